This design comes from an exercise in tuning for small area on the open sky130 flow, not from production work.
Where RTL was checked, it was by simulation tests only, not by an equivalence proof against the original.
The runs stand in the order in which they began. Some may have run side by side, so a run need not build on the results above it, and the first need not be the original design.
Not every run is shown, and edits may drop behaviour that the tests do not exercise.
The RTL of runs 6, 8, 10 and 16 was laid out without a check of its function.
The clock cells of runs 15 to 23 come from the design's own scripts or RTL, not from TritonCTS.
The clock input has no modelled driver; a real chip could not lean on it and would need a root buffer or a full tree.

==> flow/design.v <==
module ultrasonic_sensor(
    input clk,
    input reset,
    input echo,
    output reg trig,
    output reg [7:0] distance_cm,
    output reg transmit_ready
);
    reg [19:0] counter;
    reg [21:0] echo_counter;  
    reg [3:0] state;
    localparam IDLE      = 0;
    localparam TRIG_HIGH = 1;
    localparam WAIT_ECHO = 2;
    localparam COUNT_ECHO = 3;
    localparam DONE      = 4;
    always @(posedge clk or posedge reset) begin
        if (reset) begin
            counter <= 0;
            echo_counter <= 0;
            trig <= 0;
            distance_cm <= 0;
            state <= IDLE;
            transmit_ready <= 0;
        end else begin
            case (state)
                IDLE: begin
                    trig <= 0;
                    transmit_ready <= 0;
                    counter <= counter + 1;
                    if (counter == 20'd500000) begin   
                        counter <= 0;
                        state <= TRIG_HIGH;
                    end
                end
                TRIG_HIGH: begin
                    trig <= 1;
                    counter <= counter + 1;
                    if (counter == 20'd500) begin     
                        trig <= 0;
                        counter <= 0;
                        state <= WAIT_ECHO;
                    end
                end
                WAIT_ECHO: begin
                    if (echo == 1) begin
                        echo_counter <= 0;
                        state <= COUNT_ECHO;
                    end
                end
                COUNT_ECHO: begin
                    if (echo == 1) begin
                        echo_counter <= echo_counter + 1;
                    end else begin
                        state <= DONE;
                    end
                end
					DONE: begin
						 distance_cm <= (echo_counter * 37'd22000) >> 26;
						 transmit_ready <= 1;
						 state <= IDLE;
					end
                default: state <= IDLE;
            endcase
        end
    end
endmodule
module uart_rx #(
    parameter CLK_FREQ = 50000000,
    parameter BAUD_RATE = 9600
)(
    input clk,
    input reset,
    input rx_in,
    output reg [7:0] data_out,
    output reg data_ready
);
    localparam integer BAUD_TICK_COUNT = CLK_FREQ / BAUD_RATE;
    localparam integer HALF_BAUD_TICK = BAUD_TICK_COUNT / 2;
    reg [15:0] baud_counter;
    reg [3:0] bit_index;
    reg rx_sync_0, rx_sync_1;
    reg rx_sampled;
    reg receiving;
    reg [7:0] data_buffer;
    always @(posedge clk or posedge reset) begin
        if (reset) begin
            rx_sync_0 <= 1;
            rx_sync_1 <= 1;
        end else begin
            rx_sync_0 <= rx_in;
            rx_sync_1 <= rx_sync_0;
        end
    end
    always @(posedge clk or posedge reset) begin
        if (reset) begin
            baud_counter <= 0;
            bit_index <= 0;
            receiving <= 0;
            data_ready <= 0;
            data_out <= 0;
        end else begin
            data_ready <= 0;   
            if (!receiving) begin
                if (rx_sync_1 == 0) begin
                    receiving <= 1;
                    baud_counter <= HALF_BAUD_TICK;   
                    bit_index <= 0;
                end
            end else begin
                if (baud_counter == BAUD_TICK_COUNT - 1) begin
                    baud_counter <= 0;
                    if (bit_index == 0) begin
                        if (rx_sync_1 == 0) begin
                            bit_index <= bit_index + 1;
                        end else begin
                            receiving <= 0;
                        end
                    end else if (bit_index >= 1 && bit_index <= 8) begin
                        data_buffer[bit_index - 1] <= rx_sync_1;
                        bit_index <= bit_index + 1;
                    end else if (bit_index == 9) begin
                        if (rx_sync_1 == 1) begin
                            data_out <= data_buffer;
                            data_ready <= 1;
                        end
                        receiving <= 0;
                    end
                end else begin
                    baud_counter <= baud_counter + 1;
                end
            end
        end
    end
endmodule
module uart_tx #(
    parameter CLK_FREQ = 50000000,  
    parameter BAUD_RATE = 9600
)(
    input clk,
    input reset,
    input [7:0] data_in,
    input data_valid,
    output reg tx_out,
    output reg tx_done
);
    localparam integer BAUD_TICK_COUNT = CLK_FREQ / BAUD_RATE;
    reg [15:0] baud_rate_counter;
    reg [3:0] state;
    reg [7:0] data_buffer;
    reg [2:0] bit_index;
    localparam IDLE = 0;
    localparam START_BIT = 1;
    localparam DATA_BITS = 2;
    localparam STOP_BIT = 3;
    always @(posedge clk or posedge reset) begin
        if (reset) begin
            baud_rate_counter <= 0;
            state <= IDLE;
            tx_out <= 1;  
            tx_done <= 0;
            data_buffer <= 0;
            bit_index <= 0;
        end else begin
            case (state)
                IDLE: begin
                    tx_done <= 0;
                    baud_rate_counter <= 0;
                    if (data_valid) begin
                        data_buffer <= data_in;
                        state <= START_BIT;
                    end
                end
                START_BIT: begin
                    if (baud_rate_counter == BAUD_TICK_COUNT - 1) begin
                        baud_rate_counter <= 0;
                        tx_out <= 0;  
                        state <= DATA_BITS;
                        bit_index <= 0;
                    end else begin
                        baud_rate_counter <= baud_rate_counter + 1;
                    end
                end
                DATA_BITS: begin
                    if (baud_rate_counter == BAUD_TICK_COUNT - 1) begin
                        baud_rate_counter <= 0;
                        tx_out <= data_buffer[bit_index];
                        if (bit_index == 7) begin
                            state <= STOP_BIT;
                        end else begin
                            bit_index <= bit_index + 1;
                        end
                    end else begin
                        baud_rate_counter <= baud_rate_counter + 1;
                    end
                end
                STOP_BIT: begin
                    if (baud_rate_counter == BAUD_TICK_COUNT - 1) begin
                        baud_rate_counter <= 0;
                        tx_out <= 1;  
                        state <= IDLE;
                        tx_done <= 1;
                    end else begin
                        baud_rate_counter <= baud_rate_counter + 1;
                    end
                end
            endcase
        end
    end
endmodule
  module top_module(
    input clk,
    input reset,
    input echo,
    input RS232_DTE_RXD,   
    output trig,
    output RS232_DTE_TXD,
    output [7:0] led
);
    wire [7:0] raw_distance;
	 reg [7:0] filtered_distance;
    wire transmit_ready;
    wire [7:0] rx_data;
    wire rx_data_ready;
    reg measure_enable;   
    uart_rx #(
        .CLK_FREQ(50000000),
        .BAUD_RATE(9600)
    ) uart_rx_inst (
        .clk(clk),
        .reset(reset),
        .rx_in(RS232_DTE_RXD),
        .data_out(rx_data),
        .data_ready(rx_data_ready)
    );
    reg usensor_reset;
    always @(posedge clk or posedge reset) begin
        if (reset) 
            usensor_reset <= 1;
        else
            usensor_reset <= ~measure_enable;
    end
    ultrasonic_sensor usensor(
        .clk(clk),
        .reset(usensor_reset),
        .echo(echo),
        .trig(trig),
        .distance_cm(raw_distance),
        .transmit_ready(transmit_ready)
    );
    uart_tx #(
        .CLK_FREQ(50000000),
        .BAUD_RATE(9600)
    ) uart_tx_inst (
        .clk(clk),
        .reset(reset),
        .data_in(filtered_distance),  
        .data_valid(transmit_ready),
        .tx_out(RS232_DTE_TXD),
        .tx_done()
    );
 always @(posedge clk or posedge reset) begin
    if (reset) begin
        measure_enable <= 1;
    end else if (rx_data_ready) begin
        if (rx_data == 8'h44)  
            measure_enable <= 0;
        else if (rx_data == 8'h45)  
            measure_enable <= 1;
    end
end
    reg [1:0] dist_index;
    reg [7:0] dist_buffer [0:3];
    reg [9:0] avg_distance;  
    always @(posedge clk or posedge reset) begin
        if (reset) begin
            dist_index <= 0;
            dist_buffer[0] <= 0;
            dist_buffer[1] <= 0;
            dist_buffer[2] <= 0;
            dist_buffer[3] <= 0;
            avg_distance <= 0;
            filtered_distance <= 0;
        end else if (transmit_ready) begin
            dist_buffer[dist_index] <= raw_distance;
            dist_index <= dist_index + 1;
            if (dist_index == 2'd3) begin
                avg_distance <= (dist_buffer[0] + dist_buffer[1] + dist_buffer[2] + dist_buffer[3]) >> 2;
                filtered_distance <= avg_distance[7:0];
            end
        end
    end
assign led = filtered_distance;
endmodule
==> flow/run.sh <==
#!/bin/bash
# synth_recipe.tcl (not shown) runs the flow's synth.tcl, then flattens the netlist and writes it again
# the make line also repeats each setting of config.mk as NAME=value (left out here)
make -C /OpenROAD-flow-scripts/flow DESIGN_CONFIG=/design/flow/config.mk WORK_HOME=/design/flow/orfs CLKGATE_MAP_FILE= SYNTH_SCRIPT=/design/flow/synth_recipe.tcl finish
==> flow/config.mk <==
export PLATFORM = sky130hd
export DESIGN_NAME = top_module
export DESIGN_NICKNAME = top_module
export VERILOG_FILES = /design/flow/design.v
export SDC_FILE = /design/flow/constraint.sdc
export NUM_CORES = 4
export LEC_CHECK = 0
export CAP_MARGIN = 20
export CORE_MARGIN = 2
export CORE_UTILIZATION = 40
export SLEW_MARGIN = 20
==> flow/constraint.sdc <==
create_clock -name core_clock -period 20.0 [get_ports {clk}]
set_input_delay 4.0000 -clock core_clock [delete_from_list [all_inputs] [get_ports {clk}]]
set_output_delay 4.0000 -clock core_clock [all_outputs]
set_load 0.01 [all_outputs]
==> impl_metrics.toml, run 1 <==
[worst_setup_path]
required_ns = 20.36
timing.rr.end = "usensor.distance_cm[4]"
cp.buffers_inverters = 2
worstPathCellList = "clkdlybuf4s50_1 -> nand3b_1 -> inv_1 -> nand2_1 -> or3_1 -> o21ai_0"
critPathLaunch = "echo"
crit_family = "simple AND/OR/NAND/NOR gates"
path_max_fanout = 22
cp_slowest_stage_delay_ns = 0.67
cp_num_cells = 6
startpoint_type = "primary input"
timing.rr.start = "usensor.echo_counter[14]"
rrSetupSlack_ns = 14.79
crit_type = "in -> reg"
endpoint = "usensor.echo_counter[21]"
worst_path_max_delay_cell = "nand3b_1"
cp.arrival_ns = 6.64
worstSetupEndpointType = "flip-flop"
ff2ff_path_depth = 15

[global_route]
grt_overflow_total = 0
grt_pass1_wl_um = 48400
grt_max_degree = 64
grt_pass1_vias = 9763
antenna_found_initial = 0
grt_util_all_layers = 0.165

[drt]
dr.pass1.iters = 5
wl_um = 27700
dr_wl_met3_um = 672
drtAntennaViolNets = 0
vias = 9420
vias_per_cell = 5.23
met2_length_um = 13300
routedWlPerCell_um = 15.4
m1WireLength_um = 13400
highest_layer = "met4"
drcViolationCount = 0
drt_iter0_markers = 489

[cells_and_area]
syn_to_final_growth_pct = 8.74
layout-drive-gt1-share = 0.0914
diodes = 0
num-nets-final = 1607

[placement]
dp_hpwl_um = 20900
port_buffers = 13
dp_slack_ns = 13.24
gp_congestion = 0.810

[clock_network]
cts_resized = 0
numCtsBuffers = 17
ctsHoldBuffers = 0
clockBufferDepth = 2
post-cts-setup-buffer-count = 0
cts.reportedPaths.clkPinSlew_ns = 0.07
cts.sinks = 177
cts_tree = "built"
clk_latency_ns = 0.44
root_buffer = "clkbuf_16"
cts_max_level = 4

[outcome]
outcome = "complete, no violations"

[yosys]
ys_seq_area_frac = 0.323
synth_ff_type = "dfrtp_1"
syn_nets = 1599
postSynth.asyncResetShare = 0.955
synth.avg_cell_area_sq_um = 10.5
synth_common_cells = "164 x dfrtp_1, 152 x inv_1, 141 x ha_1, 129 x fa_1, 127 x nand2_1"
synth.area.top_cells = "dfrtp_1 30%, fa_1 19%, ha_1 13%"
syn_area_sq_um = 13900
yosysTopAreaCellShare = 0.296
synth_edf_count = 8
yosysWarningCount = 5
yosysUniqueCellTypes = 81
ys_ff_latch = 177
synth_cells = 1325
synth.most_common_cell = "dfrtp_1"
yosysTopAreaCell = "dfrtp_1"

[floorplanning]
ios = 14
fp.dieH_um = 190
start_util = 0.404
die_x_um = 190
dieArea_sq_um = 36100
coreArea_sq_um = 34300
row_count = 68

[timing]
fin_crit_sh = 0.314
finalMaxSlewViolations = 0
rsz0062_at_grt = "false"
tns_ns = 0
whs_ns = 0.361
max_freq_mhz = 159
fin_skew_ns = 0.0124
hold_violations = 0
period_minus_slack_ns = 6.28
worst_slew_pin_slew_ns = 0.974
setup_ws_ns = 13.72
max-slew-margin-rel = 0.349
setup_viol = 0

[job]
max-cap-violations = 0

[worst_hold_path]
hold_path.class = "reg -> reg"
[placed cells by master (no fill, tap or decap), drive strengths merged, types with 6 or more instances in the layout]
cell | synthesis | layout
a21o | 7 | 7
a21oi | 51 | 51
a22o | 8 | 8
and3 | 12 | 12
clkbuf | 21 | 19
clkdlybuf4s50 | 0 | 13
dfrtp | 164 | 164
edfxtp | 8 | 8
fa | 129 | 129
ha | 141 | 141
inv | 152 | 156
mux2 | 59 | 59
nand2 | 127 | 127
nand2b | 12 | 12
nand3 | 36 | 36
nand3b | 6 | 6
nand4 | 25 | 25
nor2 | 61 | 61
nor2b | 9 | 9
nor3 | 20 | 20
nor4 | 6 | 6
nor4b | 7 | 7
o21ai | 105 | 105
o31ai | 11 | 11
or3 | 20 | 20
xnor2 | 18 | 18
xor2 | 23 | 23
[worst reg2reg max path, delay by kind of cell, from the launching register on]
kind	cells	cell delay [ns]
simple gates	5	1.02
compound gates	2	0.47
buf+inv	2	0.11
flops	1	0.63
fa+ha+maj	6	2.88
[worst min path at each step]
stage	start	end	slack, ns	depth (start not counted)
2_1_floorplan	uart_rx_inst.rx_sync_0	uart_rx_inst.rx_sync_1	0.35	0
3_3_place_gp	uart_rx_inst.rx_sync_0	uart_rx_inst.rx_sync_1	0.35	0
3_5_place_dp	uart_rx_inst.rx_sync_0	uart_rx_inst.rx_sync_1	0.35	0
4_1_cts	uart_rx_inst.rx_sync_0	uart_rx_inst.rx_sync_1	0.36	0
5_1_grt	uart_rx_inst.rx_sync_0	uart_rx_inst.rx_sync_1	0.37	0
6_report	uart_rx_inst.rx_sync_0	uart_rx_inst.rx_sync_1	0.36	0
[cell families (layout without fill, tap and decap cells)]
family          Yosys count  count (layout)  share of synthesized area
simple gates            368             368                      0.136
fa+ha+maj               270             270                      0.314
compound gates          225             225                     0.0976
buf+inv                 179             199                     0.0490
flops                   177             177                      0.323
mux                      65              65                     0.0541
xor+xnor                 41              41                     0.0265
[layout make-up]
type                       instances  area (sq um)
clock buffer                      19           443
clock inverter                    12           150
fill                            3263         19200
inverter                         152           573
multi-input combinational        969          8700
sequential                       177          4480
tap                              455           569
timing repair buffer              16           153
[flip-flops by register name (all words and copies together) (netlist names), 4 cells and up]
name / cells
usensor.counter: 20
uart_rx_inst.data_out: 8
avg_distance: 8
uart_rx_inst.baud_counter: 16
usensor.echo_counter: 22
uart_rx_inst.bit_index: 4
uart_rx_inst.data_buffer: 8
uart_tx_inst.data_buffer: 8
usensor.distance_cm: 8
dist_buffer: 32
filtered_distance: 8
uart_tx_inst.baud_rate_counter: 16
[per-layer routing]
layer  GRT usage  up-vias
li1            -     4559
met4      0.0408        0
met5           0        -
met3      0.0291       23
met2       0.276       95
met1       0.224     4743
[per-stage QoR]
stage                     std cells   util  cell area, sq um
after CTS                      1800  0.439             15100
after floorplan                1325      -             13900
after global routing           1800  0.439             15100
final                          1800  0.439             15100
after global placement         1769  0.422             14500
after detailed placement       1769  0.422             14500
Power of run 1 is not shown: the default activity estimate is doubtful for this run.
==> run 2, diff against run 1 <==
==> flow/design.v (replaced) <==
module top_module(
    input clk,
    input reset,
    input echo,
    input RS232_DTE_RXD,
    output trig,
    output RS232_DTE_TXD,
    output [7:0] led
);
    localparam [12:0] LZ = 13'd1;
    localparam [12:0] LH = 13'd306;
    localparam [12:0] LT = 13'd4822;
    function [12:0] lstep(input [12:0] s);
        lstep = {s[11:0], s[12] ^ s[2]};
    endfunction
    reg rx_s0, rx_s1;
    always @(posedge clk or posedge reset)
        if (reset) begin
            rx_s0 <= 1'b1;
            rx_s1 <= 1'b1;
        end else begin
            rx_s0 <= RS232_DTE_RXD;
            rx_s1 <= rx_s0;
        end
    reg [3:0]  ri;
    reg [12:0] rc;
    reg        rx_m;    
    reg        rx_b0;   
    reg        me_e;    
    reg        me;
    reg        usr;     
    wire rx_idle = (ri == 4'd0);
    wire rx_tick = (rc == LT);
    always @(posedge clk) begin
        if (rx_idle)
            rc <= LH;
        else if (rx_tick)
            rc <= LZ;
        else
            rc <= lstep(rc);
    end
    always @(posedge clk) begin
        if (rx_idle)
            rx_m <= 1'b1;
        else if (rx_tick && ri >= 4'd3 && ri <= 4'd9 &&
                 (rx_s1 != (ri == 4'd4 || ri == 4'd8)))
            rx_m <= 1'b0;
        if (rx_tick && ri == 4'd2)
            rx_b0 <= rx_s1;
    end
    always @(posedge clk or posedge reset)
        if (reset) begin
            ri <= 4'd0;
            me_e <= 1'b1;
        end else begin
            if (rx_idle) begin
                if (!rx_s1) ri <= 4'd1;
            end else if (rx_tick) begin
                if (ri == 4'd10 || (ri == 4'd1 && rx_s1))
                    ri <= 4'd0;
                else
                    ri <= ri + 4'd1;
                if (ri == 4'd10 && rx_s1 && rx_m)
                    me_e <= rx_b0;
            end
        end
    always @(posedge clk or posedge reset)
        if (reset) begin
            me <= 1'b1;
            usr <= 1'b1;
        end else begin
            me <= me_e;
            usr <= ~me;
        end
    localparam [29:0] K     = 30'd1375;
    localparam [29:0] SS    = 30'd386241428;   
    localparam [29:0] XEND  = 30'd687104;      
    localparam [21:0] WRAPV = 22'd4192929;     
    localparam [2:0] S_FR = 3'b000;   
    localparam [2:0] S_FT = 3'b010;   
    localparam [2:0] S_CN = 3'b001;   
    localparam [2:0] S_W  = 3'b100;   
    localparam [2:0] S_C  = 3'b101;   
    localparam [2:0] S_D  = 3'b110;   
    reg [2:0]  st;
    reg [29:0] sr;
    wire st_f  = (st == S_FR) || (st == S_FT);
    wire st_cn = (st == S_CN);
    wire st_w  = (st == S_W);
    wire st_c  = (st == S_C);
    wire transmit_ready = (st == S_FT);
    wire trig_win = (sr[29:28] == 2'b00);
    wire cn_end = trig_win && ((sr & XEND) == XEND);
    wire wrap = (sr[21:0] == WRAPV);
    wire inc = st_cn || (st_c && echo);
    wire [7:0] raw_distance = sr[29:22];
    assign trig = st_cn && trig_win;
    always @(posedge clk) begin
        if (st_f)
            sr <= SS;
        else if (st_w || (st_c && echo && wrap))
            sr <= 30'd0;
        else
            sr <= sr + (inc ? K : 30'd0);
    end
    always @(posedge clk or posedge usr)
        if (usr)
            st <= S_FR;
        else case (st)
            S_FR, S_FT: st <= S_CN;
            S_CN: if (cn_end) st <= S_W;
            S_W:  if (echo) st <= S_C;
            S_C:  if (!echo) st <= S_D;
            S_D:  st <= S_FT;
            default: st <= S_FR;
        endcase
    reg [1:0] fi;
    reg [9:0] acc;
    reg [7:0] avg;
    reg [7:0] filt;
    always @(posedge clk or posedge reset)
        if (reset) begin
            fi <= 2'd0;
            acc <= 10'd0;
            avg <= 8'd0;
            filt <= 8'd0;
        end else if (transmit_ready) begin
            fi <= fi + 2'd1;
            if (fi == 2'd3) begin
                avg <= acc[9:2];
                filt <= avg;
                acc <= {2'b00, raw_distance};
            end else
                acc <= acc + {2'b00, raw_distance};
        end
    assign led = filt;
    reg [12:0] tc;
    reg [9:0]  ts;
    wire tx_tick = (tc == LT);
    always @(posedge clk)
        if (transmit_ready || tx_tick)
            tc <= LZ;
        else
            tc <= lstep(tc);
    always @(posedge clk or posedge reset)
        if (reset)
            ts <= 10'h3ff;
        else begin
            if (tx_tick)
                ts[0] <= ts[1];
            if (transmit_ready)
                ts[9:1] <= {filt, 1'b0};
            else if (tx_tick)
                ts[9:1] <= {1'b1, ts[9:2]};
        end
    assign RS232_DTE_TXD = ts[0];
endmodule
==> impl_metrics.toml, run 2 <==
[cells_and_area]
syn_to_final_growth_pct = 10.7
diodes = 0
layout_common_cells = "57 x dfxtp_1, 40 x o21ai_0, 37 x nor2_1"
largestRegisters = "sr (30), rc (13), tc (13)"
final_common_cell = "dfxtp_1"
largest_register_ffs = 30
top_register = "sr"
finalInstanceArea_sq_um = 5580
layout-drive-gt1-share = 0.123
num-nets-final = 529

[timing]
finalMaxSlewViolations = 0
max-slew-margin-rel = 0.398
worst_slew_pin_slew_ns = 0.901
rsz0062_at_grt = "false"
hold_violations = 0
period_minus_slack_ns = 6.61
max_freq_mhz = 151
fin_crit_sh = 0.330
tns_ns = 0
fin_skew_ns = 0.0115
setup_viol = 0

[global_route]
grt_max_degree = 48
grt_util_all_layers = 0.144
grt_overflow_total = 0
antenna_found_initial = 0
grt_pass1_wl_um = 15500
grt_pass1_vias = 3397

[drt]
vias = 3486
dr.pass1.iters = 5
vias_per_cell = 5.17
drcViolationCount = 0
drtAntennaViolNets = 0
drt_iter0_markers = 170
wl_um = 8940
routedWlPerCell_um = 13.3

[yosys]
yosysTopAreaCellShare = 0.227
ys_ff_latch = 108
synth.most_common_cell = "dfxtp_1"
synth.area.top_cells = "dfxtp_1 23%, dfrtp_1 17%, dfstp_2 7.8%"
synth.avg_cell_area_sq_um = 10.1
yosysWarningCount = 1
ys_seq_area_frac = 0.485
synth_cells = 500
synth_common_cells = "57 x dfxtp_1, 41 x o21ai_0, 37 x nor2_1, 36 x nand2_1, 35 x dfrtp_1"
yosysTopAreaCell = "dfxtp_1"
synth_edf_count = 1
syn_area_sq_um = 5040
syn_nets = 528
synth_ff_type = "dfxtp_1"
yosysUniqueCellTypes = 58
postSynth.asyncResetShare = 0.463

[floorplanning]
start_util = 0.414
fp.dieH_um = 116
row_count = 40
dieArea_sq_um = 13500
ios = 14
coreArea_sq_um = 12200
die_x_um = 116

[worst_setup_path]
path_max_fanout = 10
ff2ff_path_depth = 10
crit_family = "simple AND/OR/NAND/NOR gates"
cp.arrival_ns = 6.82
worstPathCellList = "clkdlybuf4s50_1 -> nor2_1 -> nor2_1 -> ha_1 -> fa_1 -> a21oi_1 -> o211ai_1 -> o21ba_2 -> nand4_1 -> xor2_1 -> o21ai_0"
cp.buffers_inverters = 1
worst_path_max_delay_cell = "nor2_1"
worstSetupEndpointType = "flip-flop"
crit_type = "in -> reg"
cp_common_cell = "nor2_1"
startpoint_type = "primary input"
required_ns = 20.21
cp_num_cells = 11
cp_slowest_stage_delay_ns = 0.59

[clock_network]
cts.reportedPaths.clkPinSlew_ns = 0.07
cts_max_level = 3
post-cts-setup-buffer-count = 0
cts_tree = "built"
cts_resized = 0
root_buffer = "clkbuf_16"
numCtsBuffers = 9
clockBufferDepth = 2
ctsHoldBuffers = 0
clk_latency_ns = 0.35
cts.sinks = 108

[job]
max-cap-violations = 0

[placement]
place_area_sq_um = 5280
dp_hpwl_um = 6170
port_buffers = 13
gp_congestion = 0.865

[outcome]
outcome = "complete, no violations"

[worst_hold_path]
hold_path.class = "reg -> async"
==> run 2: cell count changes after synthesis, sizes merged, moves of 41 or more <==
cell | previous run | this run
fa | 129 | 2
dfxtp | 0 | 57
dfrtp | 164 | 35
o21ai | 105 | 42
mux2 | 59 | 18
nand2 | 127 | 36
ha | 141 | 22
inv | 152 | 13
==> run 2: layout make-up <==
class,instances,area (sq um)
sequential,108,2440
timing repair buffer,15,145
inverter,13,50.0
tap,168,210
fill,1137,6580
clock buffer,10,239
multi-input combinational,354,2440
clock inverter,6,53.8
==> run 2: logic make-up after synthesis <==
| kind of cell | Yosys count | synth area share |
|---|---|---|
| compound gates | 102 | 0.127 |
| xor+xnor | 33 | 0.0574 |
| fa+ha+maj | 24 | 0.0626 |
| buf+inv | 38 | 0.0313 |
| flops | 108 | 0.485 |
| mux | 29 | 0.0621 |
| simple gates | 166 | 0.175 |
==> run 2: final timing paths <==
path | end | start | slack [ns]
max | sr[18] | echo | 13.39
min | st[0] | usr | 0.12
max reg2reg | sr[18] | st[1] | 16.95
min reg2reg | st[0] | usr | 0.12
max in group asynchronous | filt[3] | reset | 15.42
min in group core_clock | rx_s1 | rx_s0 | 0.36
==> run 2: per-layer routing <==
layer  vias up  GRT usage  share of wire
li1       1776          -              -
met1      1652      0.176           0.48
met5         -          0              0
met2        48      0.240           0.48
met4         0     0.0484          0.012
met3        10     0.0498          0.030
==> run 2: through the flow <==
| stage | hold slack, ns | cells | util | setup slack (ns) |
|---|---|---|---|---|
| 2_1_floorplan | 0.0966 | 500 | - | 13.93 |
| 3_3_place_gp | 0.107 | 658 | 0.434 | 13.14 |
| 3_5_place_dp | 0.121 | 658 | 0.434 | 13.03 |
| 4_1_cts | 0.128 | 674 | 0.459 | 13.40 |
| 5_1_grt | 0.147 | 674 | 0.459 | 13.11 |
| 6_report | 0.120 | 674 | 0.459 | 13.39 |
Power of run 2 is not shown: the default activity estimate is doubtful for this run.
==> run 3, diff against run 2 <==
--- a/flow/config.mk
+++ b/flow/config.mk
@@ -5,6 +5,7 @@
 export SDC_FILE = /design/flow/constraint.sdc
 export NUM_CORES = 4
 export LEC_CHECK = 0
+export ABC_AREA = 1
 export CAP_MARGIN = 20
 export CORE_MARGIN = 2
 export CORE_UTILIZATION = 40
==> impl_metrics.toml, run 3 <==
[drt]
drcViolationCount = 0
vias_per_cell = 4.89
dr.pass1.iters = 5
routedWlPerCell_um = 12.4
vias = 4809
wl_um = 12200
drt_iter0_markers = 318
drtAntennaViolNets = 0

[timing]
fin_skew_ns = 0.0136
max-slew-margin-rel = 0.439
max_freq_mhz = 155
worst_slew_pin_slew_ns = 0.840
fin_crit_sh = 0.323
tns_ns = 0
rsz0062_at_grt = "false"
setup_viol = 0
finalMaxSlewViolations = 0
period_minus_slack_ns = 6.46
hold_violations = 0

[yosys]
synth.area.top_cells = "dfxtp_1 20%, dfrtp_1 15%, nand2_1 15%"
postSynth.asyncResetShare = 0.463
yosysWarningCount = 1
syn_nets = 816
yosysTopAreaCell = "dfxtp_1"
ys_ff_latch = 108
synth.most_common_cell = "nand2_1"
syn_area_sq_um = 5660
ys_seq_area_frac = 0.431
yosysUniqueCellTypes = 41
synth_edf_count = 1
synth.avg_cell_area_sq_um = 7.18
synth_ff_type = "dfxtp_1"
synth_cells = 788
yosysTopAreaCellShare = 0.202
synth_common_cells = "231 x nand2_1, 114 x inv_1, 106 x nor2_1, 58 x nand3_1, 57 x dfxtp_1"

[worst_setup_path]
required_ns = 20.23
timing.rr.start = "st[1]"
ff2ff_path_depth = 14
startpoint_type = "primary input"
cp.arrival_ns = 6.69
timing.rr.end = "sr[28]"
path_max_fanout = 10
rrSetupSlack_ns = 17.03
crit_type = "in -> reg"
worstSetupEndpointType = "flip-flop"

[cells_and_area]
layout-drive-gt1-share = 0.0609
syn_to_final_growth_pct = 11.2
diodes = 0
layout_common_cells = "231 x nand2_1, 113 x inv_1, 106 x nor2_1"
largest_register_ffs = 30
num-nets-final = 827
final_common_cell = "nand2_1"
largestRegisters = "sr (30), rc (13), tc (13)"
top_register = "sr"
n_fill_cell = 1450

[job]
max-cap-violations = 0

[clock_network]
numCtsBuffers = 9
root_buffer = "clkbuf_16"
clk_latency_ns = 0.36
cts_max_level = 3
cts_resized = 0
post-cts-setup-buffer-count = 0
cts.reportedPaths.clkPinSlew_ns = 0.07
clockBufferDepth = 2
cts.sinks = 108
ctsHoldBuffers = 0
cts_tree = "built"

[placement]
dp_hpwl_um = 8920
gp_congestion = 0.906
port_buffers = 13

[floorplanning]
dieArea_sq_um = 15100
coreArea_sq_um = 13800
start_util = 0.409
ios = 14
fp.dieH_um = 123
row_count = 43
die_x_um = 123

[global_route]
antenna_found_initial = 0
grt_pass1_wl_um = 20500
grt_pass1_vias = 4334
grt_util_all_layers = 0.172
grt_overflow_total = 0
grt_max_degree = 48

[worst_hold_path]
hold_path.class = "reg -> async"

[outcome]
outcome = "complete, no violations"
## run 3: cell count changes in the layout (fill, tap and decap cells not counted), sizes merged, moves of 11 or more
cell   delta
and3     -14
inv     +103
mux2     -18
mux2i    -11
nand2   +198
nand3    +48
nor2     +75
o21ai    -17
xor2     -13
## run 3: worst max-delay path by stage
stage               slack (ns)      to  from  cells after the start
finish                   13.54  sr[28]  echo                     14
global route             13.27  sr[12]  echo                     14
CTS                      13.57  sr[28]  echo                     14
detailed placement       13.20  sr[28]  echo                     14
global placement         13.26  sr[28]  echo                     14
floorplan                14.11  sr[28]  echo                     13
## run 3: per-layer routing
layer  up-vias  global-route usage  routed length, um
met5         -                   0                  0
met4         0              0.0618                203
met3        12              0.0318                461
met2        74               0.261               5320
met1      2197               0.244               6210
li1       2526                   -                  -
## run 3: area by class of cell
cell class	instances	area [sq um]	area share
clock buffers	11	275	0.0438
clock inverters	5	68.8	0.0109
well taps	180	225	0.0358
flip-flops and latches	108	2440	0.388
multi-input cells	549	2700	0.430
inverters	117	440	0.0700
repair buffers	14	138	0.0219
## run 3: kinds of logic (layout without fill, tap and decap cells)
group | after synthesis | after routing | synth area share
XOR/XNOR | 14 | 14 | 0.0217
AND/OR/NAND/NOR | 442 | 442 | 0.330
AO/OA/AOI/OAI | 69 | 69 | 0.0701
adder cells (fa/ha/maj) | 24 | 24 | 0.0557
buffers and inverters | 131 | 147 | 0.0909
flip-flops | 108 | 108 | 0.431
## run 3: per-stage QoR
| step | instances | instance area, sq um | utilization | hold slack [ns] | setup slack, ns |
|---|---|---|---|---|---|
| after CTS | 984 | 6290 | 0.455 | 0.118 | 13.57 |
| after global placement | 968 | 5950 | 0.430 | 0.112 | 13.26 |
| after floorplan | 788 | 5660 | - | 0.0966 | 14.11 |
| final | 984 | 6290 | 0.455 | 0.114 | 13.54 |
| after global routing | 984 | 6290 | 0.455 | 0.133 | 13.27 |
| after detailed placement | 968 | 5950 | 0.430 | 0.111 | 13.20 |
## run 3: worst max-delay path, cell delays in order
cell and delay (ns):
clkdlybuf4s50_1 0.48, nor2_1 0.06, nor2_1 0.62, ha_1 0.36
fa_1 0.27, nand3_1 0.09, nand3_1 0.13, nand2_1 0.07
nand2_1 0.15, nand2_1 0.07, nand2_1 0.16, nand3_1 0.09
nand3_1 0.09, nand2_1 0.05
Power of run 3 is not shown: the default activity estimate is doubtful for this run.
==> run 4, diff against run 3 <==
--- a/flow/config.mk
+++ b/flow/config.mk
@@ -5,8 +5,8 @@
 export SDC_FILE = /design/flow/constraint.sdc
 export NUM_CORES = 4
 export LEC_CHECK = 0
-export ABC_AREA = 1
 export CAP_MARGIN = 20
 export CORE_MARGIN = 2
-export CORE_UTILIZATION = 40
+export CORE_UTILIZATION = 70
+export CTS_BUF_LIST = sky130_fd_sc_hd__clkbuf_8
 export SLEW_MARGIN = 20
==> impl_metrics.toml, run 4 <==
[floorplanning]
start_util = 0.733
row_count = 30
dieArea_sq_um = 7890
ios = 14
die_x_um = 88.8
fp.dieH_um = 88.8
coreArea_sq_um = 6870

[yosys]
syn_area_sq_um = 5040
yosysTopAreaCellShare = 0.227
synth_edf_count = 1
ys_seq_area_frac = 0.485
synth_common_cells = "57 x dfxtp_1, 41 x o21ai_0, 37 x nor2_1, 36 x nand2_1, 35 x dfrtp_1"
yosysUniqueCellTypes = 58
synth.most_common_cell = "dfxtp_1"
synth_ff_type = "dfxtp_1"
synth.area.top_cells = "dfxtp_1 23%, dfrtp_1 17%, dfstp_2 7.8%"
synth_cells = 500
postSynth.asyncResetShare = 0.463
yosysWarningCount = 1
syn_nets = 528
ys_ff_latch = 108
synth.avg_cell_area_sq_um = 10.1
yosysTopAreaCell = "dfxtp_1"

[clock_network]
cts_tree = "built"
post-cts-setup-buffer-count = 0
cts.sinks = 108
cts_max_level = 3
cts_resized = 0
root_buffer = "clkbuf_8"
clockBufferDepth = 2
numCtsBuffers = 9
clk_latency_ns = 0.38
cts.reportedPaths.clkPinSlew_ns = 0.10
ctsHoldBuffers = 0

[cells_and_area]
layout-drive-gt1-share = 0.123
top_register = "sr"
n_fill_cell = 472
diodes = 0
final_common_cell = "dfxtp_1"
fin_cells = 602
finalInstanceArea_sq_um = 5390
largest_register_ffs = 30
syn_to_final_growth_pct = 6.93
num-nets-final = 529
layout_common_cells = "57 x dfxtp_1, 40 x o21ai_0, 37 x nor2_1"
final_util = 0.784
largestRegisters = "sr (30), rc (13), tc (13)"

[placement]
port_buffers = 13
place_area_sq_um = 5190
gp_congestion = 0.892
place_inst = 586
dp_hpwl_um = 5970

[drt]
highest_layer = "met4"
vias = 3527
drtAntennaViolNets = 0
dr.pass1.iters = 4
m1WireLength_um = 4100
vias_per_cell = 5.86
dr_wl_met3_um = 244
drt_iter0_markers = 106
wl_um = 8560
drcViolationCount = 0
met2_length_um = 4080
routedWlPerCell_um = 14.2

[worst_setup_path]
timing.rr.start = "st[1]"
critPathLaunch = "echo"
cp.arrival_ns = 6.86
worstSetupEndpointType = "flip-flop"
required_ns = 20.24
startpoint_type = "primary input"
crit_type = "in -> reg"
rrSetupSlack_ns = 16.90
path_max_fanout = 10
ff2ff_path_depth = 9

[outcome]
outcome = "complete, no violations"

[timing]
max-slew-margin-rel = 0.389
finalMaxSlewViolations = 0
tns_ns = 0
fin_skew_ns = 0.0163
max_freq_mhz = 151
rsz0062_at_grt = "false"
setup_viol = 0
hold_violations = 0
worst_slew_pin_slew_ns = 0.916
period_minus_slack_ns = 6.62
fin_crit_sh = 0.331

[global_route]
antenna_found_initial = 0
grt_overflow_total = 0
grt_max_degree = 48
grt_pass1_vias = 3337
grt_pass1_wl_um = 15000
grt_util_all_layers = 0.241

[worst_hold_path]
hold_path.class = "reg -> async"

[job]
max-cap-violations = 0
run 4: cells by family after synthesis:
kind of cell / count (synthesis) / synth area share
AND/OR/NAND/NOR: 166 / 0.175
flip-flops: 108 / 0.485
AO/OA/AOI/OAI: 102 / 0.127
buffers and inverters: 38 / 0.0313
XOR/XNOR: 33 / 0.0574
multiplexers: 29 / 0.0621
adder cells (fa/ha/maj): 24 / 0.0626
run 4: metrics by stage:
| stage | setup slack (ns) | hold slack, ns |
|---|---|---|
| after floorplan | 13.93 | 0.0966 |
| after global placement | 13.15 | 0.110 |
| after detailed placement | 13.00 | 0.115 |
| after CTS | 13.40 | 0.126 |
| after global routing | 13.24 | 0.143 |
| final | 13.38 | 0.119 |
run 4: path summary, 6_finish.rpt:
kind / endpoint
worst max-delay path: sr[25]
worst min-delay path: st[0]
worst max register to register: sr[25]
worst min register to register: st[0]
max in group asynchronous: acc[6]
min in group core_clock: rx_s1
run 4: final cells by class:
cell class                      instances  area, sq um  share of cell area
Multi-Input combinational cell        354         2440               0.453
Sequential cell                       108         2440               0.453
Inverter                               13         48.8             0.00906
Clock buffer                           10          138              0.0256
Clock inverter                          6         55.1              0.0102
Timing Repair Buffer                   15          145              0.0269
Tap cell                               96          120              0.0223
run 4: routing by layer:
| metal | GRT usage | vias to the layer above |
|---|---|---|
| li1 | - | 1769 |
| met1 | 0.320 | 1696 |
| met5 | 0 | - |
| met3 | 0.0513 | 12 |
| met4 | 0.0813 | 0 |
| met2 | 0.395 | 50 |
run 4: critical path: stages:
cell and delay, ns:
clkdlybuf4s50_1 0.50, nor2_1 0.07, nor2_1 0.59, ha_1 0.37
o211ai_1 0.13, o211ai_1 0.32, a41oi_2 0.28, nor4b_2 0.36
xnor2_1 0.16, o21ai_1 0.08
Power of run 4 is not shown: the default activity estimate is doubtful for this run.
==> run 5, diff against run 4 <==
--- a/flow/design.v
+++ b/flow/design.v
@@ -26,10 +26,8 @@
     reg [12:0] rc;
     reg        rx_m;    
     reg        rx_b0;   
-    reg        me_e;    
-    reg        me;
     reg        usr;     
-    wire rx_idle = (ri == 4'd0);
+    wire rx_idle = (ri == 4'd0) || (ri == 4'd11) || (ri == 4'd12) || (ri == 4'd14);
     wire rx_tick = (rc == LT);
     always @(posedge clk) begin
         if (rx_idle)
@@ -50,32 +48,33 @@
     end
     always @(posedge clk or posedge reset)
         if (reset) begin
-            ri <= 4'd0;
-            me_e <= 1'b1;
+            ri <= 4'd14;
+            usr <= 1'b1;
         end else begin
-            if (rx_idle) begin
-                if (!rx_s1) ri <= 4'd1;
+            if (ri == 4'd12 || ri == 4'd13)
+                usr <= ~rx_b0;
+            else if (ri == 4'd14)
+                usr <= 1'b0;
+            if (ri == 4'd11) begin
+                ri <= rx_s1 ? 4'd12 : 4'd13;
+            end else if (ri == 4'd13) begin
+                ri <= 4'd1;
+            end else if (rx_idle) begin
+                ri <= rx_s1 ? 4'd0 : 4'd1;
             end else if (rx_tick) begin
-                if (ri == 4'd10 || (ri == 4'd1 && rx_s1))
+                if (ri == 4'd10)
+                    ri <= (rx_s1 && rx_m) ? 4'd11 : 4'd0;
+                else if (ri == 4'd1 && rx_s1)
                     ri <= 4'd0;
                 else
                     ri <= ri + 4'd1;
-                if (ri == 4'd10 && rx_s1 && rx_m)
-                    me_e <= rx_b0;
             end
-        end
-    always @(posedge clk or posedge reset)
-        if (reset) begin
-            me <= 1'b1;
-            usr <= 1'b1;
-        end else begin
-            me <= me_e;
-            usr <= ~me;
         end
     localparam [29:0] K     = 30'd1375;
     localparam [29:0] SS    = 30'd386241428;   
     localparam [29:0] XEND  = 30'd687104;      
-    localparam [21:0] WRAPV = 22'd4192929;     
+    localparam [29:0] NB    = 30'd1073739074;  
+    localparam [21:0] WRAPV = 22'd4190179;     
     localparam [2:0] S_FR = 3'b000;   
     localparam [2:0] S_FT = 3'b010;   
     localparam [2:0] S_CN = 3'b001;   
@@ -92,16 +91,15 @@
     wire trig_win = (sr[29:28] == 2'b00);
     wire cn_end = trig_win && ((sr & XEND) == XEND);
     wire wrap = (sr[21:0] == WRAPV);
-    wire inc = st_cn || (st_c && echo);
     wire [7:0] raw_distance = sr[29:22];
     assign trig = st_cn && trig_win;
     always @(posedge clk) begin
         if (st_f)
             sr <= SS;
         else if (st_w || (st_c && echo && wrap))
-            sr <= 30'd0;
+            sr <= NB;
         else
-            sr <= sr + (inc ? K : 30'd0);
+            sr <= sr + K;
     end
     always @(posedge clk or posedge usr)
         if (usr)
==> impl_metrics.toml, run 5 <==
[clock_network]
cts_tree = "built"
root_buffer = "clkbuf_8"
cts_max_level = 3
numCtsBuffers = 9
cts_resized = 0
cts.sinks = 106
clk_latency_ns = 0.37
ctsHoldBuffers = 0
cts.reportedPaths.clkPinSlew_ns = 0.10
clockBufferDepth = 2
post-cts-setup-buffer-count = 0

[global_route]
grt_overflow_total = 0
gr-usage-met2 = 0.423
grt_util_met1 = 0.343
met3_usage = 0.0499
grt.busiest_layer = "met2"
antenna_found_initial = 0
grt_pass1_vias = 3526
grt_util_all_layers = 0.260
grt_pass1_wl_um = 16000
grt_max_degree = 46

[worst_setup_path]
cp_slowest_stage_delay_ns = 0.61
timing.rr.start = "st[2]"
rrSetupSlack_ns = 16.93
path_max_fanout = 8
required_ns = 16.00
cp.buffers_inverters = 1
worstPathCellList = "nand2b_1 -> nor4_1 -> clkdlybuf4s50_1"
ff2ff_path_depth = 4
worst_path_max_delay_cell = "clkdlybuf4s50_1"
worstSetupEndpointType = "output port"
crit_type = "reg -> out"
timing.rr.end = "filt[4]"
cp.arrival_ns = 1.94
crit_family = "buffers and inverters"
startpoint_type = "flip-flop"

[cells_and_area]
fin_cells = 603
top_register = "sr"
num-nets-final = 523
layout-drive-gt1-share = 0.124
final_common_cell = "dfxtp_1"
largestRegisters = "sr (30), rc (13), tc (13)"
diodes = 0
largest_register_ffs = 30
layout_common_cells = "57 x dfxtp_1, 39 x nand2_1, 32 x dfrtp_1"
syn_to_final_growth_pct = 6.61

[timing]
hold_violations = 0
rsz0062_at_grt = "false"
tns_ns = 0
max_freq_mhz = 168
max-slew-margin-rel = 0.315
worst_slew_pin_slew_ns = 1.03
setup_viol = 0
finalMaxSlewViolations = 0
fin_skew_ns = 0.00652
fin_crit_sh = 0.297
period_minus_slack_ns = 5.94

[drt]
wl_um = 9490
routedWlPerCell_um = 15.7
drt_iter0_markers = 155
drcViolationCount = 0
vias_per_cell = 6.04
vias = 3641
drtAntennaViolNets = 0
dr.pass1.iters = 4

[yosys]
synth_edf_count = 1
yosysTopAreaCellShare = 0.226
synth.avg_cell_area_sq_um = 10.1
synth_top_family_by_area = "simple AND/OR/NAND/NOR gates"
yosys.area_share.simple = 0.177
ys_seq_area_frac = 0.473
synth_cells = 502
synth.area.top_cells = "dfxtp_1 23%, dfrtp_1 16%, dfstp_2 8.3%"
ys_ff_latch = 106
syn_area_sq_um = 5050
synthMuxAreaShare = 0.0597
synth_common_cells = "57 x dfxtp_1, 39 x nand2_1, 32 x dfrtp_1, 29 x a21oi_1, 28 x o21ai_0"
yosysUniqueCellTypes = 71
postSynth.asyncResetShare = 0.453
synth.most_common_cell = "dfxtp_1"
synth-adder-area-share = 0.0436
synth_ff_type = "dfxtp_1"
synth-compound-area-share = 0.156
synth-xor-area-share = 0.0520
yosysWarningCount = 1
yosysTopAreaCell = "dfxtp_1"
syn_nets = 523

[placement]
port_buffers = 13
place_inst = 587
dp_hpwl_um = 6480
gp_congestion = 0.908

[floorplanning]
start_util = 0.732
ios = 14
die_x_um = 89.0
row_count = 30
dieArea_sq_um = 7920
coreArea_sq_um = 6910
fp.dieH_um = 89.0

[job]
max-cap-violations = 0

[worst_hold_path]
hold_path.class = "reg -> async"

[outcome]
outcome = "complete, no violations"
-- run 5: worst max-delay path by stage --
stage,slack (ns),end,start,depth (start not counted)
after detailed placement,14.29,sr[9],echo,6
after CTS,14.06,trig,st[1],3
final,14.06,trig,st[1],3
after global routing,13.90,trig,st[1],3
after floorplan,14.97,acc[0],reset,1
after global placement,14.34,sr[9],echo,6
-- run 5: cell families (layout without fill, tap and decap cells) --
logic type | Yosys count | after routing
AOI/OAI and AO/OA | 117 | 117
xor gates and xnor gates | 30 | 30
adders and majority gates | 17 | 17
buffers and inverters | 42 | 47
DFF | 106 | 106
muxes | 28 | 28
and+or+nand+nor | 162 | 162
-- run 5: cell type report --
cell class,count,area [sq um]
fill,492,1520
multi-input combinational,354,2470
inverter,17,63.8
sequential,106,2390
tap,96,120
timing repair buffer,14,138
clock inverter,7,83.8
clock buffer,9,124
-- run 5: layer usage --
layer / vias to the layer above / wire [um]
met4: 0 / 206
met5: - / 0
met2: 87 / 4540
met1: 1747 / 4370
met3: 23 / 377
li1: 1784 / -
-- run 5: stage by stage --
stage	worst slack, ns	hold slack (ns)	cell area [sq um]	utilization
after floorplan	14.97	0.105	5050	-
after global placement	14.34	0.120	5180	0.750
after detailed placement	14.29	0.127	5180	0.750
after CTS	14.06	0.137	5390	0.780
after global routing	13.90	0.161	5390	0.780
final	14.06	0.130	5390	0.780
Power of run 5 is not shown: the default activity estimate is doubtful for this run.
==> run 6, diff against run 5 <==
--- a/flow/design.v
+++ b/flow/design.v
@@ -26,8 +26,10 @@
     reg [12:0] rc;
     reg        rx_m;    
     reg        rx_b0;   
+    reg        me_e;    
+    reg        me;
     reg        usr;     
-    wire rx_idle = (ri == 4'd0) || (ri == 4'd11) || (ri == 4'd12) || (ri == 4'd14);
+    wire rx_idle = (ri == 4'd0);
     wire rx_tick = (rc == LT);
     always @(posedge clk) begin
         if (rx_idle)
@@ -48,27 +50,27 @@
     end
     always @(posedge clk or posedge reset)
         if (reset) begin
-            ri <= 4'd14;
-            usr <= 1'b1;
+            ri <= 4'd0;
+            me_e <= 1'b1;
         end else begin
-            if (ri == 4'd12 || ri == 4'd13)
-                usr <= ~rx_b0;
-            else if (ri == 4'd14)
-                usr <= 1'b0;
-            if (ri == 4'd11) begin
-                ri <= rx_s1 ? 4'd12 : 4'd13;
-            end else if (ri == 4'd13) begin
-                ri <= 4'd1;
-            end else if (rx_idle) begin
-                ri <= rx_s1 ? 4'd0 : 4'd1;
+            if (rx_idle) begin
+                if (!rx_s1) ri <= 4'd1;
             end else if (rx_tick) begin
-                if (ri == 4'd10)
-                    ri <= (rx_s1 && rx_m) ? 4'd11 : 4'd0;
-                else if (ri == 4'd1 && rx_s1)
+                if (ri == 4'd10 || (ri == 4'd1 && rx_s1))
                     ri <= 4'd0;
                 else
                     ri <= ri + 4'd1;
+                if (ri == 4'd10 && rx_s1 && rx_m)
+                    me_e <= rx_b0;
             end
+        end
+    always @(posedge clk or posedge reset)
+        if (reset) begin
+            me <= 1'b1;
+            usr <= 1'b1;
+        end else begin
+            me <= me_e;
+            usr <= ~me;
         end
     localparam [29:0] K     = 30'd1375;
     localparam [29:0] SS    = 30'd386241428;   
==> impl_metrics.toml, run 6 <==
[clock_network]
root_buffer = "clkbuf_8"
cts_resized = 0
cts_tree = "built"
cts_max_level = 3
ctsHoldBuffers = 0
cts.sinks = 108
clockBufferDepth = 2
cts.reportedPaths.clkPinSlew_ns = 0.11
clk_latency_ns = 0.38
post-cts-setup-buffer-count = 0
numCtsBuffers = 9

[cells_and_area]
syn_to_final_growth_pct = 7.88
final_common_cell = "dfxtp_1"
final_util = 0.782
layout-drive-gt1-share = 0.122
layout_common_cells = "57 x dfxtp_1, 44 x nand2_1, 35 x dfrtp_1"
num-nets-final = 516
top_register = "sr"
largestRegisters = "sr (30), rc (13), tc (13)"
largest_register_ffs = 30
diodes = 0

[floorplanning]
die_x_um = 88.1
dieArea_sq_um = 7770
fp.dieH_um = 88.1
row_count = 30
ios = 14
coreArea_sq_um = 6830
start_util = 0.725

[drt]
wl_um = 9220
drcViolationCount = 0
drt_iter0_markers = 257
drtAntennaViolNets = 0
routedWlPerCell_um = 15.4
vias_per_cell = 5.95
dr.pass1.iters = 4
vias = 3552

[timing]
worst_slew_pin_slew_ns = 0.968
whs_ns = 0.159
rsz0062_at_grt = "false"
fin_skew_ns = 0.0150
setup_ws_ns = 14.12
max_freq_mhz = 170
finalMaxSlewViolations = 0
tns_ns = 0
fin_crit_sh = 0.294
hold_violations = 0
setup_viol = 0
max-slew-margin-rel = 0.353
period_minus_slack_ns = 5.88

[yosys]
yosysTopAreaCellShare = 0.230
syn_nets = 513
synth.avg_cell_area_sq_um = 10.1
yosysUniqueCellTypes = 61
synth_edf_count = 1
yosysWarningCount = 1
yosysTopAreaCell = "dfxtp_1"
synth_cells = 493
syn_area_sq_um = 4950
synth.most_common_cell = "dfxtp_1"
ys_seq_area_frac = 0.493
postSynth.asyncResetShare = 0.463
ys_ff_latch = 108
synth.area.top_cells = "dfxtp_1 23%, dfrtp_1 18%, dfstp_2 8.0%"
synth_common_cells = "57 x dfxtp_1, 44 x nand2_1, 35 x dfrtp_1, 27 x a21oi_1, 27 x o21ai_0"
synth_ff_type = "dfxtp_1"

[global_route]
grt_util_all_layers = 0.254
antenna_found_initial = 0
grt_pass1_vias = 3282
grt_overflow_total = 0
grt_pass1_wl_um = 15300
grt_max_degree = 48

[worst_setup_path]
path_max_fanout = 10
startpoint_type = "flip-flop"
worstSetupEndpointType = "output port"
crit_type = "reg -> out"
cp.arrival_ns = 1.88
required_ns = 16.00

[placement]
gp_congestion = 0.866
dp_slack_ns = 14.12
dp_hpwl_um = 6370
port_buffers = 13

[worst_hold_path]
hold_path.class = "reg -> async"

[outcome]
outcome = "complete, no violations"

[job]
max-cap-violations = 0
## run 6: changes by cell type in the layout (fill, tap and decap cells not counted), sizes merged, moves of 4 or more
| cell | delta |
|---|---|
| o211ai | -5 |
| o21ai | -10 |
| nand2 | +5 |
| xnor2 | +4 |
| nand3 | +5 |
| and3 | +6 |
## run 6: worst max-delay path: stages, from the launching register on
cell	delay, ns
dfrtp_1	0.47
nand2b_1	0.21
nor4_1	0.23
clkdlybuf4s50_1	0.60
## run 6: path summary, 6_finish.rpt
check | startpoint | endpoint | slack [ns] | cells past startpoint
max reg2reg | st[2] | avg[5] | 17.46 | 3
min | usr | st[2] | 0.16 | 1
min reg2reg | usr | st[2] | 0.16 | 1
min in group core_clock | rx_s0 | rx_s1 | 0.36 | 0
max in group asynchronous | reset | ts[8] | 15.48 | 3
max | st[1] | trig | 14.12 | 3
## run 6: logic make-up after synthesis
logic type | after synthesis | synth area share
multiplexers | 31 | 0.0672
buffers and inverters | 37 | 0.0290
adder cells (fa/ha/maj) | 16 | 0.0419
AND/OR/NAND/NOR | 176 | 0.191
AO/OA/AOI/OAI | 94 | 0.123
flip-flops | 108 | 0.493
XOR/XNOR | 31 | 0.0548
## run 6: metal layers
| layer | routed length [um] | GRT usage |
|---|---|---|
| met1 | 4390 | 0.350 |
| met2 | 4360 | 0.409 |
| met3 | 373 | 0.0566 |
| met4 | 97 | 0.0661 |
| met5 | 0 | 0 |
## run 6: per-stage QoR
step	cell area (sq um)	cells
after global routing	5350	597
after global placement	5120	580
final	5350	597
after CTS	5320	596
after floorplan	4950	493
after detailed placement	5120	580
## run 6: layout make-up
type	instances	area, sq um
Clock buffer	9	124
Clock inverter	7	76.3
Fill cell	471	1490
Inverter	15	56.3
Multi-Input combinational cell	348	2370
Sequential cell	108	2440
Tap cell	96	120
Timing Repair Buffer	14	158
Power of run 6 is not shown: the default activity estimate is doubtful for this run.
==> run 7, diff against run 6 <==
--- a/flow/design.v
+++ b/flow/design.v
@@ -75,8 +75,7 @@
     localparam [29:0] K     = 30'd1375;
     localparam [29:0] SS    = 30'd386241428;   
     localparam [29:0] XEND  = 30'd687104;      
-    localparam [29:0] NB    = 30'd1073739074;  
-    localparam [21:0] WRAPV = 22'd4190179;     
+    localparam [21:0] WRAPV = 22'd4192929;     
     localparam [2:0] S_FR = 3'b000;   
     localparam [2:0] S_FT = 3'b010;   
     localparam [2:0] S_CN = 3'b001;   
@@ -93,15 +92,16 @@
     wire trig_win = (sr[29:28] == 2'b00);
     wire cn_end = trig_win && ((sr & XEND) == XEND);
     wire wrap = (sr[21:0] == WRAPV);
+    wire inc = st_cn || (st_c && echo);
     wire [7:0] raw_distance = sr[29:22];
     assign trig = st_cn && trig_win;
     always @(posedge clk) begin
         if (st_f)
             sr <= SS;
         else if (st_w || (st_c && echo && wrap))
-            sr <= NB;
+            sr <= 30'd0;
         else
-            sr <= sr + K;
+            sr <= sr + (inc ? K : 30'd0);
     end
     always @(posedge clk or posedge usr)
         if (usr)
==> flow/flow/run.sh (new file) <==
#!/bin/bash
# Standard layout, unchanged; logs kept in this folder.
bash standard.sh > standard.log 2>&1
==> flow/standard.sh (new file) <==
#!/bin/bash
# synth_recipe.tcl (not shown) runs the flow's synth.tcl, then flattens the netlist and writes it again
# the make line also repeats each setting of config.mk as NAME=value (left out here)
make -C /OpenROAD-flow-scripts/flow DESIGN_CONFIG=/design/flow/config.mk WORK_HOME=/design/flow/orfs CLKGATE_MAP_FILE= SYNTH_SCRIPT=/design/flow/synth_recipe.tcl "${@:-finish}"
removed: flow/run.sh
==> impl_metrics.toml, run 7 <==
[clock_network]
ctsHoldBuffers = 0
cts_tree = "built"
cts_max_level = 3
numCtsBuffers = 9
cts.reportedPaths.clkPinSlew_ns = 0.10
cts_resized = 0
cts.sinks = 108
clk_latency_ns = 0.38
clockBufferDepth = 2
root_buffer = "clkbuf_8"
post-cts-setup-buffer-count = 0

[global_route]
grt_pass1_wl_um = 15000
grt_max_degree = 48
antenna_found_initial = 0
grt_util_all_layers = 0.241
grt_pass1_vias = 3337
grt_overflow_total = 0

[drt]
vias_per_cell = 5.86
drtAntennaViolNets = 0
routedWlPerCell_um = 14.2
drt_iter0_markers = 106
dr.pass1.iters = 4
vias = 3527
drcViolationCount = 0
wl_um = 8560

[worst_setup_path]
path_max_fanout = 10
startpoint_type = "primary input"
worstSetupEndpointType = "flip-flop"
timing.rr.end = "sr[25]"
cp_slowest_stage_delay_ns = 0.59
required_ns = 20.24
critPathLaunch = "echo"
worstPathCellList = "clkdlybuf4s50_1 -> nor2_1 -> nor2_1 -> ha_1 -> o211ai_1 -> o211ai_1 -> a41oi_2 -> nor4b_2 -> xnor2_1 -> o21ai_1"
ff2ff_path_depth = 9
timing.rr.start = "st[1]"
crit_type = "in -> reg"
worst_path_max_delay_cell = "nor2_1"
rrSetupSlack_ns = 16.90
cp.arrival_ns = 6.86

[placement]
gp_congestion = 0.892
dp_hpwl_um = 5970
port_buffers = 13

[floorplanning]
coreArea_sq_um = 6870
ios = 14
die_x_um = 88.8
dieArea_sq_um = 7890
row_count = 30
fp.dieH_um = 88.8
start_util = 0.733

[yosys]
yosysTopAreaCellShare = 0.227
synth_edf_count = 1
synth_common_cells = "57 x dfxtp_1, 41 x o21ai_0, 37 x nor2_1, 36 x nand2_1, 35 x dfrtp_1"
yosysTopAreaCell = "dfxtp_1"
synth_cells = 500
postSynth.asyncResetShare = 0.463
yosysWarningCount = 1
synth_ff_type = "dfxtp_1"
syn_area_sq_um = 5040
ys_ff_latch = 108
ys_seq_area_frac = 0.485
synth.area.top_cells = "dfxtp_1 23%, dfrtp_1 17%, dfstp_2 7.8%"
synth.most_common_cell = "dfxtp_1"
synth.avg_cell_area_sq_um = 10.1
yosysUniqueCellTypes = 58
syn_nets = 528

[cells_and_area]
largestRegisters = "sr (30), rc (13), tc (13)"
layout_common_cells = "57 x dfxtp_1, 40 x o21ai_0, 37 x nor2_1"
top_register = "sr"
syn_to_final_growth_pct = 6.93
diodes = 0
multi_input_area_sq_um = 2440
largest_register_ffs = 30
num-nets-final = 529
seqCellArea_sq_um = 2440
n_fill_cell = 472
final_common_cell = "dfxtp_1"
layout-drive-gt1-share = 0.123

[outcome]
outcome = "complete, no violations"

[timing]
fin_skew_ns = 0.0163
hold_violations = 0
max_freq_mhz = 151
setup_viol = 0
fin_crit_sh = 0.331
tns_ns = 0
period_minus_slack_ns = 6.62
worst_slew_pin_slew_ns = 0.916
whs_ns = 0.119
max-slew-margin-rel = 0.389
rsz0062_at_grt = "false"
finalMaxSlewViolations = 0

[job]
max-cap-violations = 0

[worst_hold_path]
hold_path.class = "reg -> async"
==> run 7: kinds of logic after synthesis <==
group,share of synthesized area
muxes,0.0621
xor gates and xnor gates,0.0574
buffers and inverters,0.0313
AOI/OAI and AO/OA,0.127
adders and majority gates,0.0626
DFF,0.485
and+or+nand+nor,0.175
==> run 7: final cells by class <==
class,count,area share
well taps,96,0.0223
repair buffers,15,0.0269
flip-flops and latches,108,0.453
inverters,13,0.00906
multi-input cells,354,0.453
clock inverters,6,0.0102
clock buffers,10,0.0256
==> run 7: per-stage QoR <==
step,util,cells,worst slack (ns),cell area [sq um]
floorplan,-,500,13.93,5040
global placement,0.756,586,13.15,5190
detailed placement,0.756,586,13.00,5190
CTS,0.784,602,13.40,5390
global route,0.784,602,13.24,5390
finish,0.784,602,13.38,5390
==> run 7: worst max-delay path by stage <==
stage / endpoint / slack, ns / depth (start not counted)
after detailed placement: sr[25] / 13.00 / 10
final: sr[25] / 13.38 / 10
after floorplan: sr[26] / 13.93 / 11
after global placement: sr[25] / 13.15 / 10
after CTS: sr[25] / 13.40 / 10
after global routing: sr[28] / 13.24 / 11
==> run 7: layer usage <==
metal | part of all wire | vias up | global-route usage | routed length (um)
li1 | - | 1769 | - | -
met1 | 0.48 | 1696 | 0.320 | 4100
met2 | 0.48 | 50 | 0.395 | 4080
met3 | 0.029 | 12 | 0.0513 | 244
met4 | 0.016 | 0 | 0.0813 | 138
met5 | 0 | - | 0 | 0
==> run 7: worst max-delay path, delay by kind of cell <==
family          cells  cell delay [ns]
xor+xnor            1             0.16
fa+ha+maj           1             0.37
buf+inv             1             0.50
simple gates        3             1.02
compound gates      4             0.81
Power of run 7 is not shown: the default activity estimate is doubtful for this run.
==> run 8, diff against run 7 <==
--- a/flow/design.v
+++ b/flow/design.v
@@ -26,10 +26,8 @@
     reg [12:0] rc;
     reg        rx_m;    
     reg        rx_b0;   
-    reg        me_e;    
-    reg        me;
     reg        usr;     
-    wire rx_idle = (ri == 4'd0);
+    wire rx_idle = (ri == 4'd0) || (ri == 4'd11) || (ri == 4'd12) || (ri == 4'd14);
     wire rx_tick = (rc == LT);
     always @(posedge clk) begin
         if (rx_idle)
@@ -50,27 +48,27 @@
     end
     always @(posedge clk or posedge reset)
         if (reset) begin
-            ri <= 4'd0;
-            me_e <= 1'b1;
+            ri <= 4'd14;
+            usr <= 1'b1;
         end else begin
-            if (rx_idle) begin
-                if (!rx_s1) ri <= 4'd1;
+            if (ri == 4'd12 || ri == 4'd13)
+                usr <= ~rx_b0;
+            else if (ri == 4'd14)
+                usr <= 1'b0;
+            if (ri == 4'd11) begin
+                ri <= rx_s1 ? 4'd12 : 4'd13;
+            end else if (ri == 4'd13) begin
+                ri <= 4'd1;
+            end else if (rx_idle) begin
+                ri <= rx_s1 ? 4'd0 : 4'd1;
             end else if (rx_tick) begin
-                if (ri == 4'd10 || (ri == 4'd1 && rx_s1))
+                if (ri == 4'd10)
+                    ri <= (rx_s1 && rx_m) ? 4'd11 : 4'd0;
+                else if (ri == 4'd1 && rx_s1)
                     ri <= 4'd0;
                 else
                     ri <= ri + 4'd1;
-                if (ri == 4'd10 && rx_s1 && rx_m)
-                    me_e <= rx_b0;
             end
-        end
-    always @(posedge clk or posedge reset)
-        if (reset) begin
-            me <= 1'b1;
-            usr <= 1'b1;
-        end else begin
-            me <= me_e;
-            usr <= ~me;
         end
     localparam [29:0] K     = 30'd1375;
     localparam [29:0] SS    = 30'd386241428;   
==> flow/run.sh (new file) <==
#!/bin/bash
# synth_recipe.tcl (not shown) runs the flow's synth.tcl, then flattens the netlist and writes it again
# the make line also repeats each setting of config.mk as NAME=value (left out here)
make -C /OpenROAD-flow-scripts/flow DESIGN_CONFIG=/design/flow/config.mk WORK_HOME=/design/flow/orfs CLKGATE_MAP_FILE= SYNTH_SCRIPT=/design/flow/synth_recipe.tcl finish
removed: flow/flow/run.sh
removed: flow/standard.sh
==> impl_metrics.toml, run 8 <==
[global_route]
grt_util_all_layers = 0.256
grt_pass1_vias = 3382
antenna_found_initial = 0
grt_pass1_wl_um = 15600
grt_overflow_total = 0
grt_max_degree = 46

[placement]
gp_congestion = 0.879
dp_hpwl_um = 6430
dp_slack_ns = 12.94
port_buffers = 13

[clock_network]
root_buffer = "clkbuf_8"
cts.reportedPaths.clkPinSlew_ns = 0.10
clk_latency_ns = 0.37
numCtsBuffers = 9
cts_tree = "built"
clockBufferDepth = 2
ctsHoldBuffers = 0
cts_resized = 0
cts.sinks = 106
cts_max_level = 3
post-cts-setup-buffer-count = 0

[drt]
wl_um = 9210
drcViolationCount = 0
dr_wl_met3_um = 296
vias_per_cell = 5.84
highest_layer = "met4"
dr.pass1.iters = 4
m1WireLength_um = 4350
drtAntennaViolNets = 0
met2_length_um = 4480
vias = 3594
drt_iter0_markers = 173
routedWlPerCell_um = 15.0

[worst_setup_path]
worstSetupEndpointType = "flip-flop"
required_ns = 20.24
cp_common_cell = "inv_1"
startpoint_type = "primary input"
cp_slowest_stage_delay_ns = 0.46
worstPathCellList = "clkdlybuf4s50_1 -> inv_1 -> a21o_1 -> inv_1 -> ha_1 -> fa_1 -> a21oi_1 -> o21ai_0 -> a31oi_1 -> o2bb2ai_1 -> nor3_1 -> xnor2_1 -> o21ai_1"
cp.arrival_ns = 6.98
path_max_fanout = 11
worst_path_max_delay_cell = "clkdlybuf4s50_1"
crit_type = "in -> reg"

[timing]
fin_crit_sh = 0.337
rsz0062_at_grt = "false"
max-slew-margin-rel = 0.384
tns_ns = 0
worst_slew_pin_slew_ns = 0.924
max_freq_mhz = 148
fin_skew_ns = 0.0147
period_minus_slack_ns = 6.74
hold_violations = 0
finalMaxSlewViolations = 0
setup_ws_ns = 13.26
setup_viol = 0

[yosys]
synth_edf_count = 1
synth.area.top_cells = "dfxtp_1 23%, dfrtp_1 16%, dfstp_2 8.4%"
synth_cells = 512
yosysTopAreaCellShare = 0.229
ys_seq_area_frac = 0.480
synth_common_cells = "57 x dfxtp_1, 45 x nor2_1, 43 x nand2_1, 32 x dfrtp_1, 31 x o21ai_0"
yosysTopAreaCell = "dfxtp_1"
yosysWarningCount = 1
syn_nets = 541
yosysUniqueCellTypes = 53
postSynth.asyncResetShare = 0.453
synth.avg_cell_area_sq_um = 9.73
synth.most_common_cell = "dfxtp_1"
syn_area_sq_um = 4980
ys_ff_latch = 106
synth_ff_type = "dfxtp_1"

[floorplanning]
dieArea_sq_um = 7810
row_count = 30
ios = 14
coreArea_sq_um = 6830
start_util = 0.729
fp.dieH_um = 88.4
die_x_um = 88.4

[cells_and_area]
top_register = "sr"
n_fill_cell = 472
final_common_cell = "dfxtp_1"
diodes = 0
layout_common_cells = "57 x dfxtp_1, 45 x nor2_1, 43 x nand2_1"
syn_to_final_growth_pct = 7.46
largest_register_ffs = 30
largestRegisters = "sr (30), rc (13), tc (13)"
layout-drive-gt1-share = 0.106
num-nets-final = 543

[job]
max-cap-violations = 0

[worst_hold_path]
hold_path.class = "reg -> async"

[outcome]
outcome = "complete, no violations"
[run 8: routing by layer]
layer  vias up  track usage
met3         7       0.0662
li1       1792            -
met5         -            0
met1      1745        0.339
met4         0       0.0675
met2        50        0.422
[run 8: cells by family (layout without fill, tap and decap cells)]
kind of cell | count (synthesis) | in the layout | share of synthesized area
compound gates | 105 | 105 | 0.126
xor+xnor | 34 | 34 | 0.0598
fa+ha+maj | 25 | 25 | 0.0658
buf+inv | 41 | 48 | 0.0332
flops | 106 | 106 | 0.480
mux | 27 | 27 | 0.0585
simple gates | 174 | 174 | 0.177
[run 8: final cells by class]
cell class / instances / area (sq um) / area share
clock buffers: 9 / 124 / 0.0231
clock inverters: 7 / 83.8 / 0.0157
inverters: 17 / 63.8 / 0.0119
multi-input cells: 365 / 2420 / 0.453
flip-flops and latches: 106 / 2390 / 0.447
well taps: 96 / 120 / 0.0224
repair buffers: 15 / 145 / 0.0271
[run 8: path summary, 6_finish.rpt]
kind,from,to,slack [ns],depth (start not counted)
worst max-delay path,echo,sr[26],13.26,13
worst min-delay path,usr,st[2],0.13,1
worst max register to register,st[1],sr[26],16.80,12
worst min register to register,usr,st[2],0.13,1
max in group asynchronous,reset,acc[5],15.53,3
min in group core_clock,rx_s0,rx_s1,0.36,0
[run 8: stage by stage]
stage | cells | hold WS, ns | cell area (sq um) | util
floorplan | 512 | 0.105 | 4980 | -
global route | 615 | 0.151 | 5350 | 0.784
global placement | 599 | 0.118 | 5140 | 0.753
CTS | 615 | 0.133 | 5350 | 0.784
finish | 615 | 0.128 | 5350 | 0.784
detailed placement | 599 | 0.121 | 5140 | 0.753
[run 8: worst max-delay path: cells and delay by family]
family / cells / cell delay, ns
xor gates and xnor gates: 1 / 0.21
AOI/OAI and AO/OA: 6 / 1.20
and+or+nand+nor: 1 / 0.14
buffers and inverters: 3 / 0.74
adders and majority gates: 2 / 0.70
Power of run 8 is not shown: the default activity estimate is doubtful for this run.
==> run 9, diff against run 8 <==
--- a/flow/design.v
+++ b/flow/design.v
@@ -26,8 +26,10 @@
     reg [12:0] rc;
     reg        rx_m;    
     reg        rx_b0;   
+    reg        me_e;    
+    reg        me;
     reg        usr;     
-    wire rx_idle = (ri == 4'd0) || (ri == 4'd11) || (ri == 4'd12) || (ri == 4'd14);
+    wire rx_idle = (ri == 4'd0);
     wire rx_tick = (rc == LT);
     always @(posedge clk) begin
         if (rx_idle)
@@ -48,27 +50,27 @@
     end
     always @(posedge clk or posedge reset)
         if (reset) begin
-            ri <= 4'd14;
-            usr <= 1'b1;
+            ri <= 4'd0;
+            me_e <= 1'b1;
         end else begin
-            if (ri == 4'd12 || ri == 4'd13)
-                usr <= ~rx_b0;
-            else if (ri == 4'd14)
-                usr <= 1'b0;
-            if (ri == 4'd11) begin
-                ri <= rx_s1 ? 4'd12 : 4'd13;
-            end else if (ri == 4'd13) begin
-                ri <= 4'd1;
-            end else if (rx_idle) begin
-                ri <= rx_s1 ? 4'd0 : 4'd1;
+            if (rx_idle) begin
+                if (!rx_s1) ri <= 4'd1;
             end else if (rx_tick) begin
-                if (ri == 4'd10)
-                    ri <= (rx_s1 && rx_m) ? 4'd11 : 4'd0;
-                else if (ri == 4'd1 && rx_s1)
+                if (ri == 4'd10 || (ri == 4'd1 && rx_s1))
                     ri <= 4'd0;
                 else
                     ri <= ri + 4'd1;
+                if (ri == 4'd10 && rx_s1 && rx_m)
+                    me_e <= rx_b0;
             end
+        end
+    always @(posedge clk or posedge reset)
+        if (reset) begin
+            me <= 1'b1;
+            usr <= 1'b1;
+        end else begin
+            me <= me_e;
+            usr <= ~me;
         end
     localparam [29:0] K     = 30'd1375;
     localparam [29:0] SS    = 30'd386241428;   
==> flow/flow/run.sh (new file) <==
#!/bin/bash
# Layout flow: the standard synthesis, then the combinational logic between
# the standard synthesis's flip-flops is re-mapped for area (flip-flops are
# kept as they are: same cells, same names), then the standard ORFS steps
# from floorplan to finish with a small clock tree and small port buffers.
# Each tool writes its full output to a log file in this folder.
set -euo pipefail
HERE=$(pwd)
RES=$HERE/orfs/results/sky130hd/top_module/base
LIB=$FLOW_HOME/platforms/sky130hd/lib/sky130_fd_sc_hd__tt_025C_1v80.lib

# 1. standard synthesis (synth_recipe.tcl through standard.sh)
bash standard.sh $RES/1_2_yosys.v > log_1_synth.txt 2>&1

# 2. re-map the logic between the flip-flops for area
DU=$(sed -n '/DONT_USE_CELLS += /,/^#/p' $FLOW_HOME/platforms/sky130hd/config.mk \
     | grep -o 'sky130_fd_sc_hd__[a-z0-9_]*' | sed 's/^/-dont_use /' | tr '\n' ' ')
cp $RES/1_2_yosys.v $HERE/std_synth.v
cat > remap.ys <<EOS
read_liberty -ignore_miss_func -ignore_miss_dir $LIB
blackbox sky130_fd_sc_hd__df* sky130_fd_sc_hd__edf* sky130_fd_sc_hd__sdf* sky130_fd_sc_hd__dl* sky130_fd_sc_hd__conb_1
read_verilog $HERE/std_synth.v
hierarchy -top $FLOW_TOP
flatten
opt -purge
abc -liberty $LIB $DU -script $HERE/flow/area.abc
opt_clean -purge
hilomap -singleton -hicell sky130_fd_sc_hd__conb_1 HI -locell sky130_fd_sc_hd__conb_1 LO
splitnets
opt_clean -purge
stat -liberty $LIB
write_verilog -noattr -nohex -nodec $HERE/remapped.v
EOS
yosys -l log_2_remap.txt remap.ys > /dev/null 2>&1
cp $HERE/remapped.v $RES/1_2_yosys.v

# 3. floorplan to finish
export BUFFER_PORTS_ARGS="-buffer_cell sky130_fd_sc_hd__buf_1"
export CTS_ARGS="-sink_clustering_enable -repair_clock_nets -buf_list sky130_fd_sc_hd__clkbuf_8 -dont_use_dummy_load"
bash standard.sh > log_3_layout.txt 2>&1
==> flow/flow/area.abc (new file) <==
strash
dch -f
map -a
strash
dch -f
amap
strash
dch -f
amap
topo
==> flow/standard.sh (new file) <==
#!/bin/bash
# synth_recipe.tcl (not shown) runs the flow's synth.tcl, then flattens the netlist and writes it again
# the make line also repeats each setting of config.mk as NAME=value (left out here)
make -C /OpenROAD-flow-scripts/flow DESIGN_CONFIG=/design/flow/config.mk WORK_HOME=/design/flow/orfs CLKGATE_MAP_FILE= SYNTH_SCRIPT=/design/flow/synth_recipe.tcl "${@:-finish}"
--- a/flow/config.mk
+++ b/flow/config.mk
@@ -8,5 +8,4 @@
 export CAP_MARGIN = 20
 export CORE_MARGIN = 2
 export CORE_UTILIZATION = 70
-export CTS_BUF_LIST = sky130_fd_sc_hd__clkbuf_8
 export SLEW_MARGIN = 20
removed: flow/run.sh
==> impl_metrics.toml, run 9 <==
[outcome]
outcome = "complete, no violations"

[worst_setup_path]
path_max_fanout = 7
rrSetupSlack_ns = 15.40
timing.rr.end = "sr[29]"
required_ns = 20.23
startpoint_type = "primary input"
cp.arrival_ns = 8.06
endpoint = "sr[29]"
worstSetupEndpointType = "flip-flop"
timing.rr.start = "st[2]"
crit_type = "in -> reg"
ff2ff_path_depth = 20
critPathLaunch = "echo"

[cells_and_area]
diodes = 0
layout-drive-gt1-share = 0.0594
syn_to_final_growth_pct = 7.42
final_common_cell = "clkinv_1"
seqCellArea_sq_um = 2440
largestRegisters = "sr (30), rc (13), tc (13)"
layout_common_cells = "69 x clkinv_1, 64 x nor2_1, 57 x dfxtp_1"
num-nets-final = 511
multi_input_area_sq_um = 1560
n_fill_cell = 431
top_register = "sr"
largest_register_ffs = 30

[global_route]
met3_usage = 0.0571
antenna_found_initial = 0
grt.busiest_layer = "met2"
grt_pass1_wl_um = 13400
grt_util_all_layers = 0.257
gr-usage-met2 = 0.431
grt_util_met1 = 0.322
grt_overflow_total = 0
grt_pass1_vias = 3206
grt_max_degree = 48

[clock_network]
clk_latency_ns = 0.37
ctsHoldBuffers = 0
cts_tree = "built"
cts_max_level = 3
numCtsBuffers = 9
cts_resized = 0
post-cts-setup-buffer-count = 0
root_buffer = "clkbuf_8"
cts.reportedPaths.clkPinSlew_ns = 0.08
cts.sinks = 108
clockBufferDepth = 2

[floorplanning]
row_count = 28
ios = 14
coreArea_sq_um = 5920
fp.dieH_um = 82.1
die_x_um = 82.1
dieArea_sq_um = 6730
start_util = 0.720

[drt]
drt_iter0_markers = 178
drcViolationCount = 0
routedWlPerCell_um = 13.7
wl_um = 7970
vias = 3400
dr.pass1.iters = 4
vias_per_cell = 5.86
drtAntennaViolNets = 0

[job]
max-cap-violations = 0

[yosys]
synth.avg_cell_area_sq_um = 8.92
synth_cells = 478
syn_nets = 482
yosysWarningCount = 1
syn_area_sq_um = 4260

[placement]
port_buffers = 13
dp_hpwl_um = 5480
gp_congestion = 0.892

[timing]
fin_skew_ns = 0.0334
finalMaxSlewViolations = 0
max_freq_mhz = 128
tns_ns = 0
worst_slew_pin_slew_ns = 0.801
setup_viol = 0
period_minus_slack_ns = 7.84
fin_crit_sh = 0.392
rsz0062_at_grt = "false"
hold_violations = 0
max-slew-margin-rel = 0.459

[worst_hold_path]
hold_path.class = "reg -> async"
-- run 9: critical path, cell delays in order --
cell,delay (ns)
buf_1,0.10
nor2_1,0.07
nor2_1,0.31
clkinv_1,0.26
a21oi_1,0.22
nand2_1,0.12
nand2_1,0.10
nand2_1,0.08
or2_0,0.25
o21ai_0,0.11
nand2_1,0.14
o21ai_0,0.20
nand4_1,0.25
nor2_1,0.21
clkinv_1,0.13
nor4_1,0.55
nand3_1,0.23
nor3_1,0.32
nand2_1,0.12
a221oi_1,0.30
-- run 9: layer usage --
layer  wire length (um)  vias to the layer above
li1                   -                     1729
met1               3650                     1591
met2               3910                       66
met3                272                       14
met4                138                        0
met5                  0                        -
-- run 9: per-stage QoR --
stage | instances | worst slack, ns | hold WS, ns | instance area [sq um] | utilization
floorplan | 478 | 12.67 | 0.0858 | 4260 | -
global placement | 570 | 12.20 | 0.0963 | 4440 | 0.749
detailed placement | 570 | 11.91 | 0.101 | 4440 | 0.749
CTS | 579 | 12.23 | 0.113 | 4560 | 0.770
global route | 580 | 11.67 | 0.117 | 4580 | 0.774
finish | 580 | 12.16 | 0.107 | 4580 | 0.774
-- run 9: worst min-delay path by stage --
stage,end,slack (ns)
2_1_floorplan,st[0],0.09
3_3_place_gp,st[2],0.1
3_5_place_dp,st[2],0.10
4_1_cts,st[2],0.11
5_1_grt,st[2],0.12
6_report,st[2],0.11
-- run 9: cell type report --
| type | count | area share |
|---|---|---|
| tap | 75 | 0.0205 |
| timing repair buffer | 18 | 0.0216 |
| sequential | 108 | 0.533 |
| inverter | 70 | 0.0574 |
| clock buffer | 9 | 0.0270 |
| multi-input combinational | 300 | 0.341 |
Power of run 9 is not shown: the default activity estimate is doubtful for this run.
==> run 10, diff against run 9 <==
--- a/flow/design.v
+++ b/flow/design.v
@@ -75,7 +75,8 @@
     localparam [29:0] K     = 30'd1375;
     localparam [29:0] SS    = 30'd386241428;   
     localparam [29:0] XEND  = 30'd687104;      
-    localparam [21:0] WRAPV = 22'd4192929;     
+    localparam [29:0] NB    = 30'd1073739074;  
+    localparam [21:0] WRAPV = 22'd4190179;     
     localparam [2:0] S_FR = 3'b000;   
     localparam [2:0] S_FT = 3'b010;   
     localparam [2:0] S_CN = 3'b001;   
@@ -92,16 +93,15 @@
     wire trig_win = (sr[29:28] == 2'b00);
     wire cn_end = trig_win && ((sr & XEND) == XEND);
     wire wrap = (sr[21:0] == WRAPV);
-    wire inc = st_cn || (st_c && echo);
     wire [7:0] raw_distance = sr[29:22];
     assign trig = st_cn && trig_win;
     always @(posedge clk) begin
         if (st_f)
             sr <= SS;
         else if (st_w || (st_c && echo && wrap))
-            sr <= 30'd0;
+            sr <= NB;
         else
-            sr <= sr + (inc ? K : 30'd0);
+            sr <= sr + K;
     end
     always @(posedge clk or posedge usr)
         if (usr)
==> impl_metrics.toml, run 10 <==
[outcome]
outcome = "complete, no violations"

[cells_and_area]
final_common_cell = "clkinv_1"
fin_cells = 588
n_fill_cell = 419
layout-drive-gt1-share = 0.0546
largestRegisters = "sr (30), rc (13), tc (13)"
top_register = "sr"
largest_register_ffs = 30
num-nets-final = 519
layout_common_cells = "83 x clkinv_1, 78 x nor2_1, 57 x dfxtp_1"
syn_to_final_growth_pct = 6.69
diodes = 0
final_util = 0.772

[clock_network]
cts.reportedPaths.clkPinSlew_ns = 0.10
cts_max_level = 3
clk_latency_ns = 0.37
ctsHoldBuffers = 0
numCtsBuffers = 9
cts_resized = 0
root_buffer = "clkbuf_8"
clockBufferDepth = 2
cts.sinks = 108
post-cts-setup-buffer-count = 0
cts_tree = "built"

[floorplanning]
coreArea_sq_um = 5920
die_x_um = 82.2
row_count = 28
fp.dieH_um = 82.2
start_util = 0.724
ios = 14
dieArea_sq_um = 6760

[placement]
gp_congestion = 0.858
port_buffers = 13
dp_hpwl_um = 5880
dp_slack_ns = 13.85
place_inst = 578

[timing]
fin_crit_sh = 0.291
setup_viol = 0
rsz0062_at_grt = "false"
setup_ws_ns = 14.17
finalMaxSlewViolations = 0
worst_slew_pin_slew_ns = 0.950
max_freq_mhz = 172
max-slew-margin-rel = 0.366
tns_ns = 0
hold_violations = 0
fin_skew_ns = 0.0356
period_minus_slack_ns = 5.83

[worst_setup_path]
cp.arrival_ns = 6.09
cp_common_cell = "clkinv_1"
cp_slowest_stage_delay_ns = 0.47
worst_path_max_delay_cell = "a41oi_1"
cp.buffers_inverters = 3
path_max_fanout = 9
timing.rr.start = "sr[0]"
crit_family = "simple AND/OR/NAND/NOR gates"
worstPathCellList = "buf_1 -> nor2b_1 -> and3_1 -> a41oi_1 -> clkinv_1 -> nor2_1 -> clkinv_1 -> a211oi_1"
worstSetupEndpointType = "flip-flop"
startpoint_type = "primary input"
required_ns = 20.27
crit_type = "in -> reg"
critPathLaunch = "echo"

[drt]
routedWlPerCell_um = 14.2
drt_iter0_markers = 203
vias = 3469
vias_per_cell = 5.90
dr.pass1.iters = 5
drtAntennaViolNets = 0
wl_um = 8340
drcViolationCount = 0

[yosys]
syn_area_sq_um = 4290
syn_nets = 492
synth_cells = 488
yosysWarningCount = 1
synth.avg_cell_area_sq_um = 8.78

[global_route]
grt_pass1_wl_um = 14100
grt.busiest_layer = "met2"
grt_max_degree = 48
gr-usage-met2 = 0.467
grt_util_all_layers = 0.272
met3_usage = 0.0663
antenna_found_initial = 0
grt_overflow_total = 0
grt_util_met1 = 0.333
grt_pass1_vias = 3295

[job]
max-cap-violations = 0

[worst_hold_path]
hold_path.class = "reg -> async"
-- run 10: metal layers --
metal / share of wire / wire [um]
met2: 0.49 / 4100
met4: 0.022 / 180
met1: 0.44 / 3690
met3: 0.045 / 374
met5: 0 / 0
-- run 10: cell type report --
type,count,area [sq um],area share
clock buffers,9,124,0.0271
inverters,84,315,0.0690
multi-input cells,296,1530,0.334
flip-flops and latches,108,2440,0.534
well taps,75,93.8,0.0205
repair buffers,16,68.8,0.0151
-- run 10: worst paths after layout --
| path | end | slack, ns | cells past startpoint |
|---|---|---|---|
| hold reg to reg | st[0] | 0.07 | 1 |
| min in group core_clock | me | 0.36 | 0 |
| setup / recovery | sr[5] | 14.17 | 8 |
| max in group asynchronous | acc[1] | 15.56 | 2 |
| setup reg to reg | sr[29] | 15.83 | 18 |
| hold / removal | st[0] | 0.07 | 1 |
-- run 10: per-stage QoR --
step           hold WS, ns  cell area, sq um
3_3_place_gp        0.0995              4440
4_1_cts             0.0727              4570
5_1_grt             0.0937              4570
6_report            0.0723              4570
2_1_floorplan       0.0858              4290
3_5_place_dp        0.0928              4440
Power of run 10 is not shown: the default activity estimate is doubtful for this run.
==> run 11, diff against run 10 <==
--- a/flow/design.v
+++ b/flow/design.v
@@ -26,10 +26,8 @@
     reg [12:0] rc;
     reg        rx_m;    
     reg        rx_b0;   
-    reg        me_e;    
-    reg        me;
     reg        usr;     
-    wire rx_idle = (ri == 4'd0);
+    wire rx_idle = (ri == 4'd0) || (ri == 4'd11) || (ri == 4'd12) || (ri == 4'd14);
     wire rx_tick = (rc == LT);
     always @(posedge clk) begin
         if (rx_idle)
@@ -50,27 +48,27 @@
     end
     always @(posedge clk or posedge reset)
         if (reset) begin
-            ri <= 4'd0;
-            me_e <= 1'b1;
+            ri <= 4'd14;
+            usr <= 1'b1;
         end else begin
-            if (rx_idle) begin
-                if (!rx_s1) ri <= 4'd1;
+            if (ri == 4'd12 || ri == 4'd13)
+                usr <= ~rx_b0;
+            else if (ri == 4'd14)
+                usr <= 1'b0;
+            if (ri == 4'd11) begin
+                ri <= rx_s1 ? 4'd12 : 4'd13;
+            end else if (ri == 4'd13) begin
+                ri <= 4'd1;
+            end else if (rx_idle) begin
+                ri <= rx_s1 ? 4'd0 : 4'd1;
             end else if (rx_tick) begin
-                if (ri == 4'd10 || (ri == 4'd1 && rx_s1))
+                if (ri == 4'd10)
+                    ri <= (rx_s1 && rx_m) ? 4'd11 : 4'd0;
+                else if (ri == 4'd1 && rx_s1)
                     ri <= 4'd0;
                 else
                     ri <= ri + 4'd1;
-                if (ri == 4'd10 && rx_s1 && rx_m)
-                    me_e <= rx_b0;
             end
-        end
-    always @(posedge clk or posedge reset)
-        if (reset) begin
-            me <= 1'b1;
-            usr <= 1'b1;
-        end else begin
-            me <= me_e;
-            usr <= ~me;
         end
     localparam [29:0] K     = 30'd1375;
     localparam [29:0] SS    = 30'd386241428;   
==> impl_metrics.toml, run 11 <==
[drt]
drt_iter0_markers = 193
dr.pass1.iters = 4
wl_um = 7960
vias_per_cell = 5.71
drcViolationCount = 0
vias = 3329
drtAntennaViolNets = 0
routedWlPerCell_um = 13.7

[placement]
place_inst = 574
place_area_sq_um = 4430
dp_slack_ns = 14.51
dp_hpwl_um = 5730
port_buffers = 13
gp_congestion = 0.860

[timing]
max_freq_mhz = 188
setup_ws_ns = 14.67
fin_skew_ns = 0.0259
setup_viol = 0
rsz0062_at_grt = "false"
tns_ns = 0
hold_violations = 0
max-slew-margin-rel = 0.403
worst_slew_pin_slew_ns = 0.887
fin_crit_sh = 0.266
finalMaxSlewViolations = 0
period_minus_slack_ns = 5.33

[worst_setup_path]
cp.arrival_ns = 1.33
required_ns = 16.00
crit_family = "flip-flops"
startpoint_type = "flip-flop"
worstPathCellList = "clkinv_1 -> nand2_1 -> nor3_1 -> buf_1"
path_max_fanout = 5
worst_path_max_delay_cell = "dfrtp_1"
worstSetupEndpointType = "output port"
crit_type = "reg -> out"
cp.buffers_inverters = 2
cp_slowest_stage_delay_ns = 0.42

[floorplanning]
start_util = 0.723
die_x_um = 82.0
ios = 14
dieArea_sq_um = 6720
row_count = 28
fp.dieH_um = 82.0
coreArea_sq_um = 5890

[yosys]
yosysWarningCount = 1
synth.avg_cell_area_sq_um = 8.82
syn_nets = 487
synth_cells = 483
syn_area_sq_um = 4260

[cells_and_area]
layout_common_cells = "72 x clkinv_1, 70 x nor2_1, 57 x dfxtp_1"
final_common_cell = "clkinv_1"
layout-drive-gt1-share = 0.0591
num-nets-final = 514
finalInstanceArea_sq_um = 4550
diodes = 0
largestRegisters = "sr (30), rc (13), tc (13)"
top_register = "sr"
fin_cells = 583
syn_to_final_growth_pct = 6.91
largest_register_ffs = 30
n_fill_cell = 419

[global_route]
grt_max_degree = 46
grt_pass1_vias = 3130
grt_util_all_layers = 0.262
grt_pass1_wl_um = 13500
antenna_found_initial = 0
grt_overflow_total = 0

[clock_network]
root_buffer = "clkbuf_8"
cts.reportedPaths.clkPinSlew_ns = 0.08
ctsHoldBuffers = 0
numCtsBuffers = 9
clockBufferDepth = 2
post-cts-setup-buffer-count = 0
cts_max_level = 3
cts_tree = "built"
cts_resized = 0
clk_latency_ns = 0.36
cts.sinks = 106

[job]
max-cap-violations = 0

[worst_hold_path]
hold_path.class = "reg -> async"

[outcome]
outcome = "complete, no violations"
run 11: metrics by stage:
stage,utilization,hold slack [ns]
floorplan,-,0.0913
global placement,0.752,0.100
detailed placement,0.752,0.103
CTS,0.773,0.0938
global route,0.773,0.115
finish,0.773,0.0918
run 11: cell type report:
class / count / area (sq um) / share of cell area
clock buffers: 9 / 124 / 0.0272
repair buffers: 16 / 71.3 / 0.0157
inverters: 73 / 274 / 0.0602
well taps: 75 / 93.8 / 0.0206
multi-input cells: 304 / 1600 / 0.351
flip-flops and latches: 106 / 2390 / 0.526
run 11: metal layers:
metal	wire [um]	vias up	GRT usage	share of wire
met5	0	-	0	0
met4	97	0	0.0667	0.012
met3	288	10	0.0747	0.036
met2	3800	44	0.441	0.48
met1	3780	1564	0.335	0.47
li1	-	1711	-	-
run 11: path summary, 6_finish.rpt:
check | slack [ns] | endpoint | from | cells past startpoint
hold reg to reg | 0.09 | st[0] | usr | 1
hold / removal | 0.09 | st[0] | usr | 1
setup / recovery | 14.67 | trig | st[1] | 4
max in group asynchronous | 15.61 | acc[9] | reset | 2
min in group core_clock | 0.36 | rx_s1 | rx_s0 | 0
setup reg to reg | 16.07 | sr[29] | sr[0] | 22
Power of run 11 is not shown: the default activity estimate is doubtful for this run.
==> run 12, diff against run 11 <==
--- a/flow/flow/run.sh
+++ b/flow/flow/run.sh
@@ -36,5 +36,5 @@
 
 # 3. floorplan to finish
 export BUFFER_PORTS_ARGS="-buffer_cell sky130_fd_sc_hd__buf_1"
-export CTS_ARGS="-sink_clustering_enable -repair_clock_nets -buf_list sky130_fd_sc_hd__clkbuf_8 -dont_use_dummy_load"
+export CTS_ARGS="-sink_clustering_enable -repair_clock_nets -buf_list sky130_fd_sc_hd__clkbuf_8 -dont_use_dummy_load -sink_clustering_size 24 -sink_clustering_max_diameter 80"
 bash standard.sh > log_3_layout.txt 2>&1
--- a/flow/config.mk
+++ b/flow/config.mk
@@ -5,7 +5,7 @@
 export SDC_FILE = /design/flow/constraint.sdc
 export NUM_CORES = 4
 export LEC_CHECK = 0
-export CAP_MARGIN = 20
+export CAP_MARGIN = 0
 export CORE_MARGIN = 2
 export CORE_UTILIZATION = 70
-export SLEW_MARGIN = 20
+export SLEW_MARGIN = 0
==> impl_metrics.toml, run 12 <==
[drt]
drtAntennaViolNets = 0
vias_per_cell = 5.71
dr.pass1.iters = 4
vias = 3329
routedWlPerCell_um = 13.7
drcViolationCount = 0
drt_iter0_markers = 193
wl_um = 7960

[yosys]
yosysWarningCount = 1
syn_area_sq_um = 4260
synth_cells = 483
synth.avg_cell_area_sq_um = 8.82
syn_nets = 487

[placement]
port_buffers = 13
dp_hpwl_um = 5730
gp_congestion = 0.860

[global_route]
grt_pass1_wl_um = 13500
grt.busiest_layer = "met2"
antenna_found_initial = 0
gr-usage-met2 = 0.441
grt_util_all_layers = 0.262
grt_max_degree = 46
grt_util_met1 = 0.335
met3_usage = 0.0747
grt_pass1_vias = 3130
grt_overflow_total = 0

[cells_and_area]
largest_register_ffs = 30
layout-drive-gt1-share = 0.0591
seqCellArea_sq_um = 2390
largestRegisters = "sr (30), rc (13), tc (13)"
top_register = "sr"
multi_input_area_sq_um = 1600
num-nets-final = 514
syn_to_final_growth_pct = 6.91
final_common_cell = "clkinv_1"
n_fill_cell = 419
diodes = 0
layout_common_cells = "72 x clkinv_1, 70 x nor2_1, 57 x dfxtp_1"

[worst_setup_path]
worst_path_max_delay_cell = "dfrtp_1"
crit_type = "reg -> out"
crit_family = "flip-flops"
cp.arrival_ns = 1.33
cp_slowest_stage_delay_ns = 0.42
ff2ff_path_depth = 22
rrSetupSlack_ns = 16.07
worstPathCellList = "clkinv_1 -> nand2_1 -> nor3_1 -> buf_1"
cp_num_cells = 4
required_ns = 16.00
timing.rr.end = "sr[29]"
path_max_fanout = 5
startpoint_type = "flip-flop"
critPathLaunch = "st[1]"
cp.buffers_inverters = 2
endpoint = "trig"
timing.rr.start = "sr[0]"
worstSetupEndpointType = "output port"

[clock_network]
cts_resized = 0
ctsHoldBuffers = 0
cts_tree = "built"
cts.reportedPaths.clkPinSlew_ns = 0.08
post-cts-setup-buffer-count = 0
clk_latency_ns = 0.36
cts.sinks = 106
clockBufferDepth = 2
cts_max_level = 3
numCtsBuffers = 9
root_buffer = "clkbuf_8"

[timing]
hold_violations = 0
finalMaxSlewViolations = 0
setup_viol = 0
fin_skew_ns = 0.0259
period_minus_slack_ns = 5.33
fin_crit_sh = 0.266
worst_slew_pin_slew_ns = 0.887
max_freq_mhz = 188
max-slew-margin-rel = 0.403
tns_ns = 0
rsz0062_at_grt = "false"

[worst_hold_path]
hold_path.class = "reg -> async"

[floorplanning]
coreArea_sq_um = 5890
row_count = 28
fp.dieH_um = 82.0
die_x_um = 82.0
start_util = 0.723
dieArea_sq_um = 6720
ios = 14

[job]
max-cap-violations = 0

[outcome]
outcome = "complete, no violations"
[run 12: worst reg2reg max path, stage by stage, from the launching register on]
cell and delay (ns):
dfxtp_1 0.38, or3_1 0.18, nor2_1 0.07, clkinv_1 0.05
nor2_1 0.05, nor2b_1 0.14, or2_0 0.18, nand2_1 0.11
nand2_1 0.15, a21oi_1 0.13, nor2_1 0.17, nand2_1 0.13
nor2_1 0.17, clkinv_1 0.11, nor4_1 0.32, clkinv_1 0.17
nor2_1 0.20, clkinv_1 0.11, nor3_1 0.26, clkinv_1 0.17
nor3_1 0.26, nand2_1 0.09, a31o_1 0.21
[run 12: through the flow]
stage,utilization,std cells,hold WS (ns),setup slack (ns),instance area (sq um)
finish,0.773,583,0.0918,14.67,4550
global route,0.773,583,0.115,14.60,4550
CTS,0.773,583,0.0938,14.66,4550
detailed placement,0.752,574,0.103,14.51,4430
global placement,0.752,574,0.100,14.59,4430
floorplan,-,483,0.0913,14.94,4260
[run 12: metal layers]
metal	vias to the layer above	part of all wire	wire length [um]
met5	-	0	0
met4	0	0.012	97
met2	44	0.48	3800
li1	1711	-	-
met3	10	0.036	288
met1	1564	0.47	3780
[run 12: cell type report]
type,count,share of cell area
Clock buffer,9,0.0272
Tap cell,75,0.0206
Multi-Input combinational cell,304,0.351
Sequential cell,106,0.526
Timing Repair Buffer,16,0.0157
Inverter,73,0.0602
[run 12: worst min-delay path by stage]
stage | from | to | slack [ns] | cells after the start
final | usr | st[0] | 0.09 | 1
after global routing | usr | st[0] | 0.11 | 1
after CTS | usr | st[0] | 0.09 | 1
after detailed placement | usr | st[0] | 0.10 | 1
after global placement | usr | st[0] | 0.10 | 1
after floorplan | usr | st[0] | 0.09 | 1
Power of run 12 is not shown: the default activity estimate is doubtful for this run.
==> run 13, diff against run 12 <==
--- a/flow/design.v
+++ b/flow/design.v
@@ -116,20 +116,21 @@
     reg [9:0] acc;
     reg [7:0] avg;
     reg [7:0] filt;
+    wire f_clr = transmit_ready && (fi == 2'd3);
     always @(posedge clk or posedge reset)
         if (reset) begin
             fi <= 2'd0;
             acc <= 10'd0;
             avg <= 8'd0;
             filt <= 8'd0;
-        end else if (transmit_ready) begin
-            fi <= fi + 2'd1;
-            if (fi == 2'd3) begin
+        end else begin
+            acc <= (f_clr ? 10'd0 : acc) + {2'b00, transmit_ready ? raw_distance : 8'd0};
+            if (transmit_ready)
+                fi <= fi + 2'd1;
+            if (f_clr) begin
                 avg <= acc[9:2];
                 filt <= avg;
-                acc <= {2'b00, raw_distance};
-            end else
-                acc <= acc + {2'b00, raw_distance};
+            end
         end
     assign led = filt;
     reg [12:0] tc;
==> flow/flow/run.sh (replaced) <==
#!/bin/bash
# Layout flow: the standard synthesis, then the combinational logic between
# the standard synthesis's flip-flops is re-mapped for area with a few ABC
# scripts (flip-flops are kept as they are: same cells, same names); the
# smallest result that ABC proves equivalent to the standard netlist is used.
# Then the standard ORFS steps from floorplan to finish, with a small clock
# tree and small port buffers. Each tool writes its output to a log here.
set -euo pipefail
HERE=$(pwd)
RES=$HERE/orfs/results/sky130hd/top_module/base
LIB=$FLOW_HOME/platforms/sky130hd/lib/sky130_fd_sc_hd__tt_025C_1v80.lib
YOSYS=yosys
[ -x $FLOW_HOME/../tools/install/yosys/bin/yosys ] && YOSYS=$FLOW_HOME/../tools/install/yosys/bin/yosys
YABC=$(dirname $(command -v $YOSYS))/yosys-abc

# 1. standard synthesis (synth_recipe.tcl through standard.sh)
bash standard.sh $RES/1_2_yosys.v > log_1_synth.txt 2>&1
cp $RES/1_2_yosys.v $HERE/std_synth.v

# 2. re-map the logic between the flip-flops for area
DU=$(sed -n '/DONT_USE_CELLS += /,/^#/p' $FLOW_HOME/platforms/sky130hd/config.mk \
     | grep -o 'sky130_fd_sc_hd__[a-z0-9_]*' | sed 's/^/-dont_use /' | tr '\n' ' ')
BB="sky130_fd_sc_hd__df* sky130_fd_sc_hd__edf* sky130_fd_sc_hd__sdf* sky130_fd_sc_hd__dl* sky130_fd_sc_hd__conb_1"
# the standard netlist as BLIF for the equivalence check
cat > toblif_std.ys <<EOS
read_liberty -ignore_miss_func -ignore_miss_dir $LIB
read_verilog $HERE/std_synth.v
hierarchy -top $FLOW_TOP
flatten
async2sync
dffunmap
opt_clean
write_blif -gates $HERE/std_synth.blif
EOS
$YOSYS -l log_2_std_blif.txt toblif_std.ys > /dev/null 2>&1
best=""; best_area=""
for s in $HERE/flow/abc/*.abc; do
  n=$(basename $s .abc)
  cat > remap_$n.ys <<EOS
read_liberty -ignore_miss_func -ignore_miss_dir $LIB
blackbox $BB
read_verilog $HERE/std_synth.v
hierarchy -top $FLOW_TOP
flatten
opt -purge
abc -liberty $LIB $DU -script $s
opt_clean -purge
hilomap -singleton -hicell sky130_fd_sc_hd__conb_1 HI -locell sky130_fd_sc_hd__conb_1 LO
splitnets
opt_clean -purge
stat -liberty $LIB
write_verilog -noattr -nohex -nodec $HERE/remap_$n.v
EOS
  $YOSYS -l log_2_remap_$n.txt remap_$n.ys > /dev/null 2>&1 || continue
  a=$(grep 'Chip area' log_2_remap_$n.txt | tail -1 | awk '{print $NF}')
  cat > toblif_$n.ys <<EOS
read_liberty -ignore_miss_func -ignore_miss_dir $LIB
read_verilog $HERE/remap_$n.v
hierarchy -top $FLOW_TOP
flatten
async2sync
dffunmap
opt_clean
write_blif -gates $HERE/remap_$n.blif
EOS
  $YOSYS -l log_2_blif_$n.txt toblif_$n.ys > /dev/null 2>&1 || continue
  $YABC -c "dsec $HERE/std_synth.blif $HERE/remap_$n.blif" > log_2_dsec_$n.txt 2>&1 || true
  if grep -q "Networks are equivalent" log_2_dsec_$n.txt; then
    echo "$n area $a equivalent" >> log_2_choice.txt
    if [ -z "$best" ] || awk "BEGIN{exit !($a < $best_area)}"; then best=$n; best_area=$a; fi
  else
    echo "$n area $a NOT proven" >> log_2_choice.txt
  fi
done
if [ -n "$best" ]; then
  echo "chosen $best $best_area" >> log_2_choice.txt
  cp $HERE/remap_$best.v $RES/1_2_yosys.v
else
  echo "chosen standard" >> log_2_choice.txt
fi

# 3. floorplan to finish
export BUFFER_PORTS_ARGS="-buffer_cell sky130_fd_sc_hd__buf_1"
export CTS_ARGS="-sink_clustering_enable -repair_clock_nets -buf_list sky130_fd_sc_hd__clkbuf_8 -dont_use_dummy_load"
bash standard.sh > log_3_layout.txt 2>&1
==> flow/flow/abc/b9.abc (new file) <==
strash
dch -f
amap
mfs
strash
dch -f
amap
topo
==> flow/flow/abc/c4.abc (new file) <==
strash
balance
rewrite
refactor
balance
rewrite
rewrite -z
balance
refactor -z
rewrite -z
balance
dch -f
amap
strash
dch -f
amap
strash
dch -f
amap
topo
==> flow/flow/abc/c7.abc (new file) <==
strash
dch -f
map -a
strash
dch -f
amap
strash
dch -f
amap
topo
==> flow/flow/abc/d1.abc (new file) <==
strash
dch -f
amap
mfs
strash
dch -f
amap
mfs
strash
dch -f
amap
topo
==> flow/flow/abc/d2.abc (new file) <==
strash
balance
rewrite
refactor
balance
rewrite
rewrite -z
balance
refactor -z
rewrite -z
balance
dch -f
amap
mfs
strash
dch -f
amap
strash
dch -f
amap
topo
==> flow/flow/abc/d4.abc (new file) <==
strash
dch -f
amap
mfs -a
strash
dch -f
amap
topo
--- a/flow/config.mk
+++ b/flow/config.mk
@@ -5,7 +5,7 @@
 export SDC_FILE = /design/flow/constraint.sdc
 export NUM_CORES = 4
 export LEC_CHECK = 0
-export CAP_MARGIN = 0
+export CAP_MARGIN = 20
 export CORE_MARGIN = 2
 export CORE_UTILIZATION = 70
-export SLEW_MARGIN = 0
+export SLEW_MARGIN = 20
removed: flow/flow/area.abc
==> impl_metrics.toml, run 13 <==
[outcome]
outcome = "complete, no violations"

[drt]
routedWlPerCell_um = 14.5
drcViolationCount = 0
drt_iter0_markers = 177
vias = 3171
dr.pass1.iters = 5
drtAntennaViolNets = 0
vias_per_cell = 5.92
wl_um = 7760

[worst_setup_path]
critPathLaunch = "st[2]"
required_ns = 20.24
crit_family = "simple AND/OR/NAND/NOR gates"
ff2ff_path_depth = 18
cp_slowest_stage_delay_ns = 0.79
startpoint_type = "flip-flop"
cp_common_cell = "clkinv_1"
cp.buffers_inverters = 4
timing.rr.start = "st[2]"
cp_num_cells = 18
rrSetupSlack_ns = 14.25
timing.rr.end = "acc[9]"
worst_path_max_delay_cell = "clkinv_1"
crit_type = "reg -> reg"
endpoint = "acc[9]"
path_max_fanout = 24
worstSetupEndpointType = "flip-flop"
worstPathCellList = "nor2_1 -> nand2_1 -> clkinv_1 -> nand3_1 -> clkinv_1 -> nor2b_1 -> o21ai_0 -> nor2_1 -> clkinv_1 -> a21oi_1 -> clkinv_1 -> a311oi_1 -> nand2b_1 -> nand2_1 -> a31oi_1 -> and3_1 -> nor2_1 -> a211oi_1"
cp.arrival_ns = 5.99

[timing]
worst_slew_pin_slew_ns = 0.837
rsz0062_at_grt = "false"
fin_skew_ns = 0.0180
tns_ns = 0
max-slew-margin-rel = 0.441
finalMaxSlewViolations = 0
period_minus_slack_ns = 5.75
max_freq_mhz = 174
hold_violations = 0
fin_crit_sh = 0.287
setup_viol = 0

[clock_network]
cts_max_level = 3
cts_resized = 0
clockBufferDepth = 2
cts.reportedPaths.clkPinSlew_ns = 0.09
ctsHoldBuffers = 0
post-cts-setup-buffer-count = 0
root_buffer = "clkbuf_8"
clk_latency_ns = 0.35
cts_tree = "built"
cts.sinks = 106
numCtsBuffers = 9

[job]
max-cap-violations = 0

[placement]
port_buffers = 13
dp_hpwl_um = 5480
gp_congestion = 0.865

[floorplanning]
fp.dieH_um = 80.7
start_util = 0.734
ios = 14
coreArea_sq_um = 5610
die_x_um = 80.7
dieArea_sq_um = 6510
row_count = 27

[cells_and_area]
multi_input_area_sq_um = 1570
syn_to_final_growth_pct = 6.93
n_fill_cell = 368
top_register = "sr"
largestRegisters = "sr (30), rc (13), tc (13)"
layout-drive-gt1-share = 0.0603
seqCellArea_sq_um = 2390
largest_register_ffs = 30
num-nets-final = 470
diodes = 0
layout_common_cells = "64 x nor2_1, 57 x dfxtp_1, 43 x clkinv_1"
final_common_cell = "nor2_1"

[global_route]
grt_overflow_total = 0
grt_pass1_wl_um = 13300
grt_pass1_vias = 2957
grt_max_degree = 46
antenna_found_initial = 0
grt_util_all_layers = 0.267

[worst_hold_path]
hold_path.class = "reg -> async"

[yosys]
yosysWarningCount = 1
synth.avg_cell_area_sq_um = 9.38
syn_area_sq_um = 4120
synth_cells = 439
syn_nets = 443
[run 13: changes by cell type in the layout (fill, tap and decap cells not counted), sizes merged, moves of 5 or more]
cell | previous run | this run
a22oi | 13 | 1
nor3 | 16 | 8
o22ai | 14 | 3
a31o | 7 | 0
o22a | 2 | 27
nor2 | 70 | 64
nor2b | 6 | 16
clkinv | 72 | 43
nand4 | 3 | 10
or2 | 11 | 3
nand2 | 44 | 39
[run 13: routing by layer]
metal | up-vias | wire length (um) | GRT usage
li1 | 1610 | - | -
met4 | 0 | 119 | 0.0729
met2 | 75 | 3830 | 0.458
met5 | - | 0 | 0
met3 | 13 | 311 | 0.0685
met1 | 1473 | 3500 | 0.338
[run 13: cell type report]
cell class                 instances  share of cell area
inverter                          43              0.0366
multi-input combinational        290               0.355
sequential                       106               0.543
tap                               72              0.0205
clock buffer                       9              0.0281
timing repair buffer              16              0.0162
[run 13: worst min-delay path by stage]
stage                     startpoint  endpoint  depth (start not counted)
after floorplan                  usr     st[0]                          1
after global placement           usr     st[1]                          1
after detailed placement         usr     st[1]                          1
after CTS                        usr     st[1]                          1
after global routing             usr     st[1]                          1
final                            usr     st[1]                          1
[run 13: metrics by stage]
| stage | hold WS, ns | setup WS (ns) | cells | utilization | instance area, sq um |
|---|---|---|---|---|---|
| global placement | 0.115 | 14.41 | 527 | 0.763 | 4280 |
| global route | 0.105 | 13.45 | 536 | 0.785 | 4400 |
| floorplan | 0.0924 | 15.07 | 439 | - | 4120 |
| CTS | 0.103 | 14.28 | 536 | 0.785 | 4400 |
| finish | 0.104 | 14.25 | 536 | 0.785 | 4400 |
| detailed placement | 0.114 | 14.34 | 527 | 0.763 | 4280 |
Power of run 13 is not shown: the default activity estimate is doubtful for this run.
==> run 14, diff against run 13 <==
--- a/flow/config.mk
+++ b/flow/config.mk
@@ -7,5 +7,5 @@
 export LEC_CHECK = 0
 export CAP_MARGIN = 20
 export CORE_MARGIN = 2
-export CORE_UTILIZATION = 70
+export CORE_UTILIZATION = 85
 export SLEW_MARGIN = 20
==> impl_metrics.toml, run 14 <==
[outcome]
outcome = "complete, no violations"

[cells_and_area]
n_fill_cell = 171
largest_register_ffs = 30
layout-drive-gt1-share = 0.0603
top_register = "sr"
diodes = 0
final_common_cell = "nor2_1"
num-nets-final = 470
largestRegisters = "sr (30), rc (13), tc (13)"
syn_to_final_growth_pct = 6.38
layout_common_cells = "64 x nor2_1, 57 x dfxtp_1, 43 x clkinv_1"

[worst_setup_path]
startpoint_type = "flip-flop"
ff2ff_path_depth = 19
critPathLaunch = "st[2]"
required_ns = 20.22
crit_type = "reg -> reg"
worstSetupEndpointType = "flip-flop"
timing.rr.start = "st[2]"
cp.arrival_ns = 6.31
path_max_fanout = 23

[clock_network]
root_buffer = "clkbuf_8"
clockBufferDepth = 2
numCtsBuffers = 9
cts_tree = "built"
post-cts-setup-buffer-count = 0
ctsHoldBuffers = 0
cts.sinks = 106
cts_resized = 0
cts.reportedPaths.clkPinSlew_ns = 0.09
clk_latency_ns = 0.36
cts_max_level = 3

[drt]
drtAntennaViolNets = 0
dr.pass1.iters = 9
drt_iter0_markers = 440
vias_per_cell = 6.73
vias = 3484
drcViolationCount = 0
routedWlPerCell_um = 18.4
wl_um = 9520

[yosys]
synth.avg_cell_area_sq_um = 9.38
syn_area_sq_um = 4120
yosysWarningCount = 1
synth_cells = 439
syn_nets = 443

[timing]
hold_violations = 0
tns_ns = 0
period_minus_slack_ns = 6.08
finalMaxSlewViolations = 0
rsz0062_at_grt = "false"
max_freq_mhz = 164
worst_slew_pin_slew_ns = 0.889
setup_viol = 0
fin_crit_sh = 0.304
fin_skew_ns = 0.0164
max-slew-margin-rel = 0.405

[placement]
port_buffers = 13
gp_congestion = 0.907
dp_hpwl_um = 6170

[floorplanning]
ios = 14
fp.dieH_um = 73.6
dieArea_sq_um = 5420
coreArea_sq_um = 4690
start_util = 0.878
die_x_um = 73.6
row_count = 25

[global_route]
antenna_found_initial = 0
grt_util_all_layers = 0.381
grt_pass1_wl_um = 15500
grt_max_degree = 46
grt_pass1_vias = 3306
grt_overflow_total = 0

[job]
max-cap-violations = 0

[worst_hold_path]
hold_path.class = "reg -> async"
run 14: path summary, 6_finish.rpt:
| check | to | slack, ns |
|---|---|---|
| min in group core_clock | rx_s1 | 0.36 |
| setup reg to reg | acc[9] | 13.92 |
| max in group asynchronous | ts[5] | 15.87 |
| hold / removal | st[0] | 0.10 |
| hold reg to reg | st[0] | 0.10 |
| setup / recovery | acc[9] | 13.92 |
run 14: area by class of cell:
type,instances,area [sq um],area share
Tap cell,54,67.6,0.0154
Inverter,43,161,0.0368
Clock buffer,9,124,0.0283
Sequential cell,106,2390,0.546
Timing Repair Buffer,16,71.3,0.0163
Multi-Input combinational cell,290,1570,0.357
run 14: worst max-delay path: stages (launching register included):
cell and delay (ns):
dfrtp_1 0.44, nor2_1 0.71, nand2_1 0.69, clkinv_1 0.52, nand3_1 0.18, clkinv_1 0.39
nor2b_1 0.14, nand2_1 0.17, o21ai_0 0.18, nor2_1 0.21, clkinv_1 0.16, a21oi_1 0.31
clkinv_1 0.18, a311oi_1 0.35, nand2b_1 0.20, nand2_1 0.10, a31oi_1 0.32, and3_1 0.31
nor2_1 0.06, a211oi_1 0.33
run 14: per-stage QoR:
| stage | util | setup WS (ns) | std cells | hold slack (ns) | cell area (sq um) |
|---|---|---|---|---|---|
| after floorplan | - | 15.07 | 439 | 0.0924 | 4120 |
| after global placement | 0.907 | 14.82 | 509 | 0.114 | 4260 |
| after detailed placement | 0.907 | 14.54 | 509 | 0.121 | 4260 |
| after CTS | 0.934 | 14.23 | 518 | 0.102 | 4380 |
| after global routing | 0.934 | 13.49 | 518 | 0.0993 | 4380 |
| final | 0.934 | 13.92 | 518 | 0.104 | 4380 |
run 14: metal layers:
metal / part of all wire / global-route usage / vias up / wire length [um]
met5: 0 / 0 / - / 0
met4: 0.036 / 0.168 / 0 / 347
met3: 0.072 / 0.0933 / 41 / 684
met2: 0.51 / 0.659 / 205 / 4860
met1: 0.38 / 0.450 / 1643 / 3630
li1: - / - / 1595 / -
Power of run 14 is not shown: the default activity estimate is doubtful for this run.
==> run 15, diff against run 14 <==
--- a/flow/flow/run.sh
+++ b/flow/flow/run.sh
@@ -4,7 +4,7 @@
 # scripts (flip-flops are kept as they are: same cells, same names); the
 # smallest result that ABC proves equivalent to the standard netlist is used.
 # Then the standard ORFS steps from floorplan to finish, with a small clock
-# tree and small port buffers. Each tool writes its output to a log here.
+# tree (the clock port drives four leaf buffers) and small port buffers. Each tool writes its output to a log here.
 set -euo pipefail
 HERE=$(pwd)
 RES=$HERE/orfs/results/sky130hd/top_module/base
@@ -82,4 +82,6 @@
 # 3. floorplan to finish
 export BUFFER_PORTS_ARGS="-buffer_cell sky130_fd_sc_hd__buf_1"
 export CTS_ARGS="-sink_clustering_enable -repair_clock_nets -buf_list sky130_fd_sc_hd__clkbuf_8 -dont_use_dummy_load"
+# after CTS, the clock port drives four leaf buffers, each one cluster of flip-flops
+export POST_CTS_TCL=$HERE/flow/post_cts.tcl
 bash standard.sh > log_3_layout.txt 2>&1
==> flow/flow/post_cts.tcl (new file) <==
# Rebuild the clock tree: the clock port drives NLEAF leaf buffers directly,
# each leaf drives one cluster of flip-flops (k-means on their locations).
proc my_clock_tree { nleaf master_name } {
  set block [ord::get_db_block]
  set db [ord::get_db]
  set master [$db findMaster $master_name]
  set port_net [$block findNet clk]
  # collect buffers of the existing tree and the sinks
  set bufs {}
  set sinks {}
  set todo [list $port_net]
  set nets_to_delete {}
  while {[llength $todo]} {
    set net [lindex $todo 0]; set todo [lrange $todo 1 end]
    foreach it [$net getITerms] {
      if {[$it isOutputSignal]} { continue }
      set inst [$it getInst]
      set mname [[$inst getMaster] getName]
      if {[string match "sky130_fd_sc_hd__clkbuf_*" $mname] || [string match "sky130_fd_sc_hd__clkinv*" $mname] || [string match "sky130_fd_sc_hd__buf_*" $mname]} {
        lappend bufs $inst
        foreach o [$inst getITerms] {
          if {[$o isOutputSignal] && [$o getNet] ne "NULL"} { lappend todo [$o getNet]; lappend nets_to_delete [$o getNet] }
        }
      } else {
        lappend sinks $it
      }
    }
  }
  puts "MYCTS found [llength $bufs] buffers and [llength $sinks] sinks"
  foreach it $sinks { $it disconnect }
  foreach b $bufs { odb::dbInst_destroy $b }
  foreach n $nets_to_delete { odb::dbNet_destroy $n }
  # sink locations
  set pts {}
  foreach it $sinks {
    set bb [[$it getInst] getBBox]
    lappend pts [list [expr {([$bb xMin]+[$bb xMax])/2}] [expr {([$bb yMin]+[$bb yMax])/2}]]
  }
  # k-means, initial centers spread along a diagonal sort
  set n [llength $pts]
  set order [lsort -integer -indices [lmap p $pts {expr {[lindex $p 0] + [lindex $p 1]}}]]
  set cent {}
  for {set k 0} {$k < $nleaf} {incr k} {
    lappend cent [lindex $pts [lindex $order [expr {int(($k + 0.5) * $n / $nleaf)}]]]
  }
  for {set iter 0} {$iter < 50} {incr iter} {
    # balanced assignment: nearest center first, at most cap sinks per center
    set cap [expr {($n + $nleaf - 1) / $nleaf}]
    set pairs {}
    set i 0
    foreach p $pts {
      for {set k 0} {$k < $nleaf} {incr k} {
        set c [lindex $cent $k]
        lappend pairs [list [expr {abs([lindex $p 0]-[lindex $c 0]) + abs([lindex $p 1]-[lindex $c 1])}] $i $k]
      }
      incr i
    }
    set pairs [lsort -real -index 0 $pairs]
    set asg [lrepeat $n -1]
    set fill [lrepeat $nleaf 0]
    foreach pr $pairs {
      set i [lindex $pr 1]; set k [lindex $pr 2]
      if {[lindex $asg $i] >= 0 || [lindex $fill $k] >= $cap} { continue }
      lset asg $i $k
      lset fill $k [expr {[lindex $fill $k] + 1}]
    }
    set newc {}
    for {set k 0} {$k < $nleaf} {incr k} {
      set sx 0; set sy 0; set cnt 0
      foreach p $pts a $asg { if {$a == $k} { set sx [expr {$sx + [lindex $p 0]}]; set sy [expr {$sy + [lindex $p 1]}]; incr cnt } }
      if {$cnt} { lappend newc [list [expr {$sx / $cnt}] [expr {$sy / $cnt}]] } else { lappend newc [lindex $cent $k] }
    }
    set cent $newc
  }
  for {set k 0} {$k < $nleaf} {incr k} {
    set inst [odb::dbInst_create $block $master "myclkleaf_$k"]
    set c [lindex $cent $k]
    $inst setLocation [expr {int([lindex $c 0])}] [expr {int([lindex $c 1])}]
    $inst setPlacementStatus PLACED
    set net [odb::dbNet_create $block "myclknet_$k"]
    $net setSigType CLOCK
    [$inst findITerm A] connect $port_net
    [$inst findITerm X] connect $net
    set cnt 0
    foreach it $sinks a $asg { if {$a == $k} { $it connect $net; incr cnt } }
    puts "MYCTS leaf $k at $c drives $cnt sinks"
  }
}

# Replace the clock tree TritonCTS built by the one above, then legalize.
my_clock_tree 4 sky130_fd_sc_hd__buf_12
detailed_placement
estimate_parasitics -placement
report_worst_slack -min
report_worst_slack -max
--- a/flow/config.mk
+++ b/flow/config.mk
@@ -7,5 +7,5 @@
 export LEC_CHECK = 0
 export CAP_MARGIN = 20
 export CORE_MARGIN = 2
-export CORE_UTILIZATION = 85
+export CORE_UTILIZATION = 70
 export SLEW_MARGIN = 20
==> impl_metrics.toml, run 15 <==
[drt]
dr.pass1.iters = 5
routedWlPerCell_um = 14.6
wl_um = 7740
drcViolationCount = 0
drt_iter0_markers = 150
vias_per_cell = 5.93
vias = 3149
drtAntennaViolNets = 0

[worst_setup_path]
required_ns = 20.04
cp.arrival_ns = 5.77
worstSetupEndpointType = "flip-flop"
path_max_fanout = 24
startpoint_type = "flip-flop"
ff2ff_path_depth = 18
crit_type = "reg -> reg"

[floorplanning]
row_count = 27
dieArea_sq_um = 6510
fp.dieH_um = 80.7
ios = 14
start_util = 0.734
die_x_um = 80.7
coreArea_sq_um = 5610

[yosys]
yosysWarningCount = 1
synth_cells = 439
synth.avg_cell_area_sq_um = 9.38
syn_nets = 443
syn_area_sq_um = 4120

[global_route]
grt_pass1_vias = 2953
grt_overflow_total = 0
grt_util_all_layers = 0.260
grt_max_degree = 46
grt_pass1_wl_um = 13300
antenna_found_initial = 0

[timing]
whs_ns = 0.135
max_freq_mhz = 175
fin_skew_ns = 0.0123
fin_crit_sh = 0.287
tns_ns = 0
max-slew-margin-rel = 0.441
period_minus_slack_ns = 5.73
worst_slew_pin_slew_ns = 0.837
setup_ws_ns = 14.27
rsz0062_at_grt = "false"
hold_violations = 0
setup_viol = 0
finalMaxSlewViolations = 0

[cells_and_area]
fin_cells = 531
n_fill_cell = 372
diodes = 0
layout-drive-gt1-share = 0.0501
num-nets-final = 465
largestRegisters = "sr (30), rc (13), tc (13)"
largest_register_ffs = 30
top_register = "sr"
syn_to_final_growth_pct = 5.86
final_common_cell = "nor2_1"
layout_common_cells = "64 x nor2_1, 57 x dfxtp_1, 43 x clkinv_1"

[placement]
dp_hpwl_um = 5480
dp_slack_ns = 14.34
gp_congestion = 0.865
port_buffers = 13
place_inst = 527

[job]
max-cap-violations = 0

[clock_network]
clk_latency_ns = 0.14
cts.sinks = 106
cts.reportedPaths.clkPinSlew_ns = 0.10

[outcome]
outcome = "complete, no violations"

[worst_hold_path]
hold_path.class = "reg -> async"
[run 15: cell count changes in the layout (fill, tap and decap cells not counted), sizes merged]
cell    previous run  this run
clkbuf             9         0
buf               16        20
[run 15: per-stage QoR]
step | utilization | instance area (sq um)
floorplan | - | 4120
global placement | 0.763 | 4280
detailed placement | 0.763 | 4280
global route | 0.778 | 4360
finish | 0.778 | 4360
[run 15: cell type report]
| cell class | count | area, sq um | share of cell area |
|---|---|---|---|
| repair buffers | 16 | 71.3 | 0.0164 |
| flip-flops and latches | 106 | 2390 | 0.549 |
| plain buffers | 4 | 80.1 | 0.0184 |
| multi-input cells | 290 | 1570 | 0.359 |
| inverters | 43 | 161 | 0.0370 |
| well taps | 72 | 90.1 | 0.0207 |
[run 15: path summary, 6_finish.rpt]
kind                        from      to  slack [ns]
min in group core_clock    rx_s0   rx_s1        0.37
max in group asynchronous  reset   rx_s0       15.66
max                        st[2]  acc[9]       14.27
min reg2reg                  usr   st[1]        0.13
max reg2reg                st[2]  acc[9]       14.27
min                          usr   st[1]        0.13
[run 15: per-layer routing]
metal / vias up / share of wire / GRT usage
met1: 1477 / 0.45 / 0.336
met3: 10 / 0.028 / 0.0337
met5: - / 0 / 0
li1: 1602 / - / -
met2: 60 / 0.50 / 0.464
met4: 0 / 0.013 / 0.0678
[run 15: critical path, stage by stage, from the launching register on]
cell	delay, ns
dfrtp_1	0.44
nor2_1	0.09
nand2_1	0.54
clkinv_1	0.62
nand3_1	0.78
clkinv_1	0.78
nor2b_1	0.32
o21ai_0	0.13
nor2_1	0.15
clkinv_1	0.11
a21oi_1	0.24
clkinv_1	0.13
a311oi_1	0.33
nand2b_1	0.20
nand2_1	0.08
a31oi_1	0.20
and3_1	0.22
nor2_1	0.05
a211oi_1	0.22
Power of run 15 is not shown: the default activity estimate is doubtful for this run.
==> run 16, diff against run 15 <==
--- a/flow/design.v
+++ b/flow/design.v
@@ -134,7 +134,7 @@
         end
     assign led = filt;
     reg [12:0] tc;
-    reg [9:0]  ts;
+    reg [9:0]  tsn;     
     wire tx_tick = (tc == LT);
     always @(posedge clk)
         if (transmit_ready || tx_tick)
@@ -143,14 +143,14 @@
             tc <= lstep(tc);
     always @(posedge clk or posedge reset)
         if (reset)
-            ts <= 10'h3ff;
+            tsn <= 10'h000;
         else begin
             if (tx_tick)
-                ts[0] <= ts[1];
+                tsn[0] <= tsn[1];
             if (transmit_ready)
-                ts[9:1] <= {filt, 1'b0};
+                tsn[9:1] <= {~filt, 1'b1};
             else if (tx_tick)
-                ts[9:1] <= {1'b1, ts[9:2]};
+                tsn[9:1] <= {1'b0, tsn[9:2]};
         end
-    assign RS232_DTE_TXD = ts[0];
+    assign RS232_DTE_TXD = ~tsn[0];
 endmodule
==> impl_metrics.toml, run 16 <==
[worst_setup_path]
crit_type = "reg -> reg"
cp.arrival_ns = 5.98
path_max_fanout = 29
worstSetupEndpointType = "flip-flop"
critPathLaunch = "st[2]"
cp_slowest_stage_delay_ns = 0.70
worstPathCellList = "nor2_1 -> clkinv_1 -> nor2_2 -> clkinv_1 -> nor2b_1 -> nand2_1 -> buf_4 -> clkinv_1 -> nor2b_1 -> nand2_1 -> o21a_1 -> nand2_1 -> nand2_1 -> nand2_1 -> nand2_1 -> nor2_1 -> nor3_1 -> a21oi_1 -> nor2_1 -> nor3_1 -> nor2_1 -> and3_1 -> nor2_1 -> a211oi_1"
required_ns = 20.03
rrSetupSlack_ns = 14.05
worst_path_max_delay_cell = "clkinv_1"
startpoint_type = "flip-flop"
cp_common_cell = "nand2_1"
timing.rr.start = "st[2]"

[timing]
finalMaxSlewViolations = 0
fin_crit_sh = 0.297
setup_ws_ns = 14.05
rsz0062_at_grt = "false"
max_freq_mhz = 168
max-slew-margin-rel = 0.400
hold_violations = 0
period_minus_slack_ns = 5.95
tns_ns = 0
setup_viol = 0
fin_skew_ns = 0.0108
worst_slew_pin_slew_ns = 0.897

[floorplanning]
start_util = 0.734
row_count = 27
dieArea_sq_um = 6510
ios = 14
fp.dieH_um = 80.7
coreArea_sq_um = 5610
die_x_um = 80.7

[global_route]
grt_max_degree = 46
grt_pass1_wl_um = 13300
grt_overflow_total = 0
grt_util_all_layers = 0.263
grt_pass1_vias = 3002
antenna_found_initial = 0

[drt]
drt_iter0_markers = 178
wl_um = 7890
routedWlPerCell_um = 14.4
drtAntennaViolNets = 0
vias_per_cell = 5.83
drcViolationCount = 0
dr.pass1.iters = 4
vias = 3193

[outcome]
outcome = "complete, no violations"

[clock_network]
clk_latency_ns = 0.14
cts.sinks = 106
cts.reportedPaths.clkPinSlew_ns = 0.10

[placement]
place_inst = 544
gp_congestion = 0.907
dp_hpwl_um = 5510
dp_slack_ns = 13.71
port_buffers = 13

[yosys]
syn_nets = 459
yosysWarningCount = 1
synth.avg_cell_area_sq_um = 9.05
synth_cells = 455
syn_area_sq_um = 4120

[cells_and_area]
n_fill_cell = 377
layout_common_cells = "75 x nor2_1, 57 x dfxtp_1, 55 x clkinv_1"
num-nets-final = 482
fin_cells = 548
largest_register_ffs = 30
syn_to_final_growth_pct = 6.11
top_register = "sr"
layout-drive-gt1-share = 0.0315
largestRegisters = "sr (30), rc (13), tc (13)"
diodes = 0
final_common_cell = "nor2_1"

[worst_hold_path]
hold_path.class = "reg -> async"

[job]
max-cap-violations = 0
run 16: layout make-up:
| type | instances | area [sq um] | share of cell area |
|---|---|---|---|
| flip-flops and latches | 106 | 2380 | 0.545 |
| multi-input cells | 294 | 1530 | 0.351 |
| inverters | 55 | 206 | 0.0473 |
| well taps | 72 | 90.1 | 0.0206 |
| plain buffers | 4 | 80.1 | 0.0183 |
| repair buffers | 17 | 78.8 | 0.0180 |
run 16: worst max-delay path: cells and delay by family (launching register included):
kind | cells | cell delay (ns)
buffers and inverters | 4 | 1.72
and+or+nand+nor | 17 | 3.19
AOI/OAI and AO/OA | 3 | 0.47
DFF | 1 | 0.45
run 16: metrics by stage:
stage               hold WS, ns  utilization  instance area (sq um)
floorplan                0.0913            -                   4120
global placement          0.104        0.764                   4290
detailed placement        0.107        0.764                   4290
global route              0.124        0.779                   4370
finish                    0.111        0.779                   4370
run 16: worst paths after layout:
path                            cells after the start      end
worst max register to register                     24   acc[9]
min in group core_clock                             0    rx_s1
worst min-delay path                                1    st[2]
max in group asynchronous                           3  filt[3]
worst max-delay path                               24   acc[9]
worst min register to register                      1    st[2]
run 16: layer usage:
metal,GRT usage,up-vias,routed length [um]
met3,0.0360,12,363
met2,0.452,87,3880
met1,0.347,1477,3530
met4,0.0814,0,114
met5,0,-,0
li1,-,1617,-
Power of run 16 is not shown: the default activity estimate is doubtful for this run.
==> run 17, diff against run 16 <==
--- a/flow/design.v
+++ b/flow/design.v
@@ -134,7 +134,7 @@
         end
     assign led = filt;
     reg [12:0] tc;
-    reg [9:0]  tsn;     
+    reg [9:0]  ts;
     wire tx_tick = (tc == LT);
     always @(posedge clk)
         if (transmit_ready || tx_tick)
@@ -143,14 +143,14 @@
             tc <= lstep(tc);
     always @(posedge clk or posedge reset)
         if (reset)
-            tsn <= 10'h000;
+            ts <= 10'h3ff;
         else begin
             if (tx_tick)
-                tsn[0] <= tsn[1];
+                ts[0] <= ts[1];
             if (transmit_ready)
-                tsn[9:1] <= {~filt, 1'b1};
+                ts[9:1] <= {filt, 1'b0};
             else if (tx_tick)
-                tsn[9:1] <= {1'b0, tsn[9:2]};
+                ts[9:1] <= {1'b1, ts[9:2]};
         end
-    assign RS232_DTE_TXD = ~tsn[0];
+    assign RS232_DTE_TXD = ts[0];
 endmodule
--- a/flow/flow/run.sh
+++ b/flow/flow/run.sh
@@ -80,6 +80,7 @@
 fi
 
 # 3. floorplan to finish
+export MATCH_CELL_FOOTPRINT=0
 export BUFFER_PORTS_ARGS="-buffer_cell sky130_fd_sc_hd__buf_1"
 export CTS_ARGS="-sink_clustering_enable -repair_clock_nets -buf_list sky130_fd_sc_hd__clkbuf_8 -dont_use_dummy_load"
 # after CTS, the clock port drives four leaf buffers, each one cluster of flip-flops
==> flow/flow/abc/a2.abc (new file) <==
strash
dch -f
amap
topo
==> flow/flow/abc/b5.abc (new file) <==
strash
dch -f
amap
strash
dch -f
amap
strash
dch -f
amap
topo
==> flow/flow/abc/c8.abc (new file) <==
strash
dch -f
amap
strash
dch -f
amap
strash
dch -f
amap
strash
dch -f
amap
strash
dch -f
amap
topo
==> flow/flow/abc/d6.abc (new file) <==
strash
dch -f
amap
mfs -W 4 -F 4
strash
dch -f
amap
topo
==> flow/flow/abc/x12.abc (new file) <==
strash
dch -f
amap -m
mfs
strash
dch -f
amap -m
==> flow/flow/abc/x3.abc (new file) <==
strash
dch -f
amap -A 4
mfs
strash
dch -f
amap -A 4
==> flow/flow/abc/x8.abc (new file) <==
strash
dch -f
amap
mfs
strash
dch -f
amap
mfs
strash
dch -f
amap
mfs
strash
dch -f
amap
==> flow/flow/abc/x9.abc (new file) <==
strash
dch -f
amap
mfs -a
strash
dch -f
amap
mfs
strash
dch -f
amap
--- a/flow/config.mk
+++ b/flow/config.mk
@@ -5,7 +5,7 @@
 export SDC_FILE = /design/flow/constraint.sdc
 export NUM_CORES = 4
 export LEC_CHECK = 0
-export CAP_MARGIN = 20
+export CAP_MARGIN = 0
 export CORE_MARGIN = 2
 export CORE_UTILIZATION = 70
-export SLEW_MARGIN = 20
+export SLEW_MARGIN = 0
==> impl_metrics.toml, run 17 <==
[clock_network]
cts.sinks = 106
cts.reportedPaths.clkPinSlew_ns = 0.10
clk_latency_ns = 0.14

[timing]
fin_crit_sh = 0.254
finalMaxSlewViolations = 0
period_minus_slack_ns = 5.09
tns_ns = 0
rsz0062_at_grt = "false"
worst_slew_pin_slew_ns = 0.747
max-slew-margin-rel = 0.501
hold_violations = 0
fin_skew_ns = 0.00901
setup_viol = 0
max_freq_mhz = 197

[floorplanning]
die_x_um = 80.7
start_util = 0.734
dieArea_sq_um = 6510
coreArea_sq_um = 5610
row_count = 27
fp.dieH_um = 80.7
ios = 14

[cells_and_area]
final_common_cell = "nor2_1"
layout-drive-gt1-share = 0.0545
top_register = "sr"
largest_register_ffs = 30
num-nets-final = 465
diodes = 0
largestRegisters = "sr (30), rc (13), tc (13)"
layout_common_cells = "67 x nor2_1, 57 x dfxtp_1, 41 x clkinv_1"
syn_to_final_growth_pct = 6.23
finalInstanceArea_sq_um = 4370

[drt]
vias = 3233
dr.pass1.iters = 4
drcViolationCount = 0
routedWlPerCell_um = 15.3
drt_iter0_markers = 186
drtAntennaViolNets = 0
vias_per_cell = 6.09
wl_um = 8140

[global_route]
grt_util_all_layers = 0.272
grt_pass1_vias = 3098
grt_max_degree = 46
grt_pass1_wl_um = 13900
antenna_found_initial = 0
grt_overflow_total = 0

[placement]
place_area_sq_um = 4290
port_buffers = 13
dp_hpwl_um = 5690
gp_congestion = 0.932

[yosys]
synth.avg_cell_area_sq_um = 9.41
syn_area_sq_um = 4110
yosysWarningCount = 1
synth_cells = 437
syn_nets = 441

[worst_setup_path]
crit_type = "in -> reg"
ff2ff_path_depth = 18
path_max_fanout = 10
startpoint_type = "primary input"
cp.arrival_ns = 5.09
worstSetupEndpointType = "flip-flop"
required_ns = 20.00

[job]
max-cap-violations = 0

[outcome]
outcome = "complete, no violations"

[worst_hold_path]
hold_path.class = "reg -> async"
==> run 17: through the flow <==
step	setup WS (ns)	hold WS, ns	utilization	std cells
global route	14.30	0.137	0.779	531
global placement	14.79	0.106	0.765	527
detailed placement	14.78	0.108	0.765	527
finish	14.91	0.119	0.779	531
floorplan	15.07	0.0945	-	437
==> run 17: routing by layer <==
| layer | track usage | wire length (um) |
|---|---|---|
| met1 | 0.350 | 3650 |
| met2 | 0.473 | 4010 |
| met3 | 0.0438 | 337 |
| met4 | 0.0797 | 137 |
| met5 | 0 | 0 |
==> run 17: cell type report <==
type	instances	area [sq um]
Sequential cell	106	2390
Tap cell	72	90.1
Buffer	4	80.1
Inverter	41	154
Multi-Input combinational cell	290	1570
Fill cell	399	1240
Timing Repair Buffer	18	86.3
==> run 17: final timing paths <==
check                      endpoint  start  slack (ns)
min                           st[2]    usr        0.12
min reg2reg                   st[2]    usr        0.12
max in group asynchronous     ts[5]  reset       15.66
max reg2reg                  acc[9]  st[2]       14.94
min in group core_clock       rx_s1  rx_s0        0.37
max                          sr[29]   echo       14.91
==> run 17: critical path: stages <==
cell	delay, ns
buf_1	0.10
a41oi_1	0.37
or2_0	0.45
o21ai_0	0.17
Power of run 17 is not shown: the default activity estimate is doubtful for this run.
==> run 18, diff against run 17 <==
--- a/flow/flow/run.sh
+++ b/flow/flow/run.sh
@@ -80,7 +80,6 @@
 fi
 
 # 3. floorplan to finish
-export MATCH_CELL_FOOTPRINT=0
 export BUFFER_PORTS_ARGS="-buffer_cell sky130_fd_sc_hd__buf_1"
 export CTS_ARGS="-sink_clustering_enable -repair_clock_nets -buf_list sky130_fd_sc_hd__clkbuf_8 -dont_use_dummy_load"
 # after CTS, the clock port drives four leaf buffers, each one cluster of flip-flops
--- a/flow/config.mk
+++ b/flow/config.mk
@@ -5,7 +5,8 @@
 export SDC_FILE = /design/flow/constraint.sdc
 export NUM_CORES = 4
 export LEC_CHECK = 0
-export CAP_MARGIN = 0
+export CAP_MARGIN = 20
 export CORE_MARGIN = 2
 export CORE_UTILIZATION = 70
-export SLEW_MARGIN = 0
+export GPL_TIMING_DRIVEN = 0
+export SLEW_MARGIN = 20
==> impl_metrics.toml, run 18 <==
[worst_hold_path]
hold_path.class = "reg -> async"

[worst_setup_path]
worst_path_max_delay_cell = "nor2_1"
cp_common_cell = "clkinv_1"
path_max_fanout = 24
required_ns = 20.02
cp_slowest_stage_delay_ns = 0.80
rrSetupSlack_ns = 13.65
worstSetupEndpointType = "flip-flop"
timing.rr.start = "st[2]"
crit_type = "reg -> reg"
worstPathCellList = "nor2_1 -> nand2_1 -> clkinv_1 -> nand3_1 -> clkinv_1 -> nor2b_1 -> nand2_1 -> o21ai_0 -> nor2_1 -> clkinv_1 -> a21oi_1 -> clkinv_1 -> a311oi_1 -> nand2b_1 -> nand2_1 -> a31oi_1 -> and3_1 -> nor2_1 -> a211oi_1"
cp.buffers_inverters = 4
startpoint_type = "flip-flop"
crit_family = "simple AND/OR/NAND/NOR gates"
cp.arrival_ns = 6.37
ff2ff_path_depth = 19
timing.rr.end = "acc[9]"

[placement]
gp_congestion = 0.919
dp_hpwl_um = 5550
port_buffers = 13

[yosys]
synth_cells = 437
synth.avg_cell_area_sq_um = 9.41
syn_nets = 441
syn_area_sq_um = 4110
yosysWarningCount = 1

[job]
max-cap-violations = 0

[outcome]
outcome = "complete, no violations"

[timing]
finalMaxSlewViolations = 0
period_minus_slack_ns = 6.35
whs_ns = 0.105
worst_slew_pin_slew_ns = 1.01
fin_skew_ns = 0.0131
tns_ns = 0
fin_crit_sh = 0.317
max_freq_mhz = 158
hold_violations = 0
max-slew-margin-rel = 0.326
rsz0062_at_grt = "false"
setup_viol = 0

[floorplanning]
start_util = 0.734
coreArea_sq_um = 5610
row_count = 27
dieArea_sq_um = 6510
ios = 14
fp.dieH_um = 80.7
die_x_um = 80.7

[cells_and_area]
layout_common_cells = "67 x nor2_1, 57 x dfxtp_1, 40 x clkinv_1"
largest_register_ffs = 30
top_register = "sr"
num-nets-final = 462
diodes = 0
final_common_cell = "nor2_1"
largestRegisters = "sr (30), rc (13), tc (13)"
syn_to_final_growth_pct = 6.30
layout-drive-gt1-share = 0.0548

[drt]
routedWlPerCell_um = 15.0
drt_iter0_markers = 177
drcViolationCount = 0
vias_per_cell = 6.03
dr.pass1.iters = 4
drtAntennaViolNets = 0
wl_um = 7940
vias = 3185

[global_route]
grt_pass1_wl_um = 13700
grt_util_all_layers = 0.270
antenna_found_initial = 1
grt_max_degree = 43
grt_overflow_total = 0
grt_pass1_vias = 3140

[clock_network]
clk_latency_ns = 0.14
cts.sinks = 106
cts.reportedPaths.clkPinSlew_ns = 0.10
[run 18: per-stage QoR]
stage          instances  instance area [sq um]  utilization  setup slack [ns]
5_1_grt              528                   4370        0.780             12.91
3_3_place_gp         522                   4250        0.758             13.84
6_report             528                   4370        0.780             13.65
2_1_floorplan        437                   4110            -             15.07
3_5_place_dp         524                   4290        0.766             13.73
[run 18: final cells by class]
type	count	area, sq um
fillers	383	1230
multi-input cells	290	1580
repair buffers	15	73.8
flip-flops and latches	106	2390
inverters	41	155
plain buffers	4	80.1
well taps	72	90.1
[run 18: per-layer routing]
metal  share of wire  wire (um)  track usage
met4           0.013        106       0.0746
met1            0.44       3470        0.320
met2            0.51       4020        0.494
met5         0.00088          7            0
met3           0.043        340       0.0573
[run 18: worst max-delay path by stage]
stage                      from  cells past startpoint  slack [ns]  endpoint
after floorplan            echo                      3       15.07     sr[8]
after global placement    st[2]                     19       13.84    acc[9]
after detailed placement  st[2]                     19       13.73    acc[9]
after global routing      st[2]                     19       12.91    acc[9]
final                     st[2]                     19       13.65    acc[9]
Power of run 18 is not shown: the default activity estimate is doubtful for this run.
==> run 19, diff against run 18 <==
--- a/flow/config.mk
+++ b/flow/config.mk
@@ -7,6 +7,5 @@
 export LEC_CHECK = 0
 export CAP_MARGIN = 20
 export CORE_MARGIN = 2
-export CORE_UTILIZATION = 70
-export GPL_TIMING_DRIVEN = 0
+export CORE_UTILIZATION = 80
 export SLEW_MARGIN = 20
==> impl_metrics.toml, run 19 <==
[floorplanning]
start_util = 0.816
fp.dieH_um = 75.7
ios = 14
dieArea_sq_um = 5730
die_x_um = 75.7
row_count = 26
coreArea_sq_um = 5040

[placement]
port_buffers = 13
dp_hpwl_um = 6230
gp_congestion = 0.894

[clock_network]
cts.sinks = 106
clk_latency_ns = 0.14
cts.reportedPaths.clkPinSlew_ns = 0.10

[global_route]
grt_pass1_wl_um = 14800
grt_overflow_total = 0
grt_max_degree = 46
grt_pass1_vias = 3194
grt_util_all_layers = 0.345
antenna_found_initial = 0

[cells_and_area]
layout_common_cells = "67 x nor2_1, 57 x dfxtp_1, 41 x clkinv_1"
layout-drive-gt1-share = 0.0524
syn_to_final_growth_pct = 5.99
final_util = 0.865
final_common_cell = "nor2_1"
largestRegisters = "sr (30), rc (13), tc (13)"
diodes = 0
top_register = "sr"
num-nets-final = 464
largest_register_ffs = 30

[worst_setup_path]
rrSetupSlack_ns = 14.08
timing.rr.end = "acc[9]"
cp.arrival_ns = 5.95
path_max_fanout = 24
startpoint_type = "flip-flop"
required_ns = 20.03
ff2ff_path_depth = 20
crit_type = "reg -> reg"
worstSetupEndpointType = "flip-flop"
timing.rr.start = "st[2]"

[timing]
finalMaxSlewViolations = 0
hold_violations = 0
rsz0062_at_grt = "false"
fin_skew_ns = 0.00550
tns_ns = 0
period_minus_slack_ns = 5.92
worst_slew_pin_slew_ns = 0.965
max-slew-margin-rel = 0.354
fin_crit_sh = 0.296
setup_viol = 0
max_freq_mhz = 169

[yosys]
yosysWarningCount = 1
syn_nets = 441
syn_area_sq_um = 4110
synth.avg_cell_area_sq_um = 9.41
synth_cells = 437

[drt]
drt_iter0_markers = 222
routedWlPerCell_um = 17.5
wl_um = 9220
vias_per_cell = 6.41
drcViolationCount = 0
dr.pass1.iters = 8
vias = 3383
drtAntennaViolNets = 0

[outcome]
outcome = "complete, no violations"

[job]
max-cap-violations = 0

[worst_hold_path]
hold_path.class = "reg -> async"
[run 19: cell type report]
type / instances / area [sq um]
fill: 267 / 682
timing repair buffer: 17 / 78.8
buffer: 4 / 80.1
tap: 70 / 87.6
sequential: 106 / 2390
multi-input combinational: 290 / 1570
inverter: 41 / 154
[run 19: routing by layer]
layer	track usage	up-vias	wire length (um)
li1	-	1585	-
met1	0.415	1617	3660
met2	0.586	148	4660
met3	0.0873	33	539
met4	0.156	0	356
met5	0	-	0
[run 19: worst max-delay path by stage]
stage / startpoint / to / slack [ns] / cells after the start
final: st[2] / acc[9] / 14.08 / 20
after global routing: st[2] / acc[9] / 13.55 / 20
after global placement: st[2] / acc[9] / 14.72 / 19
after floorplan: echo / sr[8] / 15.07 / 3
after detailed placement: st[2] / acc[9] / 14.49 / 20
[run 19: critical path: stages (launching register included)]
cell and delay, ns:
dfrtp_1 0.46, nor2_1 0.77, nand2_1 0.72, clkinv_1 0.54, nand3_1 0.13, buf_4 0.23, clkinv_1 0.38, nor2b_1 0.12
nand2_1 0.15, o21ai_0 0.14, nor2_1 0.16, clkinv_1 0.14, a21oi_1 0.28, clkinv_1 0.17, a311oi_1 0.36, nand2b_1 0.22
nand2_1 0.11, a31oi_1 0.22, and3_1 0.23, nor2_1 0.05, a211oi_1 0.23
[run 19: per-stage QoR]
| step | setup slack [ns] | area (sq um) | instances | hold WS, ns |
|---|---|---|---|---|
| after floorplan | 15.07 | 4110 | 437 | 0.0945 |
| final | 14.08 | 4360 | 528 | 0.126 |
| after global placement | 14.72 | 4280 | 524 | 0.119 |
| after detailed placement | 14.49 | 4280 | 524 | 0.117 |
| after global routing | 13.55 | 4360 | 528 | 0.147 |
Power of run 19 is not shown: the default activity estimate is doubtful for this run.
==> run 20, diff against run 19 <==
--- a/flow/config.mk
+++ b/flow/config.mk
@@ -7,5 +7,5 @@
 export LEC_CHECK = 0
 export CAP_MARGIN = 20
 export CORE_MARGIN = 2
-export CORE_UTILIZATION = 80
+export CORE_UTILIZATION = 55
 export SLEW_MARGIN = 20
==> impl_metrics.toml, run 20 <==
[drt]
drcViolationCount = 0
vias = 3105
drtAntennaViolNets = 0
routedWlPerCell_um = 13.7
drt_iter0_markers = 155
wl_um = 7610
vias_per_cell = 5.58
dr.pass1.iters = 4

[worst_setup_path]
timing.rr.start = "st[2]"
ff2ff_path_depth = 20
cp.buffers_inverters = 5
worstPathCellList = "nor2_1 -> nand2_1 -> clkinv_1 -> nand3_1 -> buf_4 -> clkinv_1 -> nor2b_1 -> nand2_1 -> o21ai_0 -> nor2_1 -> clkinv_1 -> a21oi_1 -> clkinv_1 -> a311oi_1 -> nand2b_1 -> nand2_1 -> a31oi_1 -> and3_1 -> nor2_1 -> a211oi_1"
cp_slowest_stage_delay_ns = 0.81
required_ns = 20.05
rrSetupSlack_ns = 14.52
path_max_fanout = 24
crit_type = "reg -> reg"
worstSetupEndpointType = "flip-flop"
timing.rr.end = "acc[9]"
startpoint_type = "flip-flop"
crit_family = "simple AND/OR/NAND/NOR gates"
worst_path_max_delay_cell = "nor2_1"
cp_common_cell = "clkinv_1"
cp.arrival_ns = 5.53

[cells_and_area]
layout_common_cells = "67 x nor2_1, 57 x dfxtp_1, 40 x clkinv_1"
n_fill_cell = 650
num-nets-final = 463
syn_to_final_growth_pct = 6.69
diodes = 0
top_register = "sr"
largest_register_ffs = 30
fin_cells = 556
largestRegisters = "sr (30), rc (13), tc (13)"
final_common_cell = "nor2_1"
layout-drive-gt1-share = 0.0525

[floorplanning]
dieArea_sq_um = 8190
row_count = 31
coreArea_sq_um = 7250
ios = 14
start_util = 0.567
die_x_um = 90.5
fp.dieH_um = 90.5

[global_route]
grt_pass1_wl_um = 13200
antenna_found_initial = 0
grt_max_degree = 46
grt_util_all_layers = 0.196
grt_overflow_total = 0
grt_pass1_vias = 2817

[timing]
whs_ns = 0.111
tns_ns = 0
setup_viol = 0
rsz0062_at_grt = "false"
fin_skew_ns = 0.0139
fin_crit_sh = 0.274
hold_violations = 0
max_freq_mhz = 183
worst_slew_pin_slew_ns = 1.04
period_minus_slack_ns = 5.48
max-slew-margin-rel = 0.307
finalMaxSlewViolations = 0

[yosys]
synth.avg_cell_area_sq_um = 9.41
syn_area_sq_um = 4110
synth_cells = 437
syn_nets = 441
yosysWarningCount = 1

[placement]
gp_congestion = 0.825
dp_hpwl_um = 5410
place_inst = 552
port_buffers = 13

[worst_hold_path]
hold_path.class = "reg -> async"

[job]
max-cap-violations = 0

[clock_network]
clk_latency_ns = 0.14
cts.reportedPaths.clkPinSlew_ns = 0.11
cts.sinks = 106

[outcome]
outcome = "complete, no violations"
==> run 20: worst reg2reg max path: stages, from the launching register on <==
cell	delay, ns
dfrtp_1	0.44
nor2_1	0.81
nand2_1	0.69
clkinv_1	0.50
nand3_1	0.14
buf_4	0.23
clkinv_1	0.38
nor2b_1	0.12
nand2_1	0.12
o21ai_0	0.11
nor2_1	0.15
clkinv_1	0.10
a21oi_1	0.20
clkinv_1	0.11
a311oi_1	0.34
nand2b_1	0.20
nand2_1	0.09
a31oi_1	0.19
and3_1	0.22
nor2_1	0.05
a211oi_1	0.19
==> run 20: how the worst max path moves through the flow <==
| stage | start | slack, ns | cells past startpoint | end |
|---|---|---|---|---|
| 6_report | st[2] | 14.52 | 20 | acc[9] |
| 5_1_grt | st[2] | 13.80 | 20 | acc[9] |
| 3_5_place_dp | st[2] | 14.53 | 20 | acc[9] |
| 3_3_place_gp | st[2] | 14.61 | 19 | acc[9] |
| 2_1_floorplan | echo | 15.07 | 3 | sr[8] |
==> run 20: area by class of cell <==
class | count | area [sq um] | area share
Sequential cell | 106 | 2390 | 0.545
Multi-Input combinational cell | 290 | 1570 | 0.357
Tap cell | 99 | 124 | 0.0282
Inverter | 41 | 154 | 0.0351
Timing Repair Buffer | 16 | 71.3 | 0.0162
Buffer | 4 | 80.1 | 0.0182
==> run 20: through the flow <==
| step | util | instance area (sq um) | setup slack [ns] |
|---|---|---|---|
| finish | 0.605 | 4390 | 14.52 |
| global route | 0.605 | 4390 | 13.80 |
| detailed placement | 0.594 | 4310 | 14.53 |
| global placement | 0.594 | 4310 | 14.61 |
| floorplan | - | 4110 | 15.07 |
==> run 20: metal layers <==
| layer | vias to the layer above | global-route usage | share of wire |
|---|---|---|---|
| li1 | 1583 | - | - |
| met1 | 1462 | 0.300 | 0.52 |
| met2 | 55 | 0.291 | 0.43 |
| met3 | 5 | 0.0250 | 0.032 |
| met4 | 0 | 0.0577 | 0.0092 |
| met5 | - | 0 | 0 |
Power of run 20 is not shown: the default activity estimate is doubtful for this run.
==> run 21, diff against run 20 <==
--- a/flow/design.v
+++ b/flow/design.v
@@ -10,6 +10,7 @@
     localparam [12:0] LZ = 13'd1;
     localparam [12:0] LH = 13'd306;
     localparam [12:0] LT = 13'd4822;
+    localparam [12:0] LM = 13'd6135;
     function [12:0] lstep(input [12:0] s);
         lstep = {s[11:0], s[12] ^ s[2]};
     endfunction
@@ -28,7 +29,7 @@
     reg        rx_b0;   
     reg        usr;     
     wire rx_idle = (ri == 4'd0) || (ri == 4'd11) || (ri == 4'd12) || (ri == 4'd14);
-    wire rx_tick = (rc == LT);
+    wire rx_tick = ((rc & LM) == (LT & LM));
     always @(posedge clk) begin
         if (rx_idle)
             rc <= LH;
@@ -134,8 +135,8 @@
         end
     assign led = filt;
     reg [12:0] tc;
-    reg [9:0]  ts;
-    wire tx_tick = (tc == LT);
+    reg [9:0]  tsn;     
+    wire tx_tick = ((tc & LM) == (LT & LM));
     always @(posedge clk)
         if (transmit_ready || tx_tick)
             tc <= LZ;
@@ -143,14 +144,14 @@
             tc <= lstep(tc);
     always @(posedge clk or posedge reset)
         if (reset)
-            ts <= 10'h3ff;
+            tsn <= 10'h000;
         else begin
             if (tx_tick)
-                ts[0] <= ts[1];
+                tsn[0] <= tsn[1];
             if (transmit_ready)
-                ts[9:1] <= {filt, 1'b0};
+                tsn[9:1] <= {~filt, 1'b1};
             else if (tx_tick)
-                ts[9:1] <= {1'b1, ts[9:2]};
+                tsn[9:1] <= {1'b0, tsn[9:2]};
         end
-    assign RS232_DTE_TXD = ts[0];
+    assign RS232_DTE_TXD = ~tsn[0];
 endmodule
==> impl_metrics.toml, run 21 <==
[cells_and_area]
top_register = "sr"
layout_common_cells = "67 x nor2_1, 57 x dfxtp_1, 47 x clkinv_1, 47 x nand2_1, 42 x dfrtp_1"
layout-drive-gt1-share = 0.0281
final_util = 0.604
num-nets-final = 469
diodes = 0
final_common_cell = "nor2_1"
syn_to_final_growth_pct = 6.55
largestRegisters = "sr (30), rc (13), tc (13)"
largest_register_ffs = 30

[floorplanning]
fp.dieH_um = 90.2
start_util = 0.567
row_count = 31
die_x_um = 90.2
ios = 14
dieArea_sq_um = 8140
coreArea_sq_um = 7210

[yosys]
synth_cells = 444
synth.avg_cell_area_sq_um = 9.21
syn_nets = 448
yosysWarningCount = 1
syn_area_sq_um = 4090

[timing]
tns_ns = 0
fin_crit_sh = 0.355
max-slew-margin-rel = 0.350
setup_viol = 0
period_minus_slack_ns = 7.09
max_freq_mhz = 141
fin_skew_ns = 0.00865
rsz0062_at_grt = "false"
hold_violations = 0
worst_slew_pin_slew_ns = 0.971
whs_ns = 0.108
setup_ws_ns = 12.91
finalMaxSlewViolations = 0

[drt]
vias = 3060
drt_iter0_markers = 157
drcViolationCount = 0
drtAntennaViolNets = 0
dr.pass1.iters = 6
routedWlPerCell_um = 13.2
vias_per_cell = 5.44
wl_um = 7400

[global_route]
grt_pass1_wl_um = 12900
grt_overflow_total = 0
grt_util_all_layers = 0.193
grt_max_degree = 46
antenna_found_initial = 0
grt_pass1_vias = 2856

[worst_setup_path]
worstSetupEndpointType = "flip-flop"
rrSetupSlack_ns = 12.91
path_max_fanout = 28
timing.rr.end = "acc[9]"
crit_type = "reg -> reg"
ff2ff_path_depth = 24
timing.rr.start = "st[2]"
required_ns = 20.06
cp.arrival_ns = 7.15
startpoint_type = "flip-flop"

[worst_hold_path]
hold_path.class = "reg -> async"

[job]
max-cap-violations = 0

[clock_network]
cts.sinks = 106
clk_latency_ns = 0.14
cts.reportedPaths.clkPinSlew_ns = 0.10

[outcome]
outcome = "complete, no violations"

[placement]
gp_congestion = 0.836
port_buffers = 13
dp_slack_ns = 12.87
dp_hpwl_um = 5180
==> run 21: layout make-up <==
type	count	area (sq um)
flip-flops and latches	106	2380
inverters	48	180
repair buffers	15	63.8
well taps	99	124
fillers	647	2860
plain buffers	4	80.1
multi-input cells	290	1530
==> run 21: through the flow <==
stage	instances	instance area, sq um
after floorplan	444	4090
after global placement	558	4280
after detailed placement	558	4280
after global routing	562	4360
final	562	4360
==> run 21: worst max path at each step <==
stage / endpoint / cells past startpoint / startpoint
after floorplan: sr[2] / 6 / echo
after global placement: acc[9] / 24 / st[2]
after detailed placement: acc[9] / 24 / st[2]
after global routing: acc[9] / 24 / st[2]
final: acc[9] / 24 / st[2]
==> run 21: worst max-delay path: stages (launching register included) <==
cell      delay (ns)
dfrtp_1         0.45
nor2_1          0.72
clkinv_1        0.40
nor2_1          0.83
clkinv_1        0.91
nor2b_1         0.43
nand2_1         0.51
clkinv_1        0.56
nor2b_1         0.12
nor2_1          0.15
a21oi_1         0.08
a21oi_1         0.21
nand2_1         0.09
nand2_1         0.09
nand2_1         0.07
o21ai_0         0.11
nand2_1         0.13
a21oi_1         0.19
nand2b_1        0.17
nor2_1          0.05
nor2_1          0.15
o21ai_0         0.12
nor2_1          0.17
o21ai_0         0.10
a21oi_1         0.15
==> run 21: routing by layer <==
layer | part of all wire | GRT usage
met5 | 0 | 0
met4 | 0.015 | 0.0628
met3 | 0.018 | 0.0226
met2 | 0.48 | 0.324
met1 | 0.49 | 0.262
Power of run 21 is not shown: the default activity estimate is doubtful for this run.
==> run 22, diff against run 21 <==
--- a/flow/design.v
+++ b/flow/design.v
@@ -7,10 +7,10 @@
     output RS232_DTE_TXD,
     output [7:0] led
 );
-    localparam [12:0] LZ = 13'd1;
-    localparam [12:0] LH = 13'd306;
-    localparam [12:0] LT = 13'd4822;
-    localparam [12:0] LM = 13'd6135;
+    localparam [12:0] LZ = 13'd33;
+    localparam [12:0] LH = 13'd947;
+    localparam [12:0] LT = 13'd836;
+    localparam [12:0] LM = 13'd7929;
     function [12:0] lstep(input [12:0] s);
         lstep = {s[11:0], s[12] ^ s[2]};
     endfunction
==> impl_metrics.toml, run 22 <==
[outcome]
outcome = "complete, no violations"

[global_route]
grt_util_all_layers = 0.193
grt_max_degree = 46
grt_pass1_vias = 2780
grt_pass1_wl_um = 12900
grt_overflow_total = 0
antenna_found_initial = 0

[floorplanning]
die_x_um = 89.8
start_util = 0.565
row_count = 31
dieArea_sq_um = 8070
coreArea_sq_um = 7180
ios = 14
fp.dieH_um = 89.8

[job]
max-cap-violations = 0

[worst_setup_path]
crit_type = "reg -> reg"
required_ns = 20.04
cp.arrival_ns = 6.60
path_max_fanout = 25
worstSetupEndpointType = "flip-flop"
startpoint_type = "flip-flop"

[yosys]
yosysWarningCount = 1
synth_cells = 437
syn_nets = 441
syn_area_sq_um = 4050
synth.avg_cell_area_sq_um = 9.27

[drt]
drt_iter0_markers = 79
routedWlPerCell_um = 13.3
vias_per_cell = 5.36
drcViolationCount = 0
dr.pass1.iters = 5
wl_um = 7360
drtAntennaViolNets = 0
vias = 2971

[cells_and_area]
layout-drive-gt1-share = 0.0286
largestRegisters = "sr (30), rc (13), tc (13)"
syn_to_final_growth_pct = 6.61
layout_common_cells = "69 x nor2_1, 57 x dfxtp_1, 46 x clkinv_1"
diodes = 0
num-nets-final = 461
largest_register_ffs = 30
top_register = "sr"
final_common_cell = "nor2_1"
n_fill_cell = 652

[timing]
setup_viol = 0
finalMaxSlewViolations = 0
worst_slew_pin_slew_ns = 0.953
max_freq_mhz = 152
hold_violations = 0
fin_skew_ns = 0.0114
period_minus_slack_ns = 6.56
max-slew-margin-rel = 0.362
rsz0062_at_grt = "false"
fin_crit_sh = 0.328
tns_ns = 0

[clock_network]
clk_latency_ns = 0.14
cts.reportedPaths.clkPinSlew_ns = 0.10
cts.sinks = 106

[worst_hold_path]
hold_path.class = "reg -> async"

[placement]
port_buffers = 13
gp_congestion = 0.829
dp_hpwl_um = 5220
run 22: cell count changes in the layout (fill, tap and decap cells not counted), moves of 3 or more:
cell	previous run	this run
nor2b_1	10	18
nor4_1	3	6
nand2_1	47	39
and3_1	11	7
o21ai_0	34	40
a31oi_1	6	2
nand3_1	7	3
run 22: path summary, 6_finish.rpt:
path                           to  depth (start not counted)  slack, ns  start
max                        acc[9]                         27      13.44  st[2]
min                         st[1]                          1       0.10    usr
max reg2reg                acc[9]                         27      13.44  st[2]
min reg2reg                 st[1]                          1       0.10    usr
max in group asynchronous  tsn[7]                          2      15.37  reset
min in group core_clock     rx_s1                          0       0.36  rx_s0
run 22: critical path, stage by stage (launching register included):
cell and delay [ns]:
dfrtp_1 0.45, nor2_1 0.74, clkinv_1 0.41, nor2_1 0.18
buf_4 0.24, clkinv_1 0.48, nor2b_1 0.35, nand2_1 0.41
clkinv_1 0.56, nor2b_1 0.12, nand2_1 0.10, o21ai_0 0.12
o21ai_0 0.25, nand2_1 0.13, a21oi_1 0.19, nand2b_1 0.14
nand2_1 0.07, o21ai_0 0.10, and3_1 0.20, nor2_1 0.04
nor2_1 0.12, and3_1 0.19, nor2_1 0.06, nor3_1 0.22
o21ai_0 0.14, nor2_1 0.18, nor2_1 0.06, a211oi_1 0.17
run 22: cell type report:
type	instances	area [sq um]	area share
inverter	47	176	0.0408
buffer	4	80.1	0.0185
tap	99	124	0.0287
timing repair buffer	14	56.3	0.0130
sequential	106	2380	0.551
multi-input combinational	284	1500	0.348
run 22: layer usage:
| layer | track usage | vias to the layer above | part of all wire | wire [um] |
|---|---|---|---|---|
| met5 | 0 | - | 0 | 0 |
| met4 | 0.0423 | 0 | 0.0091 | 67 |
| met3 | 0.0251 | 6 | 0.019 | 140 |
| met2 | 0.327 | 31 | 0.48 | 3530 |
| met1 | 0.269 | 1379 | 0.49 | 3620 |
| li1 | - | 1555 | - | - |
run 22: metrics by stage:
stage               setup WS, ns  instance area, sq um  cells  hold slack (ns)   util
floorplan                  14.28                  4050    437           0.0913      -
global placement           13.71                  4230    550            0.112  0.590
detailed placement         13.49                  4230    550            0.114  0.590
global route               12.46                  4320    554            0.127  0.602
finish                     13.44                  4320    554            0.104  0.602
Power of run 22 is not shown: the default activity estimate is doubtful for this run.
==> run 23, diff against run 22 <==
--- a/flow/design.v
+++ b/flow/design.v
@@ -15,7 +15,7 @@
         lstep = {s[11:0], s[12] ^ s[2]};
     endfunction
     reg rx_s0, rx_s1;
-    always @(posedge clk or posedge reset)
+    always @(posedge clk)
         if (reset) begin
             rx_s0 <= 1'b1;
             rx_s1 <= 1'b1;
@@ -48,14 +48,16 @@
             rx_b0 <= rx_s1;
     end
     always @(posedge clk or posedge reset)
-        if (reset) begin
+        if (reset)
+            usr <= 1'b1;
+        else if (ri == 4'd12 || ri == 4'd13)
+            usr <= ~rx_b0;
+        else if (ri == 4'd14)
+            usr <= 1'b0;
+    always @(posedge clk)
+        if (reset)
             ri <= 4'd14;
-            usr <= 1'b1;
-        end else begin
-            if (ri == 4'd12 || ri == 4'd13)
-                usr <= ~rx_b0;
-            else if (ri == 4'd14)
-                usr <= 1'b0;
+        else begin
             if (ri == 4'd11) begin
                 ri <= rx_s1 ? 4'd12 : 4'd13;
             end else if (ri == 4'd13) begin
@@ -118,21 +120,23 @@
     reg [7:0] avg;
     reg [7:0] filt;
     wire f_clr = transmit_ready && (fi == 2'd3);
-    always @(posedge clk or posedge reset)
+    always @(posedge clk)
         if (reset) begin
             fi <= 2'd0;
             acc <= 10'd0;
             avg <= 8'd0;
-            filt <= 8'd0;
         end else begin
             acc <= (f_clr ? 10'd0 : acc) + {2'b00, transmit_ready ? raw_distance : 8'd0};
             if (transmit_ready)
                 fi <= fi + 2'd1;
-            if (f_clr) begin
+            if (f_clr)
                 avg <= acc[9:2];
-                filt <= avg;
-            end
         end
+    always @(posedge clk or posedge reset)
+        if (reset)
+            filt <= 8'd0;
+        else if (f_clr)
+            filt <= avg;
     assign led = filt;
     reg [12:0] tc;
     reg [9:0]  tsn;     
@@ -144,14 +148,15 @@
             tc <= lstep(tc);
     always @(posedge clk or posedge reset)
         if (reset)
-            tsn <= 10'h000;
-        else begin
-            if (tx_tick)
-                tsn[0] <= tsn[1];
-            if (transmit_ready)
-                tsn[9:1] <= {~filt, 1'b1};
-            else if (tx_tick)
-                tsn[9:1] <= {1'b0, tsn[9:2]};
-        end
+            tsn[0] <= 1'b0;
+        else if (tx_tick)
+            tsn[0] <= tsn[1];
+    always @(posedge clk)
+        if (reset)
+            tsn[9:1] <= 9'h000;
+        else if (transmit_ready)
+            tsn[9:1] <= {~filt, 1'b1};
+        else if (tx_tick)
+            tsn[9:1] <= {1'b0, tsn[9:2]};
     assign RS232_DTE_TXD = ~tsn[0];
 endmodule
==> impl_metrics.toml, run 23 <==
[worst_setup_path]
worstSetupEndpointType = "flip-flop"
critPathLaunch = "st[2]"
worst_path_max_delay_cell = "nor2_1"
crit_type = "reg -> reg"
cp_common_cell = "nor2_1"
required_ns = 20.06
crit_family = "simple AND/OR/NAND/NOR gates"
startpoint_type = "flip-flop"
path_max_fanout = 25
cp_slowest_stage_delay_ns = 0.76
cp.buffers_inverters = 4
cp.arrival_ns = 6.21
rrSetupSlack_ns = 13.86
timing.rr.start = "st[2]"

[timing]
fin_crit_sh = 0.307
worst_slew_pin_slew_ns = 0.959
finalMaxSlewViolations = 0
max_freq_mhz = 163
tns_ns = 0
max-slew-margin-rel = 0.358
rsz0062_at_grt = "false"
fin_skew_ns = 0.0143
hold_violations = 0
setup_viol = 0
period_minus_slack_ns = 6.14

[outcome]
outcome = "complete, no violations"

[floorplanning]
die_x_um = 89.4
start_util = 0.562
fp.dieH_um = 89.4
coreArea_sq_um = 7140
ios = 14
row_count = 31
dieArea_sq_um = 7990

[drt]
drtAntennaViolNets = 0
drt_iter0_markers = 110
vias_per_cell = 5.33
drcViolationCount = 0
routedWlPerCell_um = 12.8
vias = 3149
dr.pass1.iters = 5
wl_um = 7570

[global_route]
grt_util_all_layers = 0.199
grt_pass1_wl_um = 12500
antenna_found_initial = 0
grt_max_degree = 28
grt_pass1_vias = 2700
grt_overflow_total = 0

[cells_and_area]
final_common_cell = "dfxtp_1"
largest_register_ffs = 30
num-nets-final = 498
layout-drive-gt1-share = 0.0163
n_fill_cell = 663
layout_common_cells = "92 x dfxtp_1, 81 x nor2_1, 67 x clkinv_1"
largestRegisters = "sr (30), rc (13), tc (13)"
top_register = "sr"
syn_to_final_growth_pct = 6.87
diodes = 0

[yosys]
yosysWarningCount = 1
synth_cells = 472
syn_area_sq_um = 4010
syn_nets = 476
synth.avg_cell_area_sq_um = 8.49

[placement]
dp_hpwl_um = 5500
gp_congestion = 0.876
port_buffers = 13

[clock_network]
cts.reportedPaths.clkPinSlew_ns = 0.11
cts.sinks = 106
clk_latency_ns = 0.14

[worst_hold_path]
hold_path.class = "reg -> async"

[job]
max-cap-violations = 0
[run 23: metal layers]
metal  global-route usage  routed length (um)
met5                    0                   0
met4               0.0570                  99
met3               0.0249                 158
met2                0.298                3360
met1                0.301                3950
[run 23: final timing paths]
kind | depth (start not counted) | endpoint
worst min-delay path | 1 | st[1]
worst max register to register | 26 | acc[9]
max in group asynchronous | 3 | usr
worst min register to register | 1 | st[1]
min in group core_clock | 1 | usr
worst max-delay path | 26 | acc[9]
[run 23: final cells by class]
cell class	count	area, sq um	share of cell area
Tap cell	99	124	0.0289
Multi-Input combinational cell	299	1560	0.364
Timing Repair Buffer	16	71.3	0.0167
Inverter	67	251	0.0587
Sequential cell	106	2200	0.513
Buffer	4	80.1	0.0187
[run 23: metrics by stage]
stage / util / hold WS (ns) / setup slack, ns / instance area [sq um] / cells
final: 0.600 / 0.114 / 13.86 / 4280 / 591
after floorplan: - / 0.0913 / 14.64 / 4010 / 472
after global routing: 0.600 / 0.133 / 12.86 / 4280 / 591
after global placement: 0.589 / 0.106 / 14.23 / 4200 / 587
after detailed placement: 0.589 / 0.106 / 13.87 / 4200 / 587
Power of run 23 is not shown: the default activity estimate is doubtful for this run.

-- what the ideal ports hide --
Ports are ideal in the flow. The routed layouts listed here were re-timed in OpenROAD. Step 1 assumes that a clkbuf_16 drives the clock port and a buf_2 every other input. Step 2 times the ports against the registers' clock, not the clock port: input delays grow and output delays shrink by t, the midpoint of the rising clock arrivals with the driver on. a / b / c = ideal / step 1 / step 2; a / b = the first two.
run	shift t [ns]	setup WS [ns]	pins driven straight from the clock port
run 1	0.484	13.719 / 13.734 / 13.249	1
run 2	0.386	13.392 / 13.408 / 13.022	1
run 3	0.394	13.536 / 13.553 / 13.160	1
run 4	0.403	13.377 / 13.386 / 12.982	1
run 5	0.398	14.059 / 14.026 / 14.269	1
run 6	0.399	14.121 / 14.090 / 14.109	1
run 7	0.403	13.377 / 13.386 / 12.982	1
run 8	0.400	13.265 / 13.276 / 12.876	1
run 9	0.379	12.164 / 12.170 / 11.792	1
run 10	0.383	14.174 / 14.188 / 13.805	1
run 11	0.379	14.673 / 14.642 / 14.469	1
run 12	0.379	14.673 / 14.642 / 14.469	1
run 13	0.374	14.255 / 14.255 / 14.255	1
run 14	0.382	13.915 / 13.915 / 13.915	1
run 15	0.215	14.270 / 14.269 / 14.269	4
run 16	0.216	14.055 / 14.055 / 14.055	4
run 17	0.219	14.912 / 14.844 / 14.754	4
run 18	0.220	13.653 / 13.653 / 13.653	4
run 19	0.222	14.079 / 14.079 / 14.079	4
run 20	0.217	14.523 / 14.523 / 14.523	4
run 21	0.221	12.909 / 12.909 / 12.909	4
run 22	0.212	13.441 / 13.441 / 13.441	4
run 23	0.219	13.856 / 13.856 / 13.856	4
After both steps setup and hold are still met in every run listed. The setup slack of run 1, which loses most, moves by +0.015 ns with the drivers and by -0.470 ns with both steps.
